Background: an optimization exercise with open tools, aiming at small area. Do not read the settings as production practice. At most, simulation tests tie the RTL to the original design; equivalence was not proved. The runs stand in the order in which they began. Some may have run side by side, so a run need not build on the results above it, and the first need not be the original design. Some runs may be left out. An edit can pass the tests and still lose a function that they never use. For runs 3 to 5 and 12 to 14, only the layout was checked, not whether the RTL still works. The flow treats the clock pin as an ideal source, which a real chip does not have.

$ cat flow/design.v
module alu
#(
    parameter NB_DATA = 8,   
    parameter NB_OP   = 6    
)
(
    input  wire signed  [NB_DATA - 1 : 0] i_data_a,
    input  wire signed  [NB_DATA - 1 : 0] i_data_b,
    input  wire         [NB_OP   - 1 : 0] i_op    ,
    output wire signed  [NB_DATA - 1 : 0] o_result
);
    localparam ADD = 6'b100000;
    localparam SUB = 6'b100010;
    localparam AND = 6'b100100;
    localparam OR  = 6'b100101;
    localparam XOR = 6'b100110;
    localparam SRA = 6'b000011;  
    localparam SRL = 6'b000010;  
    localparam NOR = 6'b100111;
    reg signed [NB_DATA-1 : 0] r_result;
    always @(*) begin
        case (i_op)
            ADD     : r_result = i_data_a + i_data_b;
            SUB     : r_result = i_data_a - i_data_b;
            AND     : r_result = i_data_a & i_data_b;
            OR      : r_result = i_data_a | i_data_b;
            XOR     : r_result = i_data_a ^ i_data_b;
            SRA     : r_result = i_data_a >>> i_data_b;
            SRL     : r_result = $unsigned(i_data_a) >> i_data_b[$clog2(NB_DATA)-1:0];
            NOR     : r_result = ~(i_data_a | i_data_b);
            default : r_result = {NB_DATA{1'b0}};  
        endcase
    end
    assign o_result = r_result;
endmodule
`timescale 1ns / 1ps
module baud_gen #(
    parameter CLK_FREQ = 100_000_000,  
    parameter BAUD_RATE = 9600         
)(
    input  wire clk, reset,
    output reg  sample_tick
);
    localparam integer DIVISOR = CLK_FREQ / (BAUD_RATE * 16);
    reg [$clog2(DIVISOR)-1:0] count_reg, count_next;
    always @(posedge clk)
        if (reset)
            count_reg <= 0;
        else
            count_reg <= count_next;
    always @* begin
        count_next  = count_reg + 1;
        sample_tick = 1'b0;
        if (count_reg == (DIVISOR-1)) begin
            count_next  = 0;
            sample_tick = 1'b1;
        end
    end
endmodule
`timescale 1ns / 1ps
module uart_rx #(
    parameter DBIT = 8,           
    parameter SB_TICK = 16        
)(
    input  wire       clk, reset,
    input  wire       rx,
    input  wire       sample_tick,
    output reg        rx_done_tick,
    output wire [7:0] dout
);
    localparam [1:0]
        IDLE  = 2'b00,
        START = 2'b01,
        DATA  = 2'b10,
        STOP  = 2'b11;
    reg [1:0] state_reg, state_next;
    reg [3:0] tick_count_reg, tick_count_next; 
    reg [2:0] bit_count_reg, bit_count_next;  
    reg [7:0] rx_shift_reg, rx_shift_next;    
    always @(posedge clk)
        if (reset) begin
            state_reg      <= IDLE;
            tick_count_reg <= 0;
            bit_count_reg  <= 0;
            rx_shift_reg   <= 0;
        end else begin
            state_reg      <= state_next;
            tick_count_reg <= tick_count_next;
            bit_count_reg  <= bit_count_next;
            rx_shift_reg   <= rx_shift_next;
        end
    always @* begin
        state_next      = state_reg;
        tick_count_next = tick_count_reg;
        bit_count_next  = bit_count_reg;
        rx_shift_next   = rx_shift_reg;
        rx_done_tick    = 1'b0;
        case (state_reg)
            IDLE: 
                if (~rx) begin
                    state_next      = START;
                    tick_count_next = 0;
                end
            START: 
                if (sample_tick)
                    if (tick_count_reg == 7) begin
                        state_next      = DATA;
                        tick_count_next = 0;
                        bit_count_next  = 0;
                    end else
                        tick_count_next = tick_count_reg + 1;
            DATA:
                if (sample_tick)
                    if (tick_count_reg == 15) begin
                        tick_count_next = 0;
                        rx_shift_next   = {rx, rx_shift_reg[7:1]};
                        if (bit_count_reg == (DBIT-1))
                            state_next = STOP;
                        else
                            bit_count_next = bit_count_reg + 1;
                    end else
                        tick_count_next = tick_count_reg + 1;
            STOP:
                if (sample_tick)
                    if (tick_count_reg == (SB_TICK-1)) begin
                        state_next      = IDLE;
                        rx_done_tick    = 1'b1;
                    end else
                        tick_count_next = tick_count_reg + 1;
        endcase
    end
    assign dout = rx_shift_reg;
endmodule
`timescale 1ns / 1ps
module uart_tx #(
    parameter DBIT = 8,
    parameter SB_TICK = 16
)(
    input  wire       clk, reset,
    input  wire       tx_start, sample_tick,
    input  wire [7:0] din,
    output reg        tx_done_tick,
    output wire       tx
);
    localparam [1:0]
        IDLE  = 2'b00,
        START = 2'b01,
        DATA  = 2'b10,
        STOP  = 2'b11;
    reg [1:0] state_reg, state_next;
    reg [3:0] tick_count_reg, tick_count_next;
    reg [2:0] bit_count_reg, bit_count_next;
    reg [7:0] tx_shift_reg, tx_shift_next;
    reg       tx_reg, tx_next;
    always @(posedge clk)
        if (reset) begin
            state_reg      <= IDLE;
            tick_count_reg <= 0;
            bit_count_reg  <= 0;
            tx_shift_reg   <= 0;
            tx_reg         <= 1'b1;
        end else begin
            state_reg      <= state_next;
            tick_count_reg <= tick_count_next;
            bit_count_reg  <= bit_count_next;
            tx_shift_reg   <= tx_shift_next;
            tx_reg         <= tx_next;
        end
    always @* begin
        state_next      = state_reg;
        tick_count_next = tick_count_reg;
        bit_count_next  = bit_count_reg;
        tx_shift_next   = tx_shift_reg;
        tx_next         = tx_reg;
        tx_done_tick    = 1'b0;
        case (state_reg)
            IDLE: begin
                tx_next = 1'b1;
                if (tx_start) begin
                    state_next      = START;
                    tick_count_next = 0;
                    tx_shift_next   = din;
                end
            end
            START: begin
                tx_next = 1'b0;
                if (sample_tick)
                    if (tick_count_reg == 15) begin
                        state_next      = DATA;
                        tick_count_next = 0;
                        bit_count_next  = 0;
                    end else
                        tick_count_next = tick_count_reg + 1;
            end
            DATA: begin
                tx_next = tx_shift_reg[0];
                if (sample_tick)
                    if (tick_count_reg == 15) begin
                        tick_count_next = 0;
                        tx_shift_next   = tx_shift_reg >> 1;
                        if (bit_count_reg == (DBIT-1))
                            state_next = STOP;
                        else
                            bit_count_next = bit_count_reg + 1;
                    end else
                        tick_count_next = tick_count_reg + 1;
            end
            STOP: begin
                tx_next = 1'b1;
                if (sample_tick)
                    if (tick_count_reg == (SB_TICK-1)) begin
                        state_next   = IDLE;
                        tx_done_tick = 1'b1;
                    end else
                        tick_count_next = tick_count_reg + 1;
            end
        endcase
    end
    assign tx = tx_reg;
endmodule
`timescale 1ns / 1ps
module fifo #(
    parameter W = 8,    
    parameter N = 16    
)(
    input  wire         clk, reset,
    input  wire         wr, rd,
    input  wire [W-1:0] w_data,
    output wire [W-1:0] r_data,
    output wire         full, empty
);
    localparam ADDR_W = $clog2(N);
    reg [W-1:0] array_reg [0:N-1];
    integer i;
    reg [ADDR_W-1:0] w_ptr_reg, w_ptr_next;
    reg [ADDR_W-1:0] r_ptr_reg, r_ptr_next;
    reg [ADDR_W:0]   count_reg, count_next;   
    always @(posedge clk) begin
        if (reset) begin
            for (i = 0; i < N; i = i + 1)
                array_reg[i] <= {W{1'b0}};
        end else if (wr && !full) begin
            array_reg[w_ptr_reg] <= w_data;
        end
    end
    always @(posedge clk) begin
        if (reset) begin
            w_ptr_reg <= 0;
            r_ptr_reg <= 0;
            count_reg <= 0;
        end else begin
            w_ptr_reg <= w_ptr_next;
            r_ptr_reg <= r_ptr_next;
            count_reg <= count_next;
        end
    end
    always @* begin
        w_ptr_next = w_ptr_reg;
        r_ptr_next = r_ptr_reg;
        count_next = count_reg;
        case ({wr && !full, rd && !empty})
            2'b01: begin  
                r_ptr_next = r_ptr_reg + 1;
                count_next = count_reg - 1;
            end
            2'b10: begin  
                w_ptr_next = w_ptr_reg + 1;
                count_next = count_reg + 1;
            end
            2'b11: begin  
                w_ptr_next = w_ptr_reg + 1;
                r_ptr_next = r_ptr_reg + 1;
            end
            2'b00: begin
            end
        endcase
    end
    assign full  = (count_reg == N);
    assign empty = (count_reg == 0);
    assign r_data = array_reg[r_ptr_reg];
endmodule
module rv_decoder #(
    parameter NB_OP = 6
)(
    input  wire [31:0] instr,
    output wire [4:0]  rs1,
    output wire [4:0]  rs2,
    output wire [4:0]  rd,
    output reg  [NB_OP-1:0] alu_op,
    output wire         is_rtype,
    output wire         is_itype,
    output wire signed [11:0] imm_i
);
    wire [6:0] opcode = instr[6:0];
    wire [2:0] funct3 = instr[14:12];
    wire [6:0] funct7 = instr[31:25];
    assign rd   = instr[11:7];
    assign rs1  = instr[19:15];
    assign rs2  = instr[24:20];
    assign imm_i = instr[31:20];   
    assign is_rtype = (opcode == 7'b0110011);
    assign is_itype = (opcode == 7'b0010011);
    localparam ADD = 6'b100000,
               SUB = 6'b100010,
               AND = 6'b100100,
               OR  = 6'b100101,
               XOR = 6'b100110,
               SRA = 6'b000011,
               SRL = 6'b000010,
               NOR = 6'b100111;
    always @* begin
        alu_op = ADD;  
        if (is_rtype) begin
            case (funct3)
                3'b000: alu_op = (funct7 == 7'b0100000) ? SUB : ADD;
                3'b111: alu_op = AND;
                3'b110: alu_op = OR;
                3'b100: alu_op = XOR;
                3'b101: alu_op = (funct7 == 7'b0100000) ? SRA : SRL;
                default: alu_op = ADD;
            endcase
        end
        else if (is_itype) begin
            case (funct3)
                3'b000: alu_op = ADD;  
                3'b111: alu_op = AND;
                3'b110: alu_op = OR;
                3'b100: alu_op = XOR;
                default: alu_op = ADD;
            endcase
        end
    end
endmodule
module rv_interface #(
    parameter FIFO_W = 8,
    parameter NB_OP  = 6
)(
    input  wire clk, reset,
    input  wire [FIFO_W-1:0] r_data,
    input  wire              rx_empty,
    output reg               rd_uart,
    input  wire              tx_full,
    output reg               wr_uart,
    output reg               rf_we,
    output reg  [4:0]        rf_waddr,
    output reg  [FIFO_W-1:0] rf_wdata,
    output reg  [4:0]        rf_raddr1,
    output reg  [4:0]        rf_raddr2,
    input  wire [FIFO_W-1:0] rf_rdata1,
    input  wire [FIFO_W-1:0] rf_rdata2,
    output wire [NB_OP-1:0]  o_op,
    output wire signed [11:0] o_imm_i,
    output wire              o_is_itype,
    input  wire [FIFO_W-1:0] alu_result_in
);
    reg [31:0] instr;
    reg [2:0]  state, state_n;
    wire [4:0] rs1, rs2, rd;
    wire       is_rtype, is_itype;
    wire signed [11:0] imm_i;
    wire [NB_OP-1:0] alu_op;
    rv_decoder #(.NB_OP(NB_OP)) dec_i (
        .instr(instr),
        .rs1(rs1), .rs2(rs2), .rd(rd),
        .alu_op(alu_op),
        .is_rtype(is_rtype),
        .is_itype(is_itype),
        .imm_i(imm_i)
    );
    assign o_op = alu_op;
    assign o_imm_i    = imm_i;
    assign o_is_itype = is_itype;
    localparam S_IDLE = 3'd0,
               S_I0   = 3'd1,
               S_I1   = 3'd2,
               S_I2   = 3'd3,
               S_I3   = 3'd4,
               S_EX   = 3'd5,
               S_WB   = 3'd6,
               S_TX   = 3'd7;
    always @(posedge clk) begin
        if (reset) begin
            state <= S_IDLE;
        end else begin
            state <= state_n;
        end
    end
    always @(posedge clk) begin
        if (reset) begin
            instr <= 32'd0;
        end else begin
            case (state)
                S_I0: if (!rx_empty && rd_uart) instr[7:0]    <= r_data;    
                S_I1: if (!rx_empty && rd_uart) instr[15:8]   <= r_data;    
                S_I2: if (!rx_empty && rd_uart) instr[23:16]  <= r_data;    
                S_I3: if (!rx_empty && rd_uart) instr[31:24]  <= r_data;    
                default: ;
            endcase
        end
    end
    always @* begin
        state_n   = state;
        rd_uart   = 1'b0;
        wr_uart   = 1'b0;
        rf_we     = 1'b0;
        rf_waddr  = 5'd0;
        rf_wdata  = {FIFO_W{1'b0}};
        rf_raddr1 = rs1;
        rf_raddr2 = rs2;
        case (state)
            S_IDLE: begin
                if (!rx_empty) state_n = S_I0;
            end
            S_I0: begin
                if (!rx_empty) begin
                    rd_uart = 1'b1;
                    state_n = S_I1;
                end
            end
            S_I1: begin
                if (!rx_empty) begin
                    rd_uart = 1'b1;
                    state_n = S_I2;
                end
            end
            S_I2: begin
                if (!rx_empty) begin
                    rd_uart = 1'b1;
                    state_n = S_I3;
                end
            end
            S_I3: begin
                if (!rx_empty) begin
                    rd_uart = 1'b1;
                    state_n = S_EX;
                end
            end
            S_EX: begin
                state_n = S_WB;
            end
            S_WB: begin
                if (!tx_full) begin
                    if ((is_rtype || is_itype) && (rd != 5'd0)) begin
                        rf_we    = 1'b1;
                        rf_waddr = rd;
                        rf_wdata = alu_result_in;    
                    end
                    wr_uart = 1'b1;
                    state_n = S_IDLE;
                end
            end
            default: state_n = S_IDLE;
        endcase
    end
endmodule
module regfile #(
    parameter DATA_W = 8,
    parameter NREGS  = 32
)(
    input  wire               clk,
    input  wire [4:0]         raddr1,
    input  wire [4:0]         raddr2,
    output wire [DATA_W-1:0]  rdata1,
    output wire [DATA_W-1:0]  rdata2,
    input  wire               we,
    input  wire [4:0]         waddr,
    input  wire [DATA_W-1:0]  wdata
);
    reg [DATA_W-1:0] regs [0:NREGS-1];
    integer i;
    always @(posedge clk) begin
        if (we && (waddr != 5'd0))
            regs[waddr] <= wdata;
    end
    assign rdata1 = (raddr1 == 5'd0) ? {DATA_W{1'b0}} : regs[raddr1];
    assign rdata2 = (raddr2 == 5'd0) ? {DATA_W{1'b0}} : regs[raddr2];
endmodule
`timescale 1ns / 1ps
module top #(
    parameter integer DBIT    = 8,     
    parameter integer SB_TICK = 16,    
    parameter integer FIFO_W  = 8,     
    parameter integer NB_DATA  = 16,    
    parameter integer NB_OP   = 6,     
    parameter integer CLK_FREQ  = 100_000_000,
    parameter integer BAUD_RATE = 625_000
)(
    input  wire       clk, reset,
    input  wire       rx,              
    output wire       tx              
);
    wire sample_tick;
    wire [FIFO_W-1:0] rx_dout;   
    wire       rx_done_tick;
    wire [FIFO_W-1:0] tx_din;   
    wire       tx_start, tx_done_tick;
    wire       tx_empty;
    wire       rd_uart;         
    wire [FIFO_W-1:0] r_data;          
    wire       rx_empty;        
    wire       wr_uart;         
    wire       tx_full;         
    wire [NB_OP-1:0] op;
    wire [FIFO_W-1:0] alu_result;
    wire [7:0] rf_rdata1, rf_rdata2, rf_wdata;
    wire       rf_we;
    wire [4:0] rf_waddr, rf_raddr1, rf_raddr2;
    baud_gen #(
        .CLK_FREQ(CLK_FREQ),
        .BAUD_RATE(BAUD_RATE)
    ) baud_unit (
        .clk(clk),
        .reset(reset),
        .sample_tick(sample_tick)
    );
    uart_rx #(.DBIT(DBIT), .SB_TICK(SB_TICK)) rx_unit (
        .clk(clk), .reset(reset),
        .rx(rx),
        .sample_tick(sample_tick),
        .rx_done_tick(rx_done_tick),
        .dout(rx_dout)
    );
    fifo #(.W(FIFO_W), .N(NB_DATA)) fifo_rx (
        .clk(clk), .reset(reset),
        .wr(rx_done_tick),        
        .rd(rd_uart),             
        .w_data(rx_dout),
        .r_data(r_data),      
        .full(),                  
        .empty(rx_empty)          
    );
    fifo #(.W(FIFO_W), .N(NB_DATA)) fifo_tx (
        .clk(clk), .reset(reset),
        .wr(wr_uart),             
        .rd(tx_done_tick),        
        .w_data(alu_result),      
        .r_data(tx_din),
        .full(tx_full),           
        .empty(tx_empty)          
    );
    assign tx_start = ~tx_empty;   
    uart_tx #(.DBIT(DBIT), .SB_TICK(SB_TICK)) tx_unit (
        .clk(clk), .reset(reset),
        .tx_start(tx_start),
        .sample_tick(sample_tick),
        .din(tx_din),
        .tx_done_tick(tx_done_tick),
        .tx(tx)
    );
    wire signed [11:0] imm_i;
    wire               is_itype;
    wire [FIFO_W-1:0] alu_src_b = is_itype ? imm_i[7:0] : rf_rdata2;
    alu alu_inst (
        .i_data_a(rf_rdata1),
        .i_data_b(alu_src_b),
        .i_op(op),
        .o_result(alu_result)
    );
    rv_interface #(.FIFO_W(FIFO_W), .NB_OP(NB_OP)) iface_inst (
        .clk(clk), .reset(reset),
        .r_data(r_data),
        .rx_empty(rx_empty),
        .rd_uart(rd_uart),
        .tx_full(tx_full),
        .wr_uart(wr_uart),
        .rf_we(rf_we),
        .rf_waddr(rf_waddr),
        .rf_wdata(rf_wdata),
        .rf_raddr1(rf_raddr1),
        .rf_raddr2(rf_raddr2),
        .rf_rdata1(rf_rdata1),
        .rf_rdata2(rf_rdata2),
        .o_op(op),
        .o_imm_i(imm_i),
        .o_is_itype(is_itype),
        .alu_result_in(alu_result)
    );
    regfile #(.DATA_W(FIFO_W), .NREGS(32)) rf0 (
        .clk(clk),
        .raddr1(rf_raddr1),
        .raddr2(rf_raddr2),
        .rdata1(rf_rdata1),
        .rdata2(rf_rdata2),
        .we(rf_we),
        .waddr(rf_waddr),
        .wdata(rf_wdata)
    );
endmodule
$ cat flow/run.sh
#!/bin/bash
# synth_recipe.tcl (not shown) runs the flow's synth.tcl, then flattens the netlist and writes it again
# the make line also repeats each setting of config.mk as NAME=value (left out here)
make -C /OpenROAD-flow-scripts/flow DESIGN_CONFIG=/design/flow/config.mk WORK_HOME=/design/flow/orfs CLKGATE_MAP_FILE= SYNTH_SCRIPT=/design/flow/synth_recipe.tcl finish
$ cat flow/config.mk
export PLATFORM = sky130hd
export DESIGN_NAME = top
export DESIGN_NICKNAME = top
export VERILOG_FILES = /design/flow/design.v
export SDC_FILE = /design/flow/constraint.sdc
export NUM_CORES = 4
export LEC_CHECK = 0
export CAP_MARGIN = 20
export CORE_MARGIN = 2
export CORE_UTILIZATION = 45
export PLACE_DENSITY = 0.6
export SLEW_MARGIN = 20
$ cat flow/constraint.sdc
create_clock -name core_clock -period 10.0 [get_ports {clk}]
set_input_delay 2.0000 -clock core_clock [delete_from_list [all_inputs] [get_ports {clk}]]
set_output_delay 2.0000 -clock core_clock [all_outputs]
set_load 0.01 [all_outputs]
==> qor.csv, run 1 <==
stage;metric;value;unit
status;status;timing/DRC/antenna clean;
logic_synthesis;Synth Instances;2172;
sta;RSZ-0062 raised after global routing;false;
critical_path;CP Data Arrival Time;6790;ps
critical_path;Worst EP required;10240;ps
place;gpl congestion;0.9019;
logic_synthesis;YS warnings;8;
clocking;# H-tree levels;3;
critical_path;R2R Setup Slk;3450;ps
clocking;Post-CTS Hold Buffers;0;
logic_synthesis;Netlist cell types;88;
critical_path;Critical Path Start;iface_inst.instr[22]$_SDFFE_PP0P_;
detailed_routing;Via density;5.970;
floorplan;io pins;4;
critical_path;Critical-path top delay cell;dfxtp_2;
detailed_routing;via count;18279;
detailed_routing;DRC viols;0;
sta;clock skew;32.20;ps
place;hpwl dp;50310;microns
critical_path;crit-path max FO;38;
sta;final setup TNS;0;ps
logic_synthesis;multiplexer share of the synthesized area;18.75;%
min_path;min-delay worst type;reg -> reg;
flow_run;max_cap viols;0;
detailed_routing;drt first pass iters;6;
finish;Area Growth Syn to Fin;9.653;%
clocking;CTS-repair resized insts;0;
sta;Slew Limit Headroom;24.03;%
detailed_routing;wire per inst;24.73;microns
logic_synthesis;ys flop type;edfxtp_1;
global_route;Total GRT Usage;21.80;%
critical_path;Startpoint Class;flip-flop;
critical_path;kind of critical path;reg -> reg;
logic_synthesis;Synth Area in Compound Gates;4.872;%
finish;sequential cell area;0.01756;sq mm
critical_path;max incr delay on CP;980;ps
logic_synthesis;asr flop ratio synth;0;%
logic_synthesis;count of state elements after synthesis;620;
critical_path;Buf/Inv on CP;1;
detailed_routing;DR iter-0 viols;2186;
clocking;clock root cell;clkbuf_16;
global_route;largest net degree at the start of global routing;70;
clocking;Sink Count;620;
logic_synthesis;Mapped Area;0.03036;sq mm
floorplan;row count;95;
finish;max reg flops;256;
place;Port Buffers;3;
logic_synthesis;Synth Area in XOR/XNOR;1.096;%
logic_synthesis;adder-cell share of the synthesized area;2.795;%
critical_path;most used cell, CP;a21o_1;
floorplan;Die Wd;263.7;microns
floorplan;Initial Utilization;45.36;%
sta;Worst-Margin Slew;1135;ps
critical_path;worst r2r src;iface_inst.instr[22]$_SDFFE_PP0P_;
critical_path;cell family with most CP delay;compound AO/OA/AOI/OAI gates;
sta;min Tclk post-route;6553;ps
critical_path;FF-to-FF path depth;18;
sta;f_max;152.6;MHz
detailed_routing;antenna-violating nets left;0;
sta;Final Hold Viols;0;
critical_path;crit end category;flip-flop;
sta;fin crit share;65.53;%
clocking;clock slew at reported path FFs;60;ps
sta;final setup violating endpoints;0;
floorplan;core area;0.06692;sq mm
min_path;hold depth;2;
finish;layout cells sized above 1;18.23;%
detailed_routing;total wire length;75730;microns
finish;area of the multi-input gates;0.01204;sq mm
finish;Fill cells;5631;
floorplan;Die Ht;263.7;microns
clocking;CTS Buffer Depth;3;
critical_path;critical path cell sequence;buf_4 -> mux4_2 -> mux2i_1 -> nand2_1 -> nand4_1 -> and2_1 -> ha_1 -> a21oi_1 -> ha_1 -> a21o_1 -> a21o_1 -> a21o_1 -> a21o_1 -> a31oi_1 -> xnor2_1 -> xnor2_1 -> a21oi_2 -> nor2_4;
global_route;first-pass GRT wire length;114300;microns
logic_synthesis;Seq/Total Area, Yosys;57.77;%
min_path;Hold EP;tx_unit.bit_count_reg[2]$_SDFFE_PP0P_;
logic_synthesis;syn_area_per_cell;13.98;sq um
logic_synthesis;Post-synth EDFFs;512;
critical_path;Reg-to-Reg End;rf0.regs[27][7]$_DFFE_PP_;
clocking;CTS Buf Count;67;
min_path;Hold Crit Start;tx_unit.bit_count_reg[2]$_SDFFE_PP0P_;
finish;layout net count;2209;
sta;Slew Limit Fails;0;
global_route;vias in the first global route;18306;
finish;diodes inserted;0;
clocking;worst-skew pair later-pin latency;620;ps
clocking;TritonCTS clock tree;done;
global_route;GRT Residual Overflow;0;
floorplan;die area;0.06955;sq mm
clocking;Setup Buffers After CTS;0;
global_route;initial antenna violation count;3;
logic_synthesis;post-synthesis simple-gate area fraction;11.82;%
logic_synthesis;largest family of logic cells by synthesized area;multiplexers;
-- cell usage after synthesis, types with 17 or more instances --
master    count  area share (%)
nand2b_1     30            0.62
dfxtp_1     108             7.1
xnor2_1      22            0.63
edfxtp_1    512              51
mux4_2      191              14
buf_2        24            0.40
and2_1      137             2.8
or2_2        22            0.45
o21ai_0      27            0.45
nand3_1      25            0.41
a22oi_1      20            0.49
a21oi_1      68             1.1
a21o_1       17            0.42
buf_1        20            0.25
mux2i_1     112             3.7
ha_1         63             2.6
nand2_1      99             1.2
nor2_1      307             3.8
clkbuf_1     65            0.80
inv_1        44            0.54
nor3_1       21            0.35
-- worst register-to-register path: stages, from the launching register on --
cell     delay [ps]
dfxtp_2         980
buf_4           550
mux4_2          400
mux2i_1         150
nand2_1         120
nand4_1         180
and2_1          540
ha_1            350
a21oi_1         250
ha_1            290
a21o_1          180
a21o_1          210
a21o_1          180
a21o_1          200
a31oi_1         210
xnor2_1         160
xnor2_1         120
a21oi_2         770
nor2_4          330
-- per-stage QoR --
step	hold WS, ps	instances	util (%)	cell area, sq um	setup slack, ps
after global placement	444.4	2944	46.41	31050	3414
after CTS	464.1	3062	49.69	33250	3191
after detailed placement	454.9	2944	46.41	31060	3230
after floorplan	435.6	2179	-	30380	4669
after global routing	486.4	3062	49.74	33290	3069
final	465.7	3062	49.74	33290	3447
-- routing by layer --
layer / vias to the layer above / GRT usage, % / part of all wire (%) / routed length (microns)
met3: 131 / 4.167 / 7.8 / 5885
met4: 2 / 7.089 / 2.5 / 1917
met5: - / 0 / 0.017 / 13
li1: 8126 / - / - / -
met1: 9316 / 30.08 / 42 / 31840
met2: 704 / 35.00 / 48 / 36080
-- cell usage in the layout (no fill, tap or decap), drive strengths merged, types with 16 or more instances in the layout --
master / n
and2: 139
nor2: 308
inv: 47
clkinv: 21
or2: 23
clkbuf: 90
nor3: 21
nand2b: 30
mux2i: 112
xor2: 16
xnor2: 22
mux4: 194
nand2: 99
a21o: 17
a22oi: 20
buf: 26
dfxtp: 108
edfxtp: 512
nand3: 25
a21oi: 74
mux2: 17
ha: 63
o21ai: 29
-- cell type report --
cell class	instances	share of cell area (%)
Tap cell	873	3.282
Clock buffer	90	5.578
Clock inverter	28	1.007
Sequential cell	620	52.75
Multi-Input combinational cell	1375	36.18
Timing Repair Buffer	28	0.6465
Inverter	48	0.5563
-- worst max-delay path by stage --
stage | cells after the start | endpoint | slack [ps]
after global placement | 18 | rf0.regs[29][7]$_DFFE_PP_ | 3410
final | 18 | rf0.regs[27][7]$_DFFE_PP_ | 3450
after CTS | 18 | rf0.regs[3][7]$_DFFE_PP_ | 3190
after detailed placement | 18 | rf0.regs[29][7]$_DFFE_PP_ | 3230
after global routing | 18 | rf0.regs[2][7]$_DFFE_PP_ | 3070
after floorplan | 22 | rf0.regs[0][7]$_DFFE_PP_ | 4670
-- logic make-up (layout without fill, tap and decap cells) --
group                      Yosys count  after routing
muxes                              323            323
buffers and inverters              184            194
AOI/OAI and AO/OA                  212            212
xor gates and xnor gates            38             38
other                                1              8
adders and majority gates           66             66
DFF                                620            620
and+or+nand+nor                    728            728
Power of run 1 is not shown: the default activity estimate is doubtful for this run.
==> run 2, diff against run 1 <==
==> flow/design.v (replaced) <==
`timescale 1ns / 1ps
module top (
    input  wire clk,
    input  wire reset,
    input  wire rx,
    output wire tx
);
    reg [2:0] ph;      
    reg [4:0] s;       
    reg [4:0] t;       
    wire wend = (ph == 3'd7);
    wire tick = wend & (t == 5'd19);
    always @(posedge clk) begin
        ph <= ph + 3'd1;
        if (wend)
            s <= (s == 5'd31) ? 5'd1 : s + 5'd1;
        if (reset)
            t <= 5'd0;
        else if (wend)
            t <= (t == 5'd19) ? 5'd0 : t + 5'd1;
    end
    reg  [247:0] rf;
    wire tap = rf[247];
    wire lin;
    always @(posedge clk) rf <= {rf[246:0], lin};
    reg       inframe;
    reg [4:0] ib;            
    wire rxd = tick & inframe;
    always @(posedge clk) begin
        if (reset) begin
            inframe <= 1'b0;
            ib      <= 5'd0;
        end else if (tick) begin
            if (!inframe) begin
                if (!rx) inframe <= 1'b1;
            end else begin
                ib <= ib + 5'd1;
                if (ib[2:0] == 3'd7) inframe <= 1'b0;
            end
        end
    end
    reg [20:0] sr;
    wire [4:0] rd  = sr[4:0];
    wire [2:0] f3  = sr[7:5];
    wire [4:0] rs1 = sr[12:8];
    wire [7:0] imm = sr[20:13];
    wire [4:0] rs2 = sr[17:13];
    reg mlo, b5, f7s;
    always @(posedge clk) begin
        if (rxd) begin
            case (ib)
                5'd0: mlo <= rx;
                5'd1, 5'd4: mlo <= mlo & rx;
                5'd2, 5'd3, 5'd6: mlo <= mlo & ~rx;
                5'd5: b5 <= rx;
                5'd25: f7s <= ~rx;
                5'd30: f7s <= f7s & rx;
                5'd26, 5'd27, 5'd28, 5'd29, 5'd31: f7s <= f7s & ~rx;
                default: ;
            endcase
        end
    end
    wire is_r = mlo & b5;
    wire is_i = mlo & ~b5;
    wire ev27 = rxd & (ib == 5'd27);
    wire ev31 = rxd & (ib == 5'd31);
    localparam S_IDLE = 4'd0, S_LAW = 4'd1, S_LAD = 4'd2, S_LBW = 4'd3,
               S_LBD  = 4'd4, S_WT  = 4'd5, S_EX0 = 4'd6, S_EX1 = 4'd7,
               S_EX2  = 4'd8, S_EX3 = 4'd9, S_WRW = 4'd10, S_WRD = 4'd11,
               S_LBZ  = 4'd12;
    reg [3:0] st, st_n;
    wire rs1z = (rs1 == 5'd0);
    wire rs2z = (rs2 == 5'd0);
    wire wen  = (is_r | is_i) & (rd != 5'd0);
    always @* begin
        st_n = st;
        case (st)
            S_IDLE: if (ev27) st_n = S_LAW;
            S_LAW:  if (rs1z || s == rs1) st_n = S_LAD;
            S_LAD:  st_n = S_LBW;
            S_LBW:  if (is_i) st_n = S_WT;
                    else if (rs2z) st_n = S_LBZ;
                    else if (s == rs2) st_n = S_LBD;
            S_LBD, S_LBZ: st_n = S_WT;
            S_WT:   if (ev31) st_n = S_EX0;
            S_EX0:  st_n = S_EX1;
            S_EX1:  st_n = S_EX2;
            S_EX2:  st_n = S_EX3;
            S_EX3:  st_n = S_WRW;
            S_WRW:  if (!wen) st_n = S_IDLE;
                    else if (s == rd) st_n = S_WRD;
            default: st_n = S_IDLE;
        endcase
    end
    always @(posedge clk) begin
        if (reset && st != S_WRD)
            st <= S_IDLE;
        else if (wend)
            st <= st_n;
    end
    reg  [7:0] acc;           
    reg        cy;
    wire a  = acc[7];
    wire b  = sr[13];
    wire shift = is_r & (f3 == 3'b101);
    wire sub   = is_r & (f3 == 3'b000) & f7s;
    wire sra   = shift & f7s;
    wire logic_op = (is_r | is_i) & f3[2] & (f3[1] | ~f3[0]);
    wire bb  = b ^ sub;
    wire cin = (ph == 3'd0) ? sub : cy;
    wire sum = a ^ bb ^ cin;
    wire co  = (a & bb) | (a & cin) | (bb & cin);
    wire lres = f3[1] ? (f3[0] ? (a & b) : (a | b)) : (a ^ b);
    wire res  = logic_op ? lres : sum;
    wire [2:0] shamt = (sra && imm[7:3] != 5'd0) ? 3'b111 : imm[2:0];
    localparam T_IDLE = 4'd0, T_PRE = 4'd1, T_START = 4'd2, T_D0 = 4'd3, T_D7 = 4'd10;
    reg [3:0] ts, ts_n;
    reg       txr;
    always @* begin
        if (ev31) ts_n = T_PRE;
        else if (ts == T_IDLE) ts_n = T_IDLE;
        else if (ts == T_D7 || ts > T_D7) ts_n = T_IDLE;
        else ts_n = ts + 4'd1;
    end
    wire ts_data = (ts >= T_D0) && (ts <= T_D7);
    wire tx_shw  = ts_data && (ts != T_D7) && (t == 5'd0);
    always @(posedge clk) begin
        if (reset) begin
            ts  <= T_IDLE;
            txr <= 1'b1;
        end else if (tick) begin
            ts  <= ts_n;
            txr <= (ts_n == T_START) ? 1'b0 :
                   (ts_n >= T_D0 && ts_n <= T_D7) ? acc[6] : 1'b1;
        end
    end
    assign tx = txr;
    reg ain;
    always @* begin
        ain = a;
        case (st)
            S_LAD: ain = tap & ~rs1z;
            S_EX0: ain = shift ? a : res;
            S_EX1, S_EX2, S_EX3: begin
                if (shift && ((st == S_EX1 && shamt[0]) || (st == S_EX2 && shamt[1]) || (st == S_EX3 && shamt[2]))) begin
                    case (st)
                        S_EX1:   ain = (ph == 3'd7)  ? (sra & cy) : acc[6];
                        S_EX2:   ain = (ph >= 3'd6)  ? (sra & cy) : acc[5];
                        default: ain = (ph >= 3'd4)  ? (sra & cy) : acc[3];
                    endcase
                end
            end
            default: if (tx_shw) ain = acc[6];
        endcase
    end
    always @(posedge clk) begin
        acc <= {acc[6:0], ain};
        if (st == S_EX0) cy <= shift ? a : co;
    end
    wire sr_rx = rxd & (ib < 5'd28);
    always @(posedge clk) begin
        if (sr_rx)
            sr <= {rx, sr[20:1]};
        else if (st == S_LBD || st == S_LBZ)
            sr[20:13] <= {tap & (st == S_LBD), sr[20:14]};
        else if (st == S_EX0)
            sr[20:13] <= {sr[13], sr[20:14]};
    end
    assign lin = (st == S_WRD) ? a : tap;
endmodule
==> qor.csv, run 2 <==
stage;metric;value;unit;change
global_route;grt met3 use;2.803;%;was 4.167%
floorplan;Die Ht;140.0;microns;was 263.7 microns
clocking;CTS Buf Count;28;;was 67
floorplan;io pins;4;;unchanged
logic_synthesis;Post-synth EDFFs;30;;was 512
logic_synthesis;Yosys top cell area share;67.08;%;was 50.65%
clocking;clock slew at reported path FFs;60;ps;about the same
logic_synthesis;Netlist cell types;56;;was 88
clocking;# H-tree levels;1;;was 3
critical_path;FF-to-FF path depth;8;;was 18
global_route;met2 GRT Util;18.93;%;was 35.00%
clocking;Setup Buffers After CTS;0;;unchanged
sta;Slew Limit Fails;0;;unchanged
critical_path;Startpoint Class;flip-flop;;unchanged
global_route;GRT Residual Overflow;0;;unchanged
logic_synthesis;YS warnings;1;;was 8
detailed_routing;antenna-violating nets left;0;;unchanged
critical_path;Critical Path Start;txr$_SDFFE_PP1N_;;was iface_inst.instr[22]$_SDFFE_PP0P_
global_route;met1 usage;18.75;%;was 30.08%
global_route;grt peak-use layer;met2;;unchanged
global_route;initial antenna violation count;0;;was 3
place;Post-DP Area;0.008578;sq mm;was 0.03106 sq mm
clocking;CTS Buffer Depth;3;;unchanged
critical_path;Buf/Inv on CP;1;;unchanged
finish;layout cells sized above 1;8.477;%;was 18.23%
sta;min Tclk post-route;3408;ps;was 6553 ps
sta;final setup violating endpoints;0;;unchanged
logic_synthesis;Synth area leader;dfxtp_1;;was edfxtp_1
logic_synthesis;ys flop type;dfxtp_1;;was edfxtp_1
floorplan;die area;0.01961;sq mm;was 0.06955 sq mm
clocking;Sink Count;309;;was 620
finish;max reg flops;248;;was 256
global_route;Total GRT Usage;12.89;%;was 21.80%
status;status;timing/DRC/antenna clean;;unchanged
sta;f_max;293.4;MHz;was 152.6 MHz
detailed_routing;via count;4180;;was 18,279
finish;design area;0.009507;sq mm;was 0.03329 sq mm
flow_run;max_cap viols;0;;unchanged
finish;commonest non-fill, non-tap cell in the layout;dfxtp_1;;was edfxtp_1
critical_path;R2R Setup Slk;7030;ps;was 3450 ps
critical_path;worst r2r src;ph[1]$_DFF_P_;;was iface_inst.instr[22]$_SDFFE_PP0P_
clocking;clock root cell;clkbuf_16;;unchanged
detailed_routing;DRC viols;0;;unchanged
critical_path;critical path cell sequence;clkdlybuf4s50_1;;was buf_4 -> mux4_2 -> mux2i_1 -> nand2_1 -> nand4_1 -> and2_1 -> ha_1 -> a21oi_1 -> ha_1 -> a21o_1 -> a21o_1 -> a21o_1 -> a21o_1 -> a31oi_1 -> xnor2_1 -> xnor2_1 -> a21oi_2 -> nor2_4
critical_path;crit path to;tx;;was rf0.regs[27][7]$_DFFE_PP_
sta;RSZ-0062 raised after global routing;false;;unchanged
sta;hold_ws;321.8;ps;was 465.7 ps
logic_synthesis;most instantiated library cell after synthesis;dfxtp_1;;was edfxtp_1
floorplan;Initial Utilization;46.04;%;was 45.36%
critical_path;Reg-to-Reg End;st[2]$_SDFFE_PP0P_;;was rf0.regs[27][7]$_DFFE_PP_
finish;diodes inserted;0;;unchanged
critical_path;crit-path max FO;2;;was 38
logic_synthesis;Mapped Area;0.008327;sq mm;was 0.03036 sq mm
logic_synthesis;Seq/Total Area, Yosys;77.90;%;was 57.77%
sta;Worst-Margin Slew;705.2;ps;was 1135 ps
place;Port Buffers;3;;unchanged
logic_synthesis;count of state elements after synthesis;309;;was 620
place;gpl congestion;0.8137;;was 0.9019
finish;Fill cells;1541;;was 5,631
detailed_routing;Via density;4.827;;was 5.970
finish;most frequent cells in the layout;279 x dfxtp_1, 33 x nor2_1, 30 x edfxtp_1, 28 x clkbuf_16, 27 x nand2_1;;was 512 x edfxtp_1, 298 x nor2_1, 191 x mux4_2, 137 x and2_1, 112 x mux2i_1
critical_path;kind of critical path;reg -> out;;was reg -> reg
detailed_routing;total wire length;12020;microns;was 75,730 microns
min_path;min-delay worst type;reg -> reg;;unchanged
place;hpwl dp;7034;microns;was 50,310 microns
critical_path;cell family with most CP delay;buffers and inverters;;was compound AO/OA/AOI/OAI gates
finish;Top reg by flops;rf;;
detailed_routing;wire per inst;13.88;microns;was 24.73 microns
global_route;first-pass GRT wire length;20920;microns;was 114,300 microns
finish;layout net count;638;;was 2,209
sta;Slew Limit Headroom;52.99;%;was 24.03%
floorplan;core area;0.01809;sq mm;was 0.06692 sq mm
floorplan;row count;49;;was 95
critical_path;max incr delay on CP;540;ps;was 980 ps
clocking;worst-skew pair later-pin latency;540;ps;was 620 ps
clocking;TritonCTS clock tree;done;;unchanged
critical_path;instance count on the critical path;1;;was 18
detailed_routing;drt first pass iters;7;;was 6
logic_synthesis;Synth Instances;598;;was 2,172
critical_path;crit end category;output port;;was flip-flop
critical_path;Critical-path top delay cell;clkdlybuf4s50_1;;was dfxtp_2
floorplan;Die Wd;140.0;microns;was 263.7 microns
sta;fin crit share;34.08;%;was 65.53%
finish;Area Growth Syn to Fin;14.17;%;was 9.653%
sta;clock skew;12.30;ps;was 32.20 ps
sta;Final Hold Viols;0;;unchanged
sta;final setup TNS;0;ps;unchanged
logic_synthesis;asr flop ratio synth;0;%;unchanged
logic_synthesis;synth cell count leaders;279 x dfxtp_1, 33 x nor2_1, 30 x edfxtp_1, 27 x nand2_1;;was 512 x edfxtp_1, 307 x nor2_1, 191 x mux4_2, 137 x and2_1, 112 x mux2i_1
clocking;CTS-repair resized insts;0;;unchanged
clocking;Post-CTS Hold Buffers;0;;unchanged
logic_synthesis;syn_area_per_cell;13.92;sq um;was 13.98 sq um
logic_synthesis;largest cells by area after synthesis;dfxtp_1 67%, edfxtp_1 11%, ha_1 2.9%, xor2_1 1.7%, nor2_1 1.5%;;was edfxtp_1 51%, mux4_2 14%, dfxtp_1 7.1%, nor2_1 3.8%, mux2i_1 3.7%
global_route;vias in the first global route;4128;;was 18,306
critical_path;CP Data Arrival Time;1410;ps;was 6790 ps
detailed_routing;DR iter-0 viols;301;;was 2,186
critical_path;Worst EP required;8000;ps;was 10,240 ps
global_route;largest net degree at the start of global routing;18;;was 70
[run 2: cell count changes in the layout (fill, tap and decap cells not counted), sizes merged, moves of 55 or more]
cell	before	now
nor2	308	33
edfxtp	512	30
mux2i	112	5
and2	139	2
dfxtp	108	279
mux4	194	0
nand2	99	27
a21oi	74	19
[run 2: kinds of logic after synthesis]
family,after synthesis,share of synthesized area [%]
buffers and inverters,37,1.773
AO/OA/AOI/OAI,64,5.019
multiplexers,6,0.7363
flip-flops,309,77.90
AND/OR/NAND/NOR,135,8.625
adder cells (fa/ha/maj),21,3.216
XOR/XNOR,26,2.735
[run 2: final cells by class]
class                   count  area (sq um)  share of cell area, %
well taps                 229         286.5                  3.014
multi-input cells         252          1693                  17.81
clock inverters            10         95.09                  1.000
repair buffers              4         37.54                 0.3948
flip-flops and latches    309          6486                  68.23
inverters                  20         75.07                 0.7897
clock buffers              42         833.3                  8.765
[run 2: stage by stage]
stage | util [%] | setup WS, ps | instances
2_1_floorplan | - | 7168 | 598
3_3_place_gp | 47.43 | 6594 | 814
5_1_grt | 52.56 | 6525 | 866
6_report | 52.56 | 6592 | 866
4_1_cts | 52.56 | 6561 | 866
3_5_place_dp | 47.43 | 6497 | 814
[run 2: how the worst min path moves through the flow]
stage,start,cells past startpoint,end
final,rf[119]$_DFF_P_,0,rf[120]$_DFF_P_
after global routing,rf[197]$_DFF_P_,0,rf[198]$_DFF_P_
after CTS,rf[119]$_DFF_P_,0,rf[120]$_DFF_P_
after detailed placement,rf[116]$_DFF_P_,0,rf[117]$_DFF_P_
after global placement,acc[4]$_DFF_P_,0,acc[5]$_DFF_P_
after floorplan,acc[0]$_DFF_P_,0,acc[1]$_DFF_P_
[run 2: metal layers]
metal / part of all wire [%] / wire (microns) / up-vias
li1: - / - / 2050
met2: 42 / 5037 / 107
met3: 5.0 / 606 / 31
met4: 3.4 / 412 / 0
met1: 50 / 5960 / 1992
met5: 0 / 0 / -
Power of run 2 is not shown: the default activity estimate is doubtful for this run.
==> run 3, diff against run 2 <==
==> flow/design.v (replaced) <==
`timescale 1ns / 1ps
module top (
    input  wire clk,
    input  wire reset,
    input  wire rx,
    output wire tx
);
    reg [2:0] ph;      
    reg [1:0] x;       
    reg [2:0] q;       
    reg [4:0] s;       
    wire wend = (ph == 3'd7);
    wire tick = wend & (x == 2'd3) & (q == 3'd4);
    always @(posedge clk) begin
        ph <= ph + 3'd1;
        s  <= {s[3:0], (s[4] ^ s[2]) | (s == 5'd0)};
        if (reset) begin
            x <= 2'd0;
            q <= 3'd0;
        end else begin
            x <= x + {1'b0, wend};
            q <= {q[1:0], ~q[2] & ~q[1]};
        end
    end
    reg  [247:0] rf;
    wire tap = rf[247];
    wire lin;
    always @(posedge clk) rf <= {rf[246:0], lin};
    reg       inframe;
    reg [4:0] ib;            
    wire rxd = tick & inframe;
    always @(posedge clk) begin
        if (reset) begin
            inframe <= 1'b0;
            ib      <= 5'd0;
        end else begin
            ib <= ib + {4'd0, rxd};
            if (tick) begin
                if (!inframe) begin
                    if (!rx) inframe <= 1'b1;
                end else if (ib[2:0] == 3'd7) begin
                    inframe <= 1'b0;
                end
            end
        end
    end
    reg [20:0] sr;
    wire [4:0] rd  = sr[4:0];
    wire [2:0] f3  = sr[7:5];
    wire [4:0] rs1 = sr[12:8];
    wire [7:0] imm = sr[20:13];
    wire [4:0] rs2 = sr[17:13];
    reg mlo, b5, f7s;
    always @(posedge clk) begin
        if (rxd) begin
            case (ib)
                5'd0: mlo <= rx;
                5'd1, 5'd4: mlo <= mlo & rx;
                5'd2, 5'd3, 5'd6: mlo <= mlo & ~rx;
                5'd5: b5 <= rx;
                5'd25: f7s <= ~rx;
                5'd30: f7s <= f7s & rx;
                5'd26, 5'd27, 5'd28, 5'd29, 5'd31: f7s <= f7s & ~rx;
                default: ;
            endcase
        end
    end
    wire is_r = mlo & b5;
    wire is_i = mlo & ~b5;
    wire ev27 = rxd & (ib == 5'd27);
    wire ev31 = rxd & (ib == 5'd31);
    localparam S_IDLE = 5'd0,  S_LAW = 5'd1,  S_LAD = 5'd2,  S_LBW = 5'd3,
               S_LBD  = 5'd4,  S_LBZ = 5'd5,  S_WT  = 5'd6,  S_EX0 = 5'd7,
               S_EX1  = 5'd8,  S_EX2 = 5'd9,  S_EX3 = 5'd10, S_WRW = 5'd11,
               S_WRD  = 5'd12, S_TXW = 5'd13, S_WRX = 5'd14, S_TST = 5'd15,
               S_D0   = 5'd16;
    reg [4:0] st, st_n;
    wire rs1z = (rs1 == 5'd0);
    wire rs2z = (rs2 == 5'd0);
    wire wen  = (is_r | is_i) & (rd != 5'd0);
    always @* begin
        st_n = st;
        case (st)
            S_IDLE: if (ev27) st_n = S_LAW;
            S_LAW:  if (rs1z || s == rs1) st_n = S_LAD;
            S_LAD:  st_n = S_LBW;
            S_LBW:  if (is_i) st_n = S_WT;
                    else if (rs2z) st_n = S_LBZ;
                    else if (s == rs2) st_n = S_LBD;
            S_LBD, S_LBZ: st_n = S_WT;
            S_WT:   if (ev31) st_n = S_EX0;
            S_EX0:  st_n = S_EX1;
            S_EX1:  st_n = S_EX2;
            S_EX2:  st_n = S_EX3;
            S_EX3:  st_n = S_WRW;
            S_WRW:  if (!wen) st_n = S_TXW;
                    else if (s == rd) st_n = S_WRD;
            S_WRD:  st_n = S_TXW;
            S_WRX:  st_n = S_IDLE;    
            S_TXW:  if (tick) st_n = S_TST;
            S_TST:  if (tick) st_n = S_D0;
            default: if (!st[0] || tick) st_n = st + 5'd1;    
        endcase
    end
    always @(posedge clk) begin
        if (reset)
            st <= (st == S_WRD || st == S_WRX) ? ((wend) ? S_IDLE : S_WRX) : S_IDLE;
        else if (wend)
            st <= st_n;
    end
    reg  [7:0] acc;           
    reg        cy;
    wire a  = acc[7];
    wire b  = sr[13];
    wire shift = is_r & (f3 == 3'b101);
    wire sub   = is_r & (f3 == 3'b000) & f7s;
    wire sra   = shift & f7s;
    wire logic_op = (is_r | is_i) & f3[2] & (f3[1] | ~f3[0]);
    wire bb  = b ^ sub;
    wire cin = (ph == 3'd0) ? sub : cy;
    wire sum = a ^ bb ^ cin;
    wire co  = (a & bb) | (a & cin) | (bb & cin);
    wire lres = f3[1] ? (f3[0] ? (a & b) : (a | b)) : (a ^ b);
    wire res  = logic_op ? lres : sum;
    wire [2:0] shamt = (sra && imm[7:3] != 5'd0) ? 3'b111 : imm[2:0];
    reg txr;
    wire tx_shw = st[4] & ~st[0];
    always @(posedge clk) begin
        if (reset)
            txr <= 1'b1;
        else if (tick)
            txr <= (st_n == S_TST) ? 1'b0 : st_n[4] ? acc[6] : 1'b1;
    end
    assign tx = txr;
    reg ain;
    always @* begin
        ain = a;
        case (st)
            S_LAD: ain = tap & ~rs1z;
            S_EX0: ain = shift ? a : res;
            S_EX1: if (shift && shamt[0]) ain = (ph == 3'd7) ? (sra & cy) : acc[6];
            S_EX2: if (shift && shamt[1]) ain = (ph >= 3'd6) ? (sra & cy) : acc[5];
            S_EX3: if (shift && shamt[2]) ain = (ph >= 3'd4) ? (sra & cy) : acc[3];
            default: if (tx_shw) ain = acc[6];
        endcase
    end
    always @(posedge clk) begin
        acc <= {acc[6:0], ain};
        if (st == S_EX0) cy <= shift ? a : co;
    end
    wire sr_rx = rxd & (ib < 5'd28);
    always @(posedge clk) begin
        if (sr_rx)
            sr <= {rx, sr[20:1]};
        else if (st == S_LBD || st == S_LBZ)
            sr[20:13] <= {tap & (st == S_LBD), sr[20:14]};
        else if (st == S_EX0)
            sr[20:13] <= {sr[13], sr[20:14]};
    end
    wire wr_win = (st == S_WRD) || (st == S_WRX);
    assign lin = wr_win ? a : tap;
endmodule
--- a/flow/config.mk
+++ b/flow/config.mk
@@ -7,6 +7,9 @@
 export LEC_CHECK = 0
 export CAP_MARGIN = 20
 export CORE_MARGIN = 2
-export CORE_UTILIZATION = 45
-export PLACE_DENSITY = 0.6
+export CORE_UTILIZATION = 60
+export CTS_BUF_LIST = sky130_fd_sc_hd__clkbuf_8
+export CTS_CLUSTER_DIAMETER = 60
+export CTS_CLUSTER_SIZE = 18
+export PLACE_DENSITY = 0.75
 export SLEW_MARGIN = 20
==> qor.csv, run 3 <==
stage;metric;value;unit;change
status;status;timing/DRC/antenna clean;;unchanged
clocking;CTS Buffer Depth;3;;unchanged
critical_path;Worst EP required;8000;ps;about the same
floorplan;row count;42;;was 49
clocking;Post-CTS Hold Buffers;0;;unchanged
clocking;CTS-repair resized insts;0;;unchanged
floorplan;die area;0.01464;sq mm;was 0.01961 sq mm
critical_path;worst r2r src;st[0]$_SDFFCE_PP0P_;;was ph[1]$_DFF_P_
critical_path;max incr delay on CP;550;ps;was 540 ps
min_path;min-delay worst type;reg -> reg;;unchanged
logic_synthesis;Yosys top cell area share;67.27;%;was 67.08%
sta;f_max;292.8;MHz;was 293.4 MHz
global_route;GRT Residual Overflow;0;;unchanged
finish;area of the multi-input gates;0.001635;sq mm;was 0.001693 sq mm
detailed_routing;total wire length;12040;microns;was 12,020 microns
logic_synthesis;largest cells by area after synthesis;dfxtp_1 67%, edfxtp_1 11%, ha_1 2.1%, xnor2_1 1.7%, nor2_1 1.4%;;was dfxtp_1 67%, edfxtp_1 11%, ha_1 2.9%, xor2_1 1.7%, nor2_1 1.5%
finish;layout cells sized above 1;6.106;%;was 8.477%
min_path;Hold Crit Start;rf[51]$_DFF_P_;;was rf[119]$_DFF_P_
detailed_routing;drt first pass iters;5;;was 7
place;hpwl dp;7542;microns;was 7034 microns
logic_synthesis;Mapped Area;0.008214;sq mm;was 0.008327 sq mm
global_route;initial antenna violation count;0;;unchanged
critical_path;Critical Path Start;txr$_SDFFE_PP1P_;;was txr$_SDFFE_PP1N_
finish;Area Growth Syn to Fin;6.519;%;was 14.17%
critical_path;critical path cell sequence;clkdlybuf4s50_1;;unchanged
floorplan;Die Wd;121.0;microns;was 140.0 microns
detailed_routing;wire per inst;15.39;microns;was 13.88 microns
detailed_routing;via count;4095;;was 4,180
place;Port Buffers;3;;unchanged
global_route;largest net degree at the start of global routing;20;;was 18
logic_synthesis;Seq/Total Area, Yosys;78.23;%;was 77.90%
logic_synthesis;count of state elements after synthesis;306;;was 309
critical_path;crit-path max FO;2;;unchanged
finish;Top reg by flops;rf;;unchanged
finish;most frequent cells in the layout;276 x dfxtp_1, 30 x nor2_1, 30 x edfxtp_1, 27 x nand2_1, 23 x inv_1;;was 279 x dfxtp_1, 33 x nor2_1, 30 x edfxtp_1, 28 x clkbuf_16, 27 x nand2_1
sta;clock skew;15.95;ps;was 12.30 ps
finish;final core occ;65.81;%;was 52.56%
logic_synthesis;most instantiated library cell after synthesis;dfxtp_1;;unchanged
sta;fin crit share;34.16;%;was 34.08%
detailed_routing;Via density;5.237;;was 4.827
logic_synthesis;Post-synth EDFFs;30;;unchanged
clocking;worst-skew pair later-pin latency;520;ps;was 540 ps
floorplan;io pins;4;;unchanged
sta;min Tclk post-route;3416;ps;was 3408 ps
clocking;CTS Buf Count;21;;was 28
critical_path;Buf/Inv on CP;1;;unchanged
finish;commonest non-fill, non-tap cell in the layout;dfxtp_1;;unchanged
critical_path;CP Data Arrival Time;1420;ps;was 1410 ps
detailed_routing;DR iter-0 viols;351;;was 301
floorplan;Initial Utilization;61.78;%;was 46.04%
clocking;# H-tree levels;1;;unchanged
sta;final setup TNS;0;ps;unchanged
finish;sequential cell area;0.006426;sq mm;was 0.006486 sq mm
sta;Worst-Margin Slew;589.0;ps;was 705.2 ps
critical_path;crit end category;output port;;unchanged
sta;RSZ-0062 raised after global routing;false;;unchanged
clocking;clock root cell;clkbuf_8;;was clkbuf_16
global_route;first-pass GRT wire length;20090;microns;was 20,920 microns
sta;Final Hold Viols;0;;unchanged
finish;diodes inserted;0;;unchanged
logic_synthesis;syn_area_per_cell;13.97;sq um;was 13.92 sq um
finish;Fill cells;935;;was 1,541
critical_path;Critical-path top delay cell;clkdlybuf4s50_1;;unchanged
sta;Slew Limit Headroom;60.43;%;was 52.99%
finish;max reg flops;248;;unchanged
floorplan;core area;0.01330;sq mm;was 0.01809 sq mm
logic_synthesis;asr flop ratio synth;0;%;unchanged
sta;Slew Limit Fails;0;;unchanged
critical_path;Startpoint Class;flip-flop;;unchanged
global_route;Total GRT Usage;17.20;%;was 12.89%
logic_synthesis;YS warnings;1;;unchanged
finish;layout net count;617;;was 638
detailed_routing;DRC viols;0;;unchanged
clocking;Sink Count;306;;was 309
clocking;clock slew at reported path FFs;110;ps;was 60 ps
floorplan;Die Ht;121.0;microns;was 140.0 microns
clocking;Setup Buffers After CTS;0;;unchanged
flow_run;max_cap viols;0;;unchanged
logic_synthesis;Synth Instances;588;;was 598
sta;final setup violating endpoints;0;;unchanged
logic_synthesis;Synth area leader;dfxtp_1;;unchanged
global_route;vias in the first global route;4098;;was 4,128
detailed_routing;antenna-violating nets left;0;;unchanged
clocking;TritonCTS clock tree;done;;unchanged
critical_path;cell family with most CP delay;buffers and inverters;;unchanged
place;gpl congestion;0.8937;;was 0.8137
logic_synthesis;Netlist cell types;61;;was 56
logic_synthesis;synth cell count leaders;276 x dfxtp_1, 30 x edfxtp_1, 30 x nor2_1, 27 x nand2_1, 22 x o21ai_0;;was 279 x dfxtp_1, 33 x nor2_1, 30 x edfxtp_1, 27 x nand2_1
logic_synthesis;ys flop type;dfxtp_1;;unchanged
critical_path;kind of critical path;reg -> out;;unchanged
==> run 3: area by class of cell <==
class	count	area share (%)
clock inverter	9	0.8437
inverter	18	0.7722
tap	176	2.517
clock buffer	21	3.303
sequential	306	73.44
timing repair buffer	4	0.4290
multi-input combinational	248	18.69
==> run 3: per-stage QoR <==
| step | setup slack (ps) | cell area, sq um | hold slack (ps) | instances |
|---|---|---|---|---|
| detailed placement | 6498 | 8387 | 312.1 | 752 |
| global placement | 6584 | 8387 | 312.2 | 752 |
| global route | 6525 | 8750 | 330.3 | 782 |
| CTS | 6556 | 8750 | 327.5 | 782 |
| floorplan | 7196 | 8214 | 309.6 | 588 |
| finish | 6584 | 8750 | 326.4 | 782 |
==> run 3: routing by layer <==
layer	track usage, %	share of wire [%]
met5	0	0
met1	24.83	49
met2	26.05	44
met3	3.008	4.0
met4	6.759	3.2
==> run 3: cell families after synthesis <==
family / after synthesis / share of synthesized area, %
adder cells (fa/ha/maj): 15 / 2.376
AO/OA/AOI/OAI: 76 / 6.200
multiplexers: 7 / 0.8835
buffers and inverters: 34 / 1.858
XOR/XNOR: 21 / 2.239
AND/OR/NAND/NOR: 129 / 8.210
flip-flops: 306 / 78.23
==> run 3: final timing paths <==
path	end	slack (ps)	cells past startpoint
setup reg to reg	txr$_SDFFE_PP1P_	6810	10
setup / recovery	tx	6580	1
hold / removal	rf[52]$_DFF_P_	330	0
hold reg to reg	rf[52]$_DFF_P_	330	0
Power of run 3 is not shown: the default activity estimate is doubtful for this run.
==> run 4, diff against run 3 <==
==> flow/config.mk (replaced) <==
export PLATFORM = sky130hd
export DESIGN_NAME = top
export DESIGN_NICKNAME = top
export VERILOG_FILES = /design/flow/design.v
export SDC_FILE = /design/flow/constraint.sdc
export NUM_CORES = 4
export LEC_CHECK = 0
export CAP_MARGIN = 20
export CORE_MARGIN = 2
export CORE_UTILIZATION = 70
export CTS_BUF_LIST = sky130_fd_sc_hd__clkbuf_8 sky130_fd_sc_hd__clkbuf_16
export CTS_CLUSTER_DIAMETER = 70
export CTS_CLUSTER_SIZE = 24
export PLACE_DENSITY = 0.85
export SLEW_MARGIN = 20
==> qor.csv, run 4 <==
stage;metric;value;unit;change
status;status;timing/DRC/antenna clean;;unchanged
sta;final setup TNS;0;ps;unchanged
critical_path;Startpoint Class;flip-flop;;unchanged
logic_synthesis;Mapped Area;0.008214;sq mm;unchanged
clocking;TritonCTS clock tree;done;;unchanged
logic_synthesis;syn_area_per_cell;13.97;sq um;unchanged
logic_synthesis;Synth area leader;dfxtp_1;;unchanged
detailed_routing;antenna-violating nets left;0;;unchanged
critical_path;crit-path max FO;2;;unchanged
place;hpwl dp;7781;microns;was 7542 microns
critical_path;max incr delay on CP;540;ps;was 550 ps
critical_path;CP Data Arrival Time;1380;ps;was 1420 ps
finish;Top reg by flops;rf;;unchanged
min_path;hold depth;0;;unchanged
critical_path;cell family with most CP delay;buffers and inverters;;unchanged
clocking;# H-tree levels;1;;unchanged
finish;Area Growth Syn to Fin;7.525;%;was 6.519%
floorplan;Die Ht;112.3;microns;was 121.0 microns
finish;layout net count;612;;was 617
sta;Slew Limit Headroom;60.50;%;was 60.43%
logic_synthesis;asr flop ratio synth;0;%;unchanged
finish;sequential cell area;0.006426;sq mm;unchanged
clocking;clock root cell;clkbuf_16;;was clkbuf_8
place;Placed Cells;719;;was 752
critical_path;FF-to-FF path depth;10;;unchanged
detailed_routing;DRC viols;0;;unchanged
detailed_routing;drt first pass iters;5;;unchanged
logic_synthesis;count of state elements after synthesis;306;;unchanged
clocking;Post-CTS Hold Buffers;0;;unchanged
finish;max reg flops;248;;unchanged
place;gpl congestion;0.9077;;was 0.8937
clocking;clock slew at reported path FFs;90;ps;was 110 ps
finish;layout cells sized above 1;5.158;%;was 6.106%
place;Port Buffers;3;;unchanged
logic_synthesis;synth cell count leaders;276 x dfxtp_1, 30 x edfxtp_1, 30 x nor2_1, 27 x nand2_1, 22 x o21ai_0;;unchanged
finish;Non-Filler Instances;744;;was 782
logic_synthesis;largest cells by area after synthesis;dfxtp_1 67%, edfxtp_1 11%, ha_1 2.1%, xnor2_1 1.7%, nor2_1 1.4%;;unchanged
sta;final setup violating endpoints;0;;unchanged
clocking;CTS Buffer Depth;3;;unchanged
place;Post-DP Area;0.008346;sq mm;was 0.008387 sq mm
clocking;worst-skew pair later-pin latency;490;ps;was 520 ps
critical_path;Buf/Inv on CP;1;;unchanged
logic_synthesis;Synth Instances;588;;unchanged
finish;diodes inserted;0;;unchanged
critical_path;critical path cell sequence;clkdlybuf4s50_1;;unchanged
detailed_routing;DR iter-0 viols;459;;was 351
global_route;vias in the first global route;4161;;was 4,098
sta;clock skew;14.64;ps;was 15.95 ps
sta;min Tclk post-route;3376;ps;was 3416 ps
finish;design area;0.008832;sq mm;was 0.008750 sq mm
sta;fin crit share;33.76;%;was 34.16%
global_route;initial antenna violation count;0;;unchanged
floorplan;core area;0.01142;sq mm;was 0.01330 sq mm
detailed_routing;via count;4141;;was 4,095
finish;commonest non-fill, non-tap cell in the layout;dfxtp_1;;unchanged
critical_path;instance count on the critical path;1;;unchanged
sta;Worst-Margin Slew;584.5;ps;was 589.0 ps
logic_synthesis;Seq/Total Area, Yosys;78.23;%;unchanged
critical_path;Worst EP required;8000;ps;about the same
clocking;CTS Buf Count;16;;was 21
finish;Fill cells;661;;was 935
detailed_routing;wire per inst;17.56;microns;was 15.39 microns
finish;area of the multi-input gates;0.001635;sq mm;unchanged
logic_synthesis;ys flop type;dfxtp_1;;unchanged
global_route;Total GRT Usage;21.59;%;was 17.20%
detailed_routing;Via density;5.566;;was 5.237
logic_synthesis;Netlist cell types;61;;unchanged
floorplan;row count;39;;was 42
critical_path;kind of critical path;reg -> out;;unchanged
logic_synthesis;most instantiated library cell after synthesis;dfxtp_1;;unchanged
finish;most frequent cells in the layout;276 x dfxtp_1, 30 x nor2_1, 30 x edfxtp_1, 27 x nand2_1, 24 x inv_1;;was 276 x dfxtp_1, 30 x nor2_1, 30 x edfxtp_1, 27 x nand2_1, 23 x inv_1
floorplan;io pins;4;;unchanged
logic_synthesis;Yosys top cell area share;67.27;%;unchanged
detailed_routing;total wire length;13070;microns;was 12,040 microns
logic_synthesis;YS warnings;1;;unchanged
floorplan;Die Wd;112.3;microns;was 121.0 microns
critical_path;Critical-path top delay cell;clkdlybuf4s50_1;;unchanged
critical_path;crit end category;output port;;unchanged
clocking;Setup Buffers After CTS;0;;unchanged
logic_synthesis;Post-synth EDFFs;30;;unchanged
global_route;first-pass GRT wire length;21620;microns;was 20,090 microns
sta;Slew Limit Fails;0;;unchanged
sta;RSZ-0062 raised after global routing;false;;unchanged
flow_run;max_cap viols;0;;unchanged
sta;Final Hold Viols;0;;unchanged
global_route;largest net degree at the start of global routing;26;;was 20
global_route;GRT Residual Overflow;0;;unchanged
clocking;Sink Count;306;;unchanged
sta;f_max;296.2;MHz;was 292.8 MHz
min_path;min-delay worst type;reg -> reg;;unchanged
clocking;CTS-repair resized insts;0;;unchanged
floorplan;Initial Utilization;71.94;%;was 61.78%
floorplan;die area;0.01262;sq mm;was 0.01464 sq mm
-- run 4: cell counts after synthesis --
No cell type changed its count.
-- run 4: final timing paths --
kind / start / endpoint / slack (ps)
worst min-delay path: rf[6]$_DFF_P_ / rf[7]$_DFF_P_ / 330
worst max-delay path: txr$_SDFFE_PP1P_ / tx / 6620
worst max register to register: st[1]$_DFFE_PP_ / txr$_SDFFE_PP1P_ / 6680
worst min register to register: rf[6]$_DFF_P_ / rf[7]$_DFF_P_ / 330
-- run 4: through the flow --
stage	utilization [%]	setup WS [ps]	hold WS, ps
floorplan	-	7196	309.6
global placement	73.09	6592	310.9
detailed placement	73.09	6531	312.1
CTS	77.35	6609	330.0
global route	77.35	6422	335.8
finish	77.35	6624	326.3
-- run 4: logic make-up after synthesis --
logic type	Yosys count	share of synthesized area (%)
buf+inv	34	1.858
xor+xnor	21	2.239
mux	7	0.8835
flops	306	78.23
fa+ha+maj	15	2.376
simple gates	129	8.210
compound gates	76	6.200
-- run 4: routing by layer --
| metal | global-route usage (%) | part of all wire [%] | vias to the layer above |
|---|---|---|---|
| met1 | 29.44 | 44 | 1958 |
| met3 | 3.618 | 5.5 | 36 |
| met2 | 35.42 | 47 | 148 |
| met5 | 0 | 0 | - |
| li1 | - | - | 1999 |
| met4 | 8.049 | 3.7 | 0 |
-- run 4: area by class of cell --
type                       count  area share, %
multi-input combinational    248          18.52
inverter                      18         0.7650
sequential                   306          72.76
tap                          143          2.026
clock inverter                 6         0.2550
timing repair buffer           4         0.4250
clock buffer                  19          5.256
Power of run 4 is not shown: the default activity estimate is doubtful for this run.
==> run 5, diff against run 4 <==
==> flow/config.mk (replaced) <==
export PLATFORM = sky130hd
export DESIGN_NAME = top
export DESIGN_NICKNAME = top
export VERILOG_FILES = /design/flow/design.v
export SDC_FILE = /design/flow/constraint.sdc
export NUM_CORES = 4
export LEC_CHECK = 0
export CAP_MARGIN = 20
export CORE_MARGIN = 2
export CORE_UTILIZATION = 60
export CTS_BUF_LIST = sky130_fd_sc_hd__clkbuf_16
export CTS_CLUSTER_DIAMETER = 80
export CTS_CLUSTER_SIZE = 30
export PLACE_DENSITY = 0.75
export SLEW_MARGIN = 20
==> qor.csv, run 5 <==
stage;metric;value;unit;change
status;status;timing/DRC/antenna clean;;unchanged
logic_synthesis;Yosys top cell area share;67.27;%;unchanged
finish;layout cells sized above 1;5.017;%;was 5.158%
floorplan;Die Wd;121.0;microns;was 112.3 microns
critical_path;critical path cell sequence;clkdlybuf4s50_1;;unchanged
sta;final setup violating endpoints;0;;unchanged
clocking;# H-tree levels;1;;unchanged
logic_synthesis;Seq/Total Area, Yosys;78.23;%;unchanged
global_route;first-pass GRT wire length;20640;microns;was 21,620 microns
logic_synthesis;Synth area leader;dfxtp_1;;unchanged
global_route;largest net degree at the start of global routing;32;;was 26
logic_synthesis;Netlist cell types;61;;unchanged
detailed_routing;total wire length;12340;microns;was 13,070 microns
clocking;Sink Count;306;;unchanged
clocking;Setup Buffers After CTS;0;;unchanged
logic_synthesis;YS warnings;1;;unchanged
finish;layout net count;610;;was 612
floorplan;die area;0.01464;sq mm;was 0.01262 sq mm
critical_path;crit end category;output port;;unchanged
global_route;met1 usage;25.34;%;was 29.44%
global_route;met2 GRT Util;27.98;%;was 35.42%
detailed_routing;via count;4055;;was 4,141
min_path;Hold Crit Start;rf[51]$_DFF_P_;;was rf[6]$_DFF_P_
critical_path;cell family with most CP delay;buffers and inverters;;unchanged
logic_synthesis;Synth Area in Compound Gates;6.200;%;unchanged
logic_synthesis;count of state elements after synthesis;306;;unchanged
sta;fin crit share;34.07;%;was 33.76%
finish;max reg flops;248;;unchanged
finish;Top reg by flops;rf;;unchanged
clocking;CTS Buf Count;14;;was 16
logic_synthesis;asr flop ratio synth;0;%;unchanged
logic_synthesis;Synth Instances;588;;unchanged
critical_path;kind of critical path;reg -> out;;unchanged
critical_path;worst r2r src;st[0]$_SDFFCE_PP0P_;;was st[1]$_DFFE_PP_
clocking;clock root cell;clkbuf_16;;unchanged
floorplan;core area;0.01330;sq mm;was 0.01142 sq mm
logic_synthesis;ys flop type;dfxtp_1;;unchanged
flow_run;max_cap viols;0;;unchanged
logic_synthesis;Mapped Area;0.008214;sq mm;unchanged
place;hpwl dp;7542;microns;was 7781 microns
critical_path;Worst EP required;8000;ps;about the same
clocking;CTS Buffer Depth;3;;unchanged
floorplan;Die Ht;121.0;microns;was 112.3 microns
place;dpl ws;6498;ps;was 6531 ps
sta;RSZ-0062 raised after global routing;false;;unchanged
logic_synthesis;Synth Area in XOR/XNOR;2.239;%;unchanged
sta;Slew Limit Fails;0;;unchanged
finish;most frequent cells in the layout;276 x dfxtp_1, 30 x nor2_1, 30 x edfxtp_1, 27 x nand2_1;;was 276 x dfxtp_1, 30 x nor2_1, 30 x edfxtp_1, 27 x nand2_1, 24 x inv_1
detailed_routing;DRC viols;0;;unchanged
critical_path;Critical-path top delay cell;clkdlybuf4s50_1;;unchanged
logic_synthesis;post-synthesis simple-gate area fraction;8.210;%;unchanged
critical_path;R2R Setup Slk;6760;ps;was 6680 ps
sta;clock skew;22.78;ps;was 14.64 ps
critical_path;max incr delay on CP;550;ps;was 540 ps
logic_synthesis;largest family of logic cells by synthesized area;simple AND/OR/NAND/NOR gates;;unchanged
critical_path;crit-path max FO;2;;unchanged
finish;commonest non-fill, non-tap cell in the layout;dfxtp_1;;unchanged
sta;Worst Slack Setup Final;6593;ps;was 6624 ps
sta;min Tclk post-route;3407;ps;was 3376 ps
sta;Worst-Margin Slew;619.4;ps;was 584.5 ps
global_route;Total GRT Usage;17.73;%;was 21.59%
logic_synthesis;multiplexer share of the synthesized area;0.8835;%;unchanged
critical_path;Buf/Inv on CP;1;;unchanged
global_route;vias in the first global route;4109;;was 4,161
global_route;grt met3 use;2.820;%;was 3.618%
detailed_routing;antenna-violating nets left;0;;unchanged
clocking;clock slew at reported path FFs;110;ps;was 90 ps
logic_synthesis;largest cells by area after synthesis;dfxtp_1 67%, edfxtp_1 11%, ha_1 2.1%, xnor2_1 1.7%, nor2_1 1.4%;;unchanged
place;Port Buffers;3;;unchanged
logic_synthesis;Post-synth EDFFs;30;;unchanged
critical_path;Startpoint Class;flip-flop;;unchanged
finish;Area Growth Syn to Fin;7.555;%;was 7.525%
clocking;CTS-repair resized insts;0;;unchanged
clocking;worst-skew pair later-pin latency;490;ps;about the same
detailed_routing;DR iter-0 viols;364;;was 459
logic_synthesis;most instantiated library cell after synthesis;dfxtp_1;;unchanged
floorplan;row count;42;;was 39
logic_synthesis;synth cell count leaders;276 x dfxtp_1, 30 x edfxtp_1, 30 x nor2_1, 27 x nand2_1, 22 x o21ai_0;;unchanged
sta;final setup TNS;0;ps;unchanged
sta;Final Hold Viols;0;;unchanged
sta;Slew Limit Headroom;57.64;%;was 60.50%
detailed_routing;Via density;5.239;;was 5.566
logic_synthesis;syn_area_per_cell;13.97;sq um;unchanged
clocking;Post-CTS Hold Buffers;0;;unchanged
detailed_routing;drt first pass iters;5;;unchanged
clocking;TritonCTS clock tree;done;;unchanged
floorplan;Initial Utilization;61.78;%;was 71.94%
detailed_routing;wire per inst;15.94;microns;was 17.56 microns
finish;diodes inserted;0;;unchanged
critical_path;Critical Path Start;txr$_SDFFE_PP1P_;;unchanged
place;gpl congestion;0.8937;;was 0.9077
sta;f_max;293.5;MHz;was 296.2 MHz
logic_synthesis;adder-cell share of the synthesized area;2.376;%;unchanged
global_route;grt peak-use layer;met2;;unchanged
min_path;min-delay worst type;reg -> reg;;unchanged
global_route;initial antenna violation count;0;;unchanged
floorplan;io pins;4;;unchanged
global_route;GRT Residual Overflow;0;;unchanged
critical_path;CP Data Arrival Time;1410;ps;was 1380 ps
## run 5: routing by layer
metal  wire (microns)  vias to the layer above
li1                 -                     1991
met1             5931                     1936
met2             5583                      102
met3              520                       26
met4              301                        0
met5                0                        -
## run 5: worst register-to-register path, stage by stage, from the launching register on
cell,delay [ps]
edfxtp_1,520
inv_1,170
ha_1,430
o21ai_1,130
a2111oi_1,400
or4b_1,380
nor2_1,70
o32ai_1,460
inv_1,110
o41ai_2,310
o211ai_1,130
## run 5: through the flow
stage          hold WS (ps)  cells  area [sq um]  util (%)
2_1_floorplan         309.6    588          8214         -
3_3_place_gp          312.2    752          8387     63.08
3_5_place_dp          312.1    752          8387     63.08
4_1_cts               325.0    774          8835     66.45
5_1_grt               338.9    774          8835     66.45
6_report              319.4    774          8835     66.45
## run 5: final cells by class
cell class | count | area (sq um)
sequential | 306 | 6426
fill | 926 | 4461
multi-input combinational | 248 | 1635
tap | 176 | 220.2
inverter | 18 | 67.56
timing repair buffer | 4 | 37.54
clock buffer | 15 | 375.4
clock inverter | 7 | 72.57
## run 5: worst paths after layout
check / endpoint / depth (start not counted)
hold / removal: rf[52]$_DFF_P_ / 0
setup reg to reg: txr$_SDFFE_PP1P_ / 10
hold reg to reg: rf[52]$_DFF_P_ / 0
setup / recovery: tx / 1
## run 5: logic make-up after synthesis
group / count (synthesis)
fa+ha+maj: 15
mux: 7
flops: 306
simple gates: 129
compound gates: 76
xor+xnor: 21
buf+inv: 34
Power of run 5 is not shown: the default activity estimate is doubtful for this run.
==> run 6, diff against run 5 <==
==> flow/design.v (replaced) <==
`timescale 1ns / 1ps
module top (
    input  wire clk,
    input  wire reset,
    input  wire rx,
    output wire tx
);
    reg [2:0] ph;      
    reg [1:0] x;       
    reg [2:0] q;       
    reg [4:0] s;       
    wire wend = (ph == 3'd7);
    wire tick = wend & (x == 2'd3) & (q == 3'd4);
    always @(posedge clk) begin
        ph <= ph + 3'd1;
        s  <= {s[3:0], (s[4] ^ s[2]) | (s == 5'd0)};
        if (reset) begin
            x <= 2'd0;
            q <= 3'd0;
        end else begin
            x <= x + {1'b0, wend};
            q <= {q[1:0], ~q[2] & ~q[1]};
        end
    end
    reg  [247:0] rf;
    wire tap = rf[247];
    wire lin;
    always @(posedge clk) rf <= {rf[246:0], lin};
    reg       inframe;
    reg [4:0] ib;            
    wire rxd = tick & inframe;
    always @(posedge clk) begin
        if (reset) begin
            inframe <= 1'b0;
            ib      <= 5'd0;
        end else begin
            ib <= ib + {4'd0, rxd};
            if (tick) begin
                if (!inframe) begin
                    if (!rx) inframe <= 1'b1;
                end else if (ib[2:0] == 3'd7) begin
                    inframe <= 1'b0;
                end
            end
        end
    end
    reg [20:0] sr;
    wire [4:0] rd  = sr[4:0];
    wire [2:0] f3  = sr[7:5];
    wire [4:0] rs1 = sr[12:8];
    wire [7:0] imm = sr[20:13];
    wire [4:0] rs2 = sr[17:13];
    reg mlo, b5, f7s;
    always @(posedge clk) begin
        if (rxd) begin
            case (ib)
                5'd0: mlo <= rx;
                5'd1, 5'd4: mlo <= mlo & rx;
                5'd2, 5'd3, 5'd6: mlo <= mlo & ~rx;
                5'd5: b5 <= rx;
                5'd25: f7s <= ~rx;
                5'd30: f7s <= f7s & rx;
                5'd26, 5'd27, 5'd28, 5'd29, 5'd31: f7s <= f7s & ~rx;
                default: ;
            endcase
        end
    end
    wire is_r = mlo & b5;
    wire is_i = mlo & ~b5;
    wire ev27 = rxd & (ib == 5'd27);
    wire ev31 = rxd & (ib == 5'd31);
    localparam S_IDLE = 5'd0,  S_LAW = 5'd5,  S_LAD = 5'd6,  S_LBW = 5'd7,
               S_LBD  = 5'd8,  S_WT  = 5'd9,  S_EX0 = 5'd10, S_EX1 = 5'd11,
               S_EX2  = 5'd12, S_EX3 = 5'd13, S_TW1 = 5'd14, S_TW2 = 5'd15,
               S_TST  = 5'd16;
    reg [4:0] st;
    wire rs1z = (rs1 == 5'd0);
    wire rs2z = (rs2 == 5'd0);
    wire wen  = (is_r | is_i) & (rd != 5'd0);
    wire d_s   = st[4] & st[0];                        
    wire twait = (st[4] & ~st[0]) | (st[4:1] == 4'b0111);    
    reg adv;
    always @* begin
        case (st)
            S_IDLE:  adv = ev27;
            S_LAW:   adv = rs1z | (s == rs1);
            S_LBW:   adv = is_i | rs2z | (s == rs2);
            S_WT:    adv = ev31;
            default: adv = ~twait | tick;
        endcase
    end
    always @(posedge clk) begin
        if (reset)
            st <= S_IDLE;
        else if (wend)
            st <= st + {4'd0, adv};
    end
    reg wr_act;
    always @(posedge clk)
        if (wend)
            wr_act <= (st == S_TW1 || st == S_TW2 || st == S_TST) && !tick && wen && (s == rd);
    reg  [7:0] acc;           
    reg        cy;
    wire a  = acc[7];
    wire b  = sr[13];
    wire shift = is_r & (f3 == 3'b101);
    wire sub   = is_r & (f3 == 3'b000) & f7s;
    wire sra   = shift & f7s;
    wire logic_op = (is_r | is_i) & f3[2] & (f3[1] | ~f3[0]);
    wire bb  = b ^ sub;
    wire cin = (ph == 3'd0) ? sub : cy;
    wire sum = a ^ bb ^ cin;
    wire co  = (a & bb) | (a & cin) | (bb & cin);
    wire lres = f3[1] ? (f3[0] ? (a & b) : (a | b)) : (a ^ b);
    wire res  = shift ? a : logic_op ? lres : sum;
    wire [2:0] shamt = (sra && imm[7:3] != 5'd0) ? 3'b111 : imm[2:0];
    wire fill = sra & cy;
    reg txr;
    always @(posedge clk) begin
        if (reset)
            txr <= 1'b1;
        else if (tick)
            txr <= (st == S_TW2) ? 1'b0 : (st[4] & ~st[0]) ? acc[6] : 1'b1;
    end
    assign tx = txr;
    reg ain;
    always @* begin
        ain = a;
        case (st)
            S_LAD: ain = tap & ~rs1z;
            S_EX0: ain = res;
            S_EX1: if (shift && shamt[0]) ain = (ph == 3'd7) ? fill : acc[6];
            S_EX2: if (shift && shamt[1]) ain = (ph >= 3'd6) ? fill : acc[5];
            S_EX3: if (shift && shamt[2]) ain = (ph >= 3'd4) ? fill : acc[3];
            default: if (d_s) ain = acc[6];
        endcase
    end
    always @(posedge clk) begin
        acc <= {acc[6:0], ain};
        if (st == S_LBW) cy <= rs2z;           
        else if (st == S_EX0) cy <= shift ? a : co;
    end
    wire sr_rx = rxd & (ib < 5'd28);
    always @(posedge clk) begin
        if (sr_rx)
            sr <= {rx, sr[20:1]};
        else if (st == S_LBD && !is_i)
            sr[20:13] <= {tap & ~cy, sr[20:14]};
        else if (st == S_EX0)
            sr[20:13] <= {sr[13], sr[20:14]};
    end
    assign lin = wr_act ? a : tap;
endmodule
--- a/flow/config.mk
+++ b/flow/config.mk
@@ -8,8 +8,8 @@
 export CAP_MARGIN = 20
 export CORE_MARGIN = 2
 export CORE_UTILIZATION = 60
-export CTS_BUF_LIST = sky130_fd_sc_hd__clkbuf_16
-export CTS_CLUSTER_DIAMETER = 80
-export CTS_CLUSTER_SIZE = 30
+export CTS_BUF_LIST = sky130_fd_sc_hd__clkbuf_4
+export CTS_CLUSTER_DIAMETER = 40
+export CTS_CLUSTER_SIZE = 10
 export PLACE_DENSITY = 0.75
 export SLEW_MARGIN = 20
==> qor.csv, run 6 <==
stage;metric;value;unit;change
finish;diodes inserted;0;;unchanged
detailed_routing;via count;3578;;was 4,055
critical_path;max incr delay on CP;530;ps;was 550 ps
sta;clock skew;48.39;ps;was 22.78 ps
logic_synthesis;ys flop type;dfxtp_1;;unchanged
logic_synthesis;synth cell count leaders;281 x dfxtp_1, 26 x edfxtp_1, 24 x nor2_1, 14 x nand2_1, 13 x xor2_1;;was 276 x dfxtp_1, 30 x edfxtp_1, 30 x nor2_1, 27 x nand2_1, 22 x o21ai_0
detailed_routing;total wire length;10160;microns;was 12,340 microns
finish;Non-Filler Instances;733;;was 774
detailed_routing;wire per inst;13.86;microns;was 15.94 microns
floorplan;Initial Utilization;61.66;%;was 61.78%
critical_path;Startpoint Class;flip-flop;;unchanged
floorplan;core area;0.01267;sq mm;was 0.01330 sq mm
sta;Slew Limit Fails;0;;unchanged
clocking;CTS-repair resized insts;0;;unchanged
sta;RSZ-0062 raised after global routing;false;;unchanged
sta;final setup TNS;0;ps;unchanged
clocking;# H-tree levels;2;;was 1
global_route;first-pass GRT wire length;17100;microns;was 20,640 microns
floorplan;Die Wd;118.1;microns;was 121.0 microns
detailed_routing;antenna-violating nets left;0;;unchanged
clocking;CTS Buffer Depth;3;;unchanged
place;dpl ws;6802;ps;was 6498 ps
clocking;Sink Count;307;;was 306
detailed_routing;Via density;4.881;;was 5.239
critical_path;critical path cell sequence;clkdlybuf4s50_1;;unchanged
critical_path;R2R Setup Slk;7040;ps;was 6760 ps
logic_synthesis;YS warnings;1;;unchanged
status;status;timing/DRC/antenna clean;;unchanged
finish;Area Growth Syn to Fin;7.880;%;was 7.555%
floorplan;row count;41;;was 42
critical_path;Critical-path top delay cell;clkdlybuf4s50_1;;unchanged
sta;Slew Limit Headroom;60.23;%;was 57.64%
global_route;initial antenna violation count;0;;unchanged
place;Placed Cells;682;;was 752
global_route;grt peak-use layer;met2;;unchanged
global_route;Total GRT Usage;15.14;%;was 17.73%
logic_synthesis;Mapped Area;0.007812;sq mm;was 0.008214 sq mm
logic_synthesis;Netlist cell types;45;;was 61
place;Port Buffers;3;;unchanged
global_route;vias in the first global route;3617;;was 4,109
clocking;Setup Buffers After CTS;0;;unchanged
finish;layout net count;564;;was 610
logic_synthesis;count of state elements after synthesis;307;;was 306
floorplan;Die Ht;118.1;microns;was 121.0 microns
sta;min Tclk post-route;3482;ps;was 3407 ps
critical_path;kind of critical path;reg -> out;;unchanged
global_route;largest net degree at the start of global routing;18;;was 32
logic_synthesis;Yosys top cell area share;72.01;%;was 67.27%
sta;Final Hold Viols;0;;unchanged
sta;fin crit share;34.82;%;was 34.07%
clocking;clock root cell;clkbuf_4;;was clkbuf_16
critical_path;Buf/Inv on CP;1;;unchanged
min_path;min-delay worst type;reg -> reg;;unchanged
place;gpl congestion;0.8483;;was 0.8937
finish;layout cells sized above 1;11.05;%;was 5.017%
global_route;met1 usage;21.28;%;was 25.34%
finish;Top reg by flops;rf;;unchanged
critical_path;CP Data Arrival Time;1480;ps;was 1410 ps
place;hpwl dp;6080;microns;was 7542 microns
sta;f_max;287.2;MHz;was 293.5 MHz
flow_run;max_cap viols;0;;unchanged
detailed_routing;drt first pass iters;4;;was 5
floorplan;die area;0.01395;sq mm;was 0.01464 sq mm
logic_synthesis;Seq/Total Area, Yosys;82.00;%;was 78.23%
sta;Worst-Margin Slew;581.5;ps;was 619.4 ps
detailed_routing;DR iter-0 viols;194;;was 364
logic_synthesis;Post-synth EDFFs;26;;was 30
critical_path;crit end category;output port;;unchanged
logic_synthesis;Synth area leader;dfxtp_1;;unchanged
global_route;grt met3 use;4.167;%;was 2.820%
clocking;worst-skew pair later-pin latency;610;ps;was 490 ps
critical_path;cell family with most CP delay;buffers and inverters;;unchanged
sta;Worst Slack Setup Final;6518;ps;was 6593 ps
logic_synthesis;largest cells by area after synthesis;dfxtp_1 72%, edfxtp_1 10%, ha_1 1.8%, xor2_1 1.5%, xnor2_1 1.3%;;was dfxtp_1 67%, edfxtp_1 11%, ha_1 2.1%, xnor2_1 1.7%, nor2_1 1.4%
finish;commonest non-fill, non-tap cell in the layout;dfxtp_1;;unchanged
clocking;TritonCTS clock tree;done;;unchanged
floorplan;io pins;4;;unchanged
sta;final setup violating endpoints;0;;unchanged
logic_synthesis;syn_area_per_cell;15.05;sq um;was 13.97 sq um
clocking;clock slew at reported path FFs;100;ps;was 110 ps
critical_path;Worst EP required;8000;ps;about the same
logic_synthesis;asr flop ratio synth;0;%;unchanged
clocking;CTS Buf Count;37;;was 14
finish;max reg flops;248;;unchanged
logic_synthesis;Synth Instances;519;;was 588
finish;most frequent cells in the layout;281 x dfxtp_1, 45 x clkbuf_4, 26 x edfxtp_1, 24 x nor2_1, 14 x nand2_1;;was 276 x dfxtp_1, 30 x nor2_1, 30 x edfxtp_1, 27 x nand2_1
detailed_routing;DRC viols;0;;unchanged
global_route;met2 GRT Util;22.22;%;was 27.98%
global_route;GRT Residual Overflow;0;;unchanged
logic_synthesis;most instantiated library cell after synthesis;dfxtp_1;;unchanged
critical_path;crit-path max FO;2;;unchanged
clocking;Post-CTS Hold Buffers;0;;unchanged
==> run 6: cell types whose count changed after synthesis, sizes merged, moves of 5 or more <==
cell   previous run  this run
a21oi            19         6
dfxtp           276       281
inv              18        10
mux2i             5        10
nand2            27        14
nor2             30        24
o21ai            23         8
xor2              5        13
==> run 6: routing by layer <==
metal | part of all wire [%] | wire, microns
met3 | 4.9 | 500
met4 | 2.3 | 230
met5 | 0 | 0
met2 | 43 | 4383
met1 | 50 | 5043
==> run 6: path summary, 6_finish.rpt <==
path | start | to | cells past startpoint
worst max-delay path | txr$_SDFFE_PP1N_ | tx | 1
worst min-delay path | rf[240]$_DFF_P_ | rf[241]$_DFF_P_ | 0
worst max register to register | ph[1]$_DFF_P_ | st[4]$_SDFFE_PP0N_ | 11
worst min register to register | rf[240]$_DFF_P_ | rf[241]$_DFF_P_ | 0
==> run 6: metrics by stage <==
step,area [sq um],util (%),hold slack [ps]
6_report,8428,66.52,285.4
5_1_grt,8428,66.52,328.8
4_1_cts,8428,66.52,306.2
3_5_place_dp,8009,63.21,312.1
3_3_place_gp,8009,63.21,310.3
2_1_floorplan,7812,-,309.6
==> run 6: cell families after synthesis <==
group                    Yosys count  share of synthesized area, %
AO/OA/AOI/OAI                     29                         2.531
XOR/XNOR                          25                         2.803
adder cells (fa/ha/maj)           12                         2.018
buffers and inverters             22                         1.105
flip-flops                       307                         82.00
multiplexers                      12                         1.570
AND/OR/NAND/NOR                  112                         7.976
==> run 6: cell type report <==
class	count	area, sq um
clock buffer	45	337.8
clock inverter	6	81.33
fill	930	4243
timing repair buffer	3	30.03
tap	172	215.2
sequential	307	6406
inverter	10	37.54
multi-input combinational	190	1320
Power of run 6 is not shown: the default activity estimate is doubtful for this run.
==> run 7, diff against run 6 <==
--- a/flow/config.mk
+++ b/flow/config.mk
@@ -8,8 +8,8 @@
 export CAP_MARGIN = 20
 export CORE_MARGIN = 2
 export CORE_UTILIZATION = 60
-export CTS_BUF_LIST = sky130_fd_sc_hd__clkbuf_4
+export CTS_BUF_LIST = sky130_fd_sc_hd__clkbuf_8
 export CTS_CLUSTER_DIAMETER = 40
-export CTS_CLUSTER_SIZE = 10
+export CTS_CLUSTER_SIZE = 22
 export PLACE_DENSITY = 0.75
 export SLEW_MARGIN = 20
==> qor.csv, run 7 <==
stage;metric;value;unit;change
critical_path;critical path cell sequence;clkdlybuf4s50_1;;unchanged
detailed_routing;total wire length;10390;microns;was 10,160 microns
global_route;GRT Residual Overflow;0;;unchanged
floorplan;core area;0.01267;sq mm;unchanged
place;Port Buffers;3;;unchanged
clocking;Setup Buffers After CTS;0;;unchanged
critical_path;Worst EP required;8000;ps;about the same
logic_synthesis;Yosys top cell area share;72.01;%;unchanged
finish;area of the multi-input gates;0.001320;sq mm;unchanged
sta;RSZ-0062 raised after global routing;false;;unchanged
detailed_routing;DR iter-0 viols;202;;was 194
detailed_routing;drt first pass iters;4;;unchanged
floorplan;die area;0.01395;sq mm;unchanged
critical_path;Critical-path top delay cell;clkdlybuf4s50_1;;unchanged
place;hpwl dp;6080;microns;unchanged
logic_synthesis;Mapped Area;0.007812;sq mm;unchanged
finish;Area Growth Syn to Fin;10.04;%;was 7.880%
clocking;clock slew at reported path FFs;110;ps;was 100 ps
finish;Fill cells;886;;was 930
finish;max reg flops;248;;unchanged
logic_synthesis;Seq/Total Area, Yosys;82.00;%;unchanged
sta;Slew Limit Headroom;60.63;%;was 60.23%
critical_path;crit-path max FO;2;;unchanged
finish;commonest non-fill, non-tap cell in the layout;dfxtp_1;;unchanged
global_route;first-pass GRT wire length;17440;microns;was 17,100 microns
status;status;timing/DRC/antenna clean;;unchanged
clocking;CTS Buf Count;26;;was 37
finish;most frequent cells in the layout;281 x dfxtp_1, 27 x clkbuf_8, 26 x edfxtp_1, 24 x nor2_1, 14 x nand2_1;;was 281 x dfxtp_1, 45 x clkbuf_4, 26 x edfxtp_1, 24 x nor2_1, 14 x nand2_1
detailed_routing;Via density;4.808;;was 4.881
sta;Worst-Margin Slew;575.7;ps;was 581.5 ps
finish;sequential cell area;0.006406;sq mm;unchanged
detailed_routing;via count;3510;;was 3,578
sta;Final Hold Viols;0;;unchanged
logic_synthesis;Synth Instances;519;;unchanged
sta;min Tclk post-route;3405;ps;was 3482 ps
detailed_routing;DRC viols;0;;unchanged
critical_path;Startpoint Class;flip-flop;;unchanged
finish;Top reg by flops;rf;;unchanged
finish;diodes inserted;0;;unchanged
critical_path;crit end category;output port;;unchanged
clocking;Post-CTS Hold Buffers;0;;unchanged
clocking;worst-skew pair later-pin latency;550;ps;was 610 ps
critical_path;CP Data Arrival Time;1400;ps;was 1480 ps
min_path;hold depth;0;;unchanged
clocking;TritonCTS clock tree;done;;unchanged
global_route;vias in the first global route;3571;;was 3,617
floorplan;row count;41;;unchanged
logic_synthesis;most instantiated library cell after synthesis;dfxtp_1;;unchanged
logic_synthesis;Netlist cell types;45;;unchanged
sta;f_max;293.7;MHz;was 287.2 MHz
critical_path;max incr delay on CP;530;ps;about the same
clocking;# H-tree levels;1;;was 2
logic_synthesis;ys flop type;dfxtp_1;;unchanged
finish;layout net count;553;;was 564
detailed_routing;wire per inst;14.23;microns;was 13.86 microns
floorplan;Initial Utilization;61.66;%;unchanged
global_route;largest net degree at the start of global routing;22;;was 18
detailed_routing;antenna-violating nets left;0;;unchanged
logic_synthesis;Post-synth EDFFs;26;;unchanged
min_path;min-delay worst type;reg -> reg;;unchanged
flow_run;max_cap viols;0;;unchanged
sta;final setup violating endpoints;0;;unchanged
global_route;Total GRT Usage;15.42;%;was 15.14%
finish;layout cells sized above 1;10.39;%;was 11.05%
sta;final setup TNS;0;ps;unchanged
logic_synthesis;syn_area_per_cell;15.05;sq um;unchanged
critical_path;R2R Setup Slk;7050;ps;was 7040 ps
logic_synthesis;synth cell count leaders;281 x dfxtp_1, 26 x edfxtp_1, 24 x nor2_1, 14 x nand2_1, 13 x xor2_1;;unchanged
critical_path;kind of critical path;reg -> out;;unchanged
clocking;Sink Count;307;;unchanged
logic_synthesis;count of state elements after synthesis;307;;unchanged
floorplan;Die Ht;118.1;microns;unchanged
critical_path;instance count on the critical path;1;;unchanged
place;gpl congestion;0.8483;;unchanged
critical_path;FF-to-FF path depth;11;;unchanged
logic_synthesis;largest cells by area after synthesis;dfxtp_1 72%, edfxtp_1 10%, ha_1 1.8%, xor2_1 1.5%, xnor2_1 1.3%;;unchanged
floorplan;io pins;4;;unchanged
sta;clock skew;27.10;ps;was 48.39 ps
logic_synthesis;Synth area leader;dfxtp_1;;unchanged
clocking;CTS Buffer Depth;3;;unchanged
sta;fin crit share;34.05;%;was 34.82%
logic_synthesis;YS warnings;1;;unchanged
logic_synthesis;asr flop ratio synth;0;%;unchanged
floorplan;Die Wd;118.1;microns;unchanged
clocking;clock root cell;clkbuf_8;;was clkbuf_4
sta;Slew Limit Fails;0;;unchanged
critical_path;cell family with most CP delay;buffers and inverters;;unchanged
critical_path;Buf/Inv on CP;1;;unchanged
clocking;CTS-repair resized insts;0;;unchanged
global_route;initial antenna violation count;0;;unchanged
run 7: kinds of logic after synthesis:
| family | after synthesis | share of synthesized area [%] |
|---|---|---|
| muxes | 12 | 1.570 |
| and+or+nand+nor | 112 | 7.976 |
| AOI/OAI and AO/OA | 29 | 2.531 |
| DFF | 307 | 82.00 |
| adders and majority gates | 12 | 2.018 |
| buffers and inverters | 22 | 1.105 |
| xor gates and xnor gates | 25 | 2.803 |
run 7: final timing paths:
| check | startpoint | to |
|---|---|---|
| worst min-delay path | rf[182]$_DFF_P_ | rf[183]$_DFF_P_ |
| worst max register to register | ph[1]$_DFF_P_ | st[4]$_SDFFE_PP0N_ |
| worst min register to register | rf[182]$_DFF_P_ | rf[183]$_DFF_P_ |
| worst max-delay path | txr$_SDFFE_PP1N_ | tx |
run 7: stage by stage:
| stage | hold slack [ps] | area [sq um] | std cells | util [%] | worst slack [ps] |
|---|---|---|---|---|---|
| 5_1_grt | 319.2 | 8597 | 730 | 67.85 | 6512 |
| 3_5_place_dp | 312.1 | 8009 | 682 | 63.21 | 6802 |
| 3_3_place_gp | 310.3 | 8009 | 682 | 63.21 | 6842 |
| 4_1_cts | 309.5 | 8597 | 730 | 67.85 | 6558 |
| 2_1_floorplan | 309.6 | 7812 | 519 | - | 7252 |
| 6_report | 322.6 | 8597 | 730 | 67.85 | 6595 |
run 7: per-layer routing:
metal	share of wire (%)	track usage (%)	up-vias
li1	-	-	1779
met1	50	21.81	1653
met2	44	23.09	61
met3	4.3	3.731	17
met4	1.9	6.024	0
met5	0	0	-
run 7: area by class of cell:
type                       instances  share of cell area, %
sequential                       307                  74.52
multi-input combinational        190                  15.35
clock buffer                      27                  4.323
clock inverter                    21                  2.518
tap                              172                  2.503
inverter                          10                 0.4366
timing repair buffer               3                 0.3493
Power of run 7 is not shown: the default activity estimate is doubtful for this run.
==> run 8, diff against run 7 <==
--- a/flow/config.mk
+++ b/flow/config.mk
@@ -9,7 +9,7 @@
 export CORE_MARGIN = 2
 export CORE_UTILIZATION = 60
 export CTS_BUF_LIST = sky130_fd_sc_hd__clkbuf_8
-export CTS_CLUSTER_DIAMETER = 40
-export CTS_CLUSTER_SIZE = 22
+export CTS_CLUSTER_DIAMETER = 60
+export CTS_CLUSTER_SIZE = 20
 export PLACE_DENSITY = 0.75
 export SLEW_MARGIN = 20
==> qor.csv, run 8 <==
stage;metric;value;unit;change
global_route;first-pass GRT wire length;16910;microns;was 17,440 microns
place;Port Buffers;3;;unchanged
floorplan;row count;41;;unchanged
critical_path;crit end category;output port;;unchanged
critical_path;Worst EP required;8000;ps;about the same
clocking;CTS Buf Count;20;;was 26
logic_synthesis;Synth Instances;519;;unchanged
flow_run;max_cap viols;0;;unchanged
critical_path;Reg-to-Reg End;st[4]$_SDFFE_PP0N_;;unchanged
logic_synthesis;asr flop ratio synth;0;%;unchanged
logic_synthesis;most instantiated library cell after synthesis;dfxtp_1;;unchanged
detailed_routing;drt first pass iters;4;;unchanged
floorplan;core area;0.01267;sq mm;unchanged
detailed_routing;antenna-violating nets left;0;;unchanged
clocking;Setup Buffers After CTS;0;;unchanged
logic_synthesis;Seq/Total Area, Yosys;82.00;%;unchanged
critical_path;critical path cell sequence;clkdlybuf4s50_1;;unchanged
clocking;clock root cell;clkbuf_8;;unchanged
finish;max reg flops;248;;unchanged
sta;Final Hold Viols;0;;unchanged
global_route;initial antenna violation count;0;;unchanged
detailed_routing;wire per inst;14.32;microns;was 14.23 microns
critical_path;FF-to-FF path depth;11;;unchanged
logic_synthesis;Netlist cell types;45;;unchanged
detailed_routing;total wire length;10180;microns;was 10,390 microns
critical_path;cell family with most CP delay;buffers and inverters;;unchanged
clocking;CTS-repair resized insts;0;;unchanged
logic_synthesis;largest cells by area after synthesis;dfxtp_1 72%, edfxtp_1 10%, ha_1 1.8%, xor2_1 1.5%, xnor2_1 1.3%;;unchanged
detailed_routing;Via density;4.886;;was 4.808
clocking;TritonCTS clock tree;done;;unchanged
finish;Top reg by flops;rf;;unchanged
clocking;# H-tree levels;1;;unchanged
critical_path;CP Data Arrival Time;1400;ps;about the same
logic_synthesis;synth cell count leaders;281 x dfxtp_1, 26 x edfxtp_1, 24 x nor2_1, 14 x nand2_1, 13 x xor2_1;;unchanged
place;gpl congestion;0.8483;;unchanged
sta;Worst-Margin Slew;562.2;ps;was 575.7 ps
clocking;clock slew at reported path FFs;110;ps;about the same
sta;Slew Limit Headroom;61.55;%;was 60.63%
sta;f_max;294.3;MHz;was 293.7 MHz
floorplan;io pins;4;;unchanged
sta;fin crit share;33.98;%;was 34.05%
finish;layout cells sized above 1;6.865;%;was 10.39%
global_route;GRT Residual Overflow;0;;unchanged
critical_path;Buf/Inv on CP;1;;unchanged
floorplan;Die Ht;118.1;microns;unchanged
min_path;hold depth;0;;unchanged
clocking;CTS Buffer Depth;3;;unchanged
finish;diodes inserted;0;;unchanged
logic_synthesis;Mapped Area;0.007812;sq mm;unchanged
finish;most frequent cells in the layout;281 x dfxtp_1, 26 x edfxtp_1, 24 x nor2_1, 20 x clkbuf_8;;was 281 x dfxtp_1, 27 x clkbuf_8, 26 x edfxtp_1, 24 x nor2_1, 14 x nand2_1
sta;Slew Limit Fails;0;;unchanged
logic_synthesis;Post-synth EDFFs;26;;unchanged
logic_synthesis;ys flop type;dfxtp_1;;unchanged
critical_path;R2R Setup Slk;7030;ps;was 7050 ps
global_route;Total GRT Usage;14.90;%;was 15.42%
critical_path;crit-path max FO;2;;unchanged
sta;final setup TNS;0;ps;unchanged
critical_path;kind of critical path;reg -> out;;unchanged
logic_synthesis;syn_area_per_cell;15.05;sq um;unchanged
min_path;min-delay worst type;reg -> reg;;unchanged
logic_synthesis;YS warnings;1;;unchanged
global_route;vias in the first global route;3481;;was 3,571
min_path;Hold Crit Start;rf[241]$_DFF_P_;;was rf[182]$_DFF_P_
sta;RSZ-0062 raised after global routing;false;;unchanged
status;status;timing/DRC/antenna clean;;unchanged
finish;Area Growth Syn to Fin;6.919;%;was 10.04%
finish;commonest non-fill, non-tap cell in the layout;dfxtp_1;;unchanged
finish;layout net count;547;;was 553
floorplan;die area;0.01395;sq mm;unchanged
detailed_routing;via count;3474;;was 3,510
place;dpl ws;6802;ps;unchanged
clocking;Sink Count;307;;unchanged
logic_synthesis;Yosys top cell area share;72.01;%;unchanged
critical_path;max incr delay on CP;530;ps;about the same
place;hpwl dp;6080;microns;unchanged
critical_path;worst r2r src;ph[1]$_DFF_P_;;unchanged
sta;Worst Slack Setup Final;6602;ps;was 6595 ps
detailed_routing;DR iter-0 viols;249;;was 202
min_path;Hold EP;rf[242]$_DFF_P_;;was rf[183]$_DFF_P_
floorplan;Die Wd;118.1;microns;unchanged
global_route;largest net degree at the start of global routing;22;;unchanged
sta;min Tclk post-route;3398;ps;was 3405 ps
critical_path;Startpoint Class;flip-flop;;unchanged
detailed_routing;DRC viols;0;;unchanged
sta;clock skew;20.53;ps;was 27.10 ps
clocking;Post-CTS Hold Buffers;0;;unchanged
logic_synthesis;count of state elements after synthesis;307;;unchanged
floorplan;Initial Utilization;61.66;%;unchanged
logic_synthesis;Synth area leader;dfxtp_1;;unchanged
clocking;worst-skew pair later-pin latency;530;ps;was 550 ps
sta;final setup violating endpoints;0;;unchanged
critical_path;Critical-path top delay cell;clkdlybuf4s50_1;;unchanged
## run 8: cell counts after synthesis
No cell type changed its count.
## run 8: worst max-delay path by stage
stage	to	slack [ps]	cells past startpoint	from
detailed placement	mlo$_DFFE_PP_	6800	4	rx
finish	tx	6600	1	txr$_SDFFE_PP1N_
global route	tx	6530	1	txr$_SDFFE_PP1N_
global placement	mlo$_DFFE_PP_	6840	4	rx
CTS	tx	6570	1	txr$_SDFFE_PP1N_
floorplan	st[4]$_SDFFE_PP0N_	7250	13	ph[1]$_DFF_P_
## run 8: logic make-up (layout without fill, tap and decap cells)
| kind of cell | count (synthesis) | after routing | share of synthesized area (%) |
|---|---|---|---|
| DFF | 307 | 307 | 82.00 |
| and+or+nand+nor | 112 | 112 | 7.976 |
| AOI/OAI and AO/OA | 29 | 29 | 2.531 |
| xor gates and xnor gates | 25 | 25 | 2.803 |
| buffers and inverters | 22 | 42 | 1.105 |
| adders and majority gates | 12 | 12 | 2.018 |
| muxes | 12 | 12 | 1.570 |
## run 8: through the flow
stage | cell area [sq um] | instances | utilization [%] | hold slack, ps
after floorplan | 7812 | 519 | - | 309.6
after global placement | 8009 | 682 | 63.21 | 310.3
after detailed placement | 8009 | 682 | 63.21 | 312.1
after CTS | 8353 | 711 | 65.92 | 322.0
after global routing | 8353 | 711 | 65.92 | 324.6
final | 8353 | 711 | 65.92 | 316.6
## run 8: cell type report
type	count	area (sq um)
Inverter	10	37.54
Clock inverter	9	68.82
Tap cell	172	215.2
Sequential cell	307	6406
Fill cell	926	4318
Clock buffer	20	275.3
Timing Repair Buffer	3	30.03
Multi-Input combinational cell	190	1320
## run 8: metal layers
layer | up-vias | global-route usage (%) | part of all wire [%]
met3 | 18 | 2.907 | 4.6
met1 | 1641 | 21.72 | 50
met5 | - | 0 | 0
met4 | 0 | 5.422 | 2.2
li1 | 1750 | - | -
met2 | 65 | 22.29 | 43
Power of run 8 is not shown: the default activity estimate is doubtful for this run.
==> run 9, diff against run 8 <==
--- a/flow/design.v
+++ b/flow/design.v
@@ -50,14 +50,15 @@
     wire [4:0] rs1 = sr[12:8];
     wire [7:0] imm = sr[20:13];
     wire [4:0] rs2 = sr[17:13];
-    reg mlo, b5, f7s;
+    reg is_r, is_i, f7s;
+    wire opc_hit = (sr[15:14] == 2'b11) & (sr[17:16] == 2'b00) & sr[18] & ~sr[20];
     always @(posedge clk) begin
+        if (rxd && ib == 5'd7) begin
+            is_r <= opc_hit & sr[19];
+            is_i <= opc_hit & ~sr[19];
+        end
         if (rxd) begin
             case (ib)
-                5'd0: mlo <= rx;
-                5'd1, 5'd4: mlo <= mlo & rx;
-                5'd2, 5'd3, 5'd6: mlo <= mlo & ~rx;
-                5'd5: b5 <= rx;
                 5'd25: f7s <= ~rx;
                 5'd30: f7s <= f7s & rx;
                 5'd26, 5'd27, 5'd28, 5'd29, 5'd31: f7s <= f7s & ~rx;
@@ -65,20 +66,18 @@
             endcase
         end
     end
-    wire is_r = mlo & b5;
-    wire is_i = mlo & ~b5;
     wire ev27 = rxd & (ib == 5'd27);
     wire ev31 = rxd & (ib == 5'd31);
-    localparam S_IDLE = 5'd0,  S_LAW = 5'd5,  S_LAD = 5'd6,  S_LBW = 5'd7,
-               S_LBD  = 5'd8,  S_WT  = 5'd9,  S_EX0 = 5'd10, S_EX1 = 5'd11,
-               S_EX2  = 5'd12, S_EX3 = 5'd13, S_TW1 = 5'd14, S_TW2 = 5'd15,
-               S_TST  = 5'd16;
+    localparam S_IDLE = 5'd2,  S_LAW = 5'd3,  S_LAD = 5'd4,  S_LBW = 5'd5,
+               S_LBD  = 5'd6,  S_WT  = 5'd7,  S_EX0 = 5'd8,
+               S_TW1  = 5'd16, S_TW2 = 5'd17, S_TST = 5'd18;
     reg [4:0] st;
     wire rs1z = (rs1 == 5'd0);
     wire rs2z = (rs2 == 5'd0);
     wire wen  = (is_r | is_i) & (rd != 5'd0);
-    wire d_s   = st[4] & st[0];                        
-    wire twait = (st[4] & ~st[0]) | (st[4:1] == 4'b0111);    
+    wire d_w   = ~st[0] & ((st[4] & (st[3] | st[2])) | (st == 5'd0));
+    wire d_s   =  st[0] & ((st[4] & (st[3] | st[2] | (st[1:0] == 2'b11))) | (st == 5'd1));
+    wire twait = d_w | (st == S_TW1) | (st == S_TW2) | (st == S_TST);
     reg adv;
     always @* begin
         case (st)
@@ -120,20 +119,19 @@
         if (reset)
             txr <= 1'b1;
         else if (tick)
-            txr <= (st == S_TW2) ? 1'b0 : (st[4] & ~st[0]) ? acc[6] : 1'b1;
+            txr <= (st == S_TW2) ? 1'b0 : (d_w || st == S_TST) ? acc[6] : 1'b1;
     end
     assign tx = txr;
+    wire sh_pass = shift && (st[4:3] == 2'b01) && (st[2:0] != 3'd0) && (st[2:0] <= shamt);
     reg ain;
     always @* begin
         ain = a;
-        case (st)
-            S_LAD: ain = tap & ~rs1z;
-            S_EX0: ain = res;
-            S_EX1: if (shift && shamt[0]) ain = (ph == 3'd7) ? fill : acc[6];
-            S_EX2: if (shift && shamt[1]) ain = (ph >= 3'd6) ? fill : acc[5];
-            S_EX3: if (shift && shamt[2]) ain = (ph >= 3'd4) ? fill : acc[3];
-            default: if (d_s) ain = acc[6];
-        endcase
+        if (st == S_LAD)
+            ain = tap & ~rs1z;
+        else if (st == S_EX0)
+            ain = res;
+        else if (sh_pass || d_s)
+            ain = wend ? fill : acc[6];
     end
     always @(posedge clk) begin
         acc <= {acc[6:0], ain};
--- a/flow/config.mk
+++ b/flow/config.mk
@@ -5,11 +5,11 @@
 export SDC_FILE = /design/flow/constraint.sdc
 export NUM_CORES = 4
 export LEC_CHECK = 0
-export CAP_MARGIN = 20
+export CAP_MARGIN = 0
 export CORE_MARGIN = 2
 export CORE_UTILIZATION = 60
 export CTS_BUF_LIST = sky130_fd_sc_hd__clkbuf_8
 export CTS_CLUSTER_DIAMETER = 60
 export CTS_CLUSTER_SIZE = 20
 export PLACE_DENSITY = 0.75
-export SLEW_MARGIN = 20
+export SLEW_MARGIN = 0
==> qor.csv, run 9 <==
stage;metric;value;unit;change
status;status;timing/DRC/antenna clean;;unchanged
finish;layout net count;537;;was 547
logic_synthesis;YS warnings;1;;unchanged
logic_synthesis;ys flop type;dfxtp_1;;unchanged
clocking;worst-skew pair later-pin latency;510;ps;was 530 ps
place;gpl congestion;0.8867;;was 0.8483
clocking;Setup Buffers After CTS;0;;unchanged
critical_path;R2R Setup Slk;7090;ps;was 7030 ps
finish;max reg flops;248;;unchanged
detailed_routing;wire per inst;14.14;microns;was 14.32 microns
critical_path;cell family with most CP delay;buffers and inverters;;unchanged
logic_synthesis;Mapped Area;0.007744;sq mm;was 0.007812 sq mm
logic_synthesis;Synth Instances;506;;was 519
critical_path;Reg-to-Reg End;st[4]$_SDFFE_PP0N_;;unchanged
detailed_routing;total wire length;9811;microns;was 10,180 microns
flow_run;max_cap viols;0;;unchanged
floorplan;Die Wd;117.6;microns;was 118.1 microns
min_path;hold depth;0;;unchanged
finish;Top reg by flops;rf;;unchanged
place;Port Buffers;3;;unchanged
critical_path;critical path cell sequence;clkdlybuf4s50_1;;unchanged
finish;diodes inserted;0;;unchanged
critical_path;crit end category;output port;;unchanged
floorplan;row count;41;;unchanged
finish;layout cells sized above 1;5.939;%;was 6.865%
finish;commonest non-fill, non-tap cell in the layout;dfxtp_1;;unchanged
floorplan;Die Ht;117.6;microns;was 118.1 microns
clocking;clock root cell;clkbuf_8;;unchanged
clocking;Post-CTS Hold Buffers;0;;unchanged
global_route;first-pass GRT wire length;16930;microns;was 16,910 microns
detailed_routing;drt first pass iters;4;;unchanged
detailed_routing;Via density;4.944;;was 4.886
global_route;Total GRT Usage;14.72;%;was 14.90%
global_route;initial antenna violation count;0;;unchanged
clocking;CTS Buf Count;19;;was 20
finish;most frequent cells in the layout;281 x dfxtp_1, 26 x edfxtp_1, 24 x nor2_1, 20 x clkbuf_8;;unchanged
clocking;clock slew at reported path FFs;120;ps;was 110 ps
sta;Slew Limit Fails;0;;unchanged
sta;min Tclk post-route;3371;ps;was 3398 ps
place;hpwl dp;6045;microns;was 6080 microns
sta;Worst-Margin Slew;1151;ps;was 562.2 ps
clocking;Sink Count;307;;unchanged
floorplan;io pins;4;;unchanged
critical_path;Buf/Inv on CP;1;;unchanged
logic_synthesis;Netlist cell types;56;;was 45
floorplan;Initial Utilization;61.36;%;was 61.66%
global_route;GRT Residual Overflow;0;;unchanged
logic_synthesis;Seq/Total Area, Yosys;82.73;%;was 82.00%
sta;clock skew;18.50;ps;was 20.53 ps
critical_path;CP Data Arrival Time;1370;ps;was 1400 ps
critical_path;Critical-path top delay cell;clkdlybuf4s50_1;;unchanged
logic_synthesis;asr flop ratio synth;0;%;unchanged
logic_synthesis;synth cell count leaders;281 x dfxtp_1, 26 x edfxtp_1, 24 x nor2_1;;was 281 x dfxtp_1, 26 x edfxtp_1, 24 x nor2_1, 14 x nand2_1, 13 x xor2_1
clocking;TritonCTS clock tree;done;;unchanged
min_path;Hold EP;rf[12]$_DFF_P_;;was rf[242]$_DFF_P_
logic_synthesis;count of state elements after synthesis;307;;unchanged
critical_path;max incr delay on CP;530;ps;about the same
sta;fin crit share;33.71;%;was 33.98%
global_route;vias in the first global route;3472;;was 3,481
min_path;Hold Crit Start;rf[11]$_DFF_P_;;was rf[241]$_DFF_P_
detailed_routing;via count;3431;;was 3,474
min_path;min-delay worst type;reg -> reg;;unchanged
critical_path;crit-path max FO;2;;unchanged
logic_synthesis;Post-synth EDFFs;26;;unchanged
sta;final setup violating endpoints;0;;unchanged
critical_path;Startpoint Class;flip-flop;;unchanged
logic_synthesis;syn_area_per_cell;15.30;sq um;was 15.05 sq um
floorplan;die area;0.01383;sq mm;was 0.01395 sq mm
critical_path;worst r2r src;ph[0]$_DFF_P_;;was ph[1]$_DFF_P_
sta;f_max;296.7;MHz;was 294.3 MHz
finish;Fill cells;949;;was 926
clocking;CTS Buffer Depth;3;;unchanged
detailed_routing;antenna-violating nets left;0;;unchanged
critical_path;kind of critical path;reg -> out;;unchanged
clocking;CTS-repair resized insts;0;;unchanged
detailed_routing;DR iter-0 viols;172;;was 249
logic_synthesis;Synth area leader;dfxtp_1;;unchanged
global_route;largest net degree at the start of global routing;22;;unchanged
logic_synthesis;Yosys top cell area share;72.65;%;was 72.01%
finish;Area Growth Syn to Fin;6.253;%;was 6.919%
sta;final setup TNS;0;ps;unchanged
floorplan;core area;0.01262;sq mm;was 0.01267 sq mm
sta;Final Hold Viols;0;;unchanged
sta;Slew Limit Headroom;22.63;%;was 61.55%
clocking;# H-tree levels;1;;unchanged
logic_synthesis;most instantiated library cell after synthesis;dfxtp_1;;unchanged
sta;RSZ-0062 raised after global routing;false;;unchanged
detailed_routing;DRC viols;0;;unchanged
logic_synthesis;largest cells by area after synthesis;dfxtp_1 73%, edfxtp_1 10%, ha_1 2.1%, xor2_1 1.5%, nor2_1 1.2%;;was dfxtp_1 72%, edfxtp_1 10%, ha_1 1.8%, xor2_1 1.5%, xnor2_1 1.3%
critical_path;Worst EP required;8000;ps;about the same
critical_path;FF-to-FF path depth;12;;was 11
==> run 9: cell count changes after synthesis, moves of 4 or more <==
cell,previous run,this run
o31ai_1,0,4
nand3_1,12,8
mux2i_1,10,2
clkbuf_1,10,3
o21ai_0,8,2
==> run 9: metal layers <==
metal | global-route usage (%) | vias up | share of wire [%]
met5 | 0 | - | 0
met3 | 3.198 | 24 | 5.0
met4 | 5.271 | 0 | 2.8
met1 | 21.73 | 1630 | 49
li1 | - | 1709 | -
met2 | 21.58 | 68 | 43
==> run 9: cells by family (layout without fill, tap and decap cells) <==
logic type	after synthesis	count (layout)	share of synthesized area, %
buffers and inverters	21	37	1.309
xor gates and xnor gates	22	22	2.488
and+or+nand+nor	101	101	7.158
adders and majority gates	14	14	2.359
muxes	4	4	0.5494
AOI/OAI and AO/OA	37	37	3.409
DFF	307	307	82.73
==> run 9: worst max-delay path by stage <==
| stage | startpoint | end | slack [ps] | depth (start not counted) |
|---|---|---|---|---|
| floorplan | sr[16]$_DFFE_PP_ | acc[0]$_DFF_P_ | 7530 | 10 |
| global placement | reset | st[1]$_SDFFE_PP1N_ | 6820 | 2 |
| detailed placement | reset | st[1]$_SDFFE_PP1N_ | 6800 | 2 |
| CTS | txr$_SDFFE_PP1N_ | tx | 6600 | 1 |
| global route | txr$_SDFFE_PP1N_ | tx | 6550 | 1 |
| finish | txr$_SDFFE_PP1N_ | tx | 6630 | 1 |
==> run 9: layout make-up <==
| type | instances | area (sq um) | share of cell area (%) |
|---|---|---|---|
| repair buffers | 3 | 30.03 | 0.3650 |
| clock buffers | 20 | 275.3 | 3.345 |
| flip-flops and latches | 307 | 6406 | 77.86 |
| inverters | 11 | 41.29 | 0.5018 |
| clock inverters | 3 | 23.77 | 0.2889 |
| multi-input cells | 178 | 1236 | 15.02 |
| well taps | 172 | 215.2 | 2.616 |
==> run 9: stage by stage <==
stage,cell area [sq um],setup slack [ps],hold slack [ps],util (%),std cells
floorplan,7744,7528,309.6,-,506
global placement,7929,6818,312.7,62.83,671
detailed placement,7929,6796,312.1,62.83,671
CTS,8228,6597,324.1,65.20,694
global route,8228,6553,322.7,65.20,694
finish,8228,6629,321.6,65.20,694
Power of run 9 is not shown: the default activity estimate is doubtful for this run.
==> run 10, diff against run 9 <==
--- a/flow/config.mk
+++ b/flow/config.mk
@@ -5,11 +5,11 @@
 export SDC_FILE = /design/flow/constraint.sdc
 export NUM_CORES = 4
 export LEC_CHECK = 0
-export CAP_MARGIN = 0
+export CAP_MARGIN = 20
 export CORE_MARGIN = 2
 export CORE_UTILIZATION = 60
 export CTS_BUF_LIST = sky130_fd_sc_hd__clkbuf_8
 export CTS_CLUSTER_DIAMETER = 60
 export CTS_CLUSTER_SIZE = 20
 export PLACE_DENSITY = 0.75
-export SLEW_MARGIN = 0
+export SLEW_MARGIN = 20
==> qor.csv, run 10 <==
stage;metric;value;unit;change
status;status;timing/DRC/antenna clean;;unchanged
detailed_routing;DRC viols;0;;unchanged
logic_synthesis;Yosys top cell area share;72.65;%;unchanged
global_route;initial antenna violation count;0;;unchanged
global_route;Total GRT Usage;14.87;%;was 14.72%
critical_path;Reg-to-Reg End;st[4]$_SDFFE_PP0N_;;unchanged
logic_synthesis;synth cell count leaders;281 x dfxtp_1, 26 x edfxtp_1, 24 x nor2_1;;unchanged
sta;Slew Limit Headroom;51.80;%;was 22.63%
critical_path;R2R Setup Slk;7040;ps;was 7090 ps
clocking;CTS Buf Count;19;;unchanged
finish;sequential cell area;0.006406;sq mm;unchanged
clocking;CTS-repair resized insts;0;;unchanged
clocking;TritonCTS clock tree;done;;unchanged
critical_path;CP Data Arrival Time;1400;ps;was 1370 ps
critical_path;Critical-path top delay cell;clkdlybuf4s50_1;;unchanged
logic_synthesis;ys flop type;dfxtp_1;;unchanged
finish;Fill cells;931;;was 949
floorplan;io pins;4;;unchanged
sta;f_max;293.9;MHz;was 296.7 MHz
floorplan;Die Wd;117.6;microns;unchanged
sta;min Tclk post-route;3403;ps;was 3371 ps
global_route;first-pass GRT wire length;16960;microns;was 16,930 microns
logic_synthesis;YS warnings;1;;unchanged
sta;Slew Limit Fails;0;;unchanged
min_path;Hold EP;acc[6]$_DFF_P_;;was rf[12]$_DFF_P_
clocking;CTS Buffer Depth;3;;unchanged
logic_synthesis;Post-synth EDFFs;26;;unchanged
finish;Area Growth Syn to Fin;6.463;%;was 6.253%
detailed_routing;drt first pass iters;4;;unchanged
min_path;min-delay worst type;reg -> reg;;unchanged
sta;final setup TNS;0;ps;unchanged
sta;Final Hold Viols;0;;unchanged
floorplan;Die Ht;117.6;microns;unchanged
critical_path;Worst EP required;8000;ps;about the same
finish;diodes inserted;0;;unchanged
logic_synthesis;Synth Instances;506;;unchanged
critical_path;FF-to-FF path depth;12;;unchanged
logic_synthesis;largest cells by area after synthesis;dfxtp_1 73%, edfxtp_1 10%, ha_1 2.1%, xor2_1 1.5%, nor2_1 1.2%;;unchanged
detailed_routing;DR iter-0 viols;198;;was 172
detailed_routing;Via density;4.895;;was 4.944
finish;layout net count;537;;unchanged
detailed_routing;via count;3407;;was 3,431
critical_path;critical path cell sequence;clkdlybuf4s50_1;;unchanged
clocking;worst-skew pair later-pin latency;530;ps;was 510 ps
sta;RSZ-0062 raised after global routing;false;;unchanged
logic_synthesis;syn_area_per_cell;15.30;sq um;unchanged
finish;Top reg by flops;rf;;unchanged
finish;layout cells sized above 1;6.298;%;was 5.939%
logic_synthesis;Mapped Area;0.007744;sq mm;unchanged
logic_synthesis;Netlist cell types;56;;unchanged
critical_path;max incr delay on CP;540;ps;was 530 ps
clocking;clock slew at reported path FFs;120;ps;about the same
global_route;GRT Residual Overflow;0;;unchanged
critical_path;cell family with most CP delay;buffers and inverters;;unchanged
clocking;# H-tree levels;1;;unchanged
critical_path;worst r2r src;ph[0]$_DFF_P_;;unchanged
critical_path;crit-path max FO;2;;unchanged
clocking;Post-CTS Hold Buffers;0;;unchanged
detailed_routing;total wire length;9964;microns;was 9811 microns
sta;fin crit share;34.03;%;was 33.71%
floorplan;die area;0.01383;sq mm;unchanged
place;hpwl dp;6046;microns;was 6045 microns
critical_path;Startpoint Class;flip-flop;;unchanged
floorplan;row count;41;;unchanged
min_path;hold depth;0;;unchanged
place;Port Buffers;3;;unchanged
place;gpl congestion;0.8867;;unchanged
finish;most frequent cells in the layout;281 x dfxtp_1, 26 x edfxtp_1, 24 x nor2_1, 20 x clkbuf_8, 14 x inv_1;;was 281 x dfxtp_1, 26 x edfxtp_1, 24 x nor2_1, 20 x clkbuf_8
flow_run;max_cap viols;0;;unchanged
finish;area of the multi-input gates;0.001241;sq mm;was 0.001236 sq mm
logic_synthesis;asr flop ratio synth;0;%;unchanged
clocking;Setup Buffers After CTS;0;;unchanged
finish;commonest non-fill, non-tap cell in the layout;dfxtp_1;;unchanged
critical_path;Buf/Inv on CP;1;;unchanged
critical_path;kind of critical path;reg -> out;;unchanged
sta;clock skew;34.45;ps;was 18.50 ps
critical_path;crit end category;output port;;unchanged
min_path;Hold Crit Start;acc[5]$_DFF_P_;;was rf[11]$_DFF_P_
global_route;vias in the first global route;3419;;was 3,472
global_route;largest net degree at the start of global routing;22;;unchanged
logic_synthesis;Seq/Total Area, Yosys;82.73;%;unchanged
sta;Worst-Margin Slew;718.7;ps;was 1151 ps
logic_synthesis;count of state elements after synthesis;307;;unchanged
clocking;clock root cell;clkbuf_8;;unchanged
logic_synthesis;most instantiated library cell after synthesis;dfxtp_1;;unchanged
finish;max reg flops;248;;unchanged
logic_synthesis;Synth area leader;dfxtp_1;;unchanged
detailed_routing;antenna-violating nets left;0;;unchanged
detailed_routing;wire per inst;14.32;microns;was 14.14 microns
sta;final setup violating endpoints;0;;unchanged
clocking;Sink Count;307;;unchanged
floorplan;core area;0.01262;sq mm;unchanged
floorplan;Initial Utilization;61.36;%;unchanged
-- run 10: cells by family (layout without fill, tap and decap cells) --
group	count (synthesis)	after routing	share of synthesized area, %
adders and majority gates	14	14	2.359
AOI/OAI and AO/OA	37	37	3.409
muxes	4	4	0.5494
buffers and inverters	21	39	1.309
xor gates and xnor gates	22	22	2.488
DFF	307	307	82.73
and+or+nand+nor	101	101	7.158
-- run 10: through the flow --
stage	hold slack, ps	worst slack [ps]	area, sq um	util, %	std cells
after global placement	312.7	6818	7929	62.83	671
after CTS	293.6	6557	8244	65.33	696
after floorplan	309.6	7528	7744	-	506
after global routing	299.0	6532	8244	65.33	696
final	303.8	6597	8244	65.33	696
after detailed placement	312.1	6789	7934	62.87	671
-- run 10: worst max path at each step --
stage                startpoint  slack, ps                  to  cells past startpoint
6_report       txr$_SDFFE_PP1N_       6600                  tx                      1
5_1_grt        txr$_SDFFE_PP1N_       6530                  tx                      1
2_1_floorplan  sr[16]$_DFFE_PP_       7530      acc[0]$_DFF_P_                     10
3_5_place_dp              reset       6790  st[1]$_SDFFE_PP1N_                      2
4_1_cts        txr$_SDFFE_PP1N_       6560                  tx                      1
3_3_place_gp              reset       6820  st[1]$_SDFFE_PP1N_                      2
-- run 10: layout make-up --
cell class                      instances  share of cell area, %
Sequential cell                       307                  77.71
Multi-Input combinational cell        178                  15.06
Clock buffer                           20                  3.339
Tap cell                              172                  2.610
Inverter                               11                 0.5008
Clock inverter                          5                 0.4250
Timing Repair Buffer                    3                 0.3642
-- run 10: layer usage --
layer	wire, microns	GRT usage (%)	vias to the layer above
li1	-	-	1710
met1	4891	21.67	1622
met2	4347	21.88	57
met3	436	3.391	18
met4	289	5.572	0
met5	0	0	-
Power of run 10 is not shown: the default activity estimate is doubtful for this run.
==> run 11, diff against run 10 <==
==> flow/config.mk (replaced) <==
export PLATFORM = sky130hd
export DESIGN_NAME = top
export DESIGN_NICKNAME = top
export VERILOG_FILES = /design/flow/design.v
export SDC_FILE = /design/flow/constraint.sdc
export NUM_CORES = 4
export LEC_CHECK = 0
export CAP_MARGIN = 0
export CORE_MARGIN = 2
export CORE_UTILIZATION = 75
export CTS_BUF_LIST = sky130_fd_sc_hd__clkbuf_8
export CTS_CLUSTER_DIAMETER = 60
export CTS_CLUSTER_SIZE = 20
export PLACE_DENSITY = 0.9
export SLEW_MARGIN = 0
==> qor.csv, run 11 <==
stage;metric;value;unit;change
status;status;timing/DRC/antenna clean;;unchanged
floorplan;io pins;4;;unchanged
clocking;worst-skew pair later-pin latency;530;ps;about the same
critical_path;cell family with most CP delay;buffers and inverters;;unchanged
global_route;GRT Residual Overflow;0;;unchanged
clocking;clock root cell;clkbuf_8;;unchanged
floorplan;Die Ht;105.6;microns;was 117.6 microns
clocking;Sink Count;307;;unchanged
critical_path;Startpoint Class;flip-flop;;unchanged
critical_path;crit-path max FO;2;;unchanged
floorplan;row count;37;;was 41
finish;Area Growth Syn to Fin;6.011;%;was 6.463%
logic_synthesis;largest cells by area after synthesis;dfxtp_1 73%, edfxtp_1 10%, ha_1 2.1%, xor2_1 1.5%, nor2_1 1.2%;;unchanged
clocking;clock slew at reported path FFs;120;ps;about the same
sta;final setup violating endpoints;0;;unchanged
sta;Worst-Margin Slew;1150;ps;was 718.7 ps
sta;Final Hold Viols;0;;unchanged
clocking;CTS-repair resized insts;0;;unchanged
detailed_routing;antenna-violating nets left;0;;unchanged
logic_synthesis;Post-synth EDFFs;26;;unchanged
detailed_routing;via count;3640;;was 3,407
global_route;largest net degree at the start of global routing;22;;unchanged
clocking;Setup Buffers After CTS;0;;unchanged
logic_synthesis;most instantiated library cell after synthesis;dfxtp_1;;unchanged
logic_synthesis;Netlist cell types;56;;unchanged
place;hpwl dp;7059;microns;was 6046 microns
finish;final core occ;80.60;%;was 65.33%
clocking;# H-tree levels;1;;unchanged
min_path;min-delay worst type;reg -> reg;;unchanged
finish;commonest non-fill, non-tap cell in the layout;dfxtp_1;;unchanged
clocking;CTS Buf Count;19;;unchanged
floorplan;Die Wd;105.6;microns;was 117.6 microns
critical_path;critical path cell sequence;clkdlybuf4s50_1;;unchanged
finish;layout cells sized above 1;6.095;%;was 6.298%
place;gpl congestion;0.9395;;was 0.8867
logic_synthesis;Mapped Area;0.007744;sq mm;unchanged
global_route;first-pass GRT wire length;20710;microns;was 16,960 microns
logic_synthesis;asr flop ratio synth;0;%;unchanged
sta;fin crit share;35.21;%;was 34.03%
clocking;Post-CTS Hold Buffers;0;;unchanged
finish;layout net count;537;;unchanged
detailed_routing;wire per inst;19.48;microns;was 14.32 microns
critical_path;crit end category;output port;;unchanged
place;Placed Cells;635;;was 671
logic_synthesis;Yosys top cell area share;72.65;%;unchanged
logic_synthesis;YS warnings;1;;unchanged
place;Port Buffers;3;;unchanged
floorplan;die area;0.01115;sq mm;was 0.01383 sq mm
logic_synthesis;Synth area leader;dfxtp_1;;unchanged
sta;Slew Limit Fails;0;;unchanged
flow_run;max_cap viols;0;;unchanged
sta;final setup TNS;0;ps;unchanged
detailed_routing;DR iter-0 viols;339;;was 198
detailed_routing;Via density;5.507;;was 4.895
finish;max reg flops;248;;unchanged
finish;diodes inserted;0;;unchanged
logic_synthesis;ys flop type;dfxtp_1;;unchanged
detailed_routing;drt first pass iters;5;;was 4
clocking;CTS Buffer Depth;3;;unchanged
sta;Slew Limit Headroom;22.68;%;was 51.80%
global_route;vias in the first global route;3741;;was 3,419
finish;Non-Filler Instances;661;;was 696
critical_path;Buf/Inv on CP;1;;unchanged
logic_synthesis;Synth Instances;506;;unchanged
finish;most frequent cells in the layout;281 x dfxtp_1, 26 x edfxtp_1, 24 x nor2_1, 19 x clkbuf_8, 15 x inv_1;;was 281 x dfxtp_1, 26 x edfxtp_1, 24 x nor2_1, 20 x clkbuf_8, 14 x inv_1
global_route;Total GRT Usage;24.64;%;was 14.87%
sta;min Tclk post-route;3521;ps;was 3403 ps
detailed_routing;DRC viols;0;;unchanged
critical_path;Worst EP required;8000;ps;about the same
finish;Top reg by flops;rf;;unchanged
floorplan;core area;0.01018;sq mm;was 0.01262 sq mm
place;dpl ws;6793;ps;was 6789 ps
critical_path;max incr delay on CP;600;ps;was 540 ps
critical_path;kind of critical path;reg -> out;;unchanged
sta;clock skew;19.90;ps;was 34.45 ps
clocking;TritonCTS clock tree;done;;unchanged
sta;f_max;284.0;MHz;was 293.9 MHz
logic_synthesis;synth cell count leaders;281 x dfxtp_1, 26 x edfxtp_1, 24 x nor2_1;;unchanged
sta;Worst Slack Setup Final;6479;ps;was 6597 ps
floorplan;Initial Utilization;76.03;%;was 61.36%
detailed_routing;total wire length;12880;microns;was 9964 microns
logic_synthesis;syn_area_per_cell;15.30;sq um;unchanged
logic_synthesis;count of state elements after synthesis;307;;unchanged
global_route;initial antenna violation count;0;;unchanged
logic_synthesis;Seq/Total Area, Yosys;82.73;%;unchanged
critical_path;CP Data Arrival Time;1520;ps;was 1400 ps
critical_path;Critical-path top delay cell;clkdlybuf4s50_1;;unchanged
sta;RSZ-0062 raised after global routing;false;;unchanged
run 11: cell count changes in the layout (fill, tap and decap cells not counted):
cell and change:
inv_1 +1, o31ai_2 -1, bufinv_16 +1, o31ai_1 +1
clkinv_8 -1, inv_8 +1, clkbuf_8 -1
run 11: routing by layer:
layer  wire, microns  track usage, %
met1            5460           32.63
met2            6188           39.68
met3             578           4.391
met4             649           12.31
met5               0               0
run 11: metrics by stage:
stage / area [sq um] / hold slack (ps)
4_1_cts: 8209 / 330.3
3_5_place_dp: 7884 / 312.1
3_3_place_gp: 7884 / 311.0
5_1_grt: 8209 / 333.3
2_1_floorplan: 7744 / 309.6
6_report: 8209 / 323.3
run 11: final timing paths:
kind / from / endpoint / slack (ps) / cells after the start
worst max-delay path: txr$_SDFFE_PP1N_ / tx / 6480 / 1
worst min-delay path: rf[34]$_DFF_P_ / rf[35]$_DFF_P_ / 320 / 0
worst max register to register: ph[1]$_DFF_P_ / st[4]$_SDFFE_PP0N_ / 6990 / 12
worst min register to register: rf[34]$_DFF_P_ / rf[35]$_DFF_P_ / 320 / 0
run 11: cell type report:
cell class                      count  area [sq um]
Fill cell                         464          1976
Inverter                           11         41.29
Clock buffer                       19         261.5
Sequential cell                   307          6406
Multi-Input combinational cell    178          1236
Timing Repair Buffer                3         30.03
Tap cell                          136         170.2
Clock inverter                      7         63.81
run 11: cell families after synthesis:
kind of cell,after synthesis,share of synthesized area [%]
AOI/OAI and AO/OA,37,3.409
xor gates and xnor gates,22,2.488
buffers and inverters,21,1.309
adders and majority gates,14,2.359
muxes,4,0.5494
and+or+nand+nor,101,7.158
DFF,307,82.73
Power of run 11 is not shown: the default activity estimate is doubtful for this run.
==> run 12, diff against run 11 <==
--- a/flow/design.v
+++ b/flow/design.v
@@ -44,37 +44,32 @@
             end
         end
     end
-    reg [20:0] sr;
+    reg [15:0] sr;
     wire [4:0] rd  = sr[4:0];
     wire [2:0] f3  = sr[7:5];
-    wire [4:0] rs1 = sr[12:8];
-    wire [7:0] imm = sr[20:13];
-    wire [4:0] rs2 = sr[17:13];
-    reg is_r, is_i, f7s;
-    wire opc_hit = (sr[15:14] == 2'b11) & (sr[17:16] == 2'b00) & sr[18] & ~sr[20];
+    wire [7:0] imm = sr[15:8];
+    wire [4:0] rs2 = sr[12:8];
+    reg [1:0] cls;
+    wire opc_hit = (sr[10:9] == 2'b11) & (sr[12:11] == 2'b00) & sr[13] & ~sr[15];
     always @(posedge clk) begin
-        if (rxd && ib == 5'd7) begin
-            is_r <= opc_hit & sr[19];
-            is_i <= opc_hit & ~sr[19];
-        end
-        if (rxd) begin
-            case (ib)
-                5'd25: f7s <= ~rx;
-                5'd30: f7s <= f7s & rx;
-                5'd26, 5'd27, 5'd28, 5'd29, 5'd31: f7s <= f7s & ~rx;
-                default: ;
-            endcase
-        end
+        if (rxd && ib == 5'd7)
+            cls <= {opc_hit & sr[14], opc_hit};
+        else if (rxd && cls[1] && ib[4] && ib[3] && ib[2:0] != 3'd0 && (rx ^ (ib[2:0] == 3'd6)))
+            cls[0] <= 1'b0;
     end
+    wire is_r = cls[1];
+    wire is_i = (cls == 2'b01);
+    wire f7s  = cls[0];
     wire ev27 = rxd & (ib == 5'd27);
+    wire rs1_bit = (ib >= 5'd15) & (ib <= 5'd19);
+    wire rs1_put = (ib >= 5'd16) & (ib <= 5'd20) & (ph == ib[2:0]);
     wire ev31 = rxd & (ib == 5'd31);
     localparam S_IDLE = 5'd2,  S_LAW = 5'd3,  S_LAD = 5'd4,  S_LBW = 5'd5,
                S_LBD  = 5'd6,  S_WT  = 5'd7,  S_EX0 = 5'd8,
                S_TW1  = 5'd16, S_TW2 = 5'd17, S_TST = 5'd18;
     reg [4:0] st;
-    wire rs1z = (rs1 == 5'd0);
     wire rs2z = (rs2 == 5'd0);
-    wire wen  = (is_r | is_i) & (rd != 5'd0);
+    wire wen  = (cls != 2'b00) & (rd != 5'd0);
     wire d_w   = ~st[0] & ((st[4] & (st[3] | st[2])) | (st == 5'd0));
     wire d_s   =  st[0] & ((st[4] & (st[3] | st[2] | (st[1:0] == 2'b11))) | (st == 5'd1));
     wire twait = d_w | (st == S_TW1) | (st == S_TW2) | (st == S_TST);
@@ -101,11 +96,11 @@
     reg  [7:0] acc;           
     reg        cy;
     wire a  = acc[7];
-    wire b  = sr[13];
+    wire b  = sr[8];
     wire shift = is_r & (f3 == 3'b101);
     wire sub   = is_r & (f3 == 3'b000) & f7s;
     wire sra   = shift & f7s;
-    wire logic_op = (is_r | is_i) & f3[2] & (f3[1] | ~f3[0]);
+    wire logic_op = (cls != 2'b00) & f3[2] & (f3[1] | ~f3[0]);
     wire bb  = b ^ sub;
     wire cin = (ph == 3'd0) ? sub : cy;
     wire sum = a ^ bb ^ cin;
@@ -126,26 +121,32 @@
     reg ain;
     always @* begin
         ain = a;
-        if (st == S_LAD)
-            ain = tap & ~rs1z;
+        if (rs1_put)
+            ain = cy;
+        else if (st == S_LAD)
+            ain = tap & ~cy;
         else if (st == S_EX0)
             ain = res;
         else if (sh_pass || d_s)
             ain = wend ? fill : acc[6];
     end
+    wire [4:0] rs1 = {acc[2], acc[3], acc[4], acc[5], acc[6]};    
+    wire rs1z = (rs1 == 5'd0);
     always @(posedge clk) begin
         acc <= {acc[6:0], ain};
-        if (st == S_LBW) cy <= rs2z;           
+        if (rxd && rs1_bit) cy <= rx;
+        else if (st == S_LAW) cy <= rs1z;      
+        else if (st == S_LBW) cy <= rs2z;      
         else if (st == S_EX0) cy <= shift ? a : co;
     end
-    wire sr_rx = rxd & (ib < 5'd28);
+    wire sr_rx = rxd & (ib < 5'd28) & ~rs1_bit;
     always @(posedge clk) begin
         if (sr_rx)
-            sr <= {rx, sr[20:1]};
+            sr <= {rx, sr[15:1]};
         else if (st == S_LBD && !is_i)
-            sr[20:13] <= {tap & ~cy, sr[20:14]};
+            sr[15:8] <= {tap & ~cy, sr[15:9]};
         else if (st == S_EX0)
-            sr[20:13] <= {sr[13], sr[20:14]};
+            sr[15:8] <= {sr[8], sr[15:9]};
     end
     assign lin = wr_act ? a : tap;
 endmodule
--- a/flow/config.mk
+++ b/flow/config.mk
@@ -7,9 +7,9 @@
 export LEC_CHECK = 0
 export CAP_MARGIN = 0
 export CORE_MARGIN = 2
-export CORE_UTILIZATION = 75
+export CORE_UTILIZATION = 60
 export CTS_BUF_LIST = sky130_fd_sc_hd__clkbuf_8
 export CTS_CLUSTER_DIAMETER = 60
 export CTS_CLUSTER_SIZE = 20
-export PLACE_DENSITY = 0.9
+export PLACE_DENSITY = 0.75
 export SLEW_MARGIN = 0
==> qor.csv, run 12 <==
stage;metric;value;unit;change
detailed_routing;DR iter-0 viols;171;;was 339
finish;layout net count;551;;was 537
flow_run;max_cap viols;0;;unchanged
sta;Slew Limit Fails;0;;unchanged
finish;most frequent cells in the layout;281 x dfxtp_1, 23 x nor2_1, 20 x edfxtp_1, 19 x inv_1, 19 x clkbuf_8;;was 281 x dfxtp_1, 26 x edfxtp_1, 24 x nor2_1, 19 x clkbuf_8, 15 x inv_1
critical_path;CP Data Arrival Time;1380;ps;was 1520 ps
logic_synthesis;syn_area_per_cell;14.79;sq um;was 15.30 sq um
logic_synthesis;Mapped Area;0.007707;sq mm;was 0.007744 sq mm
critical_path;crit-path max FO;2;;unchanged
sta;final setup violating endpoints;0;;unchanged
logic_synthesis;synth cell count leaders;281 x dfxtp_1, 23 x nor2_1, 20 x edfxtp_1, 15 x inv_1, 14 x xnor2_1;;was 281 x dfxtp_1, 26 x edfxtp_1, 24 x nor2_1
logic_synthesis;largest cells by area after synthesis;dfxtp_1 73%, edfxtp_1 7.8%, ha_1 2.1%, xnor2_1 1.6%, xor2_1 1.1%;;was dfxtp_1 73%, edfxtp_1 10%, ha_1 2.1%, xor2_1 1.5%, nor2_1 1.2%
status;status;timing/DRC/antenna clean;;unchanged
detailed_routing;Via density;4.927;;was 5.507
place;gpl congestion;0.8336;;was 0.9395
min_path;min-delay worst type;reg -> reg;;unchanged
sta;min Tclk post-route;3383;ps;was 3521 ps
logic_synthesis;Synth Instances;521;;was 506
finish;commonest non-fill, non-tap cell in the layout;dfxtp_1;;unchanged
place;hpwl dp;6383;microns;was 7059 microns
logic_synthesis;Post-synth EDFFs;20;;was 26
floorplan;row count;41;;was 37
detailed_routing;total wire length;10300;microns;was 12,880 microns
sta;RSZ-0062 raised after global routing;false;;unchanged
finish;Top reg by flops;rf;;unchanged
logic_synthesis;Yosys top cell area share;72.99;%;was 72.65%
logic_synthesis;count of state elements after synthesis;301;;was 307
global_route;Total GRT Usage;15.52;%;was 24.64%
logic_synthesis;ys flop type;dfxtp_1;;unchanged
detailed_routing;via count;3503;;was 3,640
global_route;GRT Residual Overflow;0;;unchanged
place;dpl ws;6556;ps;was 6793 ps
critical_path;Startpoint Class;flip-flop;;unchanged
floorplan;Die Wd;117.3;microns;was 105.6 microns
clocking;CTS-repair resized insts;0;;unchanged
global_route;initial antenna violation count;0;;unchanged
critical_path;crit end category;output port;;unchanged
finish;Fill cells;934;;was 464
global_route;first-pass GRT wire length;17600;microns;was 20,710 microns
floorplan;die area;0.01377;sq mm;was 0.01115 sq mm
critical_path;kind of critical path;reg -> out;;unchanged
logic_synthesis;YS warnings;1;;unchanged
critical_path;Critical-path top delay cell;clkdlybuf4s50_1;;unchanged
floorplan;io pins;4;;unchanged
finish;layout cells sized above 1;7.236;%;was 6.095%
critical_path;cell family with most CP delay;buffers and inverters;;unchanged
sta;f_max;295.6;MHz;was 284.0 MHz
sta;fin crit share;33.83;%;was 35.21%
critical_path;Buf/Inv on CP;1;;unchanged
clocking;Post-CTS Hold Buffers;0;;unchanged
detailed_routing;antenna-violating nets left;0;;unchanged
floorplan;Initial Utilization;61.32;%;was 76.03%
sta;Worst Slack Setup Final;6617;ps;was 6479 ps
clocking;clock root cell;clkbuf_8;;unchanged
sta;Final Hold Viols;0;;unchanged
global_route;vias in the first global route;3584;;was 3,741
critical_path;max incr delay on CP;540;ps;was 600 ps
clocking;TritonCTS clock tree;done;;unchanged
logic_synthesis;Synth area leader;dfxtp_1;;unchanged
detailed_routing;wire per inst;14.48;microns;was 19.48 microns
critical_path;Worst EP required;8000;ps;about the same
sta;Worst-Margin Slew;745.6;ps;was 1150 ps
sta;Slew Limit Headroom;50.19;%;was 22.68%
logic_synthesis;Seq/Total Area, Yosys;80.78;%;was 82.73%
clocking;Sink Count;301;;was 307
clocking;CTS Buffer Depth;3;;unchanged
logic_synthesis;Netlist cell types;55;;was 56
logic_synthesis;most instantiated library cell after synthesis;dfxtp_1;;unchanged
global_route;largest net degree at the start of global routing;22;;unchanged
floorplan;Die Ht;117.3;microns;was 105.6 microns
clocking;# H-tree levels;1;;unchanged
clocking;worst-skew pair later-pin latency;500;ps;was 530 ps
place;Placed Cells;685;;was 635
clocking;CTS Buf Count;19;;unchanged
sta;final setup TNS;0;ps;unchanged
clocking;clock slew at reported path FFs;110;ps;was 120 ps
sta;clock skew;21.30;ps;was 19.90 ps
floorplan;core area;0.01257;sq mm;was 0.01018 sq mm
detailed_routing;drt first pass iters;4;;was 5
finish;Area Growth Syn to Fin;6.786;%;was 6.011%
place;Port Buffers;3;;unchanged
critical_path;critical path cell sequence;clkdlybuf4s50_1;;unchanged
detailed_routing;DRC viols;0;;unchanged
finish;max reg flops;248;;unchanged
clocking;Setup Buffers After CTS;0;;unchanged
finish;Non-Filler Instances;711;;was 661
finish;diodes inserted;0;;unchanged
logic_synthesis;asr flop ratio synth;0;%;unchanged
-- run 12: cell types whose count changed after synthesis, sizes merged, moves of 4 or more --
cell / change
clkbuf: +4
edfxtp: -6
inv: +4
nand4: +4
nor4: -4
o211ai: +5
o21ai: +6
xnor2: +5
-- run 12: cell type report --
| type | instances | area [sq um] | area share, % |
|---|---|---|---|
| Clock buffer | 19 | 261.5 | 3.177 |
| Inverter | 15 | 56.30 | 0.6841 |
| Clock inverter | 7 | 65.06 | 0.7905 |
| Sequential cell | 301 | 6226 | 75.65 |
| Tap cell | 172 | 215.2 | 2.615 |
| Multi-Input combinational cell | 193 | 1369 | 16.63 |
| Timing Repair Buffer | 4 | 37.54 | 0.4561 |
-- run 12: worst paths after layout --
| check | start | endpoint | slack (ps) | depth (start not counted) |
|---|---|---|---|---|
| worst max-delay path | txr$_SDFFE_PP1N_ | tx | 6620 | 1 |
| worst min-delay path | rf[40]$_DFF_P_ | rf[41]$_DFF_P_ | 320 | 0 |
| worst max register to register | st[0]$_SDFFE_PP0N_ | st[4]$_SDFFE_PP0N_ | 7300 | 10 |
| worst min register to register | rf[40]$_DFF_P_ | rf[41]$_DFF_P_ | 320 | 0 |
-- run 12: metal layers --
| layer | global-route usage (%) | vias to the layer above | share of wire, % |
|---|---|---|---|
| li1 | - | 1758 | - |
| met1 | 23.82 | 1667 | 52 |
| met2 | 22.70 | 53 | 42 |
| met3 | 2.529 | 25 | 3.4 |
| met4 | 4.895 | 0 | 2.9 |
| met5 | 0 | - | 0 |
-- run 12: cells by family after synthesis --
kind of cell / share of synthesized area [%]
flip-flops: 80.78
AND/OR/NAND/NOR: 6.818
AO/OA/AOI/OAI: 4.464
buffers and inverters: 1.461
XOR/XNOR: 2.727
adder cells (fa/ha/maj): 2.370
multiplexers: 1.380
-- run 12: metrics by stage --
stage	hold slack (ps)	cell area (sq um)	utilization (%)
after detailed placement	312.1	7904	62.89
after floorplan	309.6	7707	-
after global placement	310.2	7904	62.89
after global routing	332.6	8230	65.49
after CTS	330.0	8230	65.49
final	324.2	8230	65.49
Power of run 12 is not shown: the default activity estimate is doubtful for this run.
==> run 13, diff against run 12 <==
--- a/flow/design.v
+++ b/flow/design.v
@@ -49,17 +49,22 @@
     wire [2:0] f3  = sr[7:5];
     wire [7:0] imm = sr[15:8];
     wire [4:0] rs2 = sr[12:8];
-    reg [1:0] cls;
+    reg is_r, is_i, f7s;
     wire opc_hit = (sr[10:9] == 2'b11) & (sr[12:11] == 2'b00) & sr[13] & ~sr[15];
     always @(posedge clk) begin
-        if (rxd && ib == 5'd7)
-            cls <= {opc_hit & sr[14], opc_hit};
-        else if (rxd && cls[1] && ib[4] && ib[3] && ib[2:0] != 3'd0 && (rx ^ (ib[2:0] == 3'd6)))
-            cls[0] <= 1'b0;
+        if (rxd && ib == 5'd7) begin
+            is_r <= opc_hit & sr[14];
+            is_i <= opc_hit & ~sr[14];
+        end
+        if (rxd) begin
+            case (ib)
+                5'd25: f7s <= ~rx;
+                5'd30: f7s <= f7s & rx;
+                5'd26, 5'd27, 5'd28, 5'd29, 5'd31: f7s <= f7s & ~rx;
+                default: ;
+            endcase
+        end
     end
-    wire is_r = cls[1];
-    wire is_i = (cls == 2'b01);
-    wire f7s  = cls[0];
     wire ev27 = rxd & (ib == 5'd27);
     wire rs1_bit = (ib >= 5'd15) & (ib <= 5'd19);
     wire rs1_put = (ib >= 5'd16) & (ib <= 5'd20) & (ph == ib[2:0]);
@@ -69,7 +74,7 @@
                S_TW1  = 5'd16, S_TW2 = 5'd17, S_TST = 5'd18;
     reg [4:0] st;
     wire rs2z = (rs2 == 5'd0);
-    wire wen  = (cls != 2'b00) & (rd != 5'd0);
+    wire wen  = (is_r | is_i) & (rd != 5'd0);
     wire d_w   = ~st[0] & ((st[4] & (st[3] | st[2])) | (st == 5'd0));
     wire d_s   =  st[0] & ((st[4] & (st[3] | st[2] | (st[1:0] == 2'b11))) | (st == 5'd1));
     wire twait = d_w | (st == S_TW1) | (st == S_TW2) | (st == S_TST);
@@ -100,7 +105,7 @@
     wire shift = is_r & (f3 == 3'b101);
     wire sub   = is_r & (f3 == 3'b000) & f7s;
     wire sra   = shift & f7s;
-    wire logic_op = (cls != 2'b00) & f3[2] & (f3[1] | ~f3[0]);
+    wire logic_op = (is_r | is_i) & f3[2] & (f3[1] | ~f3[0]);
     wire bb  = b ^ sub;
     wire cin = (ph == 3'd0) ? sub : cy;
     wire sum = a ^ bb ^ cin;
==> qor.csv, run 13 <==
stage;metric;value;unit;change
status;status;timing/DRC/antenna clean;;unchanged
sta;final setup violating endpoints;0;;unchanged
floorplan;die area;0.01385;sq mm;was 0.01377 sq mm
flow_run;max_cap viols;0;;unchanged
place;Placed Cells;684;;was 685
place;Port Buffers;3;;unchanged
detailed_routing;DRC viols;0;;unchanged
clocking;worst-skew pair later-pin latency;500;ps;about the same
finish;diodes inserted;0;;unchanged
detailed_routing;wire per inst;14.49;microns;was 14.48 microns
finish;Top reg by flops;rf;;unchanged
sta;final setup TNS;0;ps;unchanged
finish;layout net count;550;;was 551
sta;f_max;297.5;MHz;was 295.6 MHz
clocking;Setup Buffers After CTS;0;;unchanged
clocking;Post-CTS Hold Buffers;0;;unchanged
logic_synthesis;count of state elements after synthesis;302;;was 301
detailed_routing;drt first pass iters;4;;unchanged
logic_synthesis;Yosys top cell area share;72.53;%;was 72.99%
logic_synthesis;Seq/Total Area, Yosys;80.66;%;was 80.78%
detailed_routing;Via density;4.925;;was 4.927
floorplan;Die Wd;117.7;microns;was 117.3 microns
clocking;# H-tree levels;1;;unchanged
clocking;TritonCTS clock tree;done;;unchanged
sta;fin crit share;33.62;%;was 33.83%
critical_path;kind of critical path;reg -> out;;unchanged
finish;layout cells sized above 1;6.518;%;was 7.236%
critical_path;crit end category;output port;;unchanged
critical_path;max incr delay on CP;530;ps;was 540 ps
critical_path;Critical-path top delay cell;clkdlybuf4s50_1;;unchanged
sta;Slew Limit Fails;0;;unchanged
logic_synthesis;Synth Instances;522;;was 521
global_route;vias in the first global route;3511;;was 3,584
finish;max reg flops;248;;unchanged
critical_path;CP Data Arrival Time;1360;ps;was 1380 ps
place;dpl ws;6776;ps;was 6556 ps
critical_path;Worst EP required;8000;ps;about the same
clocking;Sink Count;302;;was 301
global_route;largest net degree at the start of global routing;22;;unchanged
finish;most frequent cells in the layout;281 x dfxtp_1, 22 x nor2_1, 21 x edfxtp_1, 19 x clkbuf_8, 17 x inv_1;;was 281 x dfxtp_1, 23 x nor2_1, 20 x edfxtp_1, 19 x inv_1, 19 x clkbuf_8
clocking;CTS-repair resized insts;0;;unchanged
logic_synthesis;Netlist cell types;52;;was 55
critical_path;crit-path max FO;2;;unchanged
logic_synthesis;asr flop ratio synth;0;%;unchanged
sta;Final Hold Viols;0;;unchanged
logic_synthesis;YS warnings;1;;unchanged
logic_synthesis;largest cells by area after synthesis;dfxtp_1 73%, edfxtp_1 8.1%, ha_1 2.1%, xnor2_1 1.7%, xor2_1 1.2%;;was dfxtp_1 73%, edfxtp_1 7.8%, ha_1 2.1%, xnor2_1 1.6%, xor2_1 1.1%
floorplan;io pins;4;;unchanged
sta;Worst-Margin Slew;1095;ps;was 745.6 ps
logic_synthesis;most instantiated library cell after synthesis;dfxtp_1;;unchanged
logic_synthesis;synth cell count leaders;281 x dfxtp_1, 22 x nor2_1, 21 x edfxtp_1, 15 x xnor2_1;;was 281 x dfxtp_1, 23 x nor2_1, 20 x edfxtp_1, 15 x inv_1, 14 x xnor2_1
floorplan;row count;41;;unchanged
detailed_routing;DR iter-0 viols;212;;was 171
critical_path;cell family with most CP delay;buffers and inverters;;unchanged
floorplan;core area;0.01262;sq mm;was 0.01257 sq mm
place;gpl congestion;0.8868;;was 0.8336
critical_path;Startpoint Class;flip-flop;;unchanged
critical_path;critical path cell sequence;clkdlybuf4s50_1;;unchanged
min_path;min-delay worst type;reg -> reg;;unchanged
sta;Worst Slack Setup Final;6638;ps;was 6617 ps
floorplan;Die Ht;117.7;microns;was 117.3 microns
global_route;Total GRT Usage;15.43;%;was 15.52%
clocking;clock root cell;clkbuf_8;;unchanged
logic_synthesis;Post-synth EDFFs;21;;was 20
sta;min Tclk post-route;3362;ps;was 3383 ps
global_route;initial antenna violation count;0;;unchanged
logic_synthesis;ys flop type;dfxtp_1;;unchanged
global_route;first-pass GRT wire length;17470;microns;was 17,600 microns
floorplan;Initial Utilization;61.46;%;was 61.32%
critical_path;Buf/Inv on CP;1;;unchanged
detailed_routing;antenna-violating nets left;0;;unchanged
logic_synthesis;syn_area_per_cell;14.86;sq um;was 14.79 sq um
place;hpwl dp;6246;microns;was 6383 microns
sta;RSZ-0062 raised after global routing;false;;unchanged
clocking;CTS Buffer Depth;3;;unchanged
global_route;GRT Residual Overflow;0;;unchanged
logic_synthesis;Mapped Area;0.007756;sq mm;was 0.007707 sq mm
detailed_routing;via count;3492;;was 3,503
sta;Slew Limit Headroom;26.37;%;was 50.19%
clocking;CTS Buf Count;19;;unchanged
finish;commonest non-fill, non-tap cell in the layout;dfxtp_1;;unchanged
detailed_routing;total wire length;10280;microns;was 10,300 microns
sta;clock skew;21.26;ps;was 21.30 ps
logic_synthesis;Synth area leader;dfxtp_1;;unchanged
finish;Non-Filler Instances;709;;was 711
finish;Area Growth Syn to Fin;6.001;%;was 6.786%
clocking;clock slew at reported path FFs;120;ps;was 110 ps
==> run 13: final cells by class <==
cell class	count	area [sq um]
multi-input combinational	194	1375
inverter	13	48.80
tap	172	215.2
clock buffer	19	261.5
sequential	302	6256
clock inverter	6	35.03
fill	940	4398
timing repair buffer	3	30.03
==> run 13: cells by family (layout without fill, tap and decap cells) <==
kind of cell | after synthesis | after routing | synth area share, %
xor+xnor | 26 | 26 | 2.936
simple gates | 100 | 100 | 6.969
buf+inv | 26 | 41 | 1.613
flops | 302 | 302 | 80.66
fa+ha+maj | 15 | 15 | 2.484
mux | 10 | 10 | 1.371
compound gates | 43 | 43 | 3.969
==> run 13: final timing paths <==
| check | slack, ps | end | start | cells after the start |
|---|---|---|---|---|
| setup / recovery | 6640 | tx | txr$_SDFFE_PP1N_ | 1 |
| setup reg to reg | 7010 | st[4]$_SDFFE_PP0N_ | ph[0]$_DFF_P_ | 11 |
| hold reg to reg | 330 | rf[50]$_DFF_P_ | rf[49]$_DFF_P_ | 0 |
| hold / removal | 330 | rf[50]$_DFF_P_ | rf[49]$_DFF_P_ | 0 |
==> run 13: metrics by stage <==
step | util, % | hold WS [ps] | instance area (sq um)
CTS | 65.15 | 328.8 | 8222
finish | 65.15 | 325.4 | 8222
floorplan | - | 309.6 | 7756
detailed placement | 62.80 | 312.1 | 7925
global route | 65.15 | 332.5 | 8222
global placement | 62.80 | 311.9 | 7925
==> run 13: layer usage <==
layer  vias up  GRT usage, %  share of wire [%]
met5         -             0                  0
met4         0         6.325                3.2
met3        23         2.955                4.2
met2        51         22.35                 43
met1      1652         22.93                 49
li1       1766             -                  -
Power of run 13 is not shown: the default activity estimate is doubtful for this run.
==> run 14, diff against run 13 <==
--- a/flow/design.v
+++ b/flow/design.v
@@ -44,17 +44,18 @@
             end
         end
     end
-    reg [15:0] sr;
+    reg [20:0] sr;
     wire [4:0] rd  = sr[4:0];
     wire [2:0] f3  = sr[7:5];
-    wire [7:0] imm = sr[15:8];
-    wire [4:0] rs2 = sr[12:8];
+    wire [4:0] rs1 = sr[12:8];
+    wire [7:0] imm = sr[20:13];
+    wire [4:0] rs2 = sr[17:13];
     reg is_r, is_i, f7s;
-    wire opc_hit = (sr[10:9] == 2'b11) & (sr[12:11] == 2'b00) & sr[13] & ~sr[15];
+    wire opc_hit = (sr[15:14] == 2'b11) & (sr[17:16] == 2'b00) & sr[18] & ~sr[20];
     always @(posedge clk) begin
         if (rxd && ib == 5'd7) begin
-            is_r <= opc_hit & sr[14];
-            is_i <= opc_hit & ~sr[14];
+            is_r <= opc_hit & sr[19];
+            is_i <= opc_hit & ~sr[19];
         end
         if (rxd) begin
             case (ib)
@@ -66,13 +67,12 @@
         end
     end
     wire ev27 = rxd & (ib == 5'd27);
-    wire rs1_bit = (ib >= 5'd15) & (ib <= 5'd19);
-    wire rs1_put = (ib >= 5'd16) & (ib <= 5'd20) & (ph == ib[2:0]);
     wire ev31 = rxd & (ib == 5'd31);
     localparam S_IDLE = 5'd2,  S_LAW = 5'd3,  S_LAD = 5'd4,  S_LBW = 5'd5,
                S_LBD  = 5'd6,  S_WT  = 5'd7,  S_EX0 = 5'd8,
                S_TW1  = 5'd16, S_TW2 = 5'd17, S_TST = 5'd18;
     reg [4:0] st;
+    wire rs1z = (rs1 == 5'd0);
     wire rs2z = (rs2 == 5'd0);
     wire wen  = (is_r | is_i) & (rd != 5'd0);
     wire d_w   = ~st[0] & ((st[4] & (st[3] | st[2])) | (st == 5'd0));
@@ -101,7 +101,7 @@
     reg  [7:0] acc;           
     reg        cy;
     wire a  = acc[7];
-    wire b  = sr[8];
+    wire b  = sr[13];
     wire shift = is_r & (f3 == 3'b101);
     wire sub   = is_r & (f3 == 3'b000) & f7s;
     wire sra   = shift & f7s;
@@ -113,7 +113,7 @@
     wire lres = f3[1] ? (f3[0] ? (a & b) : (a | b)) : (a ^ b);
     wire res  = shift ? a : logic_op ? lres : sum;
     wire [2:0] shamt = (sra && imm[7:3] != 5'd0) ? 3'b111 : imm[2:0];
-    wire fill = sra & cy;
+    wire fill = sra & a;            
     reg txr;
     always @(posedge clk) begin
         if (reset)
@@ -126,32 +126,26 @@
     reg ain;
     always @* begin
         ain = a;
-        if (rs1_put)
-            ain = cy;
-        else if (st == S_LAD)
-            ain = tap & ~cy;
+        if (st == S_LAD)
+            ain = tap & ~rs1z;
         else if (st == S_EX0)
             ain = res;
         else if (sh_pass || d_s)
             ain = wend ? fill : acc[6];
     end
-    wire [4:0] rs1 = {acc[2], acc[3], acc[4], acc[5], acc[6]};    
-    wire rs1z = (rs1 == 5'd0);
     always @(posedge clk) begin
         acc <= {acc[6:0], ain};
-        if (rxd && rs1_bit) cy <= rx;
-        else if (st == S_LAW) cy <= rs1z;      
-        else if (st == S_LBW) cy <= rs2z;      
-        else if (st == S_EX0) cy <= shift ? a : co;
+        if (st == S_LBW) cy <= rs2z;           
+        else if (st == S_EX0) cy <= co;
     end
-    wire sr_rx = rxd & (ib < 5'd28) & ~rs1_bit;
+    wire sr_rx = rxd & (ib < 5'd28);
     always @(posedge clk) begin
         if (sr_rx)
-            sr <= {rx, sr[15:1]};
+            sr <= {rx, sr[20:1]};
         else if (st == S_LBD && !is_i)
-            sr[15:8] <= {tap & ~cy, sr[15:9]};
+            sr[20:13] <= {tap & ~cy, sr[20:14]};
         else if (st == S_EX0)
-            sr[15:8] <= {sr[8], sr[15:9]};
+            sr[20:13] <= {sr[13], sr[20:14]};
     end
     assign lin = wr_act ? a : tap;
 endmodule
==> qor.csv, run 14 <==
stage;metric;value;unit;change
status;status;timing/DRC/antenna clean;;unchanged
logic_synthesis;Post-synth EDFFs;26;;was 21
detailed_routing;DR iter-0 viols;229;;was 212
floorplan;Die Ht;117.4;microns;was 117.7 microns
sta;Slew Limit Headroom;60.32;%;was 26.37%
place;gpl congestion;0.8976;;was 0.8868
finish;area of the multi-input gates;0.001220;sq mm;was 0.001375 sq mm
finish;design area;0.008230;sq mm;was 0.008222 sq mm
logic_synthesis;asr flop ratio synth;0;%;unchanged
floorplan;die area;0.01379;sq mm;was 0.01385 sq mm
critical_path;Worst EP required;8000;ps;about the same
sta;RSZ-0062 raised after global routing;false;;unchanged
critical_path;cell family with most CP delay;buffers and inverters;;unchanged
logic_synthesis;Seq/Total Area, Yosys;82.97;%;was 80.66%
detailed_routing;wire per inst;14.28;microns;was 14.49 microns
critical_path;crit-path max FO;2;;unchanged
logic_synthesis;Netlist cell types;45;;was 52
logic_synthesis;YS warnings;1;;unchanged
finish;commonest non-fill, non-tap cell in the layout;dfxtp_1;;unchanged
place;hpwl dp;5971;microns;was 6246 microns
critical_path;Startpoint Class;flip-flop;;unchanged
sta;final setup violating endpoints;0;;unchanged
global_route;Total GRT Usage;14.98;%;was 15.43%
clocking;CTS Buffer Depth;3;;unchanged
finish;max reg flops;248;;unchanged
global_route;grt peak-use layer;met1;;unchanged
global_route;largest net degree at the start of global routing;22;;unchanged
critical_path;CP Data Arrival Time;1400;ps;was 1360 ps
logic_synthesis;ys flop type;dfxtp_1;;unchanged
global_route;vias in the first global route;3340;;was 3,511
finish;layout net count;539;;was 550
sta;final setup TNS;0;ps;unchanged
sta;Final Hold Viols;0;;unchanged
detailed_routing;via count;3405;;was 3,492
critical_path;Buf/Inv on CP;1;;unchanged
critical_path;max incr delay on CP;540;ps;was 530 ps
finish;Area Growth Syn to Fin;6.595;%;was 6.001%
logic_synthesis;Mapped Area;0.007721;sq mm;was 0.007756 sq mm
global_route;GRT Residual Overflow;0;;unchanged
logic_synthesis;Synth area leader;dfxtp_1;;unchanged
flow_run;max_cap viols;0;;unchanged
critical_path;Critical-path top delay cell;clkdlybuf4s50_1;;unchanged
clocking;# H-tree levels;1;;unchanged
finish;sequential cell area;0.006406;sq mm;was 0.006256 sq mm
floorplan;row count;41;;unchanged
critical_path;kind of critical path;reg -> out;;unchanged
clocking;Setup Buffers After CTS;0;;unchanged
clocking;CTS-repair resized insts;0;;unchanged
clocking;Post-CTS Hold Buffers;0;;unchanged
global_route;met2 GRT Util;20.69;%;was 22.35%
global_route;met1 usage;23.13;%;was 22.93%
sta;min Tclk post-route;3398;ps;was 3362 ps
global_route;initial antenna violation count;0;;unchanged
clocking;clock root cell;clkbuf_8;;unchanged
critical_path;critical path cell sequence;clkdlybuf4s50_1;;unchanged
logic_synthesis;Synth Instances;507;;was 522
sta;fin crit share;33.98;%;was 33.62%
clocking;Sink Count;307;;was 302
detailed_routing;drt first pass iters;5;;was 4
detailed_routing;DRC viols;0;;unchanged
floorplan;Initial Utilization;61.43;%;was 61.46%
logic_synthesis;count of state elements after synthesis;307;;was 302
sta;clock skew;16.70;ps;was 21.26 ps
logic_synthesis;largest cells by area after synthesis;dfxtp_1 73%, edfxtp_1 10%, ha_1 2.1%, xnor2_1 1.4%, xor2_1 1.4%;;was dfxtp_1 73%, edfxtp_1 8.1%, ha_1 2.1%, xnor2_1 1.7%, xor2_1 1.2%
finish;final core occ;65.49;%;was 65.15%
floorplan;io pins;4;;unchanged
logic_synthesis;most instantiated library cell after synthesis;dfxtp_1;;unchanged
global_route;grt met3 use;2.967;%;was 2.955%
finish;most frequent cells in the layout;281 x dfxtp_1, 26 x edfxtp_1, 21 x nor2_1, 19 x clkbuf_8, 18 x inv_1;;was 281 x dfxtp_1, 22 x nor2_1, 21 x edfxtp_1, 19 x clkbuf_8, 17 x inv_1
critical_path;crit end category;output port;;unchanged
place;Port Buffers;3;;unchanged
place;Post-DP Area;0.007931;sq mm;was 0.007925 sq mm
logic_synthesis;synth cell count leaders;281 x dfxtp_1, 26 x edfxtp_1, 21 x nor2_1, 15 x nor3_1, 14 x inv_1;;was 281 x dfxtp_1, 22 x nor2_1, 21 x edfxtp_1, 15 x xnor2_1
global_route;first-pass GRT wire length;16790;microns;was 17,470 microns
clocking;worst-skew pair later-pin latency;510;ps;was 500 ps
sta;f_max;294.3;MHz;was 297.5 MHz
finish;Fill cells;916;;was 940
sta;Slew Limit Fails;0;;unchanged
clocking;TritonCTS clock tree;done;;unchanged
logic_synthesis;syn_area_per_cell;15.23;sq um;was 14.86 sq um
floorplan;Die Wd;117.4;microns;was 117.7 microns
detailed_routing;Via density;4.871;;was 4.925
finish;Top reg by flops;rf;;unchanged
sta;Worst-Margin Slew;589.7;ps;was 1095 ps
clocking;clock slew at reported path FFs;120;ps;about the same
min_path;min-delay worst type;reg -> reg;;unchanged
detailed_routing;total wire length;9984;microns;was 10,280 microns
detailed_routing;antenna-violating nets left;0;;unchanged
floorplan;core area;0.01257;sq mm;was 0.01262 sq mm
finish;layout cells sized above 1;6.641;%;was 6.518%
logic_synthesis;Yosys top cell area share;72.86;%;was 72.53%
clocking;CTS Buf Count;19;;unchanged
finish;diodes inserted;0;;unchanged
[run 14: cells by family (layout without fill, tap and decap cells)]
group	Yosys count	after routing	synth area share, %
AO/OA/AOI/OAI	39	39	3.371
multiplexers	5	5	0.7130
XOR/XNOR	24	24	2.722
buffers and inverters	24	44	1.232
AND/OR/NAND/NOR	94	94	6.628
adder cells (fa/ha/maj)	14	14	2.366
flip-flops	307	307	82.97
[run 14: stage by stage]
stage	setup slack [ps]	instances	hold WS, ps
6_report	6602	699	322.4
4_1_cts	6556	699	324.3
3_5_place_dp	6771	673	312.1
2_1_floorplan	7170	507	309.6
3_3_place_gp	6817	673	310.7
5_1_grt	6496	699	326.5
[run 14: layout make-up]
type	instances	area share, %
clock inverter	7	0.4561
clock buffer	19	3.177
multi-input combinational	176	14.82
timing repair buffer	4	0.4561
sequential	307	77.84
tap	172	2.615
inverter	14	0.6385
[run 14: worst register-to-register path, cell delays in order (launching register included)]
cell and delay, ps:
dfxtp_1 350, ha_1 140, ha_1 390, and4b_1 270
nand3_1 170, nor2_1 150, or4b_2 600, a32oi_1 250
ha_1 200, ha_1 170, nand4_1 110, xor2_1 170
nor2_1 50
[run 14: worst paths after layout]
path	start	endpoint	slack, ps	cells after the start
worst max-delay path	txr$_SDFFE_PP1N_	tx	6600	1
worst max register to register	ph[1]$_DFF_P_	st[4]$_SDFFE_PP0N_	6870	12
worst min-delay path	rf[43]$_DFF_P_	rf[44]$_DFF_P_	320	0
worst min register to register	rf[43]$_DFF_P_	rf[44]$_DFF_P_	320	0
[run 14: metal layers]
metal  vias up  share of wire, %
met1      1609                52
met4         0               2.4
met3        21               3.7
met2        65                42
met5         -                 0
li1       1710                 -
Power of run 14 is not shown: the default activity estimate is doubtful for this run.
==> run 15, diff against run 14 <==
--- a/flow/design.v
+++ b/flow/design.v
@@ -44,37 +44,32 @@
             end
         end
     end
-    reg [20:0] sr;
+    reg [15:0] sr;
     wire [4:0] rd  = sr[4:0];
     wire [2:0] f3  = sr[7:5];
-    wire [4:0] rs1 = sr[12:8];
-    wire [7:0] imm = sr[20:13];
-    wire [4:0] rs2 = sr[17:13];
-    reg is_r, is_i, f7s;
-    wire opc_hit = (sr[15:14] == 2'b11) & (sr[17:16] == 2'b00) & sr[18] & ~sr[20];
+    wire [7:0] imm = sr[15:8];
+    wire [4:0] rs2 = sr[12:8];
+    reg [1:0] cls;
+    wire opc_hit = (sr[10:9] == 2'b11) & (sr[12:11] == 2'b00) & sr[13] & ~sr[15];
     always @(posedge clk) begin
-        if (rxd && ib == 5'd7) begin
-            is_r <= opc_hit & sr[19];
-            is_i <= opc_hit & ~sr[19];
-        end
-        if (rxd) begin
-            case (ib)
-                5'd25: f7s <= ~rx;
-                5'd30: f7s <= f7s & rx;
-                5'd26, 5'd27, 5'd28, 5'd29, 5'd31: f7s <= f7s & ~rx;
-                default: ;
-            endcase
-        end
+        if (rxd && ib == 5'd7)
+            cls <= {opc_hit & sr[14], opc_hit};
+        else if (rxd && cls[1] && ib[4] && ib[3] && ib[2:0] != 3'd0 && (rx ^ (ib[2:0] == 3'd6)))
+            cls[0] <= 1'b0;
     end
+    wire is_r = cls[1];
+    wire is_i = (cls == 2'b01);
+    wire f7s  = cls[0];
     wire ev27 = rxd & (ib == 5'd27);
+    wire rs1_bit = (ib >= 5'd15) & (ib <= 5'd19);
+    wire rs1_put = (ib >= 5'd16) & (ib <= 5'd20) & (ph == ib[2:0]);
     wire ev31 = rxd & (ib == 5'd31);
     localparam S_IDLE = 5'd2,  S_LAW = 5'd3,  S_LAD = 5'd4,  S_LBW = 5'd5,
                S_LBD  = 5'd6,  S_WT  = 5'd7,  S_EX0 = 5'd8,
                S_TW1  = 5'd16, S_TW2 = 5'd17, S_TST = 5'd18;
     reg [4:0] st;
-    wire rs1z = (rs1 == 5'd0);
     wire rs2z = (rs2 == 5'd0);
-    wire wen  = (is_r | is_i) & (rd != 5'd0);
+    wire wen  = (cls != 2'b00) & (rd != 5'd0);
     wire d_w   = ~st[0] & ((st[4] & (st[3] | st[2])) | (st == 5'd0));
     wire d_s   =  st[0] & ((st[4] & (st[3] | st[2] | (st[1:0] == 2'b11))) | (st == 5'd1));
     wire twait = d_w | (st == S_TW1) | (st == S_TW2) | (st == S_TST);
@@ -101,11 +96,11 @@
     reg  [7:0] acc;           
     reg        cy;
     wire a  = acc[7];
-    wire b  = sr[13];
+    wire b  = sr[8];
     wire shift = is_r & (f3 == 3'b101);
     wire sub   = is_r & (f3 == 3'b000) & f7s;
     wire sra   = shift & f7s;
-    wire logic_op = (is_r | is_i) & f3[2] & (f3[1] | ~f3[0]);
+    wire logic_op = (cls != 2'b00) & f3[2] & (f3[1] | ~f3[0]);
     wire bb  = b ^ sub;
     wire cin = (ph == 3'd0) ? sub : cy;
     wire sum = a ^ bb ^ cin;
@@ -126,26 +121,32 @@
     reg ain;
     always @* begin
         ain = a;
-        if (st == S_LAD)
-            ain = tap & ~rs1z;
+        if (rs1_put)
+            ain = cy;
+        else if (st == S_LAD)
+            ain = tap & ~cy;
         else if (st == S_EX0)
             ain = res;
         else if (sh_pass || d_s)
             ain = wend ? fill : acc[6];
     end
+    wire [4:0] rs1 = {acc[2], acc[3], acc[4], acc[5], acc[6]};    
+    wire rs1z = (rs1 == 5'd0);
     always @(posedge clk) begin
         acc <= {acc[6:0], ain};
-        if (st == S_LBW) cy <= rs2z;           
+        if (rxd && rs1_bit) cy <= rx;
+        else if (st == S_LAW) cy <= rs1z;      
+        else if (st == S_LBW) cy <= rs2z;      
         else if (st == S_EX0) cy <= co;
     end
-    wire sr_rx = rxd & (ib < 5'd28);
+    wire sr_rx = rxd & (ib < 5'd28) & ~rs1_bit;
     always @(posedge clk) begin
         if (sr_rx)
-            sr <= {rx, sr[20:1]};
+            sr <= {rx, sr[15:1]};
         else if (st == S_LBD && !is_i)
-            sr[20:13] <= {tap & ~cy, sr[20:14]};
+            sr[15:8] <= {tap & ~cy, sr[15:9]};
         else if (st == S_EX0)
-            sr[20:13] <= {sr[13], sr[20:14]};
+            sr[15:8] <= {sr[8], sr[15:9]};
     end
     assign lin = wr_act ? a : tap;
 endmodule
==> flow/flow/run.sh (new file) <==
#!/bin/bash
set -euo pipefail
rm -rf myscripts
cp -r "$FLOW_HOME/scripts" myscripts
cp flow/abc_area_only.script myscripts/abc_speed.script
bash standard.sh SCRIPTS_DIR="$PWD/myscripts" synth > synth.log 2>&1
bash standard.sh > layout.log 2>&1
==> flow/flow/abc_area_only.script (new file) <==
&get -n
&st
&dch -f
&nf -a
&put
topo
==> flow/standard.sh (new file) <==
#!/bin/bash
# synth_recipe.tcl (not shown) runs the flow's synth.tcl, then flattens the netlist and writes it again
# the make line also repeats each setting of config.mk as NAME=value (left out here)
make -C /OpenROAD-flow-scripts/flow DESIGN_CONFIG=/design/flow/config.mk WORK_HOME=/design/flow/orfs CLKGATE_MAP_FILE= SYNTH_SCRIPT=/design/flow/synth_recipe.tcl "${@:-finish}"
removed: flow/run.sh
==> qor.csv, run 15 <==
stage;metric;value;unit;change
status;status;timing/DRC/antenna clean;;unchanged
logic_synthesis;Seq/Total Area, Yosys;82.85;%;was 82.97%
critical_path;Startpoint Class;flip-flop;;unchanged
detailed_routing;drt first pass iters;4;;was 5
clocking;clock root cell;clkbuf_8;;unchanged
floorplan;Die Wd;115.9;microns;was 117.4 microns
finish;diodes inserted;0;;unchanged
finish;max reg flops;248;;unchanged
clocking;worst-skew pair later-pin latency;510;ps;about the same
place;hpwl dp;5830;microns;was 5971 microns
floorplan;io pins;4;;unchanged
clocking;# H-tree levels;1;;unchanged
logic_synthesis;Synth area leader;dfxtp_1;;unchanged
floorplan;Initial Utilization;62.05;%;was 61.43%
sta;final setup TNS;0;ps;unchanged
sta;Slew Limit Fails;0;;unchanged
clocking;Setup Buffers After CTS;0;;unchanged
global_route;vias in the first global route;3371;;was 3,340
critical_path;critical path cell sequence;clkdlybuf4s50_1;;unchanged
logic_synthesis;most instantiated library cell after synthesis;dfxtp_1;;unchanged
critical_path;cell family with most CP delay;buffers and inverters;;unchanged
sta;Final Hold Viols;0;;unchanged
sta;RSZ-0062 raised after global routing;false;;unchanged
global_route;largest net degree at the start of global routing;22;;unchanged
place;gpl congestion;0.8437;;was 0.8976
detailed_routing;Via density;4.850;;was 4.871
detailed_routing;total wire length;9655;microns;was 9984 microns
logic_synthesis;largest cells by area after synthesis;dfxtp_1 75%, edfxtp_1 8.0%, ha_1 2.2%, nor2_1 1.4%, xor2_1 1.3%;;was dfxtp_1 73%, edfxtp_1 10%, ha_1 2.1%, xnor2_1 1.4%, xor2_1 1.4%
sta;min Tclk post-route;3384;ps;was 3398 ps
sta;clock skew;13.75;ps;was 16.70 ps
min_path;min-delay worst type;reg -> reg;;unchanged
critical_path;crit end category;output port;;unchanged
detailed_routing;DRC viols;0;;unchanged
finish;most frequent cells in the layout;281 x dfxtp_1, 29 x nor2_1, 21 x nand2_1, 20 x clkbuf_8, 20 x edfxtp_1;;was 281 x dfxtp_1, 26 x edfxtp_1, 21 x nor2_1, 19 x clkbuf_8, 18 x inv_1
logic_synthesis;syn_area_per_cell;14.82;sq um;was 15.23 sq um
global_route;initial antenna violation count;0;;unchanged
clocking;CTS Buffer Depth;3;;unchanged
clocking;Post-CTS Hold Buffers;0;;unchanged
critical_path;CP Data Arrival Time;1380;ps;was 1400 ps
sta;fin crit share;33.84;%;was 33.98%
clocking;CTS Buf Count;19;;unchanged
logic_synthesis;YS warnings;1;;unchanged
floorplan;core area;0.01211;sq mm;was 0.01257 sq mm
detailed_routing;DR iter-0 viols;196;;was 229
clocking;TritonCTS clock tree;done;;unchanged
sta;f_max;295.5;MHz;was 294.3 MHz
floorplan;die area;0.01344;sq mm;was 0.01379 sq mm
critical_path;Critical-path top delay cell;clkdlybuf4s50_1;;unchanged
logic_synthesis;Mapped Area;0.007515;sq mm;was 0.007721 sq mm
detailed_routing;via count;3419;;was 3,405
logic_synthesis;ys flop type;dfxtp_1;;unchanged
clocking;Sink Count;301;;was 307
global_route;Total GRT Usage;15.49;%;was 14.98%
sta;Worst-Margin Slew;676.2;ps;was 589.7 ps
logic_synthesis;Yosys top cell area share;74.86;%;was 72.86%
floorplan;Die Ht;115.9;microns;was 117.4 microns
logic_synthesis;synth cell count leaders;281 x dfxtp_1, 29 x nor2_1, 21 x nand2_1, 20 x edfxtp_1, 17 x clkinv_1;;was 281 x dfxtp_1, 26 x edfxtp_1, 21 x nor2_1, 15 x nor3_1, 14 x inv_1
critical_path;crit-path max FO;2;;unchanged
logic_synthesis;Netlist cell types;44;;was 45
finish;commonest non-fill, non-tap cell in the layout;dfxtp_1;;unchanged
detailed_routing;antenna-violating nets left;0;;unchanged
floorplan;row count;40;;was 41
finish;layout net count;549;;was 539
finish;Top reg by flops;rf;;unchanged
critical_path;kind of critical path;reg -> out;;unchanged
global_route;GRT Residual Overflow;0;;unchanged
critical_path;max incr delay on CP;530;ps;was 540 ps
logic_synthesis;Post-synth EDFFs;20;;was 26
clocking;clock slew at reported path FFs;120;ps;about the same
finish;layout cells sized above 1;4.655;%;was 6.641%
sta;Slew Limit Headroom;54.58;%;was 60.32%
sta;final setup violating endpoints;0;;unchanged
logic_synthesis;asr flop ratio synth;0;%;unchanged
global_route;first-pass GRT wire length;16590;microns;was 16,790 microns
detailed_routing;wire per inst;13.70;microns;was 14.28 microns
critical_path;Buf/Inv on CP;1;;unchanged
logic_synthesis;Synth Instances;507;;unchanged
clocking;CTS-repair resized insts;0;;unchanged
logic_synthesis;count of state elements after synthesis;301;;was 307
critical_path;Worst EP required;8000;ps;about the same
finish;Area Growth Syn to Fin;7.459;%;was 6.595%
place;Port Buffers;3;;unchanged
flow_run;max_cap viols;0;;unchanged
run 15: cell type report:
cell class,instances,area [sq um]
fill,863,4036
clock buffer,20,275.3
sequential,301,6226
multi-input combinational,189,1225
inverter,17,63.81
timing repair buffer,4,37.54
clock inverter,6,37.54
tap,168,210.2
run 15: kinds of logic after synthesis:
| group | Yosys count | share of synthesized area, % |
|---|---|---|
| adder cells (fa/ha/maj) | 14 | 2.431 |
| multiplexers | 4 | 0.5495 |
| buffers and inverters | 17 | 0.8491 |
| flip-flops | 301 | 82.85 |
| AO/OA/AOI/OAI | 47 | 4.146 |
| AND/OR/NAND/NOR | 104 | 6.843 |
| XOR/XNOR | 20 | 2.331 |
run 15: path summary, 6_finish.rpt:
| path | from | endpoint | slack (ps) | depth (start not counted) |
|---|---|---|---|---|
| max | txr$_SDFFE_PP1N_ | tx | 6620 | 1 |
| max reg2reg | ph[0]$_DFF_P_ | st[4]$_SDFFE_PP0N_ | 6660 | 13 |
| min reg2reg | rf[232]$_DFF_P_ | rf[233]$_DFF_P_ | 320 | 0 |
| min | rf[232]$_DFF_P_ | rf[233]$_DFF_P_ | 320 | 0 |
run 15: metrics by stage:
step	util, %	instance area, sq um	setup WS, ps	std cells	hold slack, ps
final	66.67	8075	6616	705	324.3
after global routing	66.67	8075	6283	705	335.9
after CTS	66.67	8075	6591	705	329.7
after detailed placement	64.09	7762	6647	679	312.1
after global placement	64.09	7762	6687	679	312.6
after floorplan	-	7515	6897	507	309.6
run 15: routing by layer:
metal  global-route usage, %  routed length, microns
met5                       0                       0
met1                   23.08                    4970
met3                   3.243                     445
met4                   5.714                     288
met2                   22.57                    3950
Power of run 15 is not shown: the default activity estimate is doubtful for this run.
==> run 16, diff against run 15 <==
==> flow/run.sh (new file) <==
#!/bin/bash
# synth_recipe.tcl (not shown) runs the flow's synth.tcl, then flattens the netlist and writes it again
# the make line also repeats each setting of config.mk as NAME=value (left out here)
make -C /OpenROAD-flow-scripts/flow DESIGN_CONFIG=/design/flow/config.mk WORK_HOME=/design/flow/orfs CLKGATE_MAP_FILE= SYNTH_SCRIPT=/design/flow/synth_recipe.tcl finish
removed: flow/flow/run.sh
removed: flow/flow/abc_area_only.script
removed: flow/standard.sh
==> qor.csv, run 16 <==
stage;metric;value;unit;change
critical_path;R2R Setup Slk;7070;ps;was 6660 ps
sta;min Tclk post-route;3373;ps;was 3384 ps
critical_path;kind of critical path;reg -> out;;unchanged
critical_path;CP Data Arrival Time;1370;ps;was 1380 ps
critical_path;cell family with most CP delay;buffers and inverters;;unchanged
critical_path;max incr delay on CP;530;ps;about the same
clocking;CTS Buf Count;19;;unchanged
critical_path;Worst EP required;8000;ps;about the same
critical_path;critical path cell sequence;clkdlybuf4s50_1;;unchanged
detailed_routing;DRC viols;0;;unchanged
floorplan;io pins;4;;unchanged
finish;layout net count;543;;was 549
global_route;initial antenna violation count;0;;unchanged
logic_synthesis;count of state elements after synthesis;301;;unchanged
clocking;Post-CTS Hold Buffers;0;;unchanged
detailed_routing;DR iter-0 viols;290;;was 196
logic_synthesis;ys flop type;dfxtp_1;;unchanged
floorplan;core area;0.01252;sq mm;was 0.01211 sq mm
logic_synthesis;YS warnings;1;;unchanged
clocking;clock slew at reported path FFs;110;ps;was 120 ps
clocking;TritonCTS clock tree;done;;unchanged
sta;fin crit share;33.73;%;was 33.84%
clocking;CTS-repair resized insts;0;;unchanged
sta;RSZ-0062 raised after global routing;false;;unchanged
finish;Fill cells;941;;was 863
logic_synthesis;synth cell count leaders;281 x dfxtp_1, 20 x edfxtp_1, 20 x nor2_1, 16 x inv_1, 14 x xnor2_1;;was 281 x dfxtp_1, 29 x nor2_1, 21 x nand2_1, 20 x edfxtp_1, 17 x clkinv_1
sta;final setup violating endpoints;0;;unchanged
clocking;CTS Buffer Depth;3;;unchanged
detailed_routing;Via density;4.891;;was 4.850
clocking;clock root cell;clkbuf_8;;unchanged
global_route;vias in the first global route;3411;;was 3,371
critical_path;crit end category;output port;;unchanged
critical_path;Buf/Inv on CP;1;;unchanged
logic_synthesis;Netlist cell types;50;;was 44
global_route;Total GRT Usage;15.41;%;was 15.49%
sta;clock skew;10.14;ps;was 13.75 ps
finish;max reg flops;248;;unchanged
sta;f_max;296.4;MHz;was 295.5 MHz
finish;Area Growth Syn to Fin;6.513;%;was 7.459%
finish;most frequent cells in the layout;281 x dfxtp_1, 20 x inv_1, 20 x nor2_1, 20 x edfxtp_1, 19 x clkbuf_8;;was 281 x dfxtp_1, 29 x nor2_1, 21 x nand2_1, 20 x clkbuf_8, 20 x edfxtp_1
sta;final setup TNS;0;ps;unchanged
critical_path;crit-path max FO;2;;unchanged
status;status;timing/DRC/antenna clean;;unchanged
place;gpl congestion;0.9054;;was 0.8437
detailed_routing;antenna-violating nets left;0;;unchanged
flow_run;max_cap viols;0;;unchanged
finish;Top reg by flops;rf;;unchanged
critical_path;Reg-to-Reg End;st[4]$_SDFFE_PP0N_;;unchanged
global_route;largest net degree at the start of global routing;22;;unchanged
floorplan;Die Ht;116.9;microns;was 115.9 microns
logic_synthesis;Seq/Total Area, Yosys;81.43;%;was 82.85%
clocking;Setup Buffers After CTS;0;;unchanged
floorplan;Initial Utilization;61.09;%;was 62.05%
detailed_routing;drt first pass iters;4;;unchanged
critical_path;instance count on the critical path;1;;unchanged
min_path;Hold Crit Start;rf[43]$_DFF_P_;;was rf[232]$_DFF_P_
clocking;worst-skew pair later-pin latency;510;ps;about the same
logic_synthesis;largest cells by area after synthesis;dfxtp_1 74%, edfxtp_1 7.9%, ha_1 2.1%, xnor2_1 1.6%, xor2_1 1.5%;;was dfxtp_1 75%, edfxtp_1 8.0%, ha_1 2.2%, nor2_1 1.4%, xor2_1 1.3%
logic_synthesis;Synth Instances;514;;was 507
logic_synthesis;Post-synth EDFFs;20;;unchanged
finish;commonest non-fill, non-tap cell in the layout;dfxtp_1;;unchanged
finish;layout cells sized above 1;5.451;%;was 4.655%
place;hpwl dp;5827;microns;was 5830 microns
global_route;GRT Residual Overflow;0;;unchanged
sta;Worst-Margin Slew;585.6;ps;was 676.2 ps
floorplan;die area;0.01366;sq mm;was 0.01344 sq mm
sta;Final Hold Viols;0;;unchanged
critical_path;Critical-path top delay cell;clkdlybuf4s50_1;;unchanged
critical_path;FF-to-FF path depth;10;;was 13
critical_path;Startpoint Class;flip-flop;;unchanged
detailed_routing;total wire length;9729;microns;was 9655 microns
finish;area of the multi-input gates;0.001304;sq mm;was 0.001225 sq mm
critical_path;crit path to;tx;;unchanged
logic_synthesis;asr flop ratio synth;0;%;unchanged
global_route;first-pass GRT wire length;16680;microns;was 16,590 microns
finish;sequential cell area;0.006226;sq mm;unchanged
floorplan;row count;41;;was 40
clocking;Sink Count;301;;unchanged
floorplan;Die Wd;116.9;microns;was 115.9 microns
place;Port Buffers;3;;unchanged
logic_synthesis;Synth area leader;dfxtp_1;;unchanged
sta;Slew Limit Fails;0;;unchanged
detailed_routing;wire per inst;13.82;microns;was 13.70 microns
logic_synthesis;Yosys top cell area share;73.57;%;was 74.86%
clocking;# H-tree levels;1;;unchanged
logic_synthesis;Mapped Area;0.007646;sq mm;was 0.007515 sq mm
finish;diodes inserted;0;;unchanged
min_path;min-delay worst type;reg -> reg;;unchanged
logic_synthesis;syn_area_per_cell;14.88;sq um;was 14.82 sq um
sta;Slew Limit Headroom;60.84;%;was 54.58%
critical_path;Critical Path Start;txr$_SDFFE_PP1N_;;unchanged
logic_synthesis;most instantiated library cell after synthesis;dfxtp_1;;unchanged
critical_path;worst r2r src;ph[0]$_DFF_P_;;unchanged
detailed_routing;via count;3443;;was 3,419
==> run 16: changes by cell type after synthesis, moves of 7 or more <==
cell,change
clkinv_1,-17
inv_1,+16
nand2_1,-13
nor2_1,-9
nand2b_1,+8
clkbuf_1,+7
==> run 16: cell type report <==
type / instances / share of cell area, %
tap: 172 / 2.642
timing repair buffer: 3 / 0.3687
inverter: 16 / 0.7374
clock inverter: 8 / 0.5838
clock buffer: 19 / 3.211
sequential: 301 / 76.45
multi-input combinational: 185 / 16.01
==> run 16: how the worst min path moves through the flow <==
stage / to / cells past startpoint / slack (ps)
global placement: acc[1]$_DFF_P_ / 0 / 310
global route: rf[44]$_DFF_P_ / 0 / 320
detailed placement: rf[177]$_DFF_P_ / 0 / 310
floorplan: acc[1]$_DFF_P_ / 0 / 310
finish: rf[44]$_DFF_P_ / 0 / 330
CTS: rf[1]$_DFF_P_ / 0 / 330
==> run 16: cells by family after synthesis <==
group | share of synthesized area, %
buffers and inverters | 1.522
and+or+nand+nor | 6.971
muxes | 0.9164
AOI/OAI and AO/OA | 3.682
DFF | 81.43
adders and majority gates | 2.389
xor gates and xnor gates | 3.093
==> run 16: per-stage QoR <==
stage	instances	worst slack [ps]	instance area, sq um	hold WS [ps]	utilization [%]
2_1_floorplan	514	7103	7646	309.6	-
6_report	704	6627	8144	325.6	65.06
3_3_place_gp	677	6593	7835	310.4	62.60
4_1_cts	704	6593	8144	325.3	65.06
3_5_place_dp	677	6583	7835	312.1	62.60
5_1_grt	704	6558	8144	323.3	65.06
==> run 16: layer usage <==
layer / wire, microns / track usage [%] / part of all wire, %
met3: 421 / 3.399 / 4.3
met5: 0 / 0 / 0
met4: 151 / 4.784 / 1.6
met2: 4171 / 22.66 / 43
met1: 4984 / 23.12 / 51
Power of run 16 is not shown: the default activity estimate is doubtful for this run.
==> run 17, diff against run 16 <==
==> flow/flow/run.sh (new file) <==
#!/bin/bash
set -euo pipefail
rm -rf myscripts
cp -r "$FLOW_HOME/scripts" myscripts
cp flow/abc_area_only.script myscripts/abc_speed.script
bash standard.sh SCRIPTS_DIR="$PWD/myscripts" synth > synth.log 2>&1
bash standard.sh > layout.log 2>&1
==> flow/flow/abc_area_only.script (new file) <==
&get -n
&st
&dch -f
&nf -a
&put
strash
&get -n
&st
&dch -f
&nf -a
&put
topo
==> flow/standard.sh (new file) <==
#!/bin/bash
# synth_recipe.tcl (not shown) runs the flow's synth.tcl, then flattens the netlist and writes it again
# the make line also repeats each setting of config.mk as NAME=value (left out here)
make -C /OpenROAD-flow-scripts/flow DESIGN_CONFIG=/design/flow/config.mk WORK_HOME=/design/flow/orfs CLKGATE_MAP_FILE= SYNTH_SCRIPT=/design/flow/synth_recipe.tcl "${@:-finish}"
removed: flow/run.sh
==> qor.csv, run 17 <==
stage;metric;value;unit;change
logic_synthesis;Synth area leader;dfxtp_1;;unchanged
critical_path;Buf/Inv on CP;1;;unchanged
finish;final core occ;66.43;%;was 65.06%
sta;Worst Slack Setup Final;6462;ps;was 6627 ps
sta;Final Hold Viols;0;;unchanged
sta;fin crit share;35.38;%;was 33.73%
critical_path;max incr delay on CP;640;ps;was 530 ps
clocking;Sink Count;301;;unchanged
global_route;largest net degree at the start of global routing;22;;unchanged
logic_synthesis;Post-synth EDFFs;20;;unchanged
logic_synthesis;ys flop type;dfxtp_1;;unchanged
clocking;Setup Buffers After CTS;0;;unchanged
critical_path;most used cell, CP;ha_1;;
critical_path;critical path cell sequence;ha_1 -> ha_1 -> nand4_1 -> nor3_1 -> nand2_1 -> clkinv_1 -> and3_1 -> a32o_1 -> o31a_1 -> ha_1 -> ha_1 -> and3_1 -> a21oi_1 -> a311oi_1;;was clkdlybuf4s50_1
finish;layout net count;539;;was 543
logic_synthesis;asr flop ratio synth;0;%;unchanged
critical_path;Worst EP required;10410;ps;was 8000 ps
clocking;worst-skew pair later-pin latency;510;ps;about the same
critical_path;cell family with most CP delay;simple AND/OR/NAND/NOR gates;;was buffers and inverters
status;status;timing/DRC/antenna clean;;unchanged
logic_synthesis;count of state elements after synthesis;301;;unchanged
logic_synthesis;Netlist cell types;44;;was 50
critical_path;Startpoint Class;flip-flop;;unchanged
floorplan;core area;0.01211;sq mm;was 0.01252 sq mm
detailed_routing;wire per inst;13.52;microns;was 13.82 microns
flow_run;max_cap viols;0;;unchanged
sta;final setup violating endpoints;0;;unchanged
logic_synthesis;syn_area_per_cell;15.05;sq um;was 14.88 sq um
place;gpl congestion;0.9023;;was 0.9054
place;hpwl dp;5605;microns;was 5827 microns
critical_path;Critical-path top delay cell;nor3_1;;was clkdlybuf4s50_1
logic_synthesis;YS warnings;1;;unchanged
floorplan;Die Ht;115.8;microns;was 116.9 microns
floorplan;die area;0.01340;sq mm;was 0.01366 sq mm
global_route;vias in the first global route;3262;;was 3,411
detailed_routing;DRC viols;0;;unchanged
detailed_routing;DR iter-0 viols;247;;was 290
min_path;min-delay worst type;reg -> reg;;unchanged
detailed_routing;antenna-violating nets left;0;;unchanged
detailed_routing;total wire length;9382;microns;was 9729 microns
clocking;CTS Buf Count;19;;unchanged
critical_path;crit end category;flip-flop;;was output port
floorplan;Die Wd;115.8;microns;was 116.9 microns
finish;most frequent cells in the layout;281 x dfxtp_1, 20 x nor2_1, 20 x clkbuf_8, 20 x edfxtp_1;;was 281 x dfxtp_1, 20 x inv_1, 20 x nor2_1, 20 x edfxtp_1, 19 x clkbuf_8
finish;Area Growth Syn to Fin;7.346;%;was 6.513%
sta;Worst-Margin Slew;796.7;ps;was 585.6 ps
sta;min Tclk post-route;3538;ps;was 3373 ps
clocking;clock root cell;clkbuf_8;;unchanged
floorplan;io pins;4;;unchanged
sta;final setup TNS;0;ps;unchanged
sta;clock skew;18.92;ps;was 10.14 ps
critical_path;crit-path max FO;11;;was 2
finish;Top reg by flops;rf;;unchanged
place;dpl ws;6591;ps;was 6583 ps
sta;f_max;282.7;MHz;was 296.4 MHz
logic_synthesis;largest cells by area after synthesis;dfxtp_1 75%, edfxtp_1 8.0%, ha_1 2.2%, xnor2_1 1.4%, xor2_1 1.1%;;was dfxtp_1 74%, edfxtp_1 7.9%, ha_1 2.1%, xnor2_1 1.6%, xor2_1 1.5%
logic_synthesis;Yosys top cell area share;75.06;%;was 73.57%
finish;diodes inserted;0;;unchanged
critical_path;CP Data Arrival Time;3950;ps;was 1370 ps
finish;max reg flops;248;;unchanged
clocking;CTS Buffer Depth;3;;unchanged
clocking;CTS-repair resized insts;0;;unchanged
floorplan;Initial Utilization;61.88;%;was 61.09%
logic_synthesis;Synth Instances;498;;was 514
global_route;initial antenna violation count;0;;unchanged
clocking;clock slew at reported path FFs;110;ps;about the same
finish;Fill cells;908;;was 941
logic_synthesis;Mapped Area;0.007495;sq mm;was 0.007646 sq mm
floorplan;row count;40;;was 41
global_route;first-pass GRT wire length;15750;microns;was 16,680 microns
logic_synthesis;Seq/Total Area, Yosys;83.07;%;was 81.43%
logic_synthesis;most instantiated library cell after synthesis;dfxtp_1;;unchanged
detailed_routing;Via density;4.872;;was 4.891
clocking;Post-CTS Hold Buffers;0;;unchanged
sta;Slew Limit Fails;0;;unchanged
detailed_routing;drt first pass iters;4;;unchanged
critical_path;kind of critical path;reg -> reg;;was reg -> out
clocking;TritonCTS clock tree;done;;unchanged
sta;RSZ-0062 raised after global routing;false;;unchanged
finish;layout cells sized above 1;4.373;%;was 5.451%
finish;commonest non-fill, non-tap cell in the layout;dfxtp_1;;unchanged
global_route;GRT Residual Overflow;0;;unchanged
detailed_routing;via count;3381;;was 3,443
clocking;# H-tree levels;1;;unchanged
global_route;Total GRT Usage;14.67;%;was 15.41%
logic_synthesis;synth cell count leaders;281 x dfxtp_1, 20 x edfxtp_1, 20 x nor2_1, 15 x a21oi_1, 15 x o21ai_0;;was 281 x dfxtp_1, 20 x edfxtp_1, 20 x nor2_1, 16 x inv_1, 14 x xnor2_1
place;Port Buffers;3;;unchanged
sta;Slew Limit Headroom;46.48;%;was 60.84%
sta;hold_ws;327.8;ps;was 325.6 ps
-- run 17: changes by cell type after synthesis, sizes merged, moves of 6 or more --
| cell | before | now |
|---|---|---|
| and3 | 0 | 6 |
| nand4 | 9 | 3 |
| clkbuf | 7 | 0 |
| clkinv | 0 | 13 |
| nand2b | 9 | 2 |
| a21oi | 9 | 15 |
| o21ai | 6 | 15 |
| inv | 16 | 0 |
-- run 17: final timing paths --
kind / slack [ps] / start / cells after the start / endpoint
setup / recovery: 6460 / ph[1]$_DFF_P_ / 14 / st[4]$_SDFFE_PP0N_
hold / removal: 330 / rf[31]$_DFF_P_ / 0 / rf[32]$_DFF_P_
setup reg to reg: 6460 / ph[1]$_DFF_P_ / 14 / st[4]$_SDFFE_PP0N_
hold reg to reg: 330 / rf[31]$_DFF_P_ / 0 / rf[32]$_DFF_P_
-- run 17: final cells by class --
cell class	instances	area, sq um	share of cell area, %
tap	168	210.2	2.613
inverter	13	48.80	0.6065
timing repair buffer	3	30.03	0.3733
sequential	301	6226	77.39
multi-input combinational	184	1220	15.16
clock buffer	20	275.3	3.421
clock inverter	5	35.03	0.4355
-- run 17: metrics by stage --
stage / area [sq um] / cells
after floorplan: 7495 / 498
after global placement: 7735 / 669
after detailed placement: 7735 / 669
after CTS: 8045 / 694
after global routing: 8045 / 694
final: 8045 / 694
-- run 17: per-layer routing --
layer | global-route usage, % | wire [microns]
met1 | 22.79 | 5060
met2 | 20.66 | 3710
met3 | 3.086 | 396
met4 | 4.841 | 215
met5 | 0 | 0
-- run 17: kinds of logic after synthesis --
family / count (synthesis) / synth area share (%)
DFF: 301 / 83.07
and+or+nand+nor: 94 / 6.478
AOI/OAI and AO/OA: 51 / 4.341
xor gates and xnor gates: 21 / 2.454
adders and majority gates: 14 / 2.437
buffers and inverters: 13 / 0.6511
muxes: 4 / 0.5676
Power of run 17 is not shown: the default activity estimate is doubtful for this run.
==> run 18, diff against run 17 <==
--- a/flow/design.v
+++ b/flow/design.v
@@ -117,7 +117,10 @@
             txr <= (st == S_TW2) ? 1'b0 : (d_w || st == S_TST) ? acc[6] : 1'b1;
     end
     assign tx = txr;
-    wire sh_pass = shift && (st[4:3] == 2'b01) && (st[2:0] != 3'd0) && (st[2:0] <= shamt);
+    wire [2:0] k = st[2:0];
+    wire k_le = (~k[2] & shamt[2]) |
+                ((k[2] ~^ shamt[2]) & ((~k[1] & shamt[1]) | ((k[1] ~^ shamt[1]) & (~k[0] | shamt[0]))));
+    wire sh_pass = shift && (st[4:3] == 2'b01) && (k != 3'd0) && k_le;
     reg ain;
     always @* begin
         ain = a;
==> flow/flow/run.sh (replaced) <==
#!/bin/bash
set -euo pipefail
rm -rf myscripts
cp -r "$FLOW_HOME/scripts" myscripts
cp flow/abc_area_only.script myscripts/abc_speed.script
bash standard.sh SCRIPTS_DIR="$PWD/myscripts" synth > synth.log 2>&1
bash standard.sh CTS_ARGS="-sink_clustering_enable -repair_clock_nets -sink_clustering_size 20 -sink_clustering_max_diameter 60 -buf_list sky130_fd_sc_hd__clkbuf_4 -root_buf sky130_fd_sc_hd__clkbuf_8 -sink_clustering_buffer sky130_fd_sc_hd__clkbuf_8 -distance_between_buffers 2000 -branching_point_buffers_distance 2000" > layout.log 2>&1
==> qor.csv, run 18 <==
stage;metric;value;unit;change
logic_synthesis;Synth area leader;dfxtp_1;;unchanged
floorplan;core area;0.01206;sq mm;was 0.01211 sq mm
floorplan;Die Ht;115.5;microns;was 115.8 microns
sta;fin crit share;34.70;%;was 35.38%
clocking;CTS Buffer Depth;3;;unchanged
finish;layout cells sized above 1;4.924;%;was 4.373%
detailed_routing;total wire length;9892;microns;was 9382 microns
logic_synthesis;count of state elements after synthesis;301;;unchanged
sta;RSZ-0062 raised after global routing;false;;unchanged
floorplan;Die Wd;115.5;microns;was 115.8 microns
clocking;clock slew at reported path FFs;110;ps;about the same
sta;hold_ws;320.8;ps;was 327.8 ps
clocking;worst-skew pair later-pin latency;510;ps;about the same
logic_synthesis;Synth Area in XOR/XNOR;2.583;%;was 2.454%
critical_path;CP Data Arrival Time;3880;ps;was 3950 ps
logic_synthesis;most instantiated library cell after synthesis;dfxtp_1;;unchanged
sta;Final Hold Viols;0;;unchanged
place;Port Buffers;3;;unchanged
detailed_routing;drt first pass iters;4;;unchanged
clocking;# H-tree levels;1;;unchanged
sta;Slew Limit Headroom;48.28;%;was 46.48%
detailed_routing;DR iter-0 viols;246;;was 247
logic_synthesis;Netlist cell types;38;;was 44
finish;commonest non-fill, non-tap cell in the layout;dfxtp_1;;unchanged
sta;clock skew;18.90;ps;was 18.92 ps
logic_synthesis;adder-cell share of the synthesized area;2.281;%;was 2.437%
logic_synthesis;multiplexer share of the synthesized area;0.5368;%;was 0.5676%
floorplan;io pins;4;;unchanged
global_route;vias in the first global route;3305;;was 3,262
clocking;Post-CTS Hold Buffers;0;;unchanged
clocking;TritonCTS clock tree;done;;unchanged
detailed_routing;wire per inst;14.21;microns;was 13.52 microns
clocking;clock root cell;clkbuf_8;;unchanged
logic_synthesis;largest cells by area after synthesis;dfxtp_1 75%, edfxtp_1 8.1%, ha_1 2.0%, a21oi_1 1.6%, xor2_1 1.4%;;was dfxtp_1 75%, edfxtp_1 8.0%, ha_1 2.2%, xnor2_1 1.4%, xor2_1 1.1%
logic_synthesis;asr flop ratio synth;0;%;unchanged
global_route;GRT Residual Overflow;0;;unchanged
logic_synthesis;Seq/Total Area, Yosys;83.48;%;was 83.07%
global_route;initial antenna violation count;0;;unchanged
logic_synthesis;YS warnings;1;;unchanged
critical_path;R2R Setup Slk;6530;ps;was 6460 ps
clocking;CTS Buf Count;19;;unchanged
min_path;min-delay worst type;reg -> reg;;unchanged
floorplan;row count;40;;unchanged
logic_synthesis;post-synthesis simple-gate area fraction;6.492;%;was 6.477%
critical_path;kind of critical path;reg -> reg;;unchanged
finish;layout net count;539;;unchanged
logic_synthesis;largest family of logic cells by synthesized area;simple AND/OR/NAND/NOR gates;;unchanged
floorplan;Initial Utilization;61.84;%;was 61.88%
finish;diodes inserted;0;;unchanged
place;gpl congestion;0.9036;;was 0.9023
global_route;largest net degree at the start of global routing;22;;unchanged
logic_synthesis;synth cell count leaders;281 x dfxtp_1, 24 x a21oi_1, 20 x edfxtp_1, 18 x nand2_1, 18 x nor3_1;;was 281 x dfxtp_1, 20 x edfxtp_1, 20 x nor2_1, 15 x a21oi_1, 15 x o21ai_0
critical_path;crit end category;flip-flop;;unchanged
sta;final setup TNS;0;ps;unchanged
critical_path;crit-path max FO;11;;unchanged
logic_synthesis;Yosys top cell area share;75.42;%;was 75.06%
clocking;Sink Count;301;;unchanged
sta;final setup violating endpoints;0;;unchanged
sta;min Tclk post-route;3470;ps;was 3538 ps
logic_synthesis;syn_area_per_cell;14.95;sq um;was 15.05 sq um
sta;Slew Limit Fails;0;;unchanged
detailed_routing;DRC viols;0;;unchanged
sta;Worst-Margin Slew;766.1;ps;was 796.7 ps
status;status;timing/DRC/antenna clean;;unchanged
floorplan;die area;0.01334;sq mm;was 0.01340 sq mm
detailed_routing;antenna-violating nets left;0;;unchanged
logic_synthesis;ys flop type;dfxtp_1;;unchanged
finish;Area Growth Syn to Fin;7.448;%;was 7.346%
logic_synthesis;Synth Instances;499;;was 498
critical_path;Startpoint Class;flip-flop;;unchanged
finish;most frequent cells in the layout;281 x dfxtp_1, 24 x a21oi_1, 20 x edfxtp_1, 19 x clkbuf_8;;was 281 x dfxtp_1, 20 x nor2_1, 20 x clkbuf_8, 20 x edfxtp_1
global_route;Total GRT Usage;15.59;%;was 14.67%
flow_run;max_cap viols;0;;unchanged
logic_synthesis;Synth Area in Compound Gates;3.926;%;was 4.341%
logic_synthesis;Post-synth EDFFs;20;;unchanged
detailed_routing;Via density;4.861;;was 4.872
finish;max reg flops;248;;unchanged
clocking;CTS-repair resized insts;0;;unchanged
logic_synthesis;Mapped Area;0.007458;sq mm;was 0.007495 sq mm
global_route;first-pass GRT wire length;16370;microns;was 15,750 microns
detailed_routing;via count;3383;;was 3,381
clocking;Setup Buffers After CTS;0;;unchanged
sta;f_max;288.2;MHz;was 282.7 MHz
critical_path;Worst EP required;10410;ps;about the same
finish;Top reg by flops;rf;;unchanged
place;hpwl dp;6020;microns;was 5605 microns
==> run 18: final timing paths <==
check,startpoint,to,depth (start not counted)
setup / recovery,ph[1]$_DFF_P_,st[4]$_SDFFE_PP0N_,15
hold / removal,rf[39]$_DFF_P_,rf[40]$_DFF_P_,0
setup reg to reg,ph[1]$_DFF_P_,st[4]$_SDFFE_PP0N_,15
hold reg to reg,rf[39]$_DFF_P_,rf[40]$_DFF_P_,0
==> run 18: cell type report <==
| cell class | count | area [sq um] |
|---|---|---|
| clock buffers | 22 | 284.0 |
| clock inverters | 4 | 31.28 |
| repair buffers | 3 | 30.03 |
| inverters | 14 | 52.55 |
| fillers | 838 | 4048 |
| well taps | 168 | 210.2 |
| flip-flops and latches | 301 | 6226 |
| multi-input cells | 184 | 1180 |
==> run 18: kinds of logic after synthesis <==
group / count (synthesis)
flip-flops: 301
AND/OR/NAND/NOR: 96
AO/OA/AOI/OAI: 49
XOR/XNOR: 22
buffers and inverters: 14
adder cells (fa/ha/maj): 13
multiplexers: 4
==> run 18: per-layer routing <==
layer	wire [microns]	part of all wire [%]	up-vias	GRT usage (%)
li1	-	-	1715	-
met2	4107	42	78	22.85
met5	0	0	-	0
met1	5053	51	1567	23.03
met3	493	5.0	23	3.452
met4	238	2.4	0	5.863
==> run 18: per-stage QoR <==
stage               setup WS, ps  cell area (sq um)  instances  utilization, %
finish                      6530               8014        696           66.44
global route                6212               8014        696           66.44
CTS                         6576               8014        696           66.44
detailed placement          6606               7699        670           63.83
global placement            6706               7699        670           63.83
floorplan                   7170               7458        499               -
==> run 18: worst max-delay path, stage by stage, from the launching register on <==
cell and delay (ps):
dfxtp_1 380, ha_1 160, ha_1 400, nand4_1 130, nor3_1 560, nand2_1 170, clkinv_1 140, nand3_1 80
nor3_1 170, a21oi_1 90, a31oi_1 180, ha_1 200, ha_1 160, and3_1 200, a21oi_1 80, a311oi_1 250
Power of run 18 is not shown: the default activity estimate is doubtful for this run.
==> run 19, diff against run 18 <==
==> flow/flow/run.sh (replaced) <==
#!/bin/bash
set -euo pipefail
rm -rf myscripts
cp -r "$FLOW_HOME/scripts" myscripts
cp flow/abc_area_only.script myscripts/abc_speed.script
bash standard.sh SCRIPTS_DIR="$PWD/myscripts" synth > synth.log 2>&1
bash standard.sh CTS_ARGS="-sink_clustering_enable -repair_clock_nets -sink_clustering_size 20 -sink_clustering_max_diameter 60 -buf_list sky130_fd_sc_hd__clkbuf_4 -root_buf sky130_fd_sc_hd__clkbuf_4 -sink_clustering_buffer sky130_fd_sc_hd__clkbuf_8" > layout.log 2>&1
==> qor.csv, run 19 <==
stage;metric;value;unit;change
logic_synthesis;syn_area_per_cell;14.95;sq um;unchanged
detailed_routing;wire per inst;14.25;microns;was 14.21 microns
detailed_routing;total wire length;9933;microns;was 9892 microns
place;Port Buffers;3;;unchanged
floorplan;core area;0.01206;sq mm;unchanged
detailed_routing;DR iter-0 viols;243;;was 246
logic_synthesis;Mapped Area;0.007458;sq mm;unchanged
sta;Slew Limit Headroom;49.89;%;was 48.28%
critical_path;critical path cell sequence;clkdlybuf4s50_1;;was ha_1 -> ha_1 -> nand4_1 -> nor3_1 -> nand2_1 -> clkinv_1 -> nand3_1 -> nor3_1 -> a21oi_1 -> a31oi_1 -> ha_1 -> ha_1 -> and3_1 -> a21oi_1 -> a311oi_1
logic_synthesis;Synth Instances;499;;unchanged
sta;final setup TNS;0;ps;unchanged
finish;layout cells sized above 1;4.924;%;unchanged
finish;commonest non-fill, non-tap cell in the layout;dfxtp_1;;unchanged
status;status;timing/DRC/antenna clean;;unchanged
sta;clock skew;24.32;ps;was 18.90 ps
floorplan;Die Ht;115.5;microns;unchanged
detailed_routing;antenna-violating nets left;0;;unchanged
finish;max reg flops;248;;unchanged
finish;most frequent cells in the layout;281 x dfxtp_1, 24 x a21oi_1, 20 x edfxtp_1, 18 x nand2_1, 18 x nor3_1;;was 281 x dfxtp_1, 24 x a21oi_1, 20 x edfxtp_1, 19 x clkbuf_8
finish;layout net count;539;;unchanged
sta;final setup violating endpoints;0;;unchanged
clocking;CTS Buf Count;19;;unchanged
clocking;CTS-repair resized insts;0;;unchanged
critical_path;Critical-path top delay cell;clkdlybuf4s50_1;;was nor3_1
finish;sequential cell area;0.006226;sq mm;unchanged
finish;area of the multi-input gates;0.001180;sq mm;unchanged
logic_synthesis;synth cell count leaders;281 x dfxtp_1, 24 x a21oi_1, 20 x edfxtp_1, 18 x nand2_1, 18 x nor3_1;;unchanged
place;gpl congestion;0.9036;;unchanged
sta;fin crit share;34.82;%;was 34.70%
detailed_routing;drt first pass iters;4;;unchanged
global_route;Total GRT Usage;15.51;%;was 15.59%
sta;Slew Limit Fails;0;;unchanged
critical_path;cell family with most CP delay;buffers and inverters;;was simple AND/OR/NAND/NOR gates
global_route;largest net degree at the start of global routing;22;;unchanged
critical_path;max incr delay on CP;530;ps;was 560 ps
detailed_routing;via count;3416;;was 3,383
logic_synthesis;largest cells by area after synthesis;dfxtp_1 75%, edfxtp_1 8.1%, ha_1 2.0%, a21oi_1 1.6%, xor2_1 1.4%;;unchanged
clocking;Setup Buffers After CTS;0;;unchanged
sta;min Tclk post-route;3482;ps;was 3470 ps
global_route;initial antenna violation count;1;;was 0
logic_synthesis;Netlist cell types;38;;unchanged
logic_synthesis;Post-synth EDFFs;20;;unchanged
detailed_routing;Via density;4.901;;was 4.861
logic_synthesis;Seq/Total Area, Yosys;83.48;%;unchanged
logic_synthesis;YS warnings;1;;unchanged
min_path;min-delay worst type;reg -> reg;;unchanged
clocking;clock slew at reported path FFs;120;ps;was 110 ps
global_route;first-pass GRT wire length;16360;microns;was 16,370 microns
logic_synthesis;most instantiated library cell after synthesis;dfxtp_1;;unchanged
critical_path;CP Data Arrival Time;1480;ps;was 3880 ps
critical_path;Worst EP required;8000;ps;was 10,410 ps
sta;Worst-Margin Slew;742.2;ps;was 766.1 ps
sta;f_max;287.2;MHz;was 288.2 MHz
critical_path;crit end category;output port;;was flip-flop
critical_path;crit-path max FO;2;;was 11
floorplan;Die Wd;115.5;microns;unchanged
clocking;Post-CTS Hold Buffers;0;;unchanged
floorplan;Initial Utilization;61.84;%;unchanged
place;hpwl dp;6020;microns;unchanged
logic_synthesis;asr flop ratio synth;0;%;unchanged
clocking;Sink Count;301;;unchanged
critical_path;Startpoint Class;flip-flop;;unchanged
detailed_routing;DRC viols;0;;unchanged
floorplan;row count;40;;unchanged
finish;Fill cells;842;;was 838
logic_synthesis;ys flop type;dfxtp_1;;unchanged
logic_synthesis;Yosys top cell area share;75.42;%;unchanged
critical_path;kind of critical path;reg -> out;;was reg -> reg
clocking;TritonCTS clock tree;done;;unchanged
floorplan;io pins;4;;unchanged
clocking;clock root cell;clkbuf_4;;was clkbuf_8
global_route;GRT Residual Overflow;0;;unchanged
logic_synthesis;count of state elements after synthesis;301;;unchanged
clocking;CTS Buffer Depth;3;;unchanged
finish;Area Growth Syn to Fin;7.230;%;was 7.448%
global_route;vias in the first global route;3306;;was 3,305
sta;RSZ-0062 raised after global routing;false;;unchanged
clocking;# H-tree levels;1;;unchanged
finish;Top reg by flops;rf;;unchanged
clocking;worst-skew pair later-pin latency;610;ps;was 510 ps
logic_synthesis;Synth area leader;dfxtp_1;;unchanged
flow_run;max_cap viols;0;;unchanged
sta;Final Hold Viols;0;;unchanged
critical_path;Buf/Inv on CP;1;;unchanged
floorplan;die area;0.01334;sq mm;unchanged
==> run 19: cell counts after synthesis <==
No cell type changed its count.
==> run 19: cells by family after synthesis <==
kind of cell             Yosys count  share of synthesized area (%)
buffers and inverters             14                         0.7046
multiplexers                       4                         0.5368
AND/OR/NAND/NOR                   96                          6.492
AO/OA/AOI/OAI                     49                          3.926
adder cells (fa/ha/maj)           13                          2.281
XOR/XNOR                          22                          2.583
flip-flops                       301                          83.48
==> run 19: worst paths after layout <==
| kind | cells after the start | startpoint | to | slack, ps |
|---|---|---|---|---|
| worst max-delay path | 1 | txr$_SDFFE_PP1N_ | tx | 6520 |
| worst min-delay path | 0 | rf[39]$_DFF_P_ | rf[40]$_DFF_P_ | 320 |
| worst max register to register | 15 | ph[1]$_DFF_P_ | st[4]$_SDFFE_PP0N_ | 6520 |
| worst min register to register | 0 | rf[39]$_DFF_P_ | rf[40]$_DFF_P_ | 320 |
==> run 19: final cells by class <==
cell class,instances,share of cell area (%)
Tap cell,168,2.628
Clock inverter,4,0.3911
Antenna cell,1,0.03129
Timing Repair Buffer,3,0.3755
Inverter,14,0.6571
Sequential cell,301,77.85
Multi-Input combinational cell,184,14.75
Clock buffer,22,3.317
==> run 19: metrics by stage <==
stage          std cells  hold WS [ps]  utilization (%)  instance area (sq um)  setup WS (ps)
6_report             697         322.6            66.31                   7998           6518
3_3_place_gp         670         310.7            63.83                   7699           6706
5_1_grt              697         320.8            66.31                   7998           6155
3_5_place_dp         670         312.1            63.83                   7699           6606
4_1_cts              696         313.4            66.29                   7995           6472
2_1_floorplan        499         309.6                -                   7458           7170
==> run 19: metal layers <==
layer / track usage, % / vias to the layer above / routed length [microns]
li1: - / 1715 / -
met1: 23.03 / 1598 / 5011
met2: 22.92 / 80 / 4187
met3: 3.138 / 23 / 493
met4: 5.622 / 0 / 241
met5: 0 / - / 0
Power of run 19 is not shown: the default activity estimate is doubtful for this run.
==> run 20, diff against run 19 <==
--- a/flow/design.v
+++ b/flow/design.v
@@ -10,17 +10,12 @@
     reg [2:0] q;       
     reg [4:0] s;       
     wire wend = (ph == 3'd7);
-    wire tick = wend & (x == 2'd3) & (q == 3'd4);
+    wire tick = wend & (x == 2'd3) & (q == 3'd4);    
     always @(posedge clk) begin
         ph <= ph + 3'd1;
         s  <= {s[3:0], (s[4] ^ s[2]) | (s == 5'd0)};
-        if (reset) begin
-            x <= 2'd0;
-            q <= 3'd0;
-        end else begin
-            x <= x + {1'b0, wend};
-            q <= {q[1:0], ~q[2] & ~q[1]};
-        end
+        x <= x + {1'b0, wend};
+        q <= {q[1:0], ~q[2] & ~q[1]};
     end
     reg  [247:0] rf;
     wire tap = rf[247];
==> qor.csv, run 20 <==
stage;metric;value;unit;change
status;status;timing/DRC/antenna clean;;unchanged
min_path;min-delay worst type;reg -> reg;;unchanged
clocking;Sink Count;301;;unchanged
sta;min Tclk post-route;3481;ps;was 3482 ps
logic_synthesis;largest cells by area after synthesis;dfxtp_1 75%, edfxtp_1 8.1%, ha_1 2.0%, xor2_1 1.4%, xnor2_1 1.2%;;was dfxtp_1 75%, edfxtp_1 8.1%, ha_1 2.0%, a21oi_1 1.6%, xor2_1 1.4%
global_route;first-pass GRT wire length;16790;microns;was 16,360 microns
finish;layout net count;536;;was 539
logic_synthesis;asr flop ratio synth;0;%;unchanged
clocking;worst-skew pair later-pin latency;610;ps;about the same
sta;clock skew;23.98;ps;was 24.32 ps
critical_path;cell family with most CP delay;buffers and inverters;;unchanged
clocking;Post-CTS Hold Buffers;0;;unchanged
finish;Area Growth Syn to Fin;7.858;%;was 7.230%
critical_path;CP Data Arrival Time;1480;ps;about the same
logic_synthesis;Post-synth EDFFs;20;;unchanged
clocking;# H-tree levels;1;;unchanged
logic_synthesis;Mapped Area;0.007452;sq mm;was 0.007458 sq mm
logic_synthesis;synth cell count leaders;281 x dfxtp_1, 20 x edfxtp_1, 20 x nor2_1, 16 x nand2_1, 15 x a21oi_1;;was 281 x dfxtp_1, 24 x a21oi_1, 20 x edfxtp_1, 18 x nand2_1, 18 x nor3_1
detailed_routing;via count;3393;;was 3,416
clocking;clock root cell;clkbuf_4;;unchanged
logic_synthesis;Seq/Total Area, Yosys;83.55;%;was 83.48%
critical_path;critical path cell sequence;clkdlybuf4s50_1;;unchanged
finish;layout cells sized above 1;5.693;%;was 4.924%
detailed_routing;total wire length;9996;microns;was 9933 microns
clocking;CTS-repair resized insts;0;;unchanged
floorplan;io pins;4;;unchanged
clocking;CTS Buf Count;20;;was 19
logic_synthesis;YS warnings;1;;unchanged
clocking;CTS Buffer Depth;3;;unchanged
min_path;hold depth;0;;unchanged
global_route;vias in the first global route;3362;;was 3,306
global_route;Total GRT Usage;15.98;%;was 15.51%
critical_path;Worst EP required;8000;ps;about the same
sta;final setup violating endpoints;0;;unchanged
detailed_routing;drt first pass iters;4;;unchanged
detailed_routing;Via density;4.882;;was 4.901
sta;final setup TNS;0;ps;unchanged
place;Port Buffers;3;;unchanged
floorplan;die area;0.01333;sq mm;was 0.01334 sq mm
logic_synthesis;syn_area_per_cell;15.09;sq um;was 14.95 sq um
critical_path;crit end category;output port;;unchanged
sta;fin crit share;34.81;%;was 34.82%
logic_synthesis;Netlist cell types;39;;was 38
place;hpwl dp;6337;microns;was 6020 microns
critical_path;max incr delay on CP;540;ps;was 530 ps
place;gpl congestion;0.8852;;was 0.9036
logic_synthesis;most instantiated library cell after synthesis;dfxtp_1;;unchanged
detailed_routing;DRC viols;0;;unchanged
clocking;Setup Buffers After CTS;0;;unchanged
finish;Fill cells;832;;was 842
critical_path;instance count on the critical path;1;;unchanged
finish;commonest non-fill, non-tap cell in the layout;dfxtp_1;;unchanged
finish;most frequent cells in the layout;281 x dfxtp_1, 20 x nor2_1, 20 x edfxtp_1, 17 x clkbuf_8, 16 x nand2_1;;was 281 x dfxtp_1, 24 x a21oi_1, 20 x edfxtp_1, 18 x nand2_1, 18 x nor3_1
place;dpl ws;6471;ps;was 6606 ps
floorplan;row count;40;;unchanged
finish;Top reg by flops;rf;;unchanged
detailed_routing;wire per inst;14.38;microns;was 14.25 microns
finish;sequential cell area;0.006226;sq mm;unchanged
global_route;GRT Residual Overflow;0;;unchanged
detailed_routing;antenna-violating nets left;0;;unchanged
floorplan;Initial Utilization;61.78;%;was 61.84%
flow_run;max_cap viols;0;;unchanged
sta;Slew Limit Headroom;56.70;%;was 49.89%
sta;Slew Limit Fails;0;;unchanged
critical_path;Buf/Inv on CP;1;;unchanged
finish;diodes inserted;0;;was 1
logic_synthesis;Synth Instances;494;;was 499
finish;max reg flops;248;;unchanged
sta;Worst Slack Setup Final;6519;ps;was 6518 ps
critical_path;kind of critical path;reg -> out;;unchanged
sta;RSZ-0062 raised after global routing;false;;unchanged
logic_synthesis;ys flop type;dfxtp_1;;unchanged
floorplan;Die Wd;115.4;microns;was 115.5 microns
clocking;clock slew at reported path FFs;110;ps;was 120 ps
critical_path;Startpoint Class;flip-flop;;unchanged
global_route;initial antenna violation count;0;;was 1
floorplan;Die Ht;115.4;microns;was 115.5 microns
global_route;largest net degree at the start of global routing;22;;unchanged
critical_path;FF-to-FF path depth;13;;was 15
sta;Final Hold Viols;0;;unchanged
sta;f_max;287.3;MHz;was 287.2 MHz
detailed_routing;DR iter-0 viols;151;;was 243
logic_synthesis;Synth area leader;dfxtp_1;;unchanged
finish;area of the multi-input gates;0.001174;sq mm;was 0.001180 sq mm
logic_synthesis;Yosys top cell area share;75.49;%;was 75.42%
critical_path;Critical-path top delay cell;clkdlybuf4s50_1;;unchanged
sta;Worst-Margin Slew;644.6;ps;was 742.2 ps
logic_synthesis;count of state elements after synthesis;301;;unchanged
floorplan;core area;0.01206;sq mm;unchanged
clocking;TritonCTS clock tree;done;;unchanged
critical_path;crit-path max FO;2;;unchanged
## run 20: cell count changes in the layout (fill, tap and decap cells not counted), sizes merged, moves of 4 or more
cell	previous run	this run
a21oi	24	15
nor4	4	8
o21ai	7	14
nand3	14	10
nor2	16	20
nor3	18	11
## run 20: through the flow
stage / hold WS [ps] / instance area [sq um] / util, % / cells
after floorplan: 309.6 / 7452 / - / 494
after global placement: 312.3 / 7700 / 63.84 / 666
after detailed placement: 312.1 / 7700 / 63.84 / 666
final: 321.8 / 8038 / 66.64 / 695
after global routing: 327.3 / 8038 / 66.64 / 695
after CTS: 327.3 / 8038 / 66.64 / 695
## run 20: cells by family after synthesis
logic type,synth area share [%]
simple gates,6.044
flops,83.55
fa+ha+maj,2.283
mux,0.7052
buf+inv,0.7052
xor+xnor,2.586
compound gates,4.130
## run 20: metal layers
layer / GRT usage [%] / routed length, microns / up-vias
met5: 0 / 0 / -
met4: 6.345 / 269 / 0
met3: 3.661 / 514 / 23
met2: 23.04 / 4254 / 69
met1: 23.66 / 4958 / 1592
li1: - / - / 1709
## run 20: path summary, 6_finish.rpt
check        slack [ps]            endpoint        startpoint
min reg2reg         320     rf[106]$_DFF_P_   rf[105]$_DFF_P_
max reg2reg        6730  st[4]$_SDFFE_PP0N_     ph[1]$_DFF_P_
min                 320     rf[106]$_DFF_P_   rf[105]$_DFF_P_
max                6520                  tx  txr$_SDFFE_PP1N_
## run 20: area by class of cell
class	count	area share (%)
multi-input combinational	179	14.60
clock inverter	5	0.6382
clock buffer	24	3.565
tap	168	2.615
timing repair buffer	4	0.4670
inverter	14	0.6538
sequential	301	77.46
Power of run 20 is not shown: the default activity estimate is doubtful for this run.
==> run 21, diff against run 20 <==
--- a/flow/design.v
+++ b/flow/design.v
@@ -59,14 +59,14 @@
     wire rs1_bit = (ib >= 5'd15) & (ib <= 5'd19);
     wire rs1_put = (ib >= 5'd16) & (ib <= 5'd20) & (ph == ib[2:0]);
     wire ev31 = rxd & (ib == 5'd31);
-    localparam S_IDLE = 5'd2,  S_LAW = 5'd3,  S_LAD = 5'd4,  S_LBW = 5'd5,
-               S_LBD  = 5'd6,  S_WT  = 5'd7,  S_EX0 = 5'd8,
-               S_TW1  = 5'd16, S_TW2 = 5'd17, S_TST = 5'd18;
+    localparam S_IDLE = 5'd0,  S_LAW = 5'd1,  S_LAD = 5'd2,  S_LBW = 5'd3,
+               S_LBD  = 5'd4,  S_WT  = 5'd5,  S_EX0 = 5'd6,
+               S_TW1  = 5'd14, S_TW2 = 5'd15, S_TST = 5'd16;
     reg [4:0] st;
     wire rs2z = (rs2 == 5'd0);
     wire wen  = (cls != 2'b00) & (rd != 5'd0);
-    wire d_w   = ~st[0] & ((st[4] & (st[3] | st[2])) | (st == 5'd0));
-    wire d_s   =  st[0] & ((st[4] & (st[3] | st[2] | (st[1:0] == 2'b11))) | (st == 5'd1));
+    wire d_w   = st[4] & ~st[0] & (st[3] | st[2] | st[1]);
+    wire d_s   = st[4] & st[0];
     wire twait = d_w | (st == S_TW1) | (st == S_TW2) | (st == S_TST);
     reg adv;
     always @* begin
@@ -97,11 +97,10 @@
     wire sra   = shift & f7s;
     wire logic_op = (cls != 2'b00) & f3[2] & (f3[1] | ~f3[0]);
     wire bb  = b ^ sub;
-    wire cin = (ph == 3'd0) ? sub : cy;
+    wire cin = ~logic_op & ((ph == 3'd0) ? sub : cy);
     wire sum = a ^ bb ^ cin;
     wire co  = (a & bb) | (a & cin) | (bb & cin);
-    wire lres = f3[1] ? (f3[0] ? (a & b) : (a | b)) : (a ^ b);
-    wire res  = shift ? a : logic_op ? lres : sum;
+    wire res  = shift ? a : (logic_op & f3[1]) ? (f3[0] ? co : (sum | co)) : sum;
     wire [2:0] shamt = (sra && imm[7:3] != 5'd0) ? 3'b111 : imm[2:0];
     wire fill = sra & a;            
     reg txr;
@@ -113,9 +112,10 @@
     end
     assign tx = txr;
     wire [2:0] k = st[2:0];
-    wire k_le = (~k[2] & shamt[2]) |
-                ((k[2] ~^ shamt[2]) & ((~k[1] & shamt[1]) | ((k[1] ~^ shamt[1]) & (~k[0] | shamt[0]))));
-    wire sh_pass = shift && (st[4:3] == 2'b01) && (k != 3'd0) && k_le;
+    wire k_lt = (~k[2] & shamt[2]) |
+                ((k[2] ~^ shamt[2]) & ((~k[1] & shamt[1]) | ((k[1] ~^ shamt[1]) & ~k[0] & shamt[0])));
+    wire sh_pass = shift & ~st[4] &
+                   ((st[3] & ~(st[2] & st[1]) & k_lt) | ((st[3:0] == 4'd7) & (shamt == 3'd7)));
     reg ain;
     always @* begin
         ain = a;
==> qor.csv, run 21 <==
stage;metric;value;unit;change
logic_synthesis;asr flop ratio synth;0;%;unchanged
finish;design area;0.007951;sq mm;was 0.008038 sq mm
clocking;# H-tree levels;1;;unchanged
logic_synthesis;count of state elements after synthesis;301;;unchanged
flow_run;max_cap viols;0;;unchanged
place;dpl ws;6806;ps;was 6471 ps
global_route;GRT Residual Overflow;0;;unchanged
finish;Area Growth Syn to Fin;7.312;%;was 7.858%
finish;layout cells sized above 1;5.163;%;was 5.693%
logic_synthesis;Post-synth EDFFs;20;;unchanged
logic_synthesis;synth cell count leaders;281 x dfxtp_1, 23 x nor2_1, 20 x edfxtp_1, 18 x nand2_1, 15 x xor2_1;;was 281 x dfxtp_1, 20 x edfxtp_1, 20 x nor2_1, 16 x nand2_1, 15 x a21oi_1
logic_synthesis;ys flop type;dfxtp_1;;unchanged
logic_synthesis;Synth Instances;493;;was 494
clocking;TritonCTS clock tree;done;;unchanged
global_route;met2 GRT Util;24.04;%;was 23.04%
floorplan;Die Wd;115.1;microns;was 115.4 microns
status;status;timing/DRC/antenna clean;;unchanged
sta;final setup TNS;0;ps;unchanged
clocking;Setup Buffers After CTS;0;;unchanged
logic_synthesis;Synth area leader;dfxtp_1;;unchanged
global_route;met1 usage;23.02;%;was 23.66%
logic_synthesis;Seq/Total Area, Yosys;84.03;%;was 83.55%
logic_synthesis;Yosys top cell area share;75.92;%;was 75.49%
detailed_routing;Via density;5.033;;was 4.882
clocking;clock root cell;clkbuf_4;;unchanged
logic_synthesis;Mapped Area;0.007410;sq mm;was 0.007452 sq mm
clocking;Sink Count;301;;unchanged
critical_path;Startpoint Class;flip-flop;;unchanged
floorplan;die area;0.01325;sq mm;was 0.01333 sq mm
place;hpwl dp;6107;microns;was 6337 microns
global_route;first-pass GRT wire length;16840;microns;was 16,790 microns
detailed_routing;DR iter-0 viols;186;;was 151
logic_synthesis;Netlist cell types;41;;was 39
critical_path;critical path cell sequence;clkdlybuf4s50_1;;unchanged
floorplan;core area;0.01201;sq mm;was 0.01206 sq mm
critical_path;kind of critical path;reg -> out;;unchanged
finish;Top reg by flops;rf;;unchanged
finish;max reg flops;248;;unchanged
clocking;CTS-repair resized insts;0;;unchanged
clocking;Post-CTS Hold Buffers;0;;unchanged
clocking;CTS Buf Count;20;;unchanged
finish;commonest non-fill, non-tap cell in the layout;dfxtp_1;;unchanged
logic_synthesis;largest cells by area after synthesis;dfxtp_1 76%, edfxtp_1 8.1%, xor2_1 1.8%, ha_1 1.7%, nor2_1 1.2%;;was dfxtp_1 75%, edfxtp_1 8.1%, ha_1 2.0%, xor2_1 1.4%, xnor2_1 1.2%
logic_synthesis;YS warnings;1;;unchanged
critical_path;R2R Setup Slk;6970;ps;was 6730 ps
finish;most frequent cells in the layout;281 x dfxtp_1, 23 x nor2_1, 20 x edfxtp_1, 18 x nand2_1, 17 x clkbuf_8;;was 281 x dfxtp_1, 20 x nor2_1, 20 x edfxtp_1, 17 x clkbuf_8, 16 x nand2_1
critical_path;crit end category;output port;;unchanged
sta;Worst Slack Setup Final;6502;ps;was 6519 ps
place;Port Buffers;3;;unchanged
clocking;worst-skew pair later-pin latency;620;ps;was 610 ps
min_path;min-delay worst type;reg -> reg;;unchanged
sta;final setup violating endpoints;0;;unchanged
sta;Worst-Margin Slew;568.3;ps;was 644.6 ps
detailed_routing;DRC viols;0;;unchanged
sta;min Tclk post-route;3498;ps;was 3481 ps
critical_path;cell family with most CP delay;buffers and inverters;;unchanged
floorplan;io pins;4;;unchanged
floorplan;Die Ht;115.1;microns;was 115.4 microns
global_route;grt peak-use layer;met2;;was met1
critical_path;CP Data Arrival Time;1500;ps;was 1480 ps
global_route;largest net degree at the start of global routing;22;;unchanged
floorplan;Initial Utilization;61.69;%;was 61.78%
sta;f_max;285.9;MHz;was 287.3 MHz
finish;diodes inserted;0;;unchanged
critical_path;Buf/Inv on CP;1;;unchanged
global_route;vias in the first global route;3438;;was 3,362
sta;RSZ-0062 raised after global routing;false;;unchanged
sta;Slew Limit Headroom;62.03;%;was 56.70%
logic_synthesis;most instantiated library cell after synthesis;dfxtp_1;;unchanged
critical_path;crit-path max FO;2;;unchanged
sta;Slew Limit Fails;0;;unchanged
finish;layout net count;532;;was 536
global_route;grt met3 use;3.690;%;was 3.661%
global_route;initial antenna violation count;0;;unchanged
detailed_routing;total wire length;9923;microns;was 9996 microns
place;gpl congestion;0.8735;;was 0.8852
place;Post-DP Area;0.007624;sq mm;was 0.007700 sq mm
sta;hold_ws;315.4;ps;was 321.8 ps
detailed_routing;wire per inst;14.81;microns;was 14.38 microns
critical_path;max incr delay on CP;530;ps;was 540 ps
logic_synthesis;syn_area_per_cell;15.03;sq um;was 15.09 sq um
critical_path;Worst EP required;8000;ps;about the same
detailed_routing;antenna-violating nets left;0;;unchanged
global_route;Total GRT Usage;16.05;%;was 15.98%
clocking;clock slew at reported path FFs;110;ps;about the same
detailed_routing;drt first pass iters;4;;unchanged
critical_path;Critical-path top delay cell;clkdlybuf4s50_1;;unchanged
sta;fin crit share;34.98;%;was 34.81%
floorplan;row count;40;;unchanged
detailed_routing;via count;3372;;was 3,393
clocking;CTS Buffer Depth;3;;unchanged
sta;Final Hold Viols;0;;unchanged
sta;clock skew;19.92;ps;was 23.98 ps
-- run 21: cells by family (layout without fill, tap and decap cells) --
| kind of cell | count (synthesis) | count (layout) | share of synthesized area (%) |
|---|---|---|---|
| XOR/XNOR | 19 | 19 | 2.246 |
| AO/OA/AOI/OAI | 48 | 48 | 4.036 |
| multiplexers | 4 | 4 | 0.5572 |
| flip-flops | 301 | 301 | 84.03 |
| AND/OR/NAND/NOR | 97 | 97 | 6.518 |
| adder cells (fa/ha/maj) | 11 | 11 | 1.959 |
| buffers and inverters | 13 | 43 | 0.6586 |
-- run 21: final timing paths --
check,depth (start not counted),startpoint,end
hold reg to reg,0,rf[59]$_DFF_P_,rf[60]$_DFF_P_
hold / removal,0,rf[59]$_DFF_P_,rf[60]$_DFF_P_
setup reg to reg,13,ph[1]$_DFF_P_,st[4]$_SDFFE_PP0P_
setup / recovery,1,txr$_SDFFE_PP1P_,tx
-- run 21: area by class of cell --
class / count / area (sq um)
Clock buffer: 22 / 271.5
Clock inverter: 5 / 56.30
Fill cell: 851 / 4060
Inverter: 13 / 48.80
Multi-Input combinational cell: 179 / 1135
Sequential cell: 301 / 6226
Tap cell: 147 / 183.9
Timing Repair Buffer: 3 / 30.03
-- run 21: routing by layer --
layer / share of wire [%] / wire, microns
met1: 51 / 5015
met2: 43 / 4227
met3: 4.2 / 417
met4: 2.7 / 263
met5: 0 / 0
-- run 21: through the flow --
| stage | utilization [%] | cells |
|---|---|---|
| 3_5_place_dp | 63.47 | 643 |
| 6_report | 66.20 | 670 |
| 2_1_floorplan | - | 493 |
| 4_1_cts | 66.20 | 670 |
| 5_1_grt | 66.20 | 670 |
| 3_3_place_gp | 63.47 | 643 |
Power of run 21 is not shown: the default activity estimate is doubtful for this run.
==> run 22, diff against run 21 <==
==> flow/flow/run.sh (replaced) <==
#!/bin/bash
set -euo pipefail
rm -rf myscripts
cp -r "$FLOW_HOME/scripts" myscripts
cp flow/abc_area_only.script myscripts/abc_speed.script
bash standard.sh SCRIPTS_DIR="$PWD/myscripts" synth > synth.log 2>&1
bash standard.sh CTS_ARGS="-sink_clustering_enable -repair_clock_nets -sink_clustering_size 20 -sink_clustering_max_diameter 60 -buf_list sky130_fd_sc_hd__clkbuf_4 -root_buf sky130_fd_sc_hd__clkbuf_4 -sink_clustering_buffer sky130_fd_sc_hd__clkbuf_8 -dont_use_dummy_load" > layout.log 2>&1
==> qor.csv, run 22 <==
stage;metric;value;unit;change
global_route;Total GRT Usage;16.03;%;was 16.05%
global_route;initial antenna violation count;0;;unchanged
place;Post-DP Area;0.007624;sq mm;unchanged
clocking;CTS-repair resized insts;0;;unchanged
finish;sequential cell area;0.006226;sq mm;unchanged
logic_synthesis;Synth area leader;dfxtp_1;;unchanged
floorplan;Die Ht;115.1;microns;unchanged
clocking;clock root cell;clkbuf_4;;unchanged
sta;RSZ-0062 raised after global routing;false;;unchanged
logic_synthesis;most instantiated library cell after synthesis;dfxtp_1;;unchanged
critical_path;Startpoint Class;flip-flop;;unchanged
logic_synthesis;Mapped Area;0.007410;sq mm;unchanged
detailed_routing;total wire length;9947;microns;was 9923 microns
place;hpwl dp;6107;microns;unchanged
clocking;TritonCTS clock tree;done;;unchanged
logic_synthesis;count of state elements after synthesis;301;;unchanged
status;status;timing/DRC/antenna clean;;unchanged
finish;area of the multi-input gates;0.001135;sq mm;unchanged
floorplan;Initial Utilization;61.69;%;unchanged
detailed_routing;antenna-violating nets left;0;;unchanged
logic_synthesis;synth cell count leaders;281 x dfxtp_1, 23 x nor2_1, 20 x edfxtp_1, 18 x nand2_1, 15 x xor2_1;;unchanged
critical_path;crit end category;output port;;unchanged
logic_synthesis;Post-synth EDFFs;20;;unchanged
sta;clock skew;78.48;ps;was 19.92 ps
floorplan;Die Wd;115.1;microns;unchanged
finish;most frequent cells in the layout;281 x dfxtp_1, 23 x nor2_1, 20 x edfxtp_1, 18 x nand2_1, 17 x clkbuf_8;;unchanged
floorplan;row count;40;;unchanged
sta;Slew Limit Fails;0;;unchanged
floorplan;core area;0.01201;sq mm;unchanged
logic_synthesis;largest cells by area after synthesis;dfxtp_1 76%, edfxtp_1 8.1%, xor2_1 1.8%, ha_1 1.7%, nor2_1 1.2%;;unchanged
finish;design area;0.007880;sq mm;was 0.007951 sq mm
critical_path;cell family with most CP delay;buffers and inverters;;unchanged
finish;layout cells sized above 1;3.876;%;was 5.163%
critical_path;FF-to-FF path depth;13;;unchanged
global_route;largest net degree at the start of global routing;21;;was 22
detailed_routing;DR iter-0 viols;143;;was 186
global_route;GRT Residual Overflow;0;;unchanged
logic_synthesis;syn_area_per_cell;15.03;sq um;unchanged
finish;diodes inserted;0;;unchanged
logic_synthesis;YS warnings;1;;unchanged
clocking;worst-skew pair later-pin latency;620;ps;about the same
sta;Worst-Margin Slew;614.3;ps;was 568.3 ps
sta;min Tclk post-route;3464;ps;was 3498 ps
detailed_routing;wire per inst;15.00;microns;was 14.81 microns
detailed_routing;drt first pass iters;4;;unchanged
finish;max reg flops;248;;unchanged
critical_path;Reg-to-Reg End;st[4]$_SDFFE_PP0P_;;unchanged
finish;Top reg by flops;rf;;unchanged
flow_run;max_cap viols;0;;unchanged
min_path;min-delay worst type;reg -> reg;;unchanged
logic_synthesis;Synth Instances;493;;unchanged
min_path;Hold Crit Start;rf[59]$_DFF_P_;;unchanged
place;gpl congestion;0.8735;;unchanged
logic_synthesis;Yosys top cell area share;75.92;%;unchanged
logic_synthesis;Netlist cell types;41;;unchanged
place;Port Buffers;3;;unchanged
critical_path;CP Data Arrival Time;1460;ps;was 1500 ps
logic_synthesis;Seq/Total Area, Yosys;84.03;%;unchanged
critical_path;Worst EP required;8000;ps;about the same
finish;Fill cells;859;;was 851
floorplan;die area;0.01325;sq mm;unchanged
clocking;# H-tree levels;1;;unchanged
detailed_routing;DRC viols;0;;unchanged
sta;Final Hold Viols;0;;unchanged
place;Placed Cells;643;;unchanged
min_path;hold depth;0;;unchanged
critical_path;R2R Setup Slk;6930;ps;was 6970 ps
finish;layout net count;532;;unchanged
min_path;Hold EP;rf[60]$_DFF_P_;;unchanged
clocking;CTS Buf Count;20;;unchanged
critical_path;Critical-path top delay cell;clkdlybuf4s50_1;;unchanged
sta;final setup violating endpoints;0;;unchanged
detailed_routing;Via density;5.078;;was 5.033
clocking;Sink Count;301;;unchanged
floorplan;io pins;4;;unchanged
clocking;Post-CTS Hold Buffers;0;;unchanged
critical_path;max incr delay on CP;530;ps;about the same
critical_path;worst r2r src;ph[1]$_DFF_P_;;unchanged
logic_synthesis;ys flop type;dfxtp_1;;unchanged
logic_synthesis;asr flop ratio synth;0;%;unchanged
critical_path;kind of critical path;reg -> out;;unchanged
sta;f_max;288.7;MHz;was 285.9 MHz
critical_path;crit-path max FO;2;;unchanged
detailed_routing;via count;3367;;was 3,372
critical_path;critical path cell sequence;clkdlybuf4s50_1;;unchanged
clocking;clock slew at reported path FFs;110;ps;about the same
global_route;vias in the first global route;3436;;was 3,438
sta;fin crit share;34.64;%;was 34.98%
sta;final setup TNS;0;ps;unchanged
clocking;CTS Buffer Depth;3;;unchanged
global_route;first-pass GRT wire length;16820;microns;was 16,840 microns
finish;commonest non-fill, non-tap cell in the layout;dfxtp_1;;unchanged
critical_path;Buf/Inv on CP;1;;unchanged
finish;Non-Filler Instances;663;;was 670
sta;Slew Limit Headroom;58.96;%;was 62.03%
finish;Area Growth Syn to Fin;6.349;%;was 7.312%
clocking;Setup Buffers After CTS;0;;unchanged
-- run 22: cell counts after synthesis --
No cell type changed its count.
-- run 22: worst max-delay path by stage --
| stage | slack, ps | to | cells after the start | startpoint |
|---|---|---|---|---|
| 2_1_floorplan | 7230 | acc[0]$_DFF_P_ | 11 | sr[11]$_DFFE_PP_ |
| 3_3_place_gp | 6820 | cls[0]$_SDFFCE_PN0P_ | 4 | rx |
| 3_5_place_dp | 6810 | cls[0]$_SDFFCE_PN0P_ | 4 | rx |
| 4_1_cts | 6470 | tx | 1 | txr$_SDFFE_PP1P_ |
| 5_1_grt | 6440 | tx | 1 | txr$_SDFFE_PP1P_ |
| 6_report | 6540 | tx | 1 | txr$_SDFFE_PP1P_ |
-- run 22: logic make-up (layout without fill, tap and decap cells) --
kind of cell / Yosys count / after routing / share of synthesized area, %
adder cells (fa/ha/maj): 11 / 11 / 1.959
buffers and inverters: 13 / 36 / 0.6586
flip-flops: 301 / 301 / 84.03
multiplexers: 4 / 4 / 0.5572
AO/OA/AOI/OAI: 48 / 48 / 4.036
AND/OR/NAND/NOR: 97 / 97 / 6.518
XOR/XNOR: 19 / 19 / 2.246
-- run 22: final cells by class --
class,instances,area share [%]
tap,147,2.334
inverter,13,0.6192
multi-input combinational,179,14.40
timing repair buffer,3,0.3811
sequential,301,79.01
clock buffer,20,3.255
-- run 22: routing by layer --
metal | GRT usage, % | up-vias | share of wire [%]
met4 | 6.185 | 0 | 2.4
met3 | 3.690 | 19 | 3.9
met1 | 22.95 | 1605 | 51
li1 | - | 1689 | -
met2 | 24.04 | 54 | 43
met5 | 0 | - | 0
-- run 22: stage by stage --
step                      utilization (%)  hold WS [ps]  setup WS (ps)
after CTS                           65.60         278.5           6472
after global routing                65.60         280.3           6445
after floorplan                         -         309.6           7234
final                               65.60         273.8           6536
after global placement              63.47         311.3           6823
after detailed placement            63.47         312.1           6806
Power of run 22 is not shown: the default activity estimate is doubtful for this run.
==> run 23, diff against run 22 <==
==> flow/flow/run.sh (replaced) <==
#!/bin/bash
set -euo pipefail
rm -rf myscripts
cp -r "$FLOW_HOME/scripts" myscripts
cp flow/abc_area_only.script myscripts/abc_speed.script
bash standard.sh SCRIPTS_DIR="$PWD/myscripts" synth > synth.log 2>&1
bash standard.sh CTS_ARGS="-sink_clustering_enable -repair_clock_nets -sink_clustering_size 36 -sink_clustering_max_diameter 90 -buf_list sky130_fd_sc_hd__clkbuf_4 -root_buf sky130_fd_sc_hd__clkbuf_4 -sink_clustering_buffer sky130_fd_sc_hd__clkbuf_16 -dont_use_dummy_load" > layout.log 2>&1
==> qor.csv, run 23 <==
stage;metric;value;unit;change
status;status;timing/DRC/antenna clean;;unchanged
critical_path;Startpoint Class;flip-flop;;unchanged
place;Port Buffers;3;;unchanged
critical_path;Worst EP required;8000;ps;about the same
clocking;CTS-repair resized insts;0;;unchanged
floorplan;io pins;4;;unchanged
clocking;CTS Buf Count;12;;was 20
critical_path;cell family with most CP delay;buffers and inverters;;unchanged
detailed_routing;antenna-violating nets left;0;;unchanged
min_path;min-delay worst type;reg -> reg;;unchanged
critical_path;crit end category;output port;;unchanged
logic_synthesis;Synth Instances;493;;unchanged
floorplan;row count;40;;unchanged
critical_path;Reg-to-Reg End;st[4]$_SDFFE_PP0P_;;unchanged
sta;Worst Slack Setup Final;6555;ps;was 6536 ps
global_route;met2 GRT Util;24.35;%;was 24.04%
finish;most frequent cells in the layout;281 x dfxtp_1, 23 x nor2_1, 20 x edfxtp_1, 18 x nand2_1, 15 x xor2_1;;was 281 x dfxtp_1, 23 x nor2_1, 20 x edfxtp_1, 18 x nand2_1, 17 x clkbuf_8
global_route;grt met3 use;3.057;%;was 3.690%
sta;min Tclk post-route;3445;ps;was 3464 ps
global_route;met1 usage;23.18;%;was 22.95%
floorplan;Initial Utilization;61.69;%;unchanged
clocking;Post-CTS Hold Buffers;0;;unchanged
sta;Slew Limit Fails;0;;unchanged
finish;layout net count;524;;was 532
logic_synthesis;largest cells by area after synthesis;dfxtp_1 76%, edfxtp_1 8.1%, xor2_1 1.8%, ha_1 1.7%, nor2_1 1.2%;;unchanged
global_route;Total GRT Usage;15.96;%;was 16.03%
logic_synthesis;Netlist cell types;41;;unchanged
finish;Top reg by flops;rf;;unchanged
sta;f_max;290.3;MHz;was 288.7 MHz
logic_synthesis;syn_area_per_cell;15.03;sq um;unchanged
critical_path;max incr delay on CP;530;ps;about the same
detailed_routing;wire per inst;15.06;microns;was 15.00 microns
detailed_routing;via count;3331;;was 3,367
flow_run;max_cap viols;0;;unchanged
sta;Final Hold Viols;0;;unchanged
logic_synthesis;Post-synth EDFFs;20;;unchanged
clocking;worst-skew pair later-pin latency;580;ps;was 620 ps
detailed_routing;total wire length;9866;microns;was 9947 microns
finish;layout cells sized above 1;2.362;%;was 3.876%
global_route;vias in the first global route;3419;;was 3,436
place;hpwl dp;6107;microns;unchanged
critical_path;worst r2r src;ph[1]$_DFF_P_;;unchanged
sta;clock skew;33.10;ps;was 78.48 ps
sta;RSZ-0062 raised after global routing;false;;unchanged
finish;max reg flops;248;;unchanged
logic_synthesis;most instantiated library cell after synthesis;dfxtp_1;;unchanged
critical_path;FF-to-FF path depth;13;;unchanged
finish;diodes inserted;0;;unchanged
global_route;first-pass GRT wire length;16760;microns;was 16,820 microns
critical_path;critical path cell sequence;clkdlybuf4s50_1;;unchanged
sta;fin crit share;34.45;%;was 34.64%
critical_path;Critical Path Start;txr$_SDFFE_PP1P_;;unchanged
clocking;CTS Buffer Depth;3;;unchanged
finish;commonest non-fill, non-tap cell in the layout;dfxtp_1;;unchanged
logic_synthesis;count of state elements after synthesis;301;;unchanged
logic_synthesis;Yosys top cell area share;75.92;%;unchanged
global_route;largest net degree at the start of global routing;37;;was 21
floorplan;Die Ht;115.1;microns;unchanged
logic_synthesis;YS warnings;1;;unchanged
logic_synthesis;synth cell count leaders;281 x dfxtp_1, 23 x nor2_1, 20 x edfxtp_1, 18 x nand2_1, 15 x xor2_1;;unchanged
critical_path;crit-path max FO;2;;unchanged
clocking;# H-tree levels;1;;unchanged
clocking;clock slew at reported path FFs;120;ps;was 110 ps
detailed_routing;Via density;5.085;;was 5.078
critical_path;crit path to;tx;;unchanged
clocking;TritonCTS clock tree;done;;unchanged
floorplan;die area;0.01325;sq mm;unchanged
clocking;Setup Buffers After CTS;0;;unchanged
global_route;GRT Residual Overflow;0;;unchanged
detailed_routing;drt first pass iters;4;;unchanged
sta;final setup violating endpoints;0;;unchanged
clocking;clock root cell;clkbuf_4;;unchanged
global_route;grt peak-use layer;met2;;unchanged
critical_path;CP Data Arrival Time;1440;ps;was 1460 ps
floorplan;core area;0.01201;sq mm;unchanged
critical_path;R2R Setup Slk;6930;ps;about the same
sta;final setup TNS;0;ps;unchanged
detailed_routing;DR iter-0 viols;202;;was 143
logic_synthesis;Mapped Area;0.007410;sq mm;unchanged
critical_path;Critical-path top delay cell;clkdlybuf4s50_1;;unchanged
sta;Worst-Margin Slew;630.2;ps;was 614.3 ps
logic_synthesis;ys flop type;dfxtp_1;;unchanged
place;gpl congestion;0.8735;;unchanged
logic_synthesis;Synth area leader;dfxtp_1;;unchanged
clocking;Sink Count;301;;unchanged
critical_path;kind of critical path;reg -> out;;unchanged
critical_path;instance count on the critical path;1;;unchanged
sta;Slew Limit Headroom;57.89;%;was 58.96%
finish;Area Growth Syn to Fin;6.231;%;was 6.349%
logic_synthesis;asr flop ratio synth;0;%;unchanged
detailed_routing;DRC viols;0;;unchanged
critical_path;Buf/Inv on CP;1;;unchanged
logic_synthesis;Seq/Total Area, Yosys;84.03;%;unchanged
global_route;initial antenna violation count;0;;unchanged
floorplan;Die Wd;115.1;microns;unchanged
place;dpl ws;6806;ps;unchanged
-- run 23: cell counts after synthesis --
Identical to the previous run, type by type.
-- run 23: worst min-delay path by stage --
stage / endpoint / cells after the start / from / slack [ps]
floorplan: acc[1]$_DFF_P_ / 0 / acc[0]$_DFF_P_ / 310
global placement: rf[239]$_DFF_P_ / 0 / rf[238]$_DFF_P_ / 310
detailed placement: rf[10]$_DFF_P_ / 0 / rf[9]$_DFF_P_ / 310
CTS: rf[76]$_DFF_P_ / 0 / rf[75]$_DFF_P_ / 300
global route: rf[76]$_DFF_P_ / 0 / rf[75]$_DFF_P_ / 300
finish: rf[76]$_DFF_P_ / 0 / rf[75]$_DFF_P_ / 300
-- run 23: per-layer routing --
metal	routed length [microns]	part of all wire, %	vias to the layer above
met2	4217	43	43
met4	259	2.6	0
met1	5099	52	1587
li1	-	-	1681
met3	290	2.9	20
met5	0	0	-
-- run 23: layout make-up --
cell class              count  area (sq um)
flip-flops and latches    301          6226
well taps                 147         183.9
inverters                  13         48.80
repair buffers              3         30.03
multi-input cells         179          1135
fillers                   859          4140
clock buffers              12         247.7
-- run 23: stage by stage --
stage / hold WS [ps] / instances / util, % / area (sq um)
after floorplan: 309.6 / 493 / - / 7410
after detailed placement: 312.1 / 643 / 63.47 / 7624
after global placement: 311.3 / 643 / 63.47 / 7624
after global routing: 303.4 / 655 / 65.53 / 7871
after CTS: 304.4 / 655 / 65.53 / 7871
final: 299.1 / 655 / 65.53 / 7871
-- run 23: kinds of logic after synthesis --
| logic type | count (synthesis) | share of synthesized area [%] |
|---|---|---|
| buffers and inverters | 13 | 0.6586 |
| muxes | 4 | 0.5572 |
| AOI/OAI and AO/OA | 48 | 4.036 |
| DFF | 301 | 84.03 |
| adders and majority gates | 11 | 1.959 |
| and+or+nand+nor | 97 | 6.518 |
| xor gates and xnor gates | 19 | 2.246 |
Power of run 23 is not shown: the default activity estimate is doubtful for this run.
==> run 24, diff against run 23 <==
==> flow/flow/run.sh (replaced) <==
#!/bin/bash
set -euo pipefail
rm -rf myscripts
cp -r "$FLOW_HOME/scripts" myscripts
cp flow/abc_area_only.script myscripts/abc_speed.script
bash standard.sh SCRIPTS_DIR="$PWD/myscripts" synth > synth.log 2>&1
bash standard.sh CTS_ARGS="-sink_clustering_enable -repair_clock_nets -sink_clustering_size 22 -sink_clustering_max_diameter 60 -buf_list sky130_fd_sc_hd__clkbuf_4 -root_buf sky130_fd_sc_hd__clkbuf_4 -sink_clustering_buffer sky130_fd_sc_hd__clkbuf_8 -dont_use_dummy_load" BUFFER_PORTS_ARGS="-buffer_cell sky130_fd_sc_hd__buf_1" > layout.log 2>&1
==> qor.csv, run 24 <==
stage;metric;value;unit;change
global_route;Total GRT Usage;14.99;%;was 15.96%
global_route;first-pass GRT wire length;15860;microns;was 16,760 microns
logic_synthesis;Post-synth EDFFs;20;;unchanged
place;gpl congestion;0.8820;;was 0.8735
detailed_routing;wire per inst;14.15;microns;was 15.06 microns
floorplan;Die Wd;115.1;microns;unchanged
sta;fin crit share;30.60;%;was 34.45%
logic_synthesis;Yosys top cell area share;75.92;%;unchanged
logic_synthesis;synth cell count leaders;281 x dfxtp_1, 23 x nor2_1, 20 x edfxtp_1, 18 x nand2_1, 15 x xor2_1;;unchanged
logic_synthesis;most instantiated library cell after synthesis;dfxtp_1;;unchanged
logic_synthesis;Synth area leader;dfxtp_1;;unchanged
floorplan;die area;0.01325;sq mm;unchanged
sta;RSZ-0062 raised after global routing;false;;unchanged
sta;Slew Limit Headroom;62.83;%;was 57.89%
logic_synthesis;Mapped Area;0.007410;sq mm;unchanged
status;status;timing/DRC/antenna clean;;unchanged
floorplan;io pins;4;;unchanged
finish;layout net count;530;;was 524
global_route;initial antenna violation count;0;;unchanged
critical_path;max incr delay on CP;340;ps;was 530 ps
logic_synthesis;syn_area_per_cell;15.03;sq um;unchanged
critical_path;Critical-path top delay cell;dfxtp_1;;was clkdlybuf4s50_1
detailed_routing;DR iter-0 viols;237;;was 202
clocking;Setup Buffers After CTS;0;;unchanged
critical_path;Worst EP required;8000;ps;about the same
critical_path;cell family with most CP delay;flip-flops;;was buffers and inverters
min_path;min-delay worst type;reg -> reg;;unchanged
sta;Final Hold Viols;0;;unchanged
critical_path;crit end category;output port;;unchanged
place;hpwl dp;5836;microns;was 6107 microns
global_route;vias in the first global route;3324;;was 3,419
min_path;Hold EP;rf[243]$_DFF_P_;;was rf[76]$_DFF_P_
detailed_routing;drt first pass iters;5;;was 4
detailed_routing;antenna-violating nets left;0;;unchanged
critical_path;crit-path max FO;2;;unchanged
finish;layout cells sized above 1;3.502;%;was 2.362%
flow_run;max_cap viols;0;;unchanged
logic_synthesis;Netlist cell types;41;;unchanged
logic_synthesis;YS warnings;1;;unchanged
sta;final setup TNS;0;ps;unchanged
sta;f_max;326.9;MHz;was 290.3 MHz
sta;min Tclk post-route;3060;ps;was 3445 ps
critical_path;critical path cell sequence;buf_1;;was clkdlybuf4s50_1
clocking;worst-skew pair later-pin latency;600;ps;was 580 ps
critical_path;worst r2r src;ph[1]$_DFF_P_;;unchanged
clocking;clock slew at reported path FFs;120;ps;about the same
sta;Worst-Margin Slew;557.6;ps;was 630.2 ps
finish;max reg flops;248;;unchanged
finish;Fill cells;888;;was 859
clocking;Sink Count;301;;unchanged
finish;most frequent cells in the layout;281 x dfxtp_1, 23 x nor2_1, 20 x edfxtp_1, 18 x nand2_1;;was 281 x dfxtp_1, 23 x nor2_1, 20 x edfxtp_1, 18 x nand2_1, 15 x xor2_1
floorplan;Initial Utilization;61.69;%;unchanged
logic_synthesis;Seq/Total Area, Yosys;84.03;%;unchanged
critical_path;kind of critical path;reg -> out;;unchanged
detailed_routing;DRC viols;0;;unchanged
logic_synthesis;Synth Instances;493;;unchanged
finish;Top reg by flops;rf;;unchanged
detailed_routing;via count;3346;;was 3,331
min_path;Hold Crit Start;rf[242]$_DFF_P_;;was rf[75]$_DFF_P_
min_path;hold depth;0;;unchanged
finish;commonest non-fill, non-tap cell in the layout;dfxtp_1;;unchanged
critical_path;Buf/Inv on CP;1;;unchanged
critical_path;CP Data Arrival Time;1060;ps;was 1440 ps
floorplan;core area;0.01201;sq mm;unchanged
detailed_routing;total wire length;9354;microns;was 9866 microns
logic_synthesis;ys flop type;dfxtp_1;;unchanged
sta;final setup violating endpoints;0;;unchanged
clocking;CTS Buf Count;18;;was 12
clocking;CTS Buffer Depth;3;;unchanged
clocking;CTS-repair resized insts;0;;unchanged
finish;diodes inserted;0;;unchanged
logic_synthesis;count of state elements after synthesis;301;;unchanged
floorplan;row count;40;;unchanged
place;Port Buffers;3;;unchanged
detailed_routing;Via density;5.062;;was 5.085
global_route;largest net degree at the start of global routing;23;;was 37
critical_path;R2R Setup Slk;7000;ps;was 6930 ps
critical_path;FF-to-FF path depth;13;;unchanged
clocking;clock root cell;clkbuf_4;;unchanged
logic_synthesis;asr flop ratio synth;0;%;unchanged
clocking;TritonCTS clock tree;done;;unchanged
sta;Slew Limit Fails;0;;unchanged
logic_synthesis;largest cells by area after synthesis;dfxtp_1 76%, edfxtp_1 8.1%, xor2_1 1.8%, ha_1 1.7%, nor2_1 1.2%;;unchanged
sta;clock skew;70.73;ps;was 33.10 ps
critical_path;Startpoint Class;flip-flop;;unchanged
critical_path;Reg-to-Reg End;st[4]$_SDFFE_PP0P_;;unchanged
finish;Area Growth Syn to Fin;5.724;%;was 6.231%
global_route;GRT Residual Overflow;0;;unchanged
clocking;Post-CTS Hold Buffers;0;;unchanged
floorplan;Die Ht;115.1;microns;unchanged
clocking;# H-tree levels;1;;unchanged
run 24: cell counts after synthesis:
No cell type changed its count.
run 24: cell families (layout without fill, tap and decap cells):
logic type | after synthesis | after routing | share of synthesized area, %
xor gates and xnor gates | 19 | 19 | 2.246
DFF | 301 | 301 | 84.03
AOI/OAI and AO/OA | 48 | 48 | 4.036
buffers and inverters | 13 | 34 | 0.6586
and+or+nand+nor | 97 | 97 | 6.518
muxes | 4 | 4 | 0.5572
adders and majority gates | 11 | 11 | 1.959
run 24: layout make-up:
type / count / area (sq um) / share of cell area (%)
multi-input cells: 179 / 1135 / 14.49
well taps: 147 / 183.9 / 2.348
inverters: 13 / 48.80 / 0.6229
clock buffers: 18 / 229.0 / 2.923
flip-flops and latches: 301 / 6226 / 79.48
repair buffers: 3 / 11.26 / 0.1437
run 24: worst max path at each step:
| stage | from | end | slack, ps | depth (start not counted) |
|---|---|---|---|---|
| final | txr$_SDFFE_PP1P_ | tx | 6940 | 1 |
| after global routing | ph[1]$_DFF_P_ | st[4]$_SDFFE_PP0P_ | 6640 | 13 |
| after CTS | txr$_SDFFE_PP1P_ | tx | 6880 | 1 |
| after detailed placement | ph[0]$_DFF_P_ | st[4]$_SDFFE_PP0P_ | 7020 | 13 |
| after global placement | sr[11]$_DFFE_PP_ | acc[0]$_DFF_P_ | 7150 | 11 |
| after floorplan | sr[11]$_DFFE_PP_ | acc[0]$_DFF_P_ | 7230 | 11 |
run 24: per-stage QoR:
stage | setup WS (ps) | instances | hold WS [ps] | instance area (sq um) | util, %
after floorplan | 7234 | 493 | 309.6 | 7410 | -
after global placement | 7152 | 643 | 313.0 | 7605 | 63.31
after detailed placement | 7016 | 643 | 312.1 | 7605 | 63.31
final | 6941 | 661 | 303.6 | 7834 | 65.22
after global routing | 6644 | 661 | 306.2 | 7834 | 65.22
after CTS | 6880 | 661 | 302.8 | 7834 | 65.22
run 24: layer usage:
| layer | share of wire [%] | vias to the layer above | global-route usage [%] |
|---|---|---|---|
| li1 | - | 1682 | - |
| met1 | 52 | 1559 | 22.47 |
| met2 | 41 | 78 | 21.73 |
| met3 | 4.5 | 27 | 3.110 |
| met4 | 3.0 | 0 | 5.542 |
| met5 | 0 | - | 0 |
Power of run 24 is not shown: the default activity estimate is doubtful for this run.
==> run 25, diff against run 24 <==
==> flow/flow/run.sh (replaced) <==
#!/bin/bash
set -euo pipefail
rm -rf myscripts
cp -r "$FLOW_HOME/scripts" myscripts
cp flow/abc_area_only.script myscripts/abc_speed.script
bash standard.sh SCRIPTS_DIR="$PWD/myscripts" synth > synth.log 2>&1
bash standard.sh CTS_ARGS="-sink_clustering_enable -repair_clock_nets -sink_clustering_size 23 -sink_clustering_max_diameter 55 -buf_list sky130_fd_sc_hd__clkbuf_4 -root_buf sky130_fd_sc_hd__clkbuf_4 -sink_clustering_buffer sky130_fd_sc_hd__clkbuf_8 -dont_use_dummy_load" BUFFER_PORTS_ARGS="-buffer_cell sky130_fd_sc_hd__buf_1" > layout.log 2>&1
==> qor.csv, run 25 <==
stage;metric;value;unit;change
finish;Area Growth Syn to Fin;5.724;%;unchanged
clocking;CTS-repair resized insts;0;;unchanged
critical_path;Worst EP required;8000;ps;about the same
clocking;Sink Count;301;;unchanged
detailed_routing;antenna-violating nets left;0;;unchanged
global_route;Total GRT Usage;14.97;%;was 14.99%
sta;min Tclk post-route;3115;ps;was 3060 ps
clocking;clock slew at reported path FFs;120;ps;about the same
clocking;TritonCTS clock tree;done;;unchanged
logic_synthesis;YS warnings;1;;unchanged
floorplan;Initial Utilization;61.69;%;unchanged
critical_path;crit-path max FO;2;;unchanged
logic_synthesis;count of state elements after synthesis;301;;unchanged
floorplan;core area;0.01201;sq mm;unchanged
logic_synthesis;ys flop type;dfxtp_1;;unchanged
finish;commonest non-fill, non-tap cell in the layout;dfxtp_1;;unchanged
finish;Non-Filler Instances;661;;unchanged
critical_path;crit end category;output port;;unchanged
critical_path;kind of critical path;reg -> out;;unchanged
detailed_routing;total wire length;9366;microns;was 9354 microns
detailed_routing;via count;3313;;was 3,346
detailed_routing;drt first pass iters;5;;unchanged
critical_path;critical path cell sequence;buf_1;;unchanged
global_route;initial antenna violation count;0;;unchanged
sta;fin crit share;31.15;%;was 30.60%
place;Placed Cells;643;;unchanged
logic_synthesis;syn_area_per_cell;15.03;sq um;unchanged
flow_run;max_cap viols;0;;unchanged
logic_synthesis;Synth Instances;493;;unchanged
detailed_routing;DRC viols;0;;unchanged
clocking;# H-tree levels;1;;unchanged
sta;RSZ-0062 raised after global routing;false;;unchanged
logic_synthesis;Seq/Total Area, Yosys;84.03;%;unchanged
logic_synthesis;Mapped Area;0.007410;sq mm;unchanged
sta;clock skew;104.3;ps;was 70.73 ps
global_route;vias in the first global route;3319;;was 3,324
critical_path;Startpoint Class;flip-flop;;unchanged
global_route;GRT Residual Overflow;0;;unchanged
finish;max reg flops;248;;unchanged
place;Port Buffers;3;;unchanged
clocking;Setup Buffers After CTS;0;;unchanged
logic_synthesis;Post-synth EDFFs;20;;unchanged
sta;Final Hold Viols;0;;unchanged
clocking;Post-CTS Hold Buffers;0;;unchanged
place;gpl congestion;0.8820;;unchanged
global_route;first-pass GRT wire length;15830;microns;was 15,860 microns
finish;layout net count;530;;unchanged
floorplan;row count;40;;unchanged
floorplan;io pins;4;;unchanged
sta;final setup violating endpoints;0;;unchanged
clocking;CTS Buffer Depth;3;;unchanged
floorplan;Die Ht;115.1;microns;unchanged
clocking;clock root cell;clkbuf_4;;unchanged
clocking;CTS Buf Count;18;;unchanged
finish;layout cells sized above 1;3.502;%;unchanged
clocking;worst-skew pair later-pin latency;610;ps;was 600 ps
detailed_routing;DR iter-0 viols;244;;was 237
detailed_routing;Via density;5.012;;was 5.062
sta;Slew Limit Fails;0;;unchanged
place;hpwl dp;5836;microns;unchanged
logic_synthesis;most instantiated library cell after synthesis;dfxtp_1;;unchanged
finish;most frequent cells in the layout;281 x dfxtp_1, 23 x nor2_1, 20 x edfxtp_1, 18 x nand2_1;;unchanged
logic_synthesis;synth cell count leaders;281 x dfxtp_1, 23 x nor2_1, 20 x edfxtp_1, 18 x nand2_1, 15 x xor2_1;;unchanged
logic_synthesis;asr flop ratio synth;0;%;unchanged
logic_synthesis;Yosys top cell area share;75.92;%;unchanged
status;status;timing/DRC/antenna clean;;unchanged
critical_path;CP Data Arrival Time;1120;ps;was 1060 ps
min_path;min-delay worst type;reg -> reg;;unchanged
detailed_routing;wire per inst;14.17;microns;was 14.15 microns
floorplan;Die Wd;115.1;microns;unchanged
critical_path;max incr delay on CP;350;ps;was 340 ps
logic_synthesis;largest cells by area after synthesis;dfxtp_1 76%, edfxtp_1 8.1%, xor2_1 1.8%, ha_1 1.7%, nor2_1 1.2%;;unchanged
critical_path;cell family with most CP delay;flip-flops;;unchanged
sta;Worst-Margin Slew;526.6;ps;was 557.6 ps
floorplan;die area;0.01325;sq mm;unchanged
logic_synthesis;Netlist cell types;41;;unchanged
sta;final setup TNS;0;ps;unchanged
critical_path;Critical-path top delay cell;dfxtp_1;;unchanged
sta;Slew Limit Headroom;64.82;%;was 62.83%
finish;diodes inserted;0;;unchanged
sta;f_max;321.0;MHz;was 326.9 MHz
finish;Top reg by flops;rf;;unchanged
global_route;largest net degree at the start of global routing;24;;was 23
critical_path;Buf/Inv on CP;1;;unchanged
logic_synthesis;Synth area leader;dfxtp_1;;unchanged
## run 25: per-stage QoR
step	cell area [sq um]	hold WS (ps)	worst slack (ps)	util (%)
6_report	7834	300.5	6885	65.22
5_1_grt	7834	293.2	6648	65.22
4_1_cts	7834	294.3	6821	65.22
3_5_place_dp	7605	312.1	7016	63.31
3_3_place_gp	7605	313.0	7152	63.31
2_1_floorplan	7410	309.6	7234	-
## run 25: path summary, 6_finish.rpt
| check | start | to | slack (ps) | cells after the start |
|---|---|---|---|---|
| setup / recovery | txr$_SDFFE_PP1P_ | tx | 6880 | 1 |
| hold / removal | acc[0]$_DFF_P_ | acc[1]$_DFF_P_ | 300 | 0 |
| setup reg to reg | ph[1]$_DFF_P_ | st[4]$_SDFFE_PP0P_ | 7000 | 13 |
| hold reg to reg | acc[0]$_DFF_P_ | acc[1]$_DFF_P_ | 300 | 0 |
## run 25: routing by layer
| layer | wire (microns) | vias up | global-route usage [%] |
|---|---|---|---|
| met1 | 4888 | 1535 | 22.45 |
| met5 | 0 | - | 0 |
| met4 | 258 | 0 | 5.622 |
| met2 | 3818 | 71 | 21.65 |
| li1 | - | 1686 | - |
| met3 | 401 | 21 | 3.110 |
## run 25: area by class of cell
| cell class | count | area (sq um) |
|---|---|---|
| well taps | 147 | 183.9 |
| inverters | 13 | 48.80 |
| multi-input cells | 179 | 1135 |
| flip-flops and latches | 301 | 6226 |
| clock buffers | 18 | 229.0 |
| fillers | 880 | 4178 |
| repair buffers | 3 | 11.26 |
## run 25: cell families after synthesis
| logic type | synth area share (%) |
|---|---|
| adders and majority gates | 1.959 |
| DFF | 84.03 |
| AOI/OAI and AO/OA | 4.036 |
| buffers and inverters | 0.6586 |
| xor gates and xnor gates | 2.246 |
| muxes | 0.5572 |
| and+or+nand+nor | 6.518 |
Power of run 25 is not shown: the default activity estimate is doubtful for this run.
==> run 26, diff against run 25 <==
==> flow/flow/run.sh (replaced) <==
#!/bin/bash
set -euo pipefail
rm -rf myscripts
cp -r "$FLOW_HOME/scripts" myscripts
cp flow/abc_area_only.script myscripts/abc_speed.script
bash standard.sh SCRIPTS_DIR="$PWD/myscripts" synth > synth.log 2>&1
bash standard.sh CTS_ARGS="-sink_clustering_enable -repair_clock_nets -sink_clustering_size 24 -sink_clustering_max_diameter 40 -buf_list sky130_fd_sc_hd__clkbuf_4 -root_buf sky130_fd_sc_hd__clkbuf_4 -sink_clustering_buffer sky130_fd_sc_hd__clkbuf_8 -dont_use_dummy_load" BUFFER_PORTS_ARGS="-buffer_cell sky130_fd_sc_hd__buf_1" > layout.log 2>&1
==> qor.csv, run 26 <==
stage;metric;value;unit;change
clocking;clock slew at reported path FFs;110;ps;was 120 ps
finish;Top reg by flops;rf;;unchanged
logic_synthesis;Seq/Total Area, Yosys;84.03;%;unchanged
sta;Worst-Margin Slew;548.1;ps;was 526.6 ps
floorplan;io pins;4;;unchanged
min_path;Hold Crit Start;rf[234]$_DFF_P_;;was acc[0]$_DFF_P_
detailed_routing;Via density;5.019;;was 5.012
critical_path;cell family with most CP delay;flip-flops;;unchanged
global_route;largest net degree at the start of global routing;25;;was 24
logic_synthesis;Netlist cell types;41;;unchanged
global_route;initial antenna violation count;0;;unchanged
clocking;TritonCTS clock tree;done;;unchanged
clocking;Sink Count;301;;unchanged
place;hpwl dp;5836;microns;unchanged
place;Port Buffers;3;;unchanged
detailed_routing;DR iter-0 viols;215;;was 244
sta;hold_ws;266.8;ps;was 300.5 ps
detailed_routing;via count;3358;;was 3,313
clocking;# H-tree levels;1;;unchanged
clocking;clock root cell;clkbuf_4;;unchanged
critical_path;R2R Setup Slk;7010;ps;was 7000 ps
finish;Fill cells;865;;was 880
sta;Final Hold Viols;0;;unchanged
global_route;GRT Residual Overflow;0;;unchanged
sta;Slew Limit Headroom;63.46;%;was 64.82%
critical_path;Worst EP required;8000;ps;about the same
critical_path;crit-path max FO;2;;unchanged
clocking;CTS-repair resized insts;0;;unchanged
critical_path;crit end category;output port;;unchanged
sta;fin crit share;31.39;%;was 31.15%
logic_synthesis;Synth area leader;dfxtp_1;;unchanged
logic_synthesis;post-synthesis simple-gate area fraction;6.518;%;unchanged
floorplan;Initial Utilization;61.69;%;unchanged
critical_path;critical path cell sequence;buf_1;;unchanged
critical_path;FF-to-FF path depth;13;;unchanged
floorplan;die area;0.01325;sq mm;unchanged
clocking;Setup Buffers After CTS;0;;unchanged
place;Placed Cells;643;;unchanged
global_route;Total GRT Usage;15.43;%;was 14.97%
detailed_routing;total wire length;9551;microns;was 9366 microns
clocking;CTS Buf Count;26;;was 18
critical_path;Startpoint Class;flip-flop;;unchanged
critical_path;CP Data Arrival Time;1140;ps;was 1120 ps
finish;Non-Filler Instances;669;;was 661
clocking;worst-skew pair later-pin latency;660;ps;was 610 ps
logic_synthesis;syn_area_per_cell;15.03;sq um;unchanged
detailed_routing;drt first pass iters;4;;was 5
detailed_routing;antenna-violating nets left;0;;unchanged
sta;clock skew;72.62;ps;was 104.3 ps
critical_path;Reg-to-Reg End;st[4]$_SDFFE_PP0P_;;unchanged
global_route;vias in the first global route;3369;;was 3,319
finish;most frequent cells in the layout;281 x dfxtp_1, 23 x nor2_1, 23 x clkbuf_8, 20 x edfxtp_1, 18 x nand2_1;;was 281 x dfxtp_1, 23 x nor2_1, 20 x edfxtp_1, 18 x nand2_1
sta;Slew Limit Fails;0;;unchanged
critical_path;max incr delay on CP;330;ps;was 350 ps
floorplan;Die Wd;115.1;microns;unchanged
floorplan;row count;40;;unchanged
logic_synthesis;Yosys top cell area share;75.92;%;unchanged
finish;layout cells sized above 1;4.981;%;was 3.502%
logic_synthesis;count of state elements after synthesis;301;;unchanged
critical_path;Buf/Inv on CP;1;;unchanged
logic_synthesis;largest family of logic cells by synthesized area;simple AND/OR/NAND/NOR gates;;unchanged
clocking;CTS Buffer Depth;3;;unchanged
critical_path;instance count on the critical path;1;;unchanged
logic_synthesis;Synth Area in XOR/XNOR;2.246;%;unchanged
logic_synthesis;Post-synth EDFFs;20;;unchanged
critical_path;Critical Path Start;txr$_SDFFE_PP1P_;;unchanged
logic_synthesis;largest cells by area after synthesis;dfxtp_1 76%, edfxtp_1 8.1%, xor2_1 1.8%, ha_1 1.7%, nor2_1 1.2%;;unchanged
place;gpl congestion;0.8820;;unchanged
finish;max reg flops;248;;unchanged
global_route;first-pass GRT wire length;16180;microns;was 15,830 microns
logic_synthesis;multiplexer share of the synthesized area;0.5572;%;unchanged
sta;final setup violating endpoints;0;;unchanged
finish;commonest non-fill, non-tap cell in the layout;dfxtp_1;;unchanged
floorplan;core area;0.01201;sq mm;unchanged
sta;min Tclk post-route;3139;ps;was 3115 ps
sta;RSZ-0062 raised after global routing;false;;unchanged
clocking;Post-CTS Hold Buffers;0;;unchanged
logic_synthesis;Synth Instances;493;;unchanged
critical_path;worst r2r src;ph[1]$_DFF_P_;;unchanged
logic_synthesis;Mapped Area;0.007410;sq mm;unchanged
logic_synthesis;ys flop type;dfxtp_1;;unchanged
status;status;timing/DRC/antenna clean;;unchanged
logic_synthesis;YS warnings;1;;unchanged
detailed_routing;wire per inst;14.28;microns;was 14.17 microns
finish;diodes inserted;0;;unchanged
sta;final setup TNS;0;ps;unchanged
min_path;min-delay worst type;reg -> reg;;unchanged
logic_synthesis;synth cell count leaders;281 x dfxtp_1, 23 x nor2_1, 20 x edfxtp_1, 18 x nand2_1, 15 x xor2_1;;unchanged
logic_synthesis;Synth Area in Compound Gates;4.036;%;unchanged
finish;layout net count;538;;was 530
finish;Area Growth Syn to Fin;7.210;%;was 5.724%
floorplan;Die Ht;115.1;microns;unchanged
detailed_routing;DRC viols;0;;unchanged
critical_path;crit path to;tx;;unchanged
flow_run;max_cap viols;0;;unchanged
logic_synthesis;most instantiated library cell after synthesis;dfxtp_1;;unchanged
logic_synthesis;adder-cell share of the synthesized area;1.959;%;unchanged
critical_path;kind of critical path;reg -> out;;unchanged
logic_synthesis;asr flop ratio synth;0;%;unchanged
critical_path;Critical-path top delay cell;dfxtp_1;;unchanged
sta;f_max;318.6;MHz;was 321.0 MHz
## run 26: through the flow
step / setup WS [ps] / cell area, sq um / util [%]
5_1_grt: 6695 / 7944 / 66.14
6_report: 6861 / 7944 / 66.14
3_3_place_gp: 7152 / 7605 / 63.31
3_5_place_dp: 7016 / 7605 / 63.31
4_1_cts: 6804 / 7944 / 66.14
2_1_floorplan: 7234 / 7410 / -
## run 26: how the worst min path moves through the flow
stage | end | depth (start not counted)
finish | rf[235]$_DFF_P_ | 0
global route | rf[235]$_DFF_P_ | 0
CTS | rf[235]$_DFF_P_ | 0
detailed placement | rf[54]$_DFF_P_ | 0
global placement | rf[126]$_DFF_P_ | 0
floorplan | acc[1]$_DFF_P_ | 0
## run 26: cell type report
type                    count  area (sq um)  share of cell area, %
multi-input cells         179          1135                  14.29
repair buffers              3         11.26                 0.1418
well taps                 147         183.9                  2.315
inverters                  13         48.80                 0.6143
flip-flops and latches    301          6226                  78.37
clock buffers              26         339.1                  4.268
## run 26: cell families after synthesis
kind of cell,after synthesis
XOR/XNOR,19
AND/OR/NAND/NOR,97
multiplexers,4
AO/OA/AOI/OAI,48
adder cells (fa/ha/maj),11
buffers and inverters,13
flip-flops,301
## run 26: layer usage
metal,global-route usage [%],vias up,share of wire [%],routed length [microns]
met5,0,-,0,0
met4,5.863,0,2.9,278
met3,4.375,22,4.6,443
met2,21.49,70,40,3824
met1,23.07,1568,52,5004
li1,-,1698,-,-
Power of run 26 is not shown: the default activity estimate is doubtful for this run.
==> run 27, diff against run 26 <==
==> flow/flow/run.sh (replaced) <==
#!/bin/bash
set -euo pipefail
rm -rf myscripts
cp -r "$FLOW_HOME/scripts" myscripts
cp flow/abc_area_only.script myscripts/abc_speed.script
bash standard.sh SCRIPTS_DIR="$PWD/myscripts" synth > synth.log 2>&1
bash standard.sh CTS_ARGS="-sink_clustering_enable -repair_clock_nets -sink_clustering_size 22 -sink_clustering_max_diameter 60 -buf_list sky130_fd_sc_hd__clkbuf_2 -root_buf sky130_fd_sc_hd__clkbuf_2 -sink_clustering_buffer sky130_fd_sc_hd__clkbuf_8 -dont_use_dummy_load" BUFFER_PORTS_ARGS="-buffer_cell sky130_fd_sc_hd__buf_1" > layout.log 2>&1
==> qor.csv, run 27 <==
stage;metric;value;unit;change
status;status;timing/DRC/antenna clean;;unchanged
place;Post-DP Area;0.007605;sq mm;unchanged
clocking;clock slew at reported path FFs;120;ps;was 110 ps
clocking;clock root cell;clkbuf_2;;was clkbuf_4
global_route;Total GRT Usage;14.99;%;was 15.43%
sta;f_max;316.0;MHz;was 318.6 MHz
logic_synthesis;count of state elements after synthesis;301;;unchanged
logic_synthesis;ys flop type;dfxtp_1;;unchanged
detailed_routing;met3 WL;396;microns;was 443 microns
detailed_routing;wire per inst;14.15;microns;was 14.28 microns
clocking;# H-tree levels;1;;unchanged
detailed_routing;DRC viols;0;;unchanged
logic_synthesis;Yosys top cell area share;75.92;%;unchanged
global_route;largest net degree at the start of global routing;23;;was 25
min_path;min-delay worst type;reg -> reg;;unchanged
floorplan;core area;0.01201;sq mm;unchanged
critical_path;critical path cell sequence;buf_1;;unchanged
critical_path;CP Data Arrival Time;1160;ps;was 1140 ps
finish;layout cells sized above 1;3.502;%;was 4.981%
logic_synthesis;YS warnings;1;;unchanged
detailed_routing;total wire length;9352;microns;was 9551 microns
finish;most frequent cells in the layout;281 x dfxtp_1, 23 x nor2_1, 20 x edfxtp_1, 18 x nand2_1;;was 281 x dfxtp_1, 23 x nor2_1, 23 x clkbuf_8, 20 x edfxtp_1, 18 x nand2_1
finish;Non-Filler Instances;661;;was 669
clocking;CTS Buf Count;18;;was 26
sta;RSZ-0062 raised after global routing;false;;unchanged
finish;layout net count;530;;was 538
sta;final setup violating endpoints;0;;unchanged
clocking;Setup Buffers After CTS;0;;unchanged
logic_synthesis;Mapped Area;0.007410;sq mm;unchanged
sta;Worst-Margin Slew;558.4;ps;was 548.1 ps
critical_path;crit end category;output port;;unchanged
place;Placed Cells;643;;unchanged
critical_path;cell family with most CP delay;flip-flops;;unchanged
logic_synthesis;most instantiated library cell after synthesis;dfxtp_1;;unchanged
finish;design area;0.007826;sq mm;was 0.007944 sq mm
sta;fin crit share;31.64;%;was 31.39%
floorplan;Die Ht;115.1;microns;unchanged
sta;Slew Limit Headroom;62.77;%;was 63.46%
clocking;Post-CTS Hold Buffers;0;;unchanged
detailed_routing;drt first pass iters;5;;was 4
critical_path;Worst EP required;8000;ps;about the same
logic_synthesis;Synth Instances;493;;unchanged
global_route;initial antenna violation count;0;;unchanged
floorplan;Initial Utilization;61.69;%;unchanged
logic_synthesis;syn_area_per_cell;15.03;sq um;unchanged
finish;commonest non-fill, non-tap cell in the layout;dfxtp_1;;unchanged
logic_synthesis;synth cell count leaders;281 x dfxtp_1, 23 x nor2_1, 20 x edfxtp_1, 18 x nand2_1, 15 x xor2_1;;unchanged
critical_path;Startpoint Class;flip-flop;;unchanged
critical_path;instance count on the critical path;1;;unchanged
sta;Slew Limit Fails;0;;unchanged
logic_synthesis;Post-synth EDFFs;20;;unchanged
floorplan;Die Wd;115.1;microns;unchanged
critical_path;Reg-to-Reg End;st[4]$_SDFFE_PP0P_;;unchanged
clocking;CTS-repair resized insts;0;;unchanged
clocking;Sink Count;301;;unchanged
critical_path;R2R Setup Slk;6990;ps;was 7010 ps
floorplan;die area;0.01325;sq mm;unchanged
floorplan;row count;40;;unchanged
clocking;CTS Buffer Depth;3;;unchanged
critical_path;Critical-path top delay cell;dfxtp_1;;unchanged
logic_synthesis;Seq/Total Area, Yosys;84.03;%;unchanged
detailed_routing;Via density;5.065;;was 5.019
sta;final setup TNS;0;ps;unchanged
sta;hold_ws;276.3;ps;was 266.8 ps
critical_path;FF-to-FF path depth;13;;unchanged
clocking;TritonCTS clock tree;done;;unchanged
detailed_routing;top routing layer in use;met4;;unchanged
floorplan;io pins;4;;unchanged
critical_path;crit-path max FO;2;;unchanged
sta;Final Hold Viols;0;;unchanged
critical_path;crit path to;tx;;unchanged
critical_path;Critical Path Start;txr$_SDFFE_PP1P_;;unchanged
critical_path;kind of critical path;reg -> out;;unchanged
sta;clock skew;97.95;ps;was 72.62 ps
logic_synthesis;asr flop ratio synth;0;%;unchanged
finish;max reg flops;248;;unchanged
detailed_routing;antenna-violating nets left;0;;unchanged
logic_synthesis;largest cells by area after synthesis;dfxtp_1 76%, edfxtp_1 8.1%, xor2_1 1.8%, ha_1 1.7%, nor2_1 1.2%;;unchanged
flow_run;max_cap viols;0;;unchanged
global_route;first-pass GRT wire length;15860;microns;was 16,180 microns
place;Port Buffers;3;;unchanged
finish;Top reg by flops;rf;;unchanged
sta;min Tclk post-route;3164;ps;was 3139 ps
detailed_routing;routed wl met2;3825;microns;was 3824 microns
global_route;GRT Residual Overflow;0;;unchanged
logic_synthesis;Synth area leader;dfxtp_1;;unchanged
detailed_routing;Met1 Routed Length;4847;microns;was 5004 microns
finish;Area Growth Syn to Fin;5.623;%;was 7.210%
critical_path;Buf/Inv on CP;1;;unchanged
finish;diodes inserted;0;;unchanged
critical_path;worst r2r src;ph[1]$_DFF_P_;;unchanged
critical_path;max incr delay on CP;340;ps;was 330 ps
place;hpwl dp;5836;microns;unchanged
logic_synthesis;Netlist cell types;41;;unchanged
place;gpl congestion;0.8820;;unchanged
global_route;vias in the first global route;3324;;was 3,369
detailed_routing;DR iter-0 viols;237;;was 215
clocking;worst-skew pair later-pin latency;700;ps;was 660 ps
detailed_routing;via count;3348;;was 3,358
## run 27: worst min path at each step
| stage | start | endpoint | slack [ps] | cells after the start |
|---|---|---|---|---|
| floorplan | acc[0]$_DFF_P_ | acc[1]$_DFF_P_ | 310 | 0 |
| global placement | rf[125]$_DFF_P_ | rf[126]$_DFF_P_ | 310 | 0 |
| detailed placement | rf[53]$_DFF_P_ | rf[54]$_DFF_P_ | 310 | 0 |
| CTS | rf[242]$_DFF_P_ | rf[243]$_DFF_P_ | 280 | 0 |
| global route | rf[242]$_DFF_P_ | rf[243]$_DFF_P_ | 280 | 0 |
| finish | rf[242]$_DFF_P_ | rf[243]$_DFF_P_ | 280 | 0 |
## run 27: layout make-up
type | instances | area, sq um
fillers | 890 | 4185
flip-flops and latches | 301 | 6226
multi-input cells | 179 | 1135
well taps | 147 | 183.9
repair buffers | 3 | 11.26
clock buffers | 18 | 221.5
inverters | 13 | 48.80
## run 27: through the flow
stage	worst slack [ps]	utilization, %
after floorplan	7234	-
final	6836	65.16
after global placement	7152	63.31
after CTS	6749	65.16
after detailed placement	7016	63.31
after global routing	6643	65.16
## run 27: kinds of logic after synthesis
| kind of cell | count (synthesis) | synth area share (%) |
|---|---|---|
| AOI/OAI and AO/OA | 48 | 4.036 |
| xor gates and xnor gates | 19 | 2.246 |
| adders and majority gates | 11 | 1.959 |
| buffers and inverters | 13 | 0.6586 |
| DFF | 301 | 84.03 |
| muxes | 4 | 0.5572 |
| and+or+nand+nor | 97 | 6.518 |
## run 27: routing by layer
metal	up-vias	global-route usage, %
met1	1565	22.47
met3	27	3.110
met4	0	5.542
li1	1683	-
met2	73	21.73
met5	-	0
Power of run 27 is not shown: the default activity estimate is doubtful for this run.

==> port drivers added, routing unchanged <==
Ports are ideal in the flow. The routed layouts listed here were re-timed in OpenROAD. Step 1 sets driving cells, clkbuf_16 on the clock port and buf_2 on the other inputs (assumed; they add their load-dependent delay and slew). Step 2 moves the port delays by t, midway between the first and last clock arrival at a register: inputs arrive t later, outputs are due t later. That takes back most of the time a late clock gives input paths. a / b / c = no drivers / after step 1 / after step 2; a / b = the first two.
run | t, ns | setup slack, ns | worst setup path after step 2 | worst register clock-pin slew, ns
run 1 | 0.667 | 3.447 / 3.447 / 3.447 | register to register | 0.07 / 0.07
run 2 | 0.573 | 6.592 / 6.550 / 6.466 | input to register | 0.07 / 0.07
run 3 | 0.548 | 6.584 / 6.546 / 6.495 | input to register | 0.11 / 0.11
run 4 | 0.528 | 6.624 / 6.581 / 6.515 | input to register | 0.10 / 0.10
run 5 | 0.520 | 6.593 / 6.554 / 6.464 | input to register | 0.11 / 0.11
run 6 | 0.614 | 6.518 / 6.486 / 6.819 | input to register | 0.11 / 0.11
run 7 | 0.578 | 6.595 / 6.559 / 6.784 | input to register | 0.11 / 0.11
run 8 | 0.553 | 6.602 / 6.565 / 6.813 | input to register | 0.12 / 0.12
run 9 | 0.532 | 6.629 / 6.594 / 6.809 | input to register | 0.12 / 0.12
run 10 | 0.549 | 6.597 / 6.562 / 6.812 | input to register | 0.12 / 0.12
run 11 | 0.564 | 6.479 / 6.439 / 6.763 | input to register | 0.12 / 0.12
run 12 | 0.528 | 6.617 / 6.582 / 6.583 | input to register | 0.11 / 0.11
run 13 | 0.528 | 6.638 / 6.604 / 6.780 | input to register | 0.12 / 0.12
run 14 | 0.538 | 6.602 / 6.566 / 6.793 | input to register | 0.12 / 0.12
run 15 | 0.538 | 6.616 / 6.581 / 6.654 | input to register | 0.12 / 0.12
run 16 | 0.536 | 6.627 / 6.591 / 6.578 | input to register | 0.11 / 0.11
run 17 | 0.536 | 6.462 / 6.462 / 6.462 | register to register | 0.12 / 0.12
run 18 | 0.536 | 6.530 / 6.530 / 6.530 | register to register | 0.12 / 0.12
run 19 | 0.626 | 6.518 / 6.483 / 6.521 | register to register | 0.12 / 0.12
run 20 | 0.630 | 6.519 / 6.487 / 6.494 | input to register | 0.12 / 0.12
run 21 | 0.643 | 6.502 / 6.471 / 6.811 | input to register | 0.11 / 0.11
run 22 | 0.613 | 6.536 / 6.506 / 6.766 | input to register | 0.11 / 0.11
run 23 | 0.592 | 6.555 / 6.525 / 6.823 | input to register | 0.12 / 0.12
run 24 | 0.596 | 6.941 / 6.910 / 6.999 | register to register | 0.12 / 0.12
run 25 | 0.585 | 6.885 / 6.853 / 6.996 | register to register | 0.12 / 0.12
run 26 | 0.670 | 6.861 / 6.829 / 7.012 | register to register | 0.12 / 0.12
run 27 | 0.685 | 6.836 / 6.806 / 6.992 | register to register | 0.12 / 0.12
After both steps setup and hold are still met in every run listed. The setup slack of run 5, which loses most, moves by -0.039 ns with the drivers and by -0.129 ns with both steps.
